From an optimization exercise on the open Yosys and OpenROAD flow, aimed at small area; shortcuts taken in it are not production practice.
At most, simulation tests tie the RTL to the original design; equivalence was not proved.
The runs stand in the order in which they began. Some may have run side by side, so a run need not build on the results above it, and the first need not be the original design.
The series may have gaps, and a smaller design here may also do less where the tests do not look.
The RTL of run 5 was laid out without a check of its function.
Power is estimated from default activity; no workload was simulated.

==> design/flow/design.v <==
module char_ROM(
    input [6:0] addr,
    output reg [63:0] data
);
always @(*) begin
    case(addr)
        7'd33: data = 64'h0000005f00000000;
        7'd34: data = 64'h0000030003000000;
        7'd35: data = 64'h643c26643c262400;
        7'd36: data = 64'h2649497f49493200;
        7'd37: data = 64'h4225120824522100;
        7'd38: data = 64'h20504e5522582800;
        7'd39: data = 64'h0000000300000000;
        7'd40: data = 64'h00001c2241000000;
        7'd41: data = 64'h00000041221c0000;
        7'd42: data = 64'h0015150e0e151500;
        7'd43: data = 64'h0008083e08080000;
        7'd44: data = 64'h0000005030000000;
        7'd45: data = 64'h0008080808080000;
        7'd46: data = 64'h0000004000000000;
        7'd47: data = 64'h4020100804020100;
        7'd48: data = 64'h003e4141413e0000;
        7'd49: data = 64'h0000417f40000000;
        7'd50: data = 64'h00426151496e0000;
        7'd51: data = 64'h0022414949360000;
        7'd52: data = 64'h001814127f100000;
        7'd53: data = 64'h0027494949710000;
        7'd54: data = 64'h003c4a4948700000;
        7'd55: data = 64'h004321110d030000;
        7'd56: data = 64'h0036494949360000;
        7'd57: data = 64'h00060949291e0000;
        7'd58: data = 64'h0000001200000000;
        7'd59: data = 64'h0000005230000000;
        7'd60: data = 64'h0000081414220000;
        7'd61: data = 64'h0014141414141400;
        7'd62: data = 64'h0000221414080000;
        7'd63: data = 64'h0002015905020000;
        7'd64: data = 64'h3e415d554d512e00;
        7'd65: data = 64'h407c4a094a7c4000;
        7'd66: data = 64'h417f494949493600;
        7'd67: data = 64'h1c22414141412200;
        7'd68: data = 64'h417f414141221c00;
        7'd69: data = 64'h417f49495d416300;
        7'd70: data = 64'h417f49091d010300;
        7'd71: data = 64'h1c224149493a0800;
        7'd72: data = 64'h417f0808087f4100;
        7'd73: data = 64'h0041417f41410000;
        7'd74: data = 64'h304041413f010100;
        7'd75: data = 64'h417f080c12614100;
        7'd76: data = 64'h417f414040406000;
        7'd77: data = 64'h417f420c427f4100;
        7'd78: data = 64'h417f420c117f0100;
        7'd79: data = 64'h1c22414141221c00;
        7'd80: data = 64'h417f490909090600;
        7'd81: data = 64'h0c12212161524c00;
        7'd82: data = 64'h417f090919694600;
        7'd83: data = 64'h6649494949493300;
        7'd84: data = 64'h0301417f41010300;
        7'd85: data = 64'h013f4140413f0100;
        7'd86: data = 64'h010f3140310f0100;
        7'd87: data = 64'h011f6114611f0100;
        7'd88: data = 64'h4141360836414100;
        7'd89: data = 64'h0103447844030100;
        7'd90: data = 64'h4361514945436100;
        7'd91: data = 64'h00007f4141000000;
        7'd92: data = 64'h0102040810204000;
        7'd93: data = 64'h000041417f000000;
        7'd94: data = 64'h0004020101020400;
        7'd95: data = 64'h0040404040404000;
        7'd96: data = 64'h0001020000000000;
        7'd97: data = 64'h00344a4a4a3c4000;
        7'd98: data = 64'h00413f4848483000;
        7'd99: data = 64'h003c424242240000;
        7'd100: data = 64'h00304848493f4000;
        7'd101: data = 64'h003c4a4a4a2c0000;
        7'd102: data = 64'h0000487e49090000;
        7'd103: data = 64'h00264949493f0100;
        7'd104: data = 64'h417f480444784000;
        7'd105: data = 64'h0000447d40000000;
        7'd106: data = 64'h000040443d000000;
        7'd107: data = 64'h417f101824424200;
        7'd108: data = 64'h0040417f40400000;
        7'd109: data = 64'h427e027c027e4000;
        7'd110: data = 64'h427e4402427c4000;
        7'd111: data = 64'h003c4242423c0000;
        7'd112: data = 64'h00417f4909090600;
        7'd113: data = 64'h00060909497f4100;
        7'd114: data = 64'h00427e4402020400;
        7'd115: data = 64'h00644a4a4a360000;
        7'd116: data = 64'h00043f4444200000;
        7'd117: data = 64'h00023e4040227e40;
        7'd118: data = 64'h020e3240320e0200;
        7'd119: data = 64'h021e6218621e0200;
        7'd120: data = 64'h4262140814624200;
        7'd121: data = 64'h0143453805030100;
        7'd122: data = 64'h004662524a466200;
        7'd123: data = 64'h0000083641000000;
        7'd124: data = 64'h0000007f00000000;
        7'd125: data = 64'h0000004136080000;
        7'd126: data = 64'h0018080810101800;
        7'd127: data = 64'haa55aa55aa55aa55;
        default: data = 64'h0000000000000000;
    endcase
end
endmodule
module delay_generator(
    input clock,
    input en_delay,
    output reg delay_done
);
reg [17:0] counter;
always @(posedge clock) begin
    if(en_delay & counter!=200000) counter <= counter+1;
    else counter <= 0;
end
always @(posedge clock) begin
    if(en_delay & counter==200000) delay_done <= 1'b1;
    else delay_done <= 1'b0;
end
endmodule
module spi_controller(
    input  clock, reset, load_data,
    input [7:0] din,
    output reg msg_done, spi_data,
    output spi_clk
);
parameter IDLE = 'd0, SEND = 'd1, DONE = 'd2;
reg [7:0] shift_reg;
reg [2:0] counter, dataCount;
reg [1:0] state;
reg sd_clk, ce;
wire sd_fall = (counter == 4) & sd_clk;
assign spi_clk = (ce == 1) ? sd_clk : 1'b1;
always @(posedge clock) begin
    if(reset) counter <= 0;
    else if(counter != 4) counter <= counter + 1;
    else counter <= 0;
end
always @(posedge clock) begin
    if(reset) sd_clk <= 0;
    else if(counter == 4) sd_clk <= ~sd_clk;
end
always @(posedge clock) begin
    if(reset) begin
        state <= IDLE; dataCount <= 0;
        msg_done <= 1'b0; ce <= 0; spi_data <= 1'b1;
    end
    else if(sd_fall)
    begin
        case(state)
            IDLE:begin
                if(load_data) begin
                    shift_reg <= din; state <= SEND; dataCount <= 0;
                end
            end
            SEND:begin
                spi_data <= shift_reg[7]; ce <= 1;
                shift_reg <= {shift_reg[6:0],1'b0};
                if(dataCount != 7) dataCount <= dataCount + 1;
                else state <= DONE;
            end
            DONE:begin
                ce <= 0; msg_done <= 1'b1;
                if(!load_data) begin
                    msg_done <= 1'b0; state <= IDLE;
                end
            end
        endcase
    end
end
endmodule
module oled_controller(
    input  clock, reset, d_valid,
    input [6:0] sdin,
    output wire oled_spi_clk, oled_spi_data,
    output reg oled_vdd, oled_vbat, oled_reset_n, oled_dc_n, txDone
);
wire [63:0] charBitMap;
reg [7:0] spiData, columnAddr;
reg [4:0] state, next;
reg [3:0] byteCounter;
reg [1:0] currPage;
reg startDelay, spiLoadData;
wire delayDone, spiDone;
parameter   IDLE = 'd0, DELAY = 'd1, INIT  = 'd2, RESET = 'd3, CHRG_PUMP = 'd4,
            CHRG_PUMP1 = 'd5, WAIT_SPI = 'd6, PRE_CHRG = 'd7,
            PRE_CHRG1 = 'd8, VBAT_ON = 'd9, CONTRAST = 'd10,
            CONTRAST1 = 'd11, SEG_REMAP = 'd12, SCAN_DIR = 'd13,
            COM_PIN = 'd14, COM_PIN1 = 'd15, DISPLAY_ON = 'd16,
            FULL_DISPLAY = 'd17, DONE = 'd18, PAGE_ADDR = 'd19,
            PAGE_ADDR1 = 'd20, PAGE_ADDR2 = 'd21, COLUMN_ADDR = 'd22,
            SEND_DATA = 'd23;
always @(posedge clock) begin
    if(reset) begin
        state <= IDLE; next <= IDLE; oled_vdd <= 1'b1;
        oled_vbat <= 1'b1; oled_reset_n <= 1'b1; oled_dc_n <= 1'b1;
        startDelay <= 1'b0; spiData <= 8'd0; spiLoadData <= 1'b0;
        currPage <= 0; txDone <= 0; columnAddr <= 0;
    end
    else
    begin
        case(state)
            IDLE:begin
                oled_vbat <= 1'b1; oled_vdd <= 1'b0; state <= DELAY;
                oled_dc_n <= 1'b0; oled_reset_n <= 1'b1; next <= INIT;
            end
            DELAY:begin
                startDelay <= 1'b1;
                if(delayDone) begin
                    state <= next; startDelay <= 1'b0;
                end
            end
            INIT:begin
                spiData <= 'hAE; spiLoadData <= 1'b1;
                if(spiDone) begin
                    spiLoadData <= 1'b0; oled_reset_n <= 1'b0;
                    state <= DELAY; next <= RESET;
                end
            end
            RESET:begin
                 oled_reset_n <= 1'b1; state <= DELAY; next <= CHRG_PUMP;
            end
            CHRG_PUMP:begin
                spiData <= 'h8D; spiLoadData <= 1'b1;
                if(spiDone) begin
                    spiLoadData <= 1'b0; state <= WAIT_SPI; next <= CHRG_PUMP1;
                end
            end
            WAIT_SPI:begin
                if(!spiDone) state <= next;
            end
            CHRG_PUMP1:begin
                spiData <= 'h14; spiLoadData <= 1'b1;
                if(spiDone) begin
                    spiLoadData <= 1'b0; state <= WAIT_SPI; next <= PRE_CHRG;
                end
            end
            PRE_CHRG:begin
                spiData <= 'hD9; spiLoadData <= 1'b1;
                if(spiDone) begin
                    spiLoadData <= 1'b0; state <= WAIT_SPI; next <= PRE_CHRG1;
                end
            end
            PRE_CHRG1:begin
               spiData <= 'hF1; spiLoadData <= 1'b1;
               if(spiDone) begin
                   spiLoadData <= 1'b0; state <= WAIT_SPI; next <= VBAT_ON;
               end
            end            
            VBAT_ON:begin
                oled_vbat <= 1'b0; state <= DELAY; next <= CONTRAST;
            end
            CONTRAST:begin
               spiData <= 'h81; spiLoadData <= 1'b1;
               if(spiDone) begin
                   spiLoadData <= 1'b0; state <= WAIT_SPI; next <= CONTRAST1;
               end
            end  
            CONTRAST1:begin
               spiData <= 'hFF; spiLoadData <= 1'b1;
               if(spiDone) begin
                   spiLoadData <= 1'b0; state <= WAIT_SPI; next <= SEG_REMAP;
               end
            end            
            SEG_REMAP:begin
               spiData <= 'hA0; spiLoadData <= 1'b1;
               if(spiDone) begin
                   spiLoadData <= 1'b0; state <= WAIT_SPI; next <= SCAN_DIR;
               end
            end 
            SCAN_DIR:begin
               spiData <= 'hC0; spiLoadData <= 1'b1;
               if(spiDone) begin
                   spiLoadData <= 1'b0; state <= WAIT_SPI; next <= COM_PIN;
               end
            end 
            COM_PIN:begin
               spiData <= 'hDA; spiLoadData <= 1'b1;
               if(spiDone) begin
                   spiLoadData <= 1'b0; state <= WAIT_SPI; next <= COM_PIN1;
               end
            end
            COM_PIN1:begin
               spiData <= 'h00; spiLoadData <= 1'b1;
               if(spiDone)
               begin
                   spiLoadData <= 1'b0; state <= WAIT_SPI; next <= DISPLAY_ON;
               end
            end  
            DISPLAY_ON:begin
               spiData <= 'hAF; spiLoadData <= 1'b1;
               if(spiDone)
               begin
                   spiLoadData <= 1'b0; state <= WAIT_SPI; next <= PAGE_ADDR; 
               end
            end 
            PAGE_ADDR:begin
                spiData <= 'h22; spiLoadData <= 1'b1; oled_dc_n <= 1'b0;
                if(spiDone) begin
                    spiLoadData <= 1'b0; state <= WAIT_SPI; next <= PAGE_ADDR1;
                end
            end
            PAGE_ADDR1:begin
                spiData <= currPage; spiLoadData <= 1'b1;
                if(spiDone) begin
                    spiLoadData <= 1'b0; state <= WAIT_SPI;
                    currPage <= currPage+1; next <= PAGE_ADDR2;
                end
            end  
            PAGE_ADDR2:begin
                spiData <= currPage; spiLoadData <= 1'b1;
                if(spiDone) begin
                    spiLoadData <= 1'b0; state <= WAIT_SPI; next <= COLUMN_ADDR;
                end
            end              
            COLUMN_ADDR:begin
                spiData <= 'h10; spiLoadData <= 1'b1;
                if(spiDone) begin
                    spiLoadData <= 1'b0; state <= WAIT_SPI; next <= DONE;
                end
            end            
            DONE:begin
                txDone <= 1'b0;
                if(d_valid & columnAddr != 128 & !txDone) begin
                    state <= SEND_DATA;
                    byteCounter <= 8;
                end
                else if(d_valid & columnAddr == 128 & !txDone) begin
                    state <= PAGE_ADDR; columnAddr <= 0;  byteCounter <= 8;
                end
            end   
            SEND_DATA:begin
                spiData <= charBitMap[(byteCounter*8-1)-:8];
                spiLoadData <= 1'b1; oled_dc_n <= 1'b1;
                if(spiDone) begin
                    columnAddr <= columnAddr + 1;
                    spiLoadData <= 1'b0; state <= WAIT_SPI;
                    if(byteCounter != 1) begin
                        byteCounter <= byteCounter - 1; next <= SEND_DATA;
                    end
                    else begin
                        next <= DONE; txDone <= 1'b1;
                    end
                end
            end
        endcase
    end
end
delay_generator DG(.clock(clock), .en_delay(startDelay), .delay_done(delayDone)); 
spi_controller SC(
    .clock(clock), .reset(reset), .din(spiData),
    .load_data(spiLoadData), .msg_done(spiDone),
    .spi_clk(oled_spi_clk), .spi_data(oled_spi_data)
);
char_ROM CR(.addr(sdin), .data(charBitMap));
endmodule
==> design/flow/run.sh <==
#!/bin/bash
# synth_recipe.tcl (not shown) runs the flow's synth.tcl, then flattens the netlist and writes it again
# the make line also repeats each setting of config.mk as NAME=value (left out here)
make -C /OpenROAD-flow-scripts/flow DESIGN_CONFIG=/design/flow/config.mk WORK_HOME=/design/flow/orfs CLKGATE_MAP_FILE= SYNTH_SCRIPT=/design/flow/synth_recipe.tcl finish
==> design/flow/config.mk <==
export PLATFORM = sky130hd
export DESIGN_NAME = oled_controller
export DESIGN_NICKNAME = oled_controller
export VERILOG_FILES = /design/flow/design.v
export SDC_FILE = /design/flow/constraint.sdc
export NUM_CORES = 4
export LEC_CHECK = 0
export CAP_MARGIN = 20
export CORE_MARGIN = 2
export CORE_UTILIZATION = 40
export SLEW_MARGIN = 20
export SYNTH_MEMORY_MAX_BITS = 16384
==> design/flow/constraint.sdc <==
create_clock -name core_clock -period 10.0 [get_ports {clock}]
set_input_delay 2.0000 -clock core_clock [delete_from_list [all_inputs] [get_ports {clock}]]
set_output_delay 2.0000 -clock core_clock [all_outputs]
set_load 0.01 [all_outputs]
==> summary.md, run 1 <==
TritonCTS built the clock tree. Routability-driven placement finished with a final weighted congestion of 1.08. The longest clock path from root to sink contains 2 buffers. The number of buffers added by the clock tree synthesis step was 9; the ratio of final minimum period to clock period was 57.5%.

The data arrival time of the worst path is 6000 ps. The number of input and output port buffers inserted is 16, and the floorplan die area is 25700 µm². The run finished with no timing, DRC or antenna violations.

Cell area after synthesis: 9770 µm². Kind of launch point of the worst setup path: an input port. The tool flagged a number of max-cap violations equal to 0.

Via total after detailed routing: 12200. For the pin with the worst max-slew slack, the measured transition is 1270 ps. The global-route wire length before repair is 75800 µm, and the final routed wire length divided by cell count is 31.6 µm.

The tools report the worst IR drop on VDD as 0.0907 mV. Ranked by total cell area, the synthesized netlist is headed by dfxtp_1 (14%), o21ai_0 (6.4%), a21oi_1 (6.1%). Clock-pin slew was measured on the worst setup and hold paths at 60 ps. Number of max-slew violations in the final report: 0. Setup repair after global routing left no endpoint under its margin. For the HPWL after detailed placement, the log shows 36400 µm. The static leakage is 3.35 nW. Once the floorplan was initialized, standard cells occupied 40.4% of the core. The share of flip-flops with an asynchronous set or reset after synthesis was 0%.

17 I/O pins were placed. The setup slack of the critical path after layout was 4250 ps; the synthesized instance count was 1407. The proportion of synthesized chip area in sequential cells was 17.2%; the area of all placed cells without fillers was 10100 µm². The root cell of the clock tree is clkbuf_16. The critical path class was in -> reg. Counting flops and latches in the post-synthesis netlist gives 78. The distinct cell type count of the synthesized netlist came out at 102. The length of the first detailed-routing pass in iterations is 9, and the filler cell count in the final layout is 2625. Each instance of the synthesized netlist takes up on average 6.94 µm². Post-layout total power: 1.23 mW.

The largest individual stage delay along the critical path comes from the cell o311ai_0. Clock tree synthesis found a total of 78 sinks. The number of nets still failing antenna checks after routing is 0. After layout, the minimum clock period comes to 5750 ps. Gates resized during post-CTS repair numbered 0.

The flip-flop count of the largest register, all copies and words added is 18. The layout cell share with drive strength beyond 1 is 7.76%. The final hold violation count came out at 0. The worst setup path is captured at a register. DG.counter holds more flip-flops than any other register.

Global routing used 39.8% of the available tracks across all layers. Measured along the y axis, the die boundary spans 160 µm. The H-tree depth reported by CTS came out at 3.

The path class of the tightest hold or removal check is reg -> reg. Worst max-slew margin expressed relative to the limit: 15.2%. The clock arrives with 19.2 ps of skew. In the layout the commonest cells are nor2_1 (139), o21ai_0 (124), a21oi_1 (120).

The number of vias per cell after detailed routing is 7.35, and the net count of the mapped netlist is 1445. The number of flops mapped to enable cells by yosys works out to 12. The leading cell type in the layout, fill and taps excluded is nor2_1. Horizontal die dimension: 160 µm. The highest attainable clock frequency is 174 MHz. Once placement finished, the instance area stood at 9820 µm². The worst path required time is 10250 ps, and the via count of the first global-routing pass is 11000.

The net count of the finished layout was 1360. After detailed routing, the number of remaining DRC violations is 0. After clock tree synthesis, the flow added hold-fix buffers numbering 0.

The dominant cell type by area after synthesis is dfxtp_1. Traced cell by cell, the critical path runs through clkdlybuf4s50_1 > buf_4 > inv_1 > ha_1 > nand2_1 > nor2_1 > o21ai_0 > and3_1 > o311ai_0 > a31oi_1 > a221oi_2. The yosys synthesis warning count was 4.

Compared with the post-synthesis result, the final layout area differs by 3.63%. The run gives 0 as the overflow left after global routing. The worst-case setup slack after placement is 4180 ps, and the setup-violating endpoint count in the final report is 0.

Detailed-route wire length: 52400 µm. In the synthesized netlist the dominant register cell turns out to be dfxtp_1. The violation count after the first detailed-route iteration came out at 2543.

After floorplanning, the core was sized to cover 24200 µm². Entering global routing, the biggest net connects 166 pins. Summed over all failing endpoints, the final setup total negative slack is 0 ps.

The floorplan has 57 rows. The initial antenna violation count is 2. The critical path's largest stage delay is 640 ps, and the post-CTS setup buffer count is 0. Of all nets on the critical path, the largest fanout is 25. For the worst-skew pair, the clock arrives at the later sink with an insertion delay of 360 ps. In this run the biggest area consumer among cell types represents 13.5% of the synthesized area. The total power per unit cell area is 122 nW/µm².
-- metrics by stage --
step / instances / hold slack, ps / utilization, %
global placement: 1635 / 437 / 40.6
finish: 1658 / 454 / 41.9
global route: 1651 / 467 / 41.8
CTS: 1651 / 459 / 41.8
detailed placement: 1635 / 447 / 40.6
floorplan: 1407 / 425 / -
-- final cells by class --
class,instances,area (µm²),area share (%)
diodes,7,17.5,0.173
clock buffers,9,225,2.23
clock inverters,7,61.3,0.606
inverters,29,109,1.08
multi-input cells,1152,7190,71.0
flip-flops and latches,78,1680,16.6
well taps,324,405,4.01
repair buffers,52,430,4.25
-- worst max-delay path, delay by kind of cell --
family / cells / cell delay (ps)
buf+inv: 3 / 1060
compound gates: 4 / 1230
simple gates: 3 / 1070
fa+ha+maj: 1 / 610
-- kinds of logic after synthesis --
| family | share of synthesized area [%] |
|---|---|
| compound gates | 37.1 |
| simple gates | 28.0 |
| buf+inv | 9.16 |
| flops | 17.2 |
| fa+ha+maj | 3.70 |
| xor+xnor | 2.34 |
| mux | 2.45 |
-- worst paths after layout --
check                               start                 endpoint  slack, ps  cells after the start
min                 oled_vdd$_SDFFE_PP1P_    oled_vdd$_SDFFE_PP1P_        450                      1
max reg2reg  byteCounter[0]$_SDFFCE_PN0P_  spiData[1]$_SDFFE_PP0P_       5660                      9
max                               sdin[1]  spiData[1]$_SDFFE_PP0P_       4250                     11
min reg2reg         oled_vdd$_SDFFE_PP1P_    oled_vdd$_SDFFE_PP1P_        450                      1
-- power by group --
part           total (mW)  switching, mW  internal, mW  leakage, nW
clock               0.328          0.154         0.174        0.145
sequential          0.393         0.0425         0.350        0.646
combinational       0.510          0.345         0.165         2.56
-- synth_stat cells, types with 10 or more instances --
| master | instances |
|---|---|
| a22oi_1 | 14 |
| buf_6 | 12 |
| o21ai_0 | 124 |
| a211o_1 | 11 |
| nand2b_1 | 47 |
| dfxtp_1 | 66 |
| nor2b_1 | 38 |
| o211ai_1 | 23 |
| nor3_1 | 51 |
| a221oi_1 | 16 |
| clkbuf_1 | 62 |
| nand4_1 | 17 |
| nand2_1 | 108 |
| ha_1 | 28 |
| buf_1 | 10 |
| a21oi_1 | 120 |
| nor2_1 | 139 |
| edfxtp_1 | 12 |
| or3_1 | 16 |
| nand3_1 | 45 |
| buf_4 | 16 |
| a31oi_1 | 35 |
| buf_2 | 45 |
| mux2i_1 | 10 |
| inv_1 | 24 |
| and2_1 | 16 |
| nor4_1 | 10 |
| o22ai_1 | 17 |
| o31ai_1 | 15 |
| a211oi_1 | 30 |
| xor2_1 | 15 |
-- per-layer routing --
metal  global-route usage, %  share of wire (%)  up-vias
li1                        -                  -     5120
met1                    54.8                 40     5710
met2                    54.8                 39     1085
met3                    12.1                 14      269
met4                    21.7                7.1        2
met5                   0.758              0.025        -
==> run 2, diff against run 1 <==
==> design/flow/design.v (replaced) <==
module char_ROM(
    input [6:0] addr,
    input [2:0] col,
    output reg [7:0] data
);
always @(*) begin
    case({addr, col})
        10'd267: data = 8'h5f;
        10'd274: data = 8'h03;
        10'd276: data = 8'h03;
        10'd280: data = 8'h64;
        10'd281: data = 8'h3c;
        10'd282: data = 8'h26;
        10'd283: data = 8'h64;
        10'd284: data = 8'h3c;
        10'd285: data = 8'h26;
        10'd286: data = 8'h24;
        10'd288: data = 8'h26;
        10'd289: data = 8'h49;
        10'd290: data = 8'h49;
        10'd291: data = 8'h7f;
        10'd292: data = 8'h49;
        10'd293: data = 8'h49;
        10'd294: data = 8'h32;
        10'd296: data = 8'h42;
        10'd297: data = 8'h25;
        10'd298: data = 8'h12;
        10'd299: data = 8'h08;
        10'd300: data = 8'h24;
        10'd301: data = 8'h52;
        10'd302: data = 8'h21;
        10'd304: data = 8'h20;
        10'd305: data = 8'h50;
        10'd306: data = 8'h4e;
        10'd307: data = 8'h55;
        10'd308: data = 8'h22;
        10'd309: data = 8'h58;
        10'd310: data = 8'h28;
        10'd315: data = 8'h03;
        10'd322: data = 8'h1c;
        10'd323: data = 8'h22;
        10'd324: data = 8'h41;
        10'd331: data = 8'h41;
        10'd332: data = 8'h22;
        10'd333: data = 8'h1c;
        10'd337: data = 8'h15;
        10'd338: data = 8'h15;
        10'd339: data = 8'h0e;
        10'd340: data = 8'h0e;
        10'd341: data = 8'h15;
        10'd342: data = 8'h15;
        10'd345: data = 8'h08;
        10'd346: data = 8'h08;
        10'd347: data = 8'h3e;
        10'd348: data = 8'h08;
        10'd349: data = 8'h08;
        10'd355: data = 8'h50;
        10'd356: data = 8'h30;
        10'd361: data = 8'h08;
        10'd362: data = 8'h08;
        10'd363: data = 8'h08;
        10'd364: data = 8'h08;
        10'd365: data = 8'h08;
        10'd371: data = 8'h40;
        10'd376: data = 8'h40;
        10'd377: data = 8'h20;
        10'd378: data = 8'h10;
        10'd379: data = 8'h08;
        10'd380: data = 8'h04;
        10'd381: data = 8'h02;
        10'd382: data = 8'h01;
        10'd385: data = 8'h3e;
        10'd386: data = 8'h41;
        10'd387: data = 8'h41;
        10'd388: data = 8'h41;
        10'd389: data = 8'h3e;
        10'd394: data = 8'h41;
        10'd395: data = 8'h7f;
        10'd396: data = 8'h40;
        10'd401: data = 8'h42;
        10'd402: data = 8'h61;
        10'd403: data = 8'h51;
        10'd404: data = 8'h49;
        10'd405: data = 8'h6e;
        10'd409: data = 8'h22;
        10'd410: data = 8'h41;
        10'd411: data = 8'h49;
        10'd412: data = 8'h49;
        10'd413: data = 8'h36;
        10'd417: data = 8'h18;
        10'd418: data = 8'h14;
        10'd419: data = 8'h12;
        10'd420: data = 8'h7f;
        10'd421: data = 8'h10;
        10'd425: data = 8'h27;
        10'd426: data = 8'h49;
        10'd427: data = 8'h49;
        10'd428: data = 8'h49;
        10'd429: data = 8'h71;
        10'd433: data = 8'h3c;
        10'd434: data = 8'h4a;
        10'd435: data = 8'h49;
        10'd436: data = 8'h48;
        10'd437: data = 8'h70;
        10'd441: data = 8'h43;
        10'd442: data = 8'h21;
        10'd443: data = 8'h11;
        10'd444: data = 8'h0d;
        10'd445: data = 8'h03;
        10'd449: data = 8'h36;
        10'd450: data = 8'h49;
        10'd451: data = 8'h49;
        10'd452: data = 8'h49;
        10'd453: data = 8'h36;
        10'd457: data = 8'h06;
        10'd458: data = 8'h09;
        10'd459: data = 8'h49;
        10'd460: data = 8'h29;
        10'd461: data = 8'h1e;
        10'd467: data = 8'h12;
        10'd475: data = 8'h52;
        10'd476: data = 8'h30;
        10'd482: data = 8'h08;
        10'd483: data = 8'h14;
        10'd484: data = 8'h14;
        10'd485: data = 8'h22;
        10'd489: data = 8'h14;
        10'd490: data = 8'h14;
        10'd491: data = 8'h14;
        10'd492: data = 8'h14;
        10'd493: data = 8'h14;
        10'd494: data = 8'h14;
        10'd498: data = 8'h22;
        10'd499: data = 8'h14;
        10'd500: data = 8'h14;
        10'd501: data = 8'h08;
        10'd505: data = 8'h02;
        10'd506: data = 8'h01;
        10'd507: data = 8'h59;
        10'd508: data = 8'h05;
        10'd509: data = 8'h02;
        10'd512: data = 8'h3e;
        10'd513: data = 8'h41;
        10'd514: data = 8'h5d;
        10'd515: data = 8'h55;
        10'd516: data = 8'h4d;
        10'd517: data = 8'h51;
        10'd518: data = 8'h2e;
        10'd520: data = 8'h40;
        10'd521: data = 8'h7c;
        10'd522: data = 8'h4a;
        10'd523: data = 8'h09;
        10'd524: data = 8'h4a;
        10'd525: data = 8'h7c;
        10'd526: data = 8'h40;
        10'd528: data = 8'h41;
        10'd529: data = 8'h7f;
        10'd530: data = 8'h49;
        10'd531: data = 8'h49;
        10'd532: data = 8'h49;
        10'd533: data = 8'h49;
        10'd534: data = 8'h36;
        10'd536: data = 8'h1c;
        10'd537: data = 8'h22;
        10'd538: data = 8'h41;
        10'd539: data = 8'h41;
        10'd540: data = 8'h41;
        10'd541: data = 8'h41;
        10'd542: data = 8'h22;
        10'd544: data = 8'h41;
        10'd545: data = 8'h7f;
        10'd546: data = 8'h41;
        10'd547: data = 8'h41;
        10'd548: data = 8'h41;
        10'd549: data = 8'h22;
        10'd550: data = 8'h1c;
        10'd552: data = 8'h41;
        10'd553: data = 8'h7f;
        10'd554: data = 8'h49;
        10'd555: data = 8'h49;
        10'd556: data = 8'h5d;
        10'd557: data = 8'h41;
        10'd558: data = 8'h63;
        10'd560: data = 8'h41;
        10'd561: data = 8'h7f;
        10'd562: data = 8'h49;
        10'd563: data = 8'h09;
        10'd564: data = 8'h1d;
        10'd565: data = 8'h01;
        10'd566: data = 8'h03;
        10'd568: data = 8'h1c;
        10'd569: data = 8'h22;
        10'd570: data = 8'h41;
        10'd571: data = 8'h49;
        10'd572: data = 8'h49;
        10'd573: data = 8'h3a;
        10'd574: data = 8'h08;
        10'd576: data = 8'h41;
        10'd577: data = 8'h7f;
        10'd578: data = 8'h08;
        10'd579: data = 8'h08;
        10'd580: data = 8'h08;
        10'd581: data = 8'h7f;
        10'd582: data = 8'h41;
        10'd585: data = 8'h41;
        10'd586: data = 8'h41;
        10'd587: data = 8'h7f;
        10'd588: data = 8'h41;
        10'd589: data = 8'h41;
        10'd592: data = 8'h30;
        10'd593: data = 8'h40;
        10'd594: data = 8'h41;
        10'd595: data = 8'h41;
        10'd596: data = 8'h3f;
        10'd597: data = 8'h01;
        10'd598: data = 8'h01;
        10'd600: data = 8'h41;
        10'd601: data = 8'h7f;
        10'd602: data = 8'h08;
        10'd603: data = 8'h0c;
        10'd604: data = 8'h12;
        10'd605: data = 8'h61;
        10'd606: data = 8'h41;
        10'd608: data = 8'h41;
        10'd609: data = 8'h7f;
        10'd610: data = 8'h41;
        10'd611: data = 8'h40;
        10'd612: data = 8'h40;
        10'd613: data = 8'h40;
        10'd614: data = 8'h60;
        10'd616: data = 8'h41;
        10'd617: data = 8'h7f;
        10'd618: data = 8'h42;
        10'd619: data = 8'h0c;
        10'd620: data = 8'h42;
        10'd621: data = 8'h7f;
        10'd622: data = 8'h41;
        10'd624: data = 8'h41;
        10'd625: data = 8'h7f;
        10'd626: data = 8'h42;
        10'd627: data = 8'h0c;
        10'd628: data = 8'h11;
        10'd629: data = 8'h7f;
        10'd630: data = 8'h01;
        10'd632: data = 8'h1c;
        10'd633: data = 8'h22;
        10'd634: data = 8'h41;
        10'd635: data = 8'h41;
        10'd636: data = 8'h41;
        10'd637: data = 8'h22;
        10'd638: data = 8'h1c;
        10'd640: data = 8'h41;
        10'd641: data = 8'h7f;
        10'd642: data = 8'h49;
        10'd643: data = 8'h09;
        10'd644: data = 8'h09;
        10'd645: data = 8'h09;
        10'd646: data = 8'h06;
        10'd648: data = 8'h0c;
        10'd649: data = 8'h12;
        10'd650: data = 8'h21;
        10'd651: data = 8'h21;
        10'd652: data = 8'h61;
        10'd653: data = 8'h52;
        10'd654: data = 8'h4c;
        10'd656: data = 8'h41;
        10'd657: data = 8'h7f;
        10'd658: data = 8'h09;
        10'd659: data = 8'h09;
        10'd660: data = 8'h19;
        10'd661: data = 8'h69;
        10'd662: data = 8'h46;
        10'd664: data = 8'h66;
        10'd665: data = 8'h49;
        10'd666: data = 8'h49;
        10'd667: data = 8'h49;
        10'd668: data = 8'h49;
        10'd669: data = 8'h49;
        10'd670: data = 8'h33;
        10'd672: data = 8'h03;
        10'd673: data = 8'h01;
        10'd674: data = 8'h41;
        10'd675: data = 8'h7f;
        10'd676: data = 8'h41;
        10'd677: data = 8'h01;
        10'd678: data = 8'h03;
        10'd680: data = 8'h01;
        10'd681: data = 8'h3f;
        10'd682: data = 8'h41;
        10'd683: data = 8'h40;
        10'd684: data = 8'h41;
        10'd685: data = 8'h3f;
        10'd686: data = 8'h01;
        10'd688: data = 8'h01;
        10'd689: data = 8'h0f;
        10'd690: data = 8'h31;
        10'd691: data = 8'h40;
        10'd692: data = 8'h31;
        10'd693: data = 8'h0f;
        10'd694: data = 8'h01;
        10'd696: data = 8'h01;
        10'd697: data = 8'h1f;
        10'd698: data = 8'h61;
        10'd699: data = 8'h14;
        10'd700: data = 8'h61;
        10'd701: data = 8'h1f;
        10'd702: data = 8'h01;
        10'd704: data = 8'h41;
        10'd705: data = 8'h41;
        10'd706: data = 8'h36;
        10'd707: data = 8'h08;
        10'd708: data = 8'h36;
        10'd709: data = 8'h41;
        10'd710: data = 8'h41;
        10'd712: data = 8'h01;
        10'd713: data = 8'h03;
        10'd714: data = 8'h44;
        10'd715: data = 8'h78;
        10'd716: data = 8'h44;
        10'd717: data = 8'h03;
        10'd718: data = 8'h01;
        10'd720: data = 8'h43;
        10'd721: data = 8'h61;
        10'd722: data = 8'h51;
        10'd723: data = 8'h49;
        10'd724: data = 8'h45;
        10'd725: data = 8'h43;
        10'd726: data = 8'h61;
        10'd730: data = 8'h7f;
        10'd731: data = 8'h41;
        10'd732: data = 8'h41;
        10'd736: data = 8'h01;
        10'd737: data = 8'h02;
        10'd738: data = 8'h04;
        10'd739: data = 8'h08;
        10'd740: data = 8'h10;
        10'd741: data = 8'h20;
        10'd742: data = 8'h40;
        10'd746: data = 8'h41;
        10'd747: data = 8'h41;
        10'd748: data = 8'h7f;
        10'd753: data = 8'h04;
        10'd754: data = 8'h02;
        10'd755: data = 8'h01;
        10'd756: data = 8'h01;
        10'd757: data = 8'h02;
        10'd758: data = 8'h04;
        10'd761: data = 8'h40;
        10'd762: data = 8'h40;
        10'd763: data = 8'h40;
        10'd764: data = 8'h40;
        10'd765: data = 8'h40;
        10'd766: data = 8'h40;
        10'd769: data = 8'h01;
        10'd770: data = 8'h02;
        10'd777: data = 8'h34;
        10'd778: data = 8'h4a;
        10'd779: data = 8'h4a;
        10'd780: data = 8'h4a;
        10'd781: data = 8'h3c;
        10'd782: data = 8'h40;
        10'd785: data = 8'h41;
        10'd786: data = 8'h3f;
        10'd787: data = 8'h48;
        10'd788: data = 8'h48;
        10'd789: data = 8'h48;
        10'd790: data = 8'h30;
        10'd793: data = 8'h3c;
        10'd794: data = 8'h42;
        10'd795: data = 8'h42;
        10'd796: data = 8'h42;
        10'd797: data = 8'h24;
        10'd801: data = 8'h30;
        10'd802: data = 8'h48;
        10'd803: data = 8'h48;
        10'd804: data = 8'h49;
        10'd805: data = 8'h3f;
        10'd806: data = 8'h40;
        10'd809: data = 8'h3c;
        10'd810: data = 8'h4a;
        10'd811: data = 8'h4a;
        10'd812: data = 8'h4a;
        10'd813: data = 8'h2c;
        10'd818: data = 8'h48;
        10'd819: data = 8'h7e;
        10'd820: data = 8'h49;
        10'd821: data = 8'h09;
        10'd825: data = 8'h26;
        10'd826: data = 8'h49;
        10'd827: data = 8'h49;
        10'd828: data = 8'h49;
        10'd829: data = 8'h3f;
        10'd830: data = 8'h01;
        10'd832: data = 8'h41;
        10'd833: data = 8'h7f;
        10'd834: data = 8'h48;
        10'd835: data = 8'h04;
        10'd836: data = 8'h44;
        10'd837: data = 8'h78;
        10'd838: data = 8'h40;
        10'd842: data = 8'h44;
        10'd843: data = 8'h7d;
        10'd844: data = 8'h40;
        10'd850: data = 8'h40;
        10'd851: data = 8'h44;
        10'd852: data = 8'h3d;
        10'd856: data = 8'h41;
        10'd857: data = 8'h7f;
        10'd858: data = 8'h10;
        10'd859: data = 8'h18;
        10'd860: data = 8'h24;
        10'd861: data = 8'h42;
        10'd862: data = 8'h42;
        10'd865: data = 8'h40;
        10'd866: data = 8'h41;
        10'd867: data = 8'h7f;
        10'd868: data = 8'h40;
        10'd869: data = 8'h40;
        10'd872: data = 8'h42;
        10'd873: data = 8'h7e;
        10'd874: data = 8'h02;
        10'd875: data = 8'h7c;
        10'd876: data = 8'h02;
        10'd877: data = 8'h7e;
        10'd878: data = 8'h40;
        10'd880: data = 8'h42;
        10'd881: data = 8'h7e;
        10'd882: data = 8'h44;
        10'd883: data = 8'h02;
        10'd884: data = 8'h42;
        10'd885: data = 8'h7c;
        10'd886: data = 8'h40;
        10'd889: data = 8'h3c;
        10'd890: data = 8'h42;
        10'd891: data = 8'h42;
        10'd892: data = 8'h42;
        10'd893: data = 8'h3c;
        10'd897: data = 8'h41;
        10'd898: data = 8'h7f;
        10'd899: data = 8'h49;
        10'd900: data = 8'h09;
        10'd901: data = 8'h09;
        10'd902: data = 8'h06;
        10'd905: data = 8'h06;
        10'd906: data = 8'h09;
        10'd907: data = 8'h09;
        10'd908: data = 8'h49;
        10'd909: data = 8'h7f;
        10'd910: data = 8'h41;
        10'd913: data = 8'h42;
        10'd914: data = 8'h7e;
        10'd915: data = 8'h44;
        10'd916: data = 8'h02;
        10'd917: data = 8'h02;
        10'd918: data = 8'h04;
        10'd921: data = 8'h64;
        10'd922: data = 8'h4a;
        10'd923: data = 8'h4a;
        10'd924: data = 8'h4a;
        10'd925: data = 8'h36;
        10'd929: data = 8'h04;
        10'd930: data = 8'h3f;
        10'd931: data = 8'h44;
        10'd932: data = 8'h44;
        10'd933: data = 8'h20;
        10'd937: data = 8'h02;
        10'd938: data = 8'h3e;
        10'd939: data = 8'h40;
        10'd940: data = 8'h40;
        10'd941: data = 8'h22;
        10'd942: data = 8'h7e;
        10'd943: data = 8'h40;
        10'd944: data = 8'h02;
        10'd945: data = 8'h0e;
        10'd946: data = 8'h32;
        10'd947: data = 8'h40;
        10'd948: data = 8'h32;
        10'd949: data = 8'h0e;
        10'd950: data = 8'h02;
        10'd952: data = 8'h02;
        10'd953: data = 8'h1e;
        10'd954: data = 8'h62;
        10'd955: data = 8'h18;
        10'd956: data = 8'h62;
        10'd957: data = 8'h1e;
        10'd958: data = 8'h02;
        10'd960: data = 8'h42;
        10'd961: data = 8'h62;
        10'd962: data = 8'h14;
        10'd963: data = 8'h08;
        10'd964: data = 8'h14;
        10'd965: data = 8'h62;
        10'd966: data = 8'h42;
        10'd968: data = 8'h01;
        10'd969: data = 8'h43;
        10'd970: data = 8'h45;
        10'd971: data = 8'h38;
        10'd972: data = 8'h05;
        10'd973: data = 8'h03;
        10'd974: data = 8'h01;
        10'd977: data = 8'h46;
        10'd978: data = 8'h62;
        10'd979: data = 8'h52;
        10'd980: data = 8'h4a;
        10'd981: data = 8'h46;
        10'd982: data = 8'h62;
        10'd986: data = 8'h08;
        10'd987: data = 8'h36;
        10'd988: data = 8'h41;
        10'd995: data = 8'h7f;
        10'd1003: data = 8'h41;
        10'd1004: data = 8'h36;
        10'd1005: data = 8'h08;
        10'd1009: data = 8'h18;
        10'd1010: data = 8'h08;
        10'd1011: data = 8'h08;
        10'd1012: data = 8'h10;
        10'd1013: data = 8'h10;
        10'd1014: data = 8'h18;
        10'd1016: data = 8'haa;
        10'd1017: data = 8'h55;
        10'd1018: data = 8'haa;
        10'd1019: data = 8'h55;
        10'd1020: data = 8'haa;
        10'd1021: data = 8'h55;
        10'd1022: data = 8'haa;
        10'd1023: data = 8'h55;
        default: data = 8'h00;
    endcase
end
endmodule
module delay_generator(
    input clock,
    input clr,
    input inc,
    output reg [17:0] count
);
always @(posedge clock) begin
    if(clr) count <= 0;
    else if(inc) count <= count + 1;
end
endmodule
module spi_controller(
    input  clock, reset, load_data,
    input [7:0] din,
    output msg_done,
    output reg spi_data,
    output spi_clk
);
reg [2:0] counter;
reg [3:0] step;
reg [7:0] shift_reg;
reg sd_clk;
wire sd_fall = (counter == 4) & sd_clk;
wire ce = (step >= 2) & (step <= 9);
assign msg_done = (step == 10);
assign spi_clk = ce ? sd_clk : 1'b1;
always @(posedge clock) begin
    if(reset) counter <= 0;
    else if(counter != 4) counter <= counter + 1;
    else counter <= 0;
end
always @(posedge clock) begin
    if(reset) sd_clk <= 0;
    else if(counter == 4) sd_clk <= ~sd_clk;
end
always @(posedge clock) begin
    if(reset) step <= 0;
    else if(sd_fall) begin
        if(step == 0) step <= load_data ? 4'd1 : 4'd0;
        else if(step == 10) step <= 0;
        else step <= step + 1;
    end
end
always @(posedge clock) begin
    if(step == 0) begin
        if(!sd_fall) shift_reg <= din;
    end
    else if(sd_fall) shift_reg <= {shift_reg[6:0], 1'b0};
end
always @(posedge clock) begin
    if(reset) spi_data <= 1'b1;
    else if(sd_fall & (step >= 1) & (step <= 8)) spi_data <= shift_reg[7];
end
endmodule
module oled_controller(
    input  clock, reset, d_valid,
    input [6:0] sdin,
    output wire oled_spi_clk, oled_spi_data,
    output reg oled_dc_n, txDone,
    output wire oled_vdd, oled_vbat, oled_reset_n
);
localparam  IDLE = 6'd0, D1 = 6'd1, INIT = 6'd2, D2 = 6'd3, RESET = 6'd4,
            D3 = 6'd5, CHRG_PUMP = 6'd6, CHRG_PUMP1 = 6'd8, PRE_CHRG = 6'd10,
            PRE_CHRG1 = 6'd12, VBAT_ON = 6'd14, D4 = 6'd15, CONTRAST = 6'd16,
            CONTRAST1 = 6'd18, SEG_REMAP = 6'd20, SCAN_DIR = 6'd22,
            COM_PIN = 6'd24, COM_PIN1 = 6'd26, DISPLAY_ON = 6'd28,
            PAGE_ADDR = 6'd30, PAGE_ADDR1 = 6'd32, PAGE_ADDR2 = 6'd34,
            COLUMN_ADDR = 6'd36, COLUMN_W = 6'd37, DONE = 6'd38,
            SEND_DATA = 6'd39, SEND_W = 6'd40, LAST_W = 6'd41;
reg [5:0] state;
reg [1:0] currPage;
reg spiLoadData;
reg [7:0] spiData;
wire [7:0] fontData;
wire [17:0] count;
wire spiDone;
wire delayState = (state == D1) | (state == D2) | (state == D3) | (state == D4);
wire delayDone = (count == 18'd200002);
wire loadState = (state == INIT) | (state == SEND_DATA) |
                 ((state >= CHRG_PUMP) & (state <= COLUMN_ADDR) & !state[0] & (state != VBAT_ON));
wire waitState = (state >= CHRG_PUMP) & (state <= COLUMN_W) & state[0] & (state != D4);
wire accept = (state == DONE) & d_valid & !txDone;
assign oled_vdd = (state == IDLE);
assign oled_vbat = (state <= VBAT_ON);
assign oled_reset_n = !((state == D2) | (state == RESET));
always @(*) begin
    case(state)
        INIT:        spiData = 8'hAE;
        CHRG_PUMP:   spiData = 8'h8D;
        CHRG_PUMP1:  spiData = 8'h14;
        PRE_CHRG:    spiData = 8'hD9;
        PRE_CHRG1:   spiData = 8'hF1;
        CONTRAST:    spiData = 8'h81;
        CONTRAST1:   spiData = 8'hFF;
        SEG_REMAP:   spiData = 8'hA0;
        SCAN_DIR:    spiData = 8'hC0;
        COM_PIN:     spiData = 8'hDA;
        COM_PIN1:    spiData = 8'h00;
        DISPLAY_ON:  spiData = 8'hAF;
        PAGE_ADDR:   spiData = 8'h22;
        PAGE_ADDR1:  spiData = {6'd0, currPage};
        PAGE_ADDR2:  spiData = {6'd0, currPage};
        COLUMN_ADDR: spiData = 8'h10;
        default:     spiData = fontData;
    endcase
end
always @(posedge clock) begin
    if(reset) begin
        state <= IDLE; oled_dc_n <= 1'b1; spiLoadData <= 1'b0;
        currPage <= 0; txDone <= 0;
    end
    else begin
        spiLoadData <= loadState & !spiDone;
        if((state == IDLE) | (state == PAGE_ADDR)) oled_dc_n <= 1'b0;
        if(state == SEND_DATA) oled_dc_n <= 1'b1;
        if(state == DONE) txDone <= 1'b0;
        if((state == SEND_DATA) & spiDone & (count[2:0] == 7)) txDone <= 1'b1;
        if((state == PAGE_ADDR1) & spiDone) currPage <= currPage + 1;
        case(state)
            DONE: begin
                if(accept) state <= count[7] ? PAGE_ADDR : SEND_DATA;
            end
            SEND_DATA: begin
                if(spiDone) state <= (count[2:0] == 7) ? LAST_W : SEND_W;
            end
            SEND_W: begin
                if(!spiDone) state <= SEND_DATA;
            end
            LAST_W: begin
                if(!spiDone) state <= DONE;
            end
            default: begin
                if((state == IDLE) | (state == RESET) | (state == VBAT_ON) |
                   (delayState & delayDone) | (loadState & spiDone) |
                   (waitState & !spiDone))
                    state <= state + 1;
            end
        endcase
    end
end
delay_generator DG(
    .clock(clock),
    .clr(reset | (delayState & delayDone) | (accept & count[7])),
    .inc(delayState | ((state == SEND_DATA) & spiDone)),
    .count(count)
);
spi_controller SC(
    .clock(clock), .reset(reset), .din(spiData),
    .load_data(spiLoadData), .msg_done(spiDone),
    .spi_clk(oled_spi_clk), .spi_data(oled_spi_data)
);
char_ROM CR(.addr(sdin), .col(count[2:0]), .data(fontData));
endmodule
--- a/design/flow/config.mk
+++ b/design/flow/config.mk
@@ -7,2 +7,3 @@
 export LEC_CHECK = 0
+export ABC_AREA = 1
 export CAP_MARGIN = 20
==> summary.md, run 2 <==
The leading cell type in the layout, fill and taps excluded is nand2_1. The number of vias per cell after detailed routing came out at 6.18 (-16%). For the overflow left after global routing, the log shows 0 (unchanged).

The maximum buffer depth of the clock tree was 2 (unchanged). The highest-delay cell along the critical path was nand3_1. TritonCTS built the clock tree. The share of flip-flops with an asynchronous set or reset after synthesis works out to 0% (unchanged).

Dominant cell type by area after synthesis: nand2_1. The filler cell count in the final layout is 1979 (-25%). The logs give 34.8% (-5.0 points) for the global router's overall resource usage and 3.73 nW (+11%) for the static leakage.

Final routed wire length divided by cell count: 20.9 µm (-34%). Highest attainable clock frequency: 199 MHz (+15%). The logs give 0 (unchanged) for the number of max-slew violations in the final report and 17200 µm² (-29%) for the core area. For the flip-flop and latch area, the log shows 1000 µm² (-40%).

The logs give 8674 (-21%) for the via count of the first global-routing pass and 10060 ps (-190 ps) for the worst path required time. The tools report the setup slack of the critical path after layout as 4980 ps (+734 ps). For the post-cts resize count, the log shows 0 (unchanged). The time the final worst path needs with I/O delays and setup works out to 5020 ps (-734 ps). The tools report the slack of the worst reg-to-reg path as 5900 ps (+240 ps).

Ranked by instance count, the synthesized netlist is headed by nand2_1 (492), nand3_1 (188), nor2_1 (144), inv_1 (103), a21oi_1 (84). In the layout the commonest cells are nand2_1 (492), nand3_1 (188), nor2_1 (144). The logs give 0 (unchanged) for the final hold violation count and 4810 ps (+631 ps) for the worst-case setup slack after placement. The flip-flop count of the largest register, all copies and words added works out to 18 (unchanged).

The initial antenna violation count is 0 (-2). The starting utilization of the core area is 40.8% (+0.38 points), and the flip-flop and latch count after synthesis is 46 (-41%). The multi-input combinational cell area was 5240 µm² (-27%). The floorplan die area came out at 18700 µm² (-27%). The kind of launch point of the worst setup path was an input port. The routability congestion estimate from global placement came out at 1.13 (+4.1%). The worst hold path begins at SC.counter[0]$_SDFF_PP0_.

After synthesis, the largest family of logic cells by area is simple AND/OR/NAND/NOR gates. The flow ran to the end and the layout has no timing, DRC or antenna violations. The peak fanout along the critical path is 44 (+76%), and the row count is 48 (-16%). The logs give 47 (-54%) for the distinct cell type count of the synthesized netlist and 7320 µm² (-28%) for the area of all placed cells without fillers. The logs give 2 (-1) for the H-tree depth reported by CTS and 0 ps (unchanged) for the final sum of negative setup slack. The layout cell share with drive strength beyond 1 is 5.22% (-2.5 points). The clock latency on the worst-skew pair is 290 ps (-70 ps), and the utilization after layout is 42.5% (+0.59 points).

The proportion of netlist area held by the largest area contributor works out to 26.3% (+13 points). Type of the most critical hold path: reg -> reg. The worst hold path depth came out at 1 (unchanged). The HPWL after detailed placement is 23700 µm (-35%), and the transition at the pin with the smallest max-transition slack is 1020 ps (-252 ps). The ratio of final minimum period to clock period came out at 50.2% (-7.3 points).

The synthesized-area fraction occupied by xor and xnor cells was 0.498% (-1.8 points). The number of buffers inserted for hold repair after clock tree synthesis was 0 (unchanged). The worst setup path is of the in -> reg kind. The run gives 0 (unchanged) as the number of remaining DRC errors. The number of nets still failing antenna checks after routing came out at 0 (unchanged). The worst IR drop on VDD came out at 0.0878 mV (-3.2%). The antenna cell count was 0 (-7); the placed cell count was 1540 (-5.8%).

For the violation count after the first detailed-route iteration, the log shows 1939 (-24%). The simple-gate area share of the yosys netlist was 55.2% (+27 points). The height of the die is 137 µm (-15%). Setup repair after global routing left no endpoint under its margin. The clock edge transition at the registers on the reported setup and hold paths is 70 ps (about the same), and the number of input and output port buffers inserted is 16 (unchanged). The number of I/O pins came out at 17 (unchanged). The tree is rooted in a clkbuf_16.

STA classifies the critical path endpoint as a register. The setup-violating endpoint count in the final report was 0 (unchanged). The path with the worst hold slack has its endpoint at SC.counter[0]$_SDFF_PP0_. The horizontal die dimension works out to 137 µm (-15%). The post-CTS setup buffer count was 0 (unchanged); the total power per unit cell area was 152 nW/µm² (+25%). Number of cells on the worst reg-to-reg path: 17 (+8).

The main flop type after synthesis was dfxtp_1. The via total after detailed routing was 9566 (-22%). The post-synthesis area per instance works out to 5.18 µm² (-25%).

Net count of the mapped netlist: 1388 (-3.9%). In this run the critical register-to-register path is launched from DG.count[0]$_SDFFE_PP0P_. The number of sinks handled by clock tree synthesis came out at 46 (-41%). By instance count, the leading cell after synthesis is nand2_1. Placed standard-cell area: 7180 µm² (-27%). For the number of buffers added by the clock tree synthesis step, the log shows 5 (-4). The endpoint of the worst-slack reg-to-reg timing path is SC.shift_reg[4]$_DFFE_PP_. By area the synthesized netlist is led by nand2_1 (26%), nand3_1 (13%), dfxtp_1 (11%).

For the detailed-route wire length, the log shows 32300 µm (-38%). The post-synthesis share of cell area spent on full adders, half adders and majority gates is 3.92% (+0.21 points), and the mux share of post-synthesis cell area is 0% (-2.4 points). For the worst max-slew margin expressed relative to the limit, the log shows 32.1% (+17 points). The critical path's largest stage delay was 590 ps (-50 ps); the largest net degree at the start of global routing was 52 (-69%).

The worst clock skew was 6.59 ps (-12.6 ps); the compound-gate portion of the synthesized area was 14.9% (-22 points). The synthesized instance count is 1356 (-3.6%). The max-cap violation count was 0 (unchanged).

The global-route wire length before repair is 49500 µm (-35%), and the non-filler instance count after layout is 1547 (-6.7%). The run gives 1354 (-0.44%) as the net count of the finished layout. Final hold slack: 445 ps (-8.45 ps).

The logs give 1.12 mW (-9.4%) for the post-layout total power and 14.2% (-3.0 points) for the proportion of synthesized chip area in sequential cells. Compared with the post-synthesis result, the final layout area differs by 4.09%. The run gives 7030 µm² (-28%) as the cell area after synthesis. The signal on the critical path passes through clkdlybuf4s50_1 > buf_4 > inv_2 > nand3_1 > nand3_1 > a21oi_1 > o21ai_0 > nor2_1 > nor2_1 > nor2_1 > nand2_1 > nand2_1 > nand2_1.

The length of the first detailed-routing pass in iterations came out at 9 (unchanged). The yosys synthesis warning count is 4 (unchanged), and the data arrival time of the worst path is 5070 ps (-930 ps). The number of flops mapped to enable cells by yosys is 8 (-4).
run 2: routing by layer:
metal / vias up / routed length, µm / track usage [%]
met4: 0 / 2270 / 20.5
met1: 4257 / 12800 / 47.1
met2: 770 / 13300 / 51.3
met5: - / 0 / 0
met3: 180 / 3980 / 6.44
li1: 4359 / - / -
run 2: power breakdown:
part	leakage, nW	internal [mW]	switching, mW	total [mW]
combinational	3.27	0.185	0.521	0.707
sequential	0.399	0.217	0.0257	0.242
clock	0.0673	0.0917	0.0744	0.166
total	3.73	0.494	0.622	1.12
run 2: final cells by class:
type	count	area share (%)
timing repair buffer	23	2.77
multi-input combinational	1125	71.6
sequential	46	13.7
inverter	121	6.21
clock buffer	6	1.76
tap	225	3.85
clock inverter	1	0.0855
run 2: logic make-up after synthesis:
logic type / after synthesis
AND/OR/NAND/NOR: 906
AO/OA/AOI/OAI: 193
buffers and inverters: 185
flip-flops: 46
adder cells (fa/ha/maj): 22
XOR/XNOR: 4
run 2: critical path, delay by kind of cell:
kind                   cells  cell delay, ps
AOI/OAI and AO/OA          2             340
buffers and inverters      3            1360
and+or+nand+nor            8            1330
run 2: how the worst max path moves through the flow:
stage,endpoint,cells after the start,start,slack (ps)
6_report,SC.shift_reg[2]$_DFFE_PP_,13,sdin[0],4980
5_1_grt,SC.shift_reg[2]$_DFFE_PP_,13,sdin[0],4820
4_1_cts,SC.shift_reg[3]$_DFFE_PP_,17,sdin[0],5120
3_5_place_dp,SC.shift_reg[3]$_DFFE_PP_,17,sdin[0],4810
3_3_place_gp,SC.shift_reg[3]$_DFFE_PP_,17,sdin[0],4740
2_1_floorplan,SC.shift_reg[4]$_DFFE_PP_,14,sdin[0],6520
==> run 3, diff against run 2 <==
--- a/design/flow/design.v
+++ b/design/flow/design.v
@@ -535,3 +535,3 @@
     input inc,
-    output reg [17:0] count
+    output reg [14:0] count
 );
@@ -547,3 +547,5 @@
     output reg spi_data,
-    output spi_clk
+    output spi_clk,
+    output sd_fall,
+    output [3:0] phase
 );
@@ -553,3 +555,4 @@
 reg sd_clk;
-wire sd_fall = (counter == 4) & sd_clk;
+assign sd_fall = (counter == 4) & sd_clk;
+assign phase = {sd_clk, counter};
 wire ce = (step >= 2) & (step <= 9);
@@ -592,22 +595,27 @@
 );
-localparam  IDLE = 6'd0, D1 = 6'd1, INIT = 6'd2, D2 = 6'd3, RESET = 6'd4,
-            D3 = 6'd5, CHRG_PUMP = 6'd6, CHRG_PUMP1 = 6'd8, PRE_CHRG = 6'd10,
-            PRE_CHRG1 = 6'd12, VBAT_ON = 6'd14, D4 = 6'd15, CONTRAST = 6'd16,
-            CONTRAST1 = 6'd18, SEG_REMAP = 6'd20, SCAN_DIR = 6'd22,
-            COM_PIN = 6'd24, COM_PIN1 = 6'd26, DISPLAY_ON = 6'd28,
-            PAGE_ADDR = 6'd30, PAGE_ADDR1 = 6'd32, PAGE_ADDR2 = 6'd34,
-            COLUMN_ADDR = 6'd36, COLUMN_W = 6'd37, DONE = 6'd38,
-            SEND_DATA = 6'd39, SEND_W = 6'd40, LAST_W = 6'd41;
-reg [5:0] state;
+localparam  IDLE = 5'd0, D1 = 5'd1, INIT = 5'd2, D2 = 5'd3, RESET = 5'd4,
+            D3 = 5'd5, CHRG_PUMP = 5'd6, CHRG_PUMP1 = 5'd7, PRE_CHRG = 5'd8,
+            PRE_CHRG1 = 5'd9, VBAT_ON = 5'd10, D4 = 5'd11, CONTRAST = 5'd12,
+            CONTRAST1 = 5'd13, SEG_REMAP = 5'd14, SCAN_DIR = 5'd15,
+            COM_PIN = 5'd16, COM_PIN1 = 5'd17, DISPLAY_ON = 5'd18,
+            PAGE_ADDR = 5'd19, PAGE_ADDR1 = 5'd20, PAGE_ADDR2 = 5'd21,
+            COLUMN_ADDR = 5'd22, DONE = 5'd23, SEND_DATA = 5'd24;
+reg [4:0] state;
 reg [1:0] currPage;
-reg spiLoadData;
+reg spiLoadData, doneSeen;
 reg [7:0] spiData;
 wire [7:0] fontData;
-wire [17:0] count;
+wire [14:0] count;
+wire sdFall;
+wire [3:0] phase;
 wire spiDone;
 wire delayState = (state == D1) | (state == D2) | (state == D3) | (state == D4);
-wire delayDone = (count == 18'd200002);
-wire loadState = (state == INIT) | (state == SEND_DATA) |
-                 ((state >= CHRG_PUMP) & (state <= COLUMN_ADDR) & !state[0] & (state != VBAT_ON));
-wire waitState = (state >= CHRG_PUMP) & (state <= COLUMN_W) & state[0] & (state != D4);
+wire delayDone = (count == 15'd20000) &
+                 (((state == D1) | (state == D2)) ? (phase == 4'd3) :
+                  (state == D3) ? (phase == 4'd10) : (phase == 4'd4));
+wire cmdState = ((state >= CHRG_PUMP) & (state <= PRE_CHRG1)) |
+                ((state >= CONTRAST) & (state <= COLUMN_ADDR));
+wire loadState = cmdState | (state == INIT) | (state == SEND_DATA);
+wire byteSent = spiDone & !doneSeen;      
+wire spiIdle = doneSeen & !spiDone;       
 wire accept = (state == DONE) & d_valid & !txDone;
@@ -637,2 +645,3 @@
 end
+always @(posedge clock) doneSeen <= spiDone;
 always @(posedge clock) begin
@@ -643,3 +652,3 @@
     else begin
-        spiLoadData <= loadState & !spiDone;
+        spiLoadData <= loadState & !spiDone & !doneSeen;
         if((state == IDLE) | (state == PAGE_ADDR)) oled_dc_n <= 1'b0;
@@ -647,4 +656,4 @@
         if(state == DONE) txDone <= 1'b0;
-        if((state == SEND_DATA) & spiDone & (count[2:0] == 7)) txDone <= 1'b1;
-        if((state == PAGE_ADDR1) & spiDone) currPage <= currPage + 1;
+        if((state == SEND_DATA) & byteSent & (count[2:0] == 7)) txDone <= 1'b1;
+        if((state == PAGE_ADDR1) & byteSent) currPage <= currPage + 1;
         case(state)
@@ -654,9 +663,3 @@
             SEND_DATA: begin
-                if(spiDone) state <= (count[2:0] == 7) ? LAST_W : SEND_W;
-            end
-            SEND_W: begin
-                if(!spiDone) state <= SEND_DATA;
-            end
-            LAST_W: begin
-                if(!spiDone) state <= DONE;
+                if(spiIdle & txDone) state <= DONE;
             end
@@ -664,4 +667,4 @@
                 if((state == IDLE) | (state == RESET) | (state == VBAT_ON) |
-                   (delayState & delayDone) | (loadState & spiDone) |
-                   (waitState & !spiDone))
+                   (delayState & delayDone) | ((state == INIT) & spiDone) |
+                   (cmdState & spiIdle))
                     state <= state + 1;
@@ -674,3 +677,3 @@
     .clr(reset | (delayState & delayDone) | (accept & count[7])),
-    .inc(delayState | ((state == SEND_DATA) & spiDone)),
+    .inc((delayState & sdFall) | ((state == SEND_DATA) & byteSent)),
     .count(count)
@@ -680,3 +683,4 @@
     .load_data(spiLoadData), .msg_done(spiDone),
-    .spi_clk(oled_spi_clk), .spi_data(oled_spi_data)
+    .spi_clk(oled_spi_clk), .spi_data(oled_spi_data),
+    .sd_fall(sdFall), .phase(phase)
 );
==> design/flow/flow/run.sh (new file) <==
#!/bin/bash
# Standard synthesis, then the combinational logic re-mapped for area (the
# flip-flops are kept as the standard synthesis made them), proven equal to
# the standard netlist, then the standard layout from that netlist.
set -euo pipefail
R=orfs/results/$FLOW_PLATFORM/oled_controller/base
YOSYS=$(command -v yosys || echo "$FLOW_HOME/../tools/install/yosys/bin/yosys")
bash standard.sh synth > synth.log 2>&1
cp "$R/1_2_yosys.v" std_netlist.v
export REMAP_LIB="$FLOW_HOME/platforms/$FLOW_PLATFORM/lib/sky130_fd_sc_hd__tt_025C_1v80.lib"
export REMAP_IN=std_netlist.v REMAP_OUT=remap_netlist.v REMAP_ABC=flow/remap.abc
if "$YOSYS" -c flow/remap.tcl > remap.log 2>&1 && "$YOSYS" -c flow/equiv.tcl > equiv.log 2>&1; then
  cp remap_netlist.v "$R/1_2_yosys.v"
  rm -f "$R/1_synth.odb" "$R/1_synth.sdc"
  echo "using the re-mapped netlist"
else
  echo "re-mapping failed; using the standard netlist"
fi
bash standard.sh > layout.log 2>&1
==> design/flow/flow/equiv.tcl (new file) <==
# Prove the re-mapped netlist equal to the standard one: the flip-flops are
# the same instances, so the logic between them must compute the same.
yosys -import
set lib $::env(REMAP_LIB)
read_liberty -ignore_miss_func $lib
read_verilog $::env(REMAP_IN)
yosys rename $::env(FLOW_TOP) gold
read_verilog $::env(REMAP_OUT)
yosys rename $::env(FLOW_TOP) gate
foreach m [list sky130_fd_sc_hd__dfxtp_1 sky130_fd_sc_hd__edfxtp_1 sky130_fd_sc_hd__dfrtp_1 sky130_fd_sc_hd__dfstp_1 sky130_fd_sc_hd__dfxbp_1 sky130_fd_sc_hd__dfrbp_1 sky130_fd_sc_hd__dfbbp_1 sky130_fd_sc_hd__sdfxtp_1] {
  catch { setattr -mod -set keep_hierarchy 1 $m }
}
flatten gold gate
opt_clean
# internal nets get private names so that only ports and register outputs pair up
yosys rename -hide gate/w:*.* gate/w:_*_ gold/w:*.* gold/w:_*_
equiv_make gold gate equiv
hierarchy -top equiv
equiv_simple
equiv_status -assert
==> design/flow/flow/remap.abc (new file) <==
strash
dch -f
map -a
mfs2 -a
strash
dch -f
map -a
mfs2 -a
strash
dch -f
map -a
==> design/flow/flow/remap.tcl (new file) <==
# Re-map the combinational logic of the standard synthesis netlist for area.
# Flip-flops (and their instance names and cell types) are kept as they are.
yosys -import
set lib $::env(REMAP_LIB)
read_liberty -ignore_miss_func $lib
read_verilog $::env(REMAP_IN)
hierarchy -top $::env(FLOW_TOP)
foreach m [list sky130_fd_sc_hd__dfxtp_1 sky130_fd_sc_hd__edfxtp_1 sky130_fd_sc_hd__dfrtp_1 sky130_fd_sc_hd__dfstp_1 sky130_fd_sc_hd__dfxbp_1 sky130_fd_sc_hd__dfrbp_1 sky130_fd_sc_hd__dfbbp_1 sky130_fd_sc_hd__sdfxtp_1 sky130_fd_sc_hd__conb_1] {
  catch { setattr -mod -set keep_hierarchy 1 $m }
}
flatten
opt_clean -purge
abc -script $::env(REMAP_ABC) -liberty $lib -dont_use sky130_fd_sc_hd__lpflow_bleeder_1 -dont_use sky130_fd_sc_hd__lpflow_clkbufkapwr_1 -dont_use sky130_fd_sc_hd__lpflow_clkbufkapwr_16 -dont_use sky130_fd_sc_hd__lpflow_clkbufkapwr_2 -dont_use sky130_fd_sc_hd__lpflow_clkbufkapwr_4 -dont_use sky130_fd_sc_hd__lpflow_clkbufkapwr_8 -dont_use sky130_fd_sc_hd__lpflow_clkinvkapwr_1 -dont_use sky130_fd_sc_hd__lpflow_clkinvkapwr_16 -dont_use sky130_fd_sc_hd__lpflow_clkinvkapwr_2 -dont_use sky130_fd_sc_hd__lpflow_clkinvkapwr_4 -dont_use sky130_fd_sc_hd__lpflow_clkinvkapwr_8 -dont_use sky130_fd_sc_hd__lpflow_decapkapwr_12 -dont_use sky130_fd_sc_hd__lpflow_decapkapwr_3 -dont_use sky130_fd_sc_hd__lpflow_decapkapwr_4 -dont_use sky130_fd_sc_hd__lpflow_decapkapwr_6 -dont_use sky130_fd_sc_hd__lpflow_decapkapwr_8 -dont_use sky130_fd_sc_hd__lpflow_inputiso0n_1 -dont_use sky130_fd_sc_hd__lpflow_inputiso0p_1 -dont_use sky130_fd_sc_hd__lpflow_inputiso1n_1 -dont_use sky130_fd_sc_hd__lpflow_inputiso1p_1 -dont_use sky130_fd_sc_hd__lpflow_inputisolatch_1 -dont_use sky130_fd_sc_hd__lpflow_isobufsrc_1 -dont_use sky130_fd_sc_hd__lpflow_isobufsrc_16 -dont_use sky130_fd_sc_hd__lpflow_isobufsrc_2 -dont_use sky130_fd_sc_hd__lpflow_isobufsrc_4 -dont_use sky130_fd_sc_hd__lpflow_isobufsrc_8 -dont_use sky130_fd_sc_hd__lpflow_isobufsrckapwr_16 -dont_use sky130_fd_sc_hd__lpflow_lsbuf_lh_hl_isowell_tap_1 -dont_use sky130_fd_sc_hd__lpflow_lsbuf_lh_hl_isowell_tap_2 -dont_use sky130_fd_sc_hd__lpflow_lsbuf_lh_hl_isowell_tap_4 -dont_use sky130_fd_sc_hd__lpflow_lsbuf_lh_isowell_4 -dont_use sky130_fd_sc_hd__lpflow_lsbuf_lh_isowell_tap_1 -dont_use sky130_fd_sc_hd__lpflow_lsbuf_lh_isowell_tap_2 -dont_use sky130_fd_sc_hd__lpflow_lsbuf_lh_isowell_tap_4 -dont_use sky130_fd_sc_hd__probe_p_8 -dont_use sky130_fd_sc_hd__probec_p_8 
splitnets
opt_clean -purge
hilomap -singleton -hicell sky130_fd_sc_hd__conb_1 HI -locell sky130_fd_sc_hd__conb_1 LO
insbuf -buf sky130_fd_sc_hd__buf_4 A X
select $::env(FLOW_TOP)
tee -o $::env(REMAP_OUT).stat stat -liberty $lib
write_verilog -noattr -noexpr -nohex -nodec -selected $::env(REMAP_OUT)
==> design/flow/standard.sh (new file) <==
#!/bin/bash
# synth_recipe.tcl (not shown) runs the flow's synth.tcl, then flattens the netlist and writes it again
# the make line also repeats each setting of config.mk as NAME=value (left out here)
make -C /OpenROAD-flow-scripts/flow DESIGN_CONFIG=/design/flow/config.mk WORK_HOME=/design/flow/orfs CLKGATE_MAP_FILE= SYNTH_SCRIPT=/design/flow/synth_recipe.tcl "${@:-finish}"
removed: design/flow/run.sh
==> summary.md, run 3 <==
The logs give 10030 ps (-30 ps) for the worst path required time and 4 (unchanged) for the yosys synthesis warning count. Global-route wire length before repair: 45800 µm (-7.5%). The run finished with no timing, DRC or antenna violations. The run gives 5180 µm² (-26%) as the cell area after synthesis. The peak fanout along the critical path works out to 28 (-36%). Setup repair after global routing left no endpoint under its margin.

The critical path's largest stage delay was 580 ps (about the same); the time the final worst path needs with I/O delays and setup was 5940 ps (+929 ps). The max-cap violation count came out at 0 (unchanged). The HPWL after detailed placement is 22700 µm (-4.3%), and the data arrival time of the worst path is 5970 ps (+900 ps).

Static leakage: 2.03 nW (-46%). For the flip-flop and latch area, the log shows 941 µm² (-6.0%). Met1 layer wirelength in the final routing: 11500 µm (-10%). The run gives 5700 µm² (-21%) as the placed standard-cell area. The layout cell share with drive strength beyond 1 is 3.36% (-1.9 points).

The final hold violation count was 0 (unchanged). The number of sinks handled by clock tree synthesis is 43 (-6.5%). The run gives 21.0% (-11 points) as the worst max-slew margin expressed relative to the limit. The detailed-route wire length was 31100 µm (-4.0%); the filler cell count in the final layout was 1447 (-27%). The synthesized instance count came out at 939 (-31%).

The logs give 0 (unchanged) for the number of remaining DRC errors and 0 (unchanged) for the number of max-slew violations in the final report. For the violation count after the first detailed-route iteration, the log shows 1562 (-19%). The tools report the worst hold path startpoint as SC.spi_data$_SDFFE_PP1P_.

The post-CTS setup buffer count was 0 (unchanged); the number of buffers added by the clock tree synthesis step was 5 (unchanged). The tools report the setup-violating endpoint count in the final report as 0 (unchanged). Among the stages of the critical path, the cell type that occurs most often is o21ai_0. In this run the top signal layer used is met5. The clock edge transition at the registers on the reported setup and hold paths was 60 ps (about the same). On the critical path the largest part of the delay comes from compound AO/OA/AOI/OAI gates.

The length of the first detailed-routing pass in iterations is 10 (+1), and the sequential share of power is 31.7% (+10 points). The number of vias per cell after detailed routing is 7.05 (+14%), and the maximum buffer depth of the clock tree is 2 (unchanged). The via total after detailed routing was 8147 (-15%). The library cells used most frequently in the layout, excluding fill and tap cells, are nor2_1 (216), clkinv_1 (133), nand2_1 (122). The flip-flop count of the largest register, all copies and words added was 15 (-3). The worst setup path is captured at a register. Largest net degree at the start of global routing: 39 (-25%).

Ratio of final minimum period to clock period: 59.4% (+9.3 points). The kind of launch point of the worst setup path was an input port. For the part of the power in combinational logic, the log shows 41.4% (-22 points).

The logs give 0.708 mW (-37%) for the post-layout total power and 0 (unchanged) for the overflow left after global routing. The run gives 41 (-15%) as the row count. The final hold slack was 463 ps (+17.4 ps). In this run the critical register-to-register path is launched from DG.count[2]$_SDFFE_PP0P_. The area of all placed cells without fillers was 5880 µm² (-20%); the internal power was 0.422 mW (-14%).

The sum of buffers and inverters on the critical path came out at 5 (+2). The startpoint of the worst setup timing path was sdin[1]. The number of cells on the worst reg-to-reg path came out at 13 (-4). For the post-cts resize count, the log shows 0 (unchanged). The number of buffers inserted for hold repair after clock tree synthesis came out at 0 (unchanged). The core area came out at 12600 µm² (-27%).

The multi-input combinational cell area is 3740 µm² (-29%). The net count of the finished layout is 992 (-27%). The run gives 1 (+1) as the initial antenna violation count. The logs give 13900 µm² (-26%) for the floorplan die area and 0.285 mW (-54%) for the total net switching power. The total power per unit cell area came out at 120 nW/µm² (-21%).

Worst clock skew: 9.38 ps (+2.80 ps). The met3 routed wirelength is 5850 µm (+47%), and the routability congestion estimate from global placement is 1.16 (+2.9%). The number of I/O pins is 17 (unchanged). The signal on the critical path passes through clkdlybuf4s50_1 > buf_4 > clkinv_1 > buf_4 > nor2_1 > clkinv_1 > o21ai_0 > a21oi_1 > o21ai_0 > a31oi_1 > a311oi_1 > o2111ai_1 > o41ai_1 > o21ai_0. The placed cell count was 1147 (-26%).

TritonCTS built the clock tree. The library cell used most frequently in the layout, excluding fill and tap cells, is nor2_1. The post-synthesis area per instance came out at 5.51 µm² (+6.4%). The worst hold path depth works out to 2 (+1). Root cell of the clock tree: clkbuf_16. The tools report the starting utilization of the core area as 41.0% (+0.25 points). The global router's overall resource usage was 43.5% (+8.7 points).

Number of cells on the critical path: 14 (+1). The run gives 290 ps (about the same) as the clock latency on the worst-skew pair. The highest-delay cell along the critical path is nor2_1. The type of the most critical hold path was reg -> reg. The via count of the first global-routing pass was 7447 (-14%); the total length of routed met2 wires was 11300 µm (-15%). Worst IR drop on VDD: 0.0905 mV (+3.2%). For the proportion of power drawn by the clock network, the log shows 26.9% (+12 points). The H-tree depth reported by CTS was 2 (unchanged); the highest attainable clock frequency was 168 MHz (-16%).

The horizontal die dimension was 118 µm (-14%); the number of nets still failing antenna checks after routing was 0 (unchanged). The final sum of negative setup slack was 0 ps (unchanged); the net count of the mapped netlist was 949 (-32%). The height of the die is 118 µm (-14%), and the number of input and output port buffers inserted is 16 (unchanged). From synthesis to final layout, the design area changed by 13.6%.

The non-filler instance count after layout is 1156 (-25%), and the proportion of total power due to net switching is 40.3% (-15 points). The final routed wire length divided by cell count is 26.9 µm (+28%), and the transition at the pin with the smallest max-transition slack is 1180 ps (+163 ps). The setup path with the least slack is of type in -> reg.
-- run 3: per-layer routing --
layer	vias up	global-route usage, %
li1	3432	-
met1	3624	56.6
met2	840	57.6
met3	249	23.4
met4	2	20.5
met5	-	2.21
-- run 3: cell type report --
type,instances,share of cell area (%)
antenna,1,0.0426
clock buffer,6,2.36
clock inverter,2,0.596
inverter,133,8.49
multi-input combinational,763,63.6
sequential,43,16.0
tap,172,3.66
timing repair buffer,36,5.28
-- run 3: power by group through the flow --
| stage | clock network (mW) | registers (mW) | logic, mW |
|---|---|---|---|
| after global placement | 0 | 0.226 | 0.278 |
| after detailed placement | 0 | 0.227 | 0.274 |
| after floorplan | 0 | 0.223 | 0.174 |
| after CTS | 0.193 | 0.223 | 0.276 |
| after global routing | 0.200 | 0.226 | 0.310 |
| final | 0.190 | 0.225 | 0.293 |
-- run 3: worst paths after layout --
| path | to | slack, ps |
|---|---|---|
| worst max-delay path | SC.shift_reg[1]$_DFFE_PP_ | 4060 |
| worst min-delay path | SC.spi_data$_SDFFE_PP1P_ | 460 |
| worst max register to register | SC.shift_reg[0]$_SDFFCE_PN0P_ | 5140 |
| worst min register to register | SC.spi_data$_SDFFE_PP1P_ | 460 |
-- run 3: tightest hold or removal path: stages (launching register included) --
cell and delay [ps]:
dfxtp_1 310, clkinv_1 40, o21ai_0 70
-- run 3: per-stage QoR --
stage               util, %  setup slack, ps
global route           46.6             3960
finish                 46.6             4060
floorplan                 -             5180
detailed placement     45.2             4140
global placement       45.2             3980
CTS                    46.6             4440
==> run 4, diff against run 3 <==
==> design/flow/run.sh (new file) <==
#!/bin/bash
# synth_recipe.tcl (not shown) runs the flow's synth.tcl, then flattens the netlist and writes it again
# the make line also repeats each setting of config.mk as NAME=value (left out here)
make -C /OpenROAD-flow-scripts/flow DESIGN_CONFIG=/design/flow/config.mk WORK_HOME=/design/flow/orfs CLKGATE_MAP_FILE= SYNTH_SCRIPT=/design/flow/synth_recipe.tcl finish
removed: design/flow/flow/run.sh
removed: design/flow/flow/equiv.tcl
removed: design/flow/flow/remap.abc
removed: design/flow/flow/remap.tcl
removed: design/flow/standard.sh
==> summary.md, run 4 <==
The run finished with no timing, DRC or antenna violations. The clock latency on the worst-skew pair came out at 300 ps (about the same). The global router's overall resource usage was 35.1% (-8.4 points). The via count of the first global-routing pass came out at 8276 (+11%). After Yosys synthesis, and, or, nand and nor cells account for 53.5% of the synthesized area.

After synthesis, flip-flops and latches occupy 13.8% of the total area. The tools report the filler cell count in the final layout as 1911 (+32%). By area, the combinational part of the netlist is dominated by simple AND/OR/NAND/NOR gates. STA classifies the critical path endpoint as a register.

The number of sinks handled by clock tree synthesis came out at 43 (unchanged). In the post-synthesis netlist, the biggest area contributors are nand2_1 (28%), nand3_1 (11%), dfxtp_1 (10%). The tools report the H-tree depth reported by CTS as 2 (unchanged). The worst register-to-register path begins at DG.count[0]$_SDFFE_PP0P_. In the layout the commonest cells are nand2_1 (507), nand3_1 (148), nor2_1 (134). The horizontal die dimension was 135 µm (+14%); the total power per unit cell area was 119 nW/µm² (-1.0%). The tools report the synthesized instance count as 1312 (+40%). The biggest area contributor in the post-synthesis netlist is nand2_1. The clock edge transition at the registers on the reported setup and hold paths is 60 ps (about the same).

Type of the most critical hold path: reg -> reg. Sequential share of power: 27.9% (-3.8 points). For the post-CTS setup buffer count, the log shows 0 (unchanged).

The peak fanout along the critical path was 19 (-32%). The number of nets still failing antenna checks after routing came out at 0 (unchanged). The routability congestion estimate from global placement came out at 1.08 (-7.2%).

The data arrival time of the worst path came out at 5440 ps (-530 ps). The post-synthesis area per instance is 5.21 µm² (-5.5%), and the largest net degree at the start of global routing is 61 (+56%). The critical path class is in -> reg. The run gives 22.1% (-4.8 points) as the proportion of power drawn by the clock network.

The HPWL after detailed placement is 23300 µm (+2.7%), and the yosys synthesis warning count is 4 (unchanged). The run gives 3.63 nW (+79%) as the static leakage. In this run the worst setup path begins at sdin[4]. The transition at the pin with the smallest max-transition slack came out at 931 ps (-250 ps). The run gives 0 (unchanged) as the post-cts resize count.

For the highest attainable clock frequency, the log shows 186 MHz (+11%). The layout cell share with drive strength beyond 1 came out at 5.30% (+1.9 points). The layout-stage area growth over the synthesis result is 4.89%, and the synthesized-area fraction occupied by xor and xnor cells is 1.41%.

Proportion of netlist area held by the largest area contributor: 27.8%. The run gives 0 (unchanged) as the number of buffers inserted for hold repair after clock tree synthesis. Leading cell type in the layout, fill and taps excluded: nand2_1. Counting flops with an async set or reset pin after synthesis yields a share of 0%. The worst clock skew was 6.34 ps (-3.05 ps). The number of remaining DRC errors was 0 (unchanged); the final hold slack was 468 ps (+5.60 ps).

The final hold violation count came out at 0 (unchanged). The cell area after synthesis is 6830 µm² (+32%). The total net switching power came out at 0.390 mW (+37%). CTS placed an instance of clkbuf_16 at the clock tree root. The flip-flop and latch count after synthesis was 43; the net count of the mapped netlist was 1348 (+42%).

Violation count after the first detailed-route iteration: 1575 (+0.83%). The main flop type after synthesis was dfxtp_1. The number of input and output port buffers inserted was 16 (unchanged); the compound-gate portion of the synthesized area was 15.3%. The proportion of total power due to net switching works out to 45.7% (+5.4 points). The number of buffers added by the clock tree synthesis step is 5 (unchanged), and the floorplan die area is 18100 µm² (+31%). The part of the power in combinational logic came out at 49.9% (+8.5 points). Max-cap violation count: 0 (unchanged).

The row count came out at 47 (+15%). The height of the die was 135 µm (+14%). The post-synthesis share of cell area spent on full adders, half adders and majority gates works out to 4.76%. The overflow left after global routing was 0 (unchanged). The commonest cells after synthesis are nand2_1 (507), nand3_1 (148), nor2_1 (134), inv_1 (103), a21oi_1 (83).

The ratio of final minimum period to clock period was 53.8% (-5.7 points). The flip-flop count of the largest register, all copies and words added works out to 15 (unchanged). TritonCTS built the clock tree. For the number of max-slew violations in the final report, the log shows 0 (unchanged). Multiplexer cells account for 0% of the synthesized area. The number of vias per cell after detailed routing is 6.13 (-13%), and the starting utilization of the core area is 41.1% (about the same). The detailed-route wire length is 32100 µm (+3.3%), and the antenna cell count is 0 (-1). The most common cell in the synthesized netlist is nand2_1. For the worst max-slew margin expressed relative to the limit, the log shows 37.9% (+17 points). In this run the most critical hold path is launched from SC.spi_data$_SDFFE_PP1P_. Worst path required time: 10060 ps (+30 ps). The final routed wire length divided by cell count is 21.3 µm (-21%), and the length of the first detailed-routing pass in iterations is 7 (-3).

The core area was 16600 µm² (+32%). Setup-violating endpoint count in the final report: 0 (unchanged). The time the final worst path needs with I/O delays and setup is 5380 ps (-568 ps). The initial antenna violation count was 0 (-1). The distinct cell type count of the synthesized netlist was 47; the net count of the finished layout was 1319 (+33%).

The number of I/O pins came out at 17 (unchanged). The internal power is 0.464 mW (+9.8%), and the global-route wire length before repair is 48600 µm (+6.0%). The via total after detailed routing was 9227 (+13%).

Setup repair after global routing left no endpoint under its margin. The tools report the kind of launch point of the worst setup path as an input port. The number of flops mapped to enable cells by yosys was 8; the maximum buffer depth of the clock tree was 2 (unchanged).

The logs give 0 ps (unchanged) for the final sum of negative setup slack and 0.0979 mV (+8.1%) for the worst IR drop on VDD.
==> run 4: logic make-up (layout without fill, tap and decap cells) <==
logic type	Yosys count	count (layout)
AO/OA/AOI/OAI	189	189
XOR/XNOR	11	11
AND/OR/NAND/NOR	863	863
adder cells (fa/ha/maj)	26	26
buffers and inverters	180	152
flip-flops	43	43
==> run 4: layout make-up <==
class | instances | area, µm² | area share [%]
sequential | 43 | 941 | 13.1
inverter | 120 | 453 | 6.32
clock buffer | 7 | 164 | 2.29
multi-input combinational | 1089 | 5120 | 71.4
timing repair buffer | 24 | 210 | 2.93
clock inverter | 1 | 5.00 | 0.0698
tap | 220 | 275 | 3.84
==> run 4: power by group through the flow <==
stage	combinational (mW)	clock [mW]	sequential (mW)
3_5_place_dp	0.411	0	0.241
5_1_grt	0.467	0.200	0.242
2_1_floorplan	0.309	0	0.230
4_1_cts	0.412	0.194	0.238
3_3_place_gp	0.412	0	0.243
6_report	0.427	0.189	0.239
==> run 4: per-stage QoR <==
step,area [µm²],util (%),std cells,setup slack (ps),total power [mW]
finish,7170,43.1,1504,4620,0.854
detailed placement,7000,42.1,1496,4500,0.652
CTS,7170,43.1,1504,4790,0.844
global route,7170,43.1,1504,4400,0.909
global placement,7000,42.1,1496,4580,0.655
floorplan,6830,-,1312,6470,0.539
==> run 4: per-layer routing <==
layer / wire length, µm / GRT usage (%) / up-vias
met4: 2600 / 23.7 / 0
met2: 13500 / 52.7 / 704
met1: 12000 / 45.1 / 4123
met3: 3940 / 7.47 / 191
met5: 0 / 0 / -
li1: - / - / 4209
==> run 4: critical path, stage by stage <==
cell	delay [ps]
clkdlybuf4s50_1	910
clkinv_1	750
nor2_1	930
inv_1	240
a21oi_1	190
a21oi_1	90
a21oi_1	140
nand2_1	70
nand2_1	50
nand2_1	50
==> run 4: final timing paths <==
check / depth (start not counted) / slack (ps) / endpoint
hold / removal: 2 / 470 / SC.spi_data$_SDFFE_PP1P_
setup reg to reg: 15 / 6240 / SC.shift_reg[4]$_DFFE_PP_
setup / recovery: 10 / 4620 / SC.shift_reg[5]$_DFFE_PP_
hold reg to reg: 2 / 470 / SC.spi_data$_SDFFE_PP1P_
==> run 5, diff against run 4 <==
==> design/flow/design.v (replaced) <==
module char_ROM(
    input [6:0] addr,
    input [2:0] col,
    output [7:0] data
);
wire [9:0] a = {addr, col};
wire [7:0] d;
assign data = d;
  wire new_n19, new_n20, new_n21, new_n22, new_n23, new_n24, new_n25,
    new_n26, new_n27, new_n28, new_n29, new_n30, new_n31, new_n32, new_n33,
    new_n34, new_n35, new_n36, new_n37, new_n38, new_n39, new_n40, new_n41,
    new_n42, new_n43, new_n44, new_n45, new_n46, new_n47, new_n48, new_n49,
    new_n50, new_n51, new_n52, new_n53, new_n54, new_n55, new_n56, new_n57,
    new_n58, new_n59, new_n60, new_n61, new_n62, new_n63, new_n64, new_n65,
    new_n66, new_n67, new_n68, new_n69, new_n70, new_n71, new_n72, new_n73,
    new_n74, new_n75, new_n76, new_n77, new_n78, new_n79, new_n80, new_n81,
    new_n82, new_n83, new_n84, new_n85, new_n86, new_n87, new_n88, new_n89,
    new_n90, new_n91, new_n92, new_n93, new_n94, new_n95, new_n96, new_n97,
    new_n98, new_n99, new_n100, new_n101, new_n102, new_n103, new_n104,
    new_n105, new_n106, new_n107, new_n108, new_n109, new_n110, new_n111,
    new_n112, new_n113, new_n114, new_n115, new_n116, new_n117, new_n118,
    new_n119, new_n120, new_n121, new_n122, new_n123, new_n124, new_n125,
    new_n126, new_n127, new_n128, new_n129, new_n130, new_n131, new_n132,
    new_n133, new_n134, new_n135, new_n136, new_n137, new_n138, new_n139,
    new_n140, new_n141, new_n142, new_n143, new_n144, new_n145, new_n146,
    new_n147, new_n148, new_n149, new_n150, new_n151, new_n152, new_n153,
    new_n154, new_n155, new_n156, new_n157, new_n158, new_n159, new_n160,
    new_n161, new_n162, new_n163, new_n164, new_n165, new_n166, new_n167,
    new_n168, new_n169, new_n170, new_n171, new_n172, new_n173, new_n174,
    new_n175, new_n176, new_n177, new_n178, new_n179, new_n180, new_n181,
    new_n182, new_n183, new_n184, new_n185, new_n186, new_n187, new_n188,
    new_n189, new_n190, new_n191, new_n192, new_n193, new_n194, new_n195,
    new_n196, new_n197, new_n198, new_n199, new_n200, new_n201, new_n202,
    new_n203, new_n204, new_n205, new_n206, new_n207, new_n208, new_n209,
    new_n210, new_n212, new_n213, new_n214, new_n215, new_n216, new_n217,
    new_n218, new_n219, new_n220, new_n221, new_n222, new_n223, new_n224,
    new_n225, new_n226, new_n227, new_n228, new_n229, new_n230, new_n231,
    new_n232, new_n233, new_n234, new_n235, new_n236, new_n237, new_n238,
    new_n239, new_n240, new_n241, new_n242, new_n243, new_n244, new_n245,
    new_n246, new_n247, new_n248, new_n249, new_n250, new_n251, new_n252,
    new_n253, new_n254, new_n255, new_n256, new_n257, new_n258, new_n259,
    new_n260, new_n261, new_n262, new_n263, new_n264, new_n265, new_n266,
    new_n267, new_n268, new_n269, new_n270, new_n271, new_n272, new_n273,
    new_n274, new_n275, new_n276, new_n277, new_n278, new_n279, new_n280,
    new_n281, new_n282, new_n283, new_n284, new_n285, new_n286, new_n287,
    new_n288, new_n289, new_n290, new_n291, new_n292, new_n293, new_n294,
    new_n295, new_n296, new_n297, new_n298, new_n299, new_n300, new_n301,
    new_n302, new_n303, new_n304, new_n305, new_n306, new_n307, new_n308,
    new_n309, new_n310, new_n311, new_n312, new_n313, new_n314, new_n315,
    new_n316, new_n317, new_n318, new_n319, new_n320, new_n321, new_n322,
    new_n323, new_n324, new_n325, new_n326, new_n327, new_n328, new_n329,
    new_n330, new_n331, new_n332, new_n333, new_n334, new_n335, new_n336,
    new_n337, new_n338, new_n339, new_n340, new_n341, new_n342, new_n343,
    new_n344, new_n345, new_n346, new_n347, new_n348, new_n349, new_n350,
    new_n351, new_n352, new_n353, new_n354, new_n355, new_n356, new_n357,
    new_n358, new_n360, new_n361, new_n362, new_n363, new_n364, new_n365,
    new_n366, new_n367, new_n368, new_n369, new_n370, new_n371, new_n372,
    new_n373, new_n374, new_n375, new_n376, new_n377, new_n378, new_n379,
    new_n380, new_n381, new_n382, new_n383, new_n384, new_n385, new_n386,
    new_n387, new_n388, new_n389, new_n390, new_n391, new_n392, new_n393,
    new_n394, new_n395, new_n396, new_n397, new_n398, new_n399, new_n400,
    new_n401, new_n402, new_n403, new_n404, new_n405, new_n406, new_n407,
    new_n408, new_n409, new_n410, new_n411, new_n412, new_n413, new_n414,
    new_n415, new_n416, new_n417, new_n418, new_n419, new_n420, new_n421,
    new_n422, new_n423, new_n424, new_n425, new_n426, new_n427, new_n428,
    new_n429, new_n430, new_n431, new_n432, new_n433, new_n434, new_n435,
    new_n436, new_n437, new_n438, new_n439, new_n440, new_n441, new_n442,
    new_n443, new_n444, new_n445, new_n446, new_n447, new_n448, new_n449,
    new_n450, new_n451, new_n452, new_n453, new_n454, new_n455, new_n456,
    new_n457, new_n458, new_n459, new_n460, new_n461, new_n462, new_n463,
    new_n464, new_n465, new_n466, new_n467, new_n468, new_n469, new_n470,
    new_n471, new_n472, new_n473, new_n474, new_n475, new_n476, new_n477,
    new_n478, new_n479, new_n480, new_n481, new_n482, new_n483, new_n484,
    new_n485, new_n486, new_n487, new_n488, new_n489, new_n490, new_n491,
    new_n492, new_n493, new_n494, new_n495, new_n496, new_n497, new_n498,
    new_n499, new_n500, new_n501, new_n502, new_n503, new_n504, new_n506,
    new_n507, new_n508, new_n509, new_n510, new_n511, new_n512, new_n513,
    new_n514, new_n515, new_n516, new_n517, new_n518, new_n519, new_n520,
    new_n521, new_n522, new_n523, new_n524, new_n525, new_n526, new_n527,
    new_n528, new_n529, new_n530, new_n531, new_n532, new_n533, new_n534,
    new_n535, new_n536, new_n537, new_n538, new_n539, new_n540, new_n541,
    new_n542, new_n543, new_n544, new_n545, new_n546, new_n547, new_n548,
    new_n549, new_n550, new_n551, new_n552, new_n553, new_n554, new_n555,
    new_n556, new_n557, new_n558, new_n559, new_n560, new_n561, new_n562,
    new_n563, new_n564, new_n565, new_n566, new_n567, new_n568, new_n569,
    new_n570, new_n571, new_n572, new_n573, new_n574, new_n575, new_n576,
    new_n577, new_n578, new_n579, new_n580, new_n581, new_n582, new_n583,
    new_n584, new_n585, new_n586, new_n587, new_n588, new_n589, new_n590,
    new_n591, new_n592, new_n593, new_n594, new_n595, new_n596, new_n597,
    new_n598, new_n599, new_n600, new_n601, new_n602, new_n603, new_n604,
    new_n605, new_n606, new_n607, new_n608, new_n609, new_n610, new_n611,
    new_n612, new_n613, new_n614, new_n615, new_n616, new_n617, new_n619,
    new_n620, new_n621, new_n622, new_n623, new_n624, new_n625, new_n626,
    new_n627, new_n628, new_n629, new_n630, new_n631, new_n632, new_n633,
    new_n634, new_n635, new_n636, new_n637, new_n638, new_n639, new_n640,
    new_n641, new_n642, new_n643, new_n644, new_n645, new_n646, new_n647,
    new_n648, new_n649, new_n650, new_n651, new_n652, new_n653, new_n654,
    new_n655, new_n656, new_n657, new_n658, new_n659, new_n660, new_n661,
    new_n662, new_n663, new_n664, new_n665, new_n666, new_n667, new_n668,
    new_n669, new_n670, new_n671, new_n672, new_n673, new_n674, new_n675,
    new_n676, new_n677, new_n678, new_n679, new_n681, new_n682, new_n683,
    new_n684, new_n685, new_n686, new_n687, new_n688, new_n689, new_n690,
    new_n691, new_n692, new_n693, new_n694, new_n695, new_n696, new_n697,
    new_n698, new_n699, new_n700, new_n701, new_n702, new_n703, new_n704,
    new_n705, new_n706, new_n707, new_n708, new_n709, new_n710, new_n711,
    new_n712, new_n713, new_n714, new_n715, new_n716, new_n717, new_n718,
    new_n719, new_n720, new_n721, new_n722, new_n723, new_n724, new_n725,
    new_n726, new_n727, new_n728, new_n729, new_n730, new_n731, new_n732,
    new_n733, new_n734, new_n735, new_n736, new_n737, new_n738, new_n739,
    new_n740, new_n741, new_n742, new_n744, new_n745, new_n746, new_n747,
    new_n748, new_n749, new_n750, new_n751, new_n752, new_n753, new_n754,
    new_n755, new_n756, new_n757, new_n758, new_n759, new_n760, new_n761,
    new_n762, new_n763, new_n764, new_n765, new_n766, new_n767, new_n768,
    new_n769, new_n770, new_n771, new_n772, new_n773, new_n774, new_n775,
    new_n776, new_n777, new_n778, new_n779, new_n780, new_n781, new_n782,
    new_n783, new_n784, new_n785, new_n786, new_n787, new_n788, new_n789,
    new_n790, new_n791, new_n792, new_n793, new_n794, new_n795, new_n796,
    new_n797, new_n798, new_n799, new_n800, new_n801, new_n802, new_n803,
    new_n804, new_n805, new_n806, new_n807, new_n808, new_n809, new_n810,
    new_n811, new_n812, new_n813, new_n814, new_n815, new_n816, new_n817,
    new_n818, new_n819, new_n820, new_n821, new_n822, new_n823, new_n824,
    new_n825, new_n826;
  assign new_n19 = ~a[8] & a[9];
  assign new_n20 = ~a[6] & ~a[7];
  assign new_n21 = a[0] & ~a[1];
  assign new_n22 = a[5] & new_n21;
  assign new_n23 = a[3] & a[4];
  assign new_n24 = ~a[3] & ~a[4];
  assign new_n25 = a[2] & new_n24;
  assign new_n26 = ~new_n23 & ~new_n25;
  assign new_n27 = new_n22 & ~new_n26;
  assign new_n28 = new_n20 & ~new_n27;
  assign new_n29 = a[1] & a[2];
  assign new_n30 = ~a[0] & new_n29;
  assign new_n31 = ~a[1] & ~a[2];
  assign new_n32 = ~a[0] & new_n31;
  assign new_n33 = ~a[4] & new_n32;
  assign new_n34 = ~new_n30 & ~new_n33;
  assign new_n35 = a[3] & ~a[4];
  assign new_n36 = ~a[5] & ~new_n35;
  assign new_n37 = ~new_n34 & new_n36;
  assign new_n38 = new_n28 & ~new_n37;
  assign new_n39 = ~new_n29 & ~new_n31;
  assign new_n40 = ~new_n26 & ~new_n39;
  assign new_n41 = new_n38 & ~new_n40;
  assign new_n42 = ~a[0] & a[3];
  assign new_n43 = new_n31 & new_n42;
  assign new_n44 = ~new_n30 & ~new_n43;
  assign new_n45 = ~new_n23 & ~new_n24;
  assign new_n46 = ~a[5] & ~new_n45;
  assign new_n47 = new_n31 & new_n46;
  assign new_n48 = ~a[5] & ~new_n23;
  assign new_n49 = ~new_n39 & ~new_n48;
  assign new_n50 = ~new_n47 & new_n49;
  assign new_n51 = ~new_n44 & ~new_n50;
  assign new_n52 = ~a[6] & a[7];
  assign new_n53 = a[0] & a[1];
  assign new_n54 = a[5] & ~new_n24;
  assign new_n55 = new_n53 & new_n54;
  assign new_n56 = new_n52 & ~new_n55;
  assign new_n57 = ~new_n51 & new_n56;
  assign new_n58 = ~new_n41 & ~new_n57;
  assign new_n59 = ~a[4] & ~a[5];
  assign new_n60 = new_n21 & new_n59;
  assign new_n61 = ~a[3] & new_n60;
  assign new_n62 = new_n52 & ~new_n61;
  assign new_n63 = new_n42 & new_n59;
  assign new_n64 = ~new_n62 & new_n63;
  assign new_n65 = a[0] & new_n29;
  assign new_n66 = ~a[5] & new_n35;
  assign new_n67 = new_n21 & new_n66;
  assign new_n68 = ~new_n65 & ~new_n67;
  assign new_n69 = ~new_n64 & new_n68;
  assign new_n70 = ~new_n58 & new_n69;
  assign new_n71 = a[6] & a[7];
  assign new_n72 = ~a[1] & a[2];
  assign new_n73 = ~a[0] & new_n72;
  assign new_n74 = a[1] & ~a[2];
  assign new_n75 = ~new_n73 & ~new_n74;
  assign new_n76 = a[5] & new_n23;
  assign new_n77 = ~new_n59 & ~new_n76;
  assign new_n78 = ~new_n75 & ~new_n77;
  assign new_n79 = new_n71 & ~new_n78;
  assign new_n80 = new_n24 & new_n32;
  assign new_n81 = a[0] & a[4];
  assign new_n82 = ~a[3] & ~new_n81;
  assign new_n83 = new_n74 & ~new_n82;
  assign new_n84 = ~new_n80 & ~new_n83;
  assign new_n85 = new_n48 & ~new_n53;
  assign new_n86 = ~new_n24 & new_n73;
  assign new_n87 = ~new_n85 & ~new_n86;
  assign new_n88 = new_n84 & new_n87;
  assign new_n89 = new_n79 & ~new_n88;
  assign new_n90 = a[6] & ~a[7];
  assign new_n91 = new_n46 & new_n74;
  assign new_n92 = new_n90 & ~new_n91;
  assign new_n93 = ~new_n63 & ~new_n76;
  assign new_n94 = new_n75 & ~new_n93;
  assign new_n95 = a[4] & ~a[5];
  assign new_n96 = a[3] & new_n95;
  assign new_n97 = ~new_n75 & new_n96;
  assign new_n98 = ~new_n94 & ~new_n97;
  assign new_n99 = new_n92 & new_n98;
  assign new_n100 = ~a[3] & a[5];
  assign new_n101 = ~a[4] & new_n100;
  assign new_n102 = ~a[5] & new_n31;
  assign new_n103 = ~new_n101 & ~new_n102;
  assign new_n104 = ~a[3] & a[4];
  assign new_n105 = a[2] & ~a[3];
  assign new_n106 = ~new_n104 & ~new_n105;
  assign new_n107 = ~new_n103 & ~new_n106;
  assign new_n108 = a[0] & ~a[2];
  assign new_n109 = a[1] & new_n108;
  assign new_n110 = ~a[4] & a[5];
  assign new_n111 = new_n109 & new_n110;
  assign new_n112 = ~new_n65 & ~new_n111;
  assign new_n113 = ~new_n107 & new_n112;
  assign new_n114 = a[5] & new_n45;
  assign new_n115 = new_n74 & new_n114;
  assign new_n116 = a[3] & ~a[5];
  assign new_n117 = ~a[4] & new_n73;
  assign new_n118 = ~new_n116 & new_n117;
  assign new_n119 = ~new_n115 & ~new_n118;
  assign new_n120 = new_n113 & new_n119;
  assign new_n121 = new_n99 & new_n120;
  assign new_n122 = ~new_n89 & ~new_n121;
  assign new_n123 = ~new_n70 & new_n122;
  assign new_n124 = new_n19 & ~new_n123;
  assign new_n125 = a[8] & a[9];
  assign new_n126 = new_n109 & new_n116;
  assign new_n127 = ~a[4] & new_n126;
  assign new_n128 = new_n90 & ~new_n127;
  assign new_n129 = ~a[5] & new_n104;
  assign new_n130 = new_n73 & new_n129;
  assign new_n131 = new_n74 & new_n101;
  assign new_n132 = ~new_n130 & ~new_n131;
  assign new_n133 = ~new_n47 & new_n132;
  assign new_n134 = new_n128 & new_n133;
  assign new_n135 = new_n125 & ~new_n134;
  assign new_n136 = ~a[0] & a[2];
  assign new_n137 = ~a[3] & ~a[5];
  assign new_n138 = new_n74 & ~new_n137;
  assign new_n139 = ~new_n136 & ~new_n138;
  assign new_n140 = new_n76 & ~new_n139;
  assign new_n141 = ~a[1] & new_n108;
  assign new_n142 = new_n137 & new_n141;
  assign new_n143 = new_n20 & ~new_n142;
  assign new_n144 = ~a[0] & a[1];
  assign new_n145 = ~a[2] & new_n144;
  assign new_n146 = new_n129 & new_n145;
  assign new_n147 = a[5] & new_n72;
  assign new_n148 = ~new_n35 & new_n147;
  assign new_n149 = ~new_n146 & ~new_n148;
  assign new_n150 = new_n143 & new_n149;
  assign new_n151 = ~new_n140 & new_n150;
  assign new_n152 = a[0] & new_n76;
  assign new_n153 = ~new_n111 & ~new_n152;
  assign new_n154 = new_n73 & new_n116;
  assign new_n155 = new_n71 & ~new_n154;
  assign new_n156 = ~new_n53 & new_n66;
  assign new_n157 = new_n155 & ~new_n156;
  assign new_n158 = new_n153 & new_n157;
  assign new_n159 = new_n101 & new_n145;
  assign new_n160 = new_n62 & ~new_n159;
  assign new_n161 = new_n39 & new_n59;
  assign new_n162 = a[2] & new_n63;
  assign new_n163 = ~new_n161 & ~new_n162;
  assign new_n164 = new_n160 & new_n163;
  assign new_n165 = ~new_n158 & ~new_n164;
  assign new_n166 = ~new_n151 & new_n165;
  assign new_n167 = new_n135 & new_n166;
  assign new_n168 = a[4] & a[5];
  assign new_n169 = new_n109 & new_n168;
  assign new_n170 = new_n110 & new_n141;
  assign new_n171 = ~a[6] & ~new_n170;
  assign new_n172 = ~new_n169 & new_n171;
  assign new_n173 = ~a[2] & a[3];
  assign new_n174 = a[5] & new_n104;
  assign new_n175 = ~new_n66 & ~new_n174;
  assign new_n176 = ~new_n173 & ~new_n175;
  assign new_n177 = ~a[0] & new_n39;
  assign new_n178 = new_n104 & new_n177;
  assign new_n179 = ~a[7] & ~new_n178;
  assign new_n180 = new_n110 & new_n144;
  assign new_n181 = a[3] & new_n180;
  assign new_n182 = a[2] & new_n181;
  assign new_n183 = new_n39 & new_n100;
  assign new_n184 = ~new_n127 & ~new_n183;
  assign new_n185 = ~new_n182 & new_n184;
  assign new_n186 = new_n179 & new_n185;
  assign new_n187 = ~new_n176 & ~new_n186;
  assign new_n188 = new_n172 & ~new_n187;
  assign new_n189 = new_n117 & new_n137;
  assign new_n190 = ~a[0] & new_n76;
  assign new_n191 = new_n29 & new_n190;
  assign new_n192 = new_n129 & new_n144;
  assign new_n193 = new_n21 & new_n129;
  assign new_n194 = ~new_n192 & ~new_n193;
  assign new_n195 = ~new_n191 & new_n194;
  assign new_n196 = ~new_n189 & new_n195;
  assign new_n197 = new_n128 & new_n196;
  assign new_n198 = ~a[0] & ~a[1];
  assign new_n199 = ~a[2] & ~new_n198;
  assign new_n200 = new_n101 & new_n199;
  assign new_n201 = ~new_n75 & ~new_n200;
  assign new_n202 = new_n22 & ~new_n24;
  assign new_n203 = ~new_n201 & ~new_n202;
  assign new_n204 = new_n52 & new_n203;
  assign new_n205 = a[8] & ~a[9];
  assign new_n206 = ~new_n79 & new_n205;
  assign new_n207 = ~new_n204 & new_n206;
  assign new_n208 = ~new_n197 & new_n207;
  assign new_n209 = ~new_n188 & new_n208;
  assign new_n210 = ~new_n167 & ~new_n209;
  assign d[0] = new_n124 | ~new_n210;
  assign new_n212 = a[5] & new_n141;
  assign new_n213 = new_n45 & ~new_n212;
  assign new_n214 = new_n22 & ~new_n213;
  assign new_n215 = a[4] & new_n141;
  assign new_n216 = ~new_n214 & ~new_n215;
  assign new_n217 = new_n39 & new_n63;
  assign new_n218 = new_n30 & new_n114;
  assign new_n219 = ~new_n217 & ~new_n218;
  assign new_n220 = new_n38 & new_n219;
  assign new_n221 = new_n216 & new_n220;
  assign new_n222 = new_n73 & new_n95;
  assign new_n223 = new_n46 & new_n141;
  assign new_n224 = ~new_n61 & ~new_n223;
  assign new_n225 = ~new_n222 & new_n224;
  assign new_n226 = new_n128 & new_n225;
  assign new_n227 = a[5] & new_n145;
  assign new_n228 = new_n45 & new_n227;
  assign new_n229 = a[5] & new_n35;
  assign new_n230 = new_n73 & new_n229;
  assign new_n231 = ~new_n202 & ~new_n230;
  assign new_n232 = ~new_n228 & new_n231;
  assign new_n233 = new_n226 & new_n232;
  assign new_n234 = ~new_n221 & ~new_n233;
  assign new_n235 = ~new_n212 & ~new_n234;
  assign new_n236 = ~a[0] & ~a[2];
  assign new_n237 = ~new_n74 & new_n129;
  assign new_n238 = ~new_n91 & ~new_n237;
  assign new_n239 = new_n236 & ~new_n238;
  assign new_n240 = ~a[0] & new_n174;
  assign new_n241 = new_n74 & new_n240;
  assign new_n242 = new_n71 & ~new_n241;
  assign new_n243 = ~new_n73 & ~new_n141;
  assign new_n244 = ~new_n105 & ~new_n173;
  assign new_n245 = new_n110 & new_n244;
  assign new_n246 = ~new_n243 & new_n245;
  assign new_n247 = a[0] & new_n72;
  assign new_n248 = new_n104 & new_n247;
  assign new_n249 = ~new_n189 & ~new_n248;
  assign new_n250 = ~new_n246 & new_n249;
  assign new_n251 = new_n242 & new_n250;
  assign new_n252 = ~new_n239 & new_n251;
  assign new_n253 = new_n32 & new_n101;
  assign new_n254 = ~new_n142 & ~new_n202;
  assign new_n255 = ~new_n253 & new_n254;
  assign new_n256 = new_n101 & new_n109;
  assign new_n257 = new_n52 & ~new_n256;
  assign new_n258 = ~new_n35 & ~new_n168;
  assign new_n259 = ~new_n44 & new_n258;
  assign new_n260 = new_n257 & ~new_n259;
  assign new_n261 = new_n255 & new_n260;
  assign new_n262 = ~new_n252 & ~new_n261;
  assign new_n263 = ~new_n67 & ~new_n262;
  assign new_n264 = new_n19 & ~new_n263;
  assign new_n265 = ~new_n235 & new_n264;
  assign new_n266 = new_n42 & new_n147;
  assign new_n267 = ~new_n256 & ~new_n266;
  assign new_n268 = ~a[4] & new_n142;
  assign new_n269 = new_n90 & ~new_n268;
  assign new_n270 = new_n74 & new_n76;
  assign new_n271 = new_n30 & new_n96;
  assign new_n272 = new_n229 & new_n236;
  assign new_n273 = ~new_n271 & ~new_n272;
  assign new_n274 = ~new_n270 & new_n273;
  assign new_n275 = ~a[1] & ~new_n81;
  assign new_n276 = new_n114 & new_n275;
  assign new_n277 = new_n108 & new_n174;
  assign new_n278 = new_n21 & new_n96;
  assign new_n279 = ~new_n277 & ~new_n278;
  assign new_n280 = ~new_n276 & new_n279;
  assign new_n281 = new_n274 & new_n280;
  assign new_n282 = new_n269 & new_n281;
  assign new_n283 = new_n71 & ~new_n190;
  assign new_n284 = ~new_n130 & new_n283;
  assign new_n285 = new_n74 & new_n129;
  assign new_n286 = ~a[4] & new_n137;
  assign new_n287 = new_n31 & new_n286;
  assign new_n288 = ~new_n285 & ~new_n287;
  assign new_n289 = new_n21 & new_n48;
  assign new_n290 = new_n137 & new_n144;
  assign new_n291 = a[2] & new_n290;
  assign new_n292 = new_n95 & new_n109;
  assign new_n293 = ~new_n291 & ~new_n292;
  assign new_n294 = ~new_n289 & new_n293;
  assign new_n295 = new_n288 & new_n294;
  assign new_n296 = new_n284 & new_n295;
  assign new_n297 = ~new_n282 & ~new_n296;
  assign new_n298 = new_n267 & ~new_n297;
  assign new_n299 = ~a[3] & new_n169;
  assign new_n300 = ~a[5] & new_n145;
  assign new_n301 = a[3] & ~new_n168;
  assign new_n302 = ~new_n75 & new_n301;
  assign new_n303 = ~new_n300 & ~new_n302;
  assign new_n304 = ~new_n299 & new_n303;
  assign new_n305 = new_n28 & new_n304;
  assign new_n306 = a[1] & ~new_n116;
  assign new_n307 = ~a[4] & ~new_n306;
  assign new_n308 = new_n29 & new_n95;
  assign new_n309 = ~new_n53 & ~new_n308;
  assign new_n310 = new_n103 & new_n309;
  assign new_n311 = ~new_n307 & new_n310;
  assign new_n312 = new_n52 & ~new_n227;
  assign new_n313 = new_n74 & new_n96;
  assign new_n314 = new_n21 & new_n45;
  assign new_n315 = ~new_n313 & ~new_n314;
  assign new_n316 = new_n312 & new_n315;
  assign new_n317 = ~new_n311 & new_n316;
  assign new_n318 = new_n125 & ~new_n317;
  assign new_n319 = ~new_n305 & new_n318;
  assign new_n320 = ~new_n298 & new_n319;
  assign new_n321 = new_n116 & new_n117;
  assign new_n322 = new_n46 & new_n109;
  assign new_n323 = new_n90 & ~new_n322;
  assign new_n324 = ~new_n321 & new_n323;
  assign new_n325 = ~new_n130 & new_n324;
  assign new_n326 = ~new_n27 & ~new_n60;
  assign new_n327 = new_n242 & new_n326;
  assign new_n328 = ~new_n325 & ~new_n327;
  assign new_n329 = new_n76 & new_n247;
  assign new_n330 = ~new_n292 & ~new_n329;
  assign new_n331 = ~new_n328 & new_n330;
  assign new_n332 = new_n96 & new_n145;
  assign new_n333 = ~new_n253 & ~new_n272;
  assign new_n334 = ~new_n332 & new_n333;
  assign new_n335 = new_n179 & new_n334;
  assign new_n336 = new_n168 & new_n173;
  assign new_n337 = a[2] & ~new_n59;
  assign new_n338 = new_n301 & new_n337;
  assign new_n339 = ~new_n336 & ~new_n338;
  assign new_n340 = a[0] & new_n39;
  assign new_n341 = ~new_n339 & new_n340;
  assign new_n342 = new_n30 & new_n101;
  assign new_n343 = ~a[6] & ~new_n256;
  assign new_n344 = ~new_n342 & new_n343;
  assign new_n345 = ~new_n341 & new_n344;
  assign new_n346 = new_n335 & new_n345;
  assign new_n347 = new_n21 & ~new_n35;
  assign new_n348 = ~new_n212 & ~new_n347;
  assign new_n349 = ~new_n100 & ~new_n348;
  assign new_n350 = ~new_n241 & new_n257;
  assign new_n351 = new_n73 & new_n101;
  assign new_n352 = new_n350 & ~new_n351;
  assign new_n353 = ~new_n349 & new_n352;
  assign new_n354 = ~new_n346 & ~new_n353;
  assign new_n355 = ~new_n127 & ~new_n354;
  assign new_n356 = new_n205 & ~new_n355;
  assign new_n357 = ~new_n331 & new_n356;
  assign new_n358 = ~new_n320 & ~new_n357;
  assign d[1] = new_n265 | ~new_n358;
  assign new_n360 = a[2] & new_n240;
  assign new_n361 = ~new_n152 & ~new_n360;
  assign new_n362 = ~new_n29 & ~new_n361;
  assign new_n363 = new_n21 & new_n35;
  assign new_n364 = ~new_n142 & ~new_n363;
  assign new_n365 = ~new_n271 & new_n364;
  assign new_n366 = new_n350 & new_n365;
  assign new_n367 = ~new_n362 & new_n366;
  assign new_n368 = new_n129 & new_n198;
  assign new_n369 = new_n128 & ~new_n368;
  assign new_n370 = new_n22 & ~new_n25;
  assign new_n371 = ~new_n39 & new_n76;
  assign new_n372 = ~new_n370 & ~new_n371;
  assign new_n373 = ~new_n152 & ~new_n372;
  assign new_n374 = new_n225 & ~new_n373;
  assign new_n375 = new_n369 & new_n374;
  assign new_n376 = ~new_n367 & ~new_n375;
  assign new_n377 = new_n110 & ~new_n376;
  assign new_n378 = new_n52 & ~new_n377;
  assign new_n379 = a[5] & new_n108;
  assign new_n380 = ~new_n45 & new_n379;
  assign new_n381 = ~new_n22 & ~new_n142;
  assign new_n382 = ~new_n380 & new_n381;
  assign new_n383 = ~new_n51 & new_n382;
  assign new_n384 = new_n378 & ~new_n383;
  assign new_n385 = ~new_n30 & ~new_n141;
  assign new_n386 = new_n174 & ~new_n385;
  assign new_n387 = ~new_n24 & ~new_n116;
  assign new_n388 = new_n145 & ~new_n387;
  assign new_n389 = new_n35 & new_n73;
  assign new_n390 = new_n73 & new_n137;
  assign new_n391 = ~new_n389 & ~new_n390;
  assign new_n392 = ~new_n388 & new_n391;
  assign new_n393 = ~new_n386 & new_n392;
  assign new_n394 = new_n71 & ~new_n393;
  assign new_n395 = ~a[0] & new_n147;
  assign new_n396 = ~new_n141 & ~new_n395;
  assign new_n397 = new_n45 & ~new_n396;
  assign new_n398 = ~a[2] & ~new_n21;
  assign new_n399 = new_n286 & new_n398;
  assign new_n400 = a[4] & new_n43;
  assign new_n401 = ~new_n342 & ~new_n400;
  assign new_n402 = ~new_n399 & new_n401;
  assign new_n403 = new_n171 & new_n402;
  assign new_n404 = ~new_n397 & new_n403;
  assign new_n405 = new_n136 & new_n286;
  assign new_n406 = ~new_n67 & ~new_n291;
  assign new_n407 = ~new_n405 & new_n406;
  assign new_n408 = new_n404 & new_n407;
  assign new_n409 = a[6] & ~new_n130;
  assign new_n410 = ~new_n126 & new_n409;
  assign new_n411 = new_n224 & new_n410;
  assign new_n412 = new_n108 & new_n114;
  assign new_n413 = ~new_n373 & ~new_n412;
  assign new_n414 = new_n411 & new_n413;
  assign new_n415 = ~a[7] & ~new_n414;
  assign new_n416 = ~new_n408 & new_n415;
  assign new_n417 = ~new_n394 & ~new_n416;
  assign new_n418 = ~new_n384 & new_n417;
  assign new_n419 = new_n19 & ~new_n418;
  assign new_n420 = new_n21 & ~new_n104;
  assign new_n421 = ~new_n137 & new_n420;
  assign new_n422 = new_n20 & ~new_n192;
  assign new_n423 = ~new_n421 & new_n422;
  assign new_n424 = ~new_n299 & new_n423;
  assign new_n425 = a[7] & ~new_n181;
  assign new_n426 = new_n21 & new_n168;
  assign new_n427 = new_n425 & ~new_n426;
  assign new_n428 = ~new_n290 & ~new_n351;
  assign new_n429 = ~new_n200 & new_n428;
  assign new_n430 = new_n427 & ~new_n429;
  assign new_n431 = new_n21 & ~new_n110;
  assign new_n432 = new_n425 & ~new_n431;
  assign new_n433 = a[2] & a[5];
  assign new_n434 = ~a[3] & ~new_n168;
  assign new_n435 = ~new_n433 & new_n434;
  assign new_n436 = ~new_n432 & ~new_n435;
  assign new_n437 = ~new_n285 & ~new_n436;
  assign new_n438 = ~new_n430 & new_n437;
  assign new_n439 = ~new_n424 & ~new_n438;
  assign new_n440 = ~a[6] & ~new_n439;
  assign new_n441 = a[3] & ~new_n226;
  assign new_n442 = ~new_n202 & ~new_n390;
  assign new_n443 = ~a[4] & new_n109;
  assign new_n444 = new_n66 & new_n74;
  assign new_n445 = ~new_n443 & ~new_n444;
  assign new_n446 = new_n442 & new_n445;
  assign new_n447 = ~new_n23 & new_n109;
  assign new_n448 = ~new_n54 & new_n447;
  assign new_n449 = ~new_n241 & ~new_n448;
  assign new_n450 = new_n446 & new_n449;
  assign new_n451 = new_n269 & new_n450;
  assign new_n452 = ~new_n441 & new_n451;
  assign new_n453 = new_n71 & ~new_n193;
  assign new_n454 = new_n23 & new_n109;
  assign new_n455 = ~new_n389 & ~new_n454;
  assign new_n456 = new_n453 & new_n455;
  assign new_n457 = ~new_n152 & ~new_n256;
  assign new_n458 = new_n59 & new_n177;
  assign new_n459 = new_n457 & ~new_n458;
  assign new_n460 = new_n456 & new_n459;
  assign new_n461 = new_n125 & ~new_n460;
  assign new_n462 = ~new_n452 & new_n461;
  assign new_n463 = ~new_n440 & new_n462;
  assign new_n464 = ~new_n108 & ~new_n136;
  assign new_n465 = new_n244 & new_n464;
  assign new_n466 = new_n59 & ~new_n465;
  assign new_n467 = a[6] & ~new_n466;
  assign new_n468 = ~new_n60 & ~new_n192;
  assign new_n469 = ~new_n292 & new_n468;
  assign new_n470 = new_n72 & new_n190;
  assign new_n471 = ~new_n21 & ~new_n39;
  assign new_n472 = new_n137 & ~new_n471;
  assign new_n473 = ~new_n470 & ~new_n472;
  assign new_n474 = new_n469 & new_n473;
  assign new_n475 = new_n467 & ~new_n474;
  assign new_n476 = ~a[5] & new_n53;
  assign new_n477 = new_n301 & ~new_n476;
  assign new_n478 = ~new_n213 & new_n477;
  assign new_n479 = ~a[7] & ~new_n478;
  assign new_n480 = ~new_n126 & ~new_n230;
  assign new_n481 = new_n100 & new_n109;
  assign new_n482 = ~new_n253 & ~new_n481;
  assign new_n483 = ~new_n241 & new_n482;
  assign new_n484 = new_n480 & new_n483;
  assign new_n485 = new_n479 & new_n484;
  assign new_n486 = ~new_n90 & ~new_n485;
  assign new_n487 = ~new_n475 & ~new_n486;
  assign new_n488 = ~new_n45 & ~new_n395;
  assign new_n489 = ~new_n213 & ~new_n488;
  assign new_n490 = new_n95 & new_n247;
  assign new_n491 = ~new_n127 & ~new_n490;
  assign new_n492 = new_n160 & new_n491;
  assign new_n493 = ~new_n489 & new_n492;
  assign new_n494 = ~new_n60 & ~new_n395;
  assign new_n495 = ~new_n481 & new_n494;
  assign new_n496 = a[0] & ~new_n29;
  assign new_n497 = new_n229 & new_n496;
  assign new_n498 = new_n71 & ~new_n181;
  assign new_n499 = ~new_n497 & new_n498;
  assign new_n500 = new_n495 & new_n499;
  assign new_n501 = new_n205 & ~new_n500;
  assign new_n502 = ~new_n493 & new_n501;
  assign new_n503 = ~new_n487 & new_n502;
  assign new_n504 = ~new_n463 & ~new_n503;
  assign d[2] = new_n419 | ~new_n504;
  assign new_n506 = ~new_n35 & new_n300;
  assign new_n507 = ~new_n118 & ~new_n506;
  assign new_n508 = a[3] & ~new_n507;
  assign new_n509 = a[7] & ~new_n508;
  assign new_n510 = ~new_n448 & new_n509;
  assign new_n511 = a[5] & new_n177;
  assign new_n512 = ~a[0] & ~new_n511;
  assign new_n513 = new_n24 & ~new_n512;
  assign new_n514 = a[0] & ~new_n433;
  assign new_n515 = new_n45 & ~new_n514;
  assign new_n516 = ~new_n177 & new_n515;
  assign new_n517 = new_n23 & ~new_n433;
  assign new_n518 = ~new_n32 & new_n517;
  assign new_n519 = ~a[7] & ~new_n65;
  assign new_n520 = ~new_n253 & new_n519;
  assign new_n521 = ~new_n518 & new_n520;
  assign new_n522 = ~new_n516 & new_n521;
  assign new_n523 = ~new_n513 & new_n522;
  assign new_n524 = new_n172 & ~new_n523;
  assign new_n525 = ~new_n510 & ~new_n524;
  assign new_n526 = ~a[0] & ~new_n39;
  assign new_n527 = new_n66 & ~new_n526;
  assign new_n528 = new_n32 & ~new_n35;
  assign new_n529 = new_n29 & ~new_n66;
  assign new_n530 = ~new_n21 & new_n168;
  assign new_n531 = ~new_n529 & ~new_n530;
  assign new_n532 = ~new_n528 & new_n531;
  assign new_n533 = ~new_n527 & new_n532;
  assign new_n534 = new_n378 & new_n533;
  assign new_n535 = ~new_n525 & ~new_n534;
  assign new_n536 = new_n92 & ~new_n390;
  assign new_n537 = new_n414 & new_n536;
  assign new_n538 = new_n19 & ~new_n537;
  assign new_n539 = ~new_n535 & new_n538;
  assign new_n540 = ~new_n59 & ~new_n168;
  assign new_n541 = new_n74 & ~new_n110;
  assign new_n542 = ~new_n42 & ~new_n104;
  assign new_n543 = new_n541 & new_n542;
  assign new_n544 = new_n71 & ~new_n543;
  assign new_n545 = new_n31 & new_n190;
  assign new_n546 = ~new_n481 & ~new_n545;
  assign new_n547 = new_n128 & new_n546;
  assign new_n548 = ~new_n544 & ~new_n547;
  assign new_n549 = ~new_n189 & ~new_n548;
  assign new_n550 = ~new_n540 & ~new_n549;
  assign new_n551 = a[3] & new_n161;
  assign new_n552 = new_n22 & new_n104;
  assign new_n553 = a[2] & new_n552;
  assign new_n554 = new_n24 & new_n145;
  assign new_n555 = new_n71 & ~new_n554;
  assign new_n556 = ~new_n553 & new_n555;
  assign new_n557 = ~new_n551 & new_n556;
  assign new_n558 = ~new_n550 & new_n557;
  assign new_n559 = ~a[1] & new_n168;
  assign new_n560 = ~new_n100 & ~new_n559;
  assign new_n561 = ~new_n190 & new_n560;
  assign new_n562 = ~new_n471 & new_n561;
  assign new_n563 = new_n467 & new_n562;
  assign new_n564 = new_n197 & new_n563;
  assign new_n565 = new_n96 & ~new_n243;
  assign new_n566 = new_n100 & new_n247;
  assign new_n567 = new_n35 & new_n109;
  assign new_n568 = ~new_n566 & ~new_n567;
  assign new_n569 = ~new_n565 & new_n568;
  assign new_n570 = new_n101 & ~new_n471;
  assign new_n571 = a[1] & new_n240;
  assign new_n572 = ~new_n570 & ~new_n571;
  assign new_n573 = new_n569 & new_n572;
  assign new_n574 = ~a[6] & ~new_n573;
  assign new_n575 = ~a[7] & ~new_n574;
  assign new_n576 = ~new_n564 & new_n575;
  assign new_n577 = ~a[3] & new_n21;
  assign new_n578 = ~a[2] & ~a[5];
  assign new_n579 = ~new_n433 & ~new_n578;
  assign new_n580 = new_n577 & new_n579;
  assign new_n581 = new_n198 & new_n337;
  assign new_n582 = ~new_n126 & ~new_n581;
  assign new_n583 = ~new_n580 & new_n582;
  assign new_n584 = new_n62 & ~new_n115;
  assign new_n585 = new_n583 & new_n584;
  assign new_n586 = new_n205 & ~new_n585;
  assign new_n587 = ~new_n576 & new_n586;
  assign new_n588 = ~new_n558 & new_n587;
  assign new_n589 = ~new_n111 & ~new_n202;
  assign new_n590 = new_n411 & new_n589;
  assign new_n591 = ~new_n92 & ~new_n487;
  assign new_n592 = new_n590 & ~new_n591;
  assign new_n593 = new_n108 & new_n478;
  assign new_n594 = new_n39 & ~new_n46;
  assign new_n595 = new_n20 & ~new_n594;
  assign new_n596 = ~new_n593 & new_n595;
  assign new_n597 = new_n125 & ~new_n596;
  assign new_n598 = ~a[6] & ~new_n154;
  assign new_n599 = new_n145 & ~new_n168;
  assign new_n600 = ~new_n161 & ~new_n454;
  assign new_n601 = ~new_n599 & new_n600;
  assign new_n602 = new_n598 & new_n601;
  assign new_n603 = new_n427 & new_n602;
  assign new_n604 = new_n59 & new_n109;
  assign new_n605 = ~new_n277 & ~new_n332;
  assign new_n606 = ~new_n604 & new_n605;
  assign new_n607 = ~new_n571 & new_n606;
  assign new_n608 = ~new_n23 & ~new_n173;
  assign new_n609 = new_n22 & new_n608;
  assign new_n610 = new_n35 & new_n609;
  assign new_n611 = ~new_n481 & ~new_n610;
  assign new_n612 = new_n284 & new_n611;
  assign new_n613 = new_n607 & new_n612;
  assign new_n614 = ~new_n603 & ~new_n613;
  assign new_n615 = new_n597 & new_n614;
  assign new_n616 = ~new_n592 & new_n615;
  assign new_n617 = ~new_n588 & ~new_n616;
  assign d[3] = new_n539 | ~new_n617;
  assign new_n619 = new_n73 & new_n104;
  assign new_n620 = ~new_n376 & ~new_n619;
  assign new_n621 = new_n21 & ~new_n77;
  assign new_n622 = ~new_n192 & ~new_n621;
  assign new_n623 = a[2] & ~new_n622;
  assign new_n624 = ~a[7] & ~new_n623;
  assign new_n625 = new_n404 & new_n624;
  assign new_n626 = new_n71 & ~new_n127;
  assign new_n627 = new_n507 & new_n626;
  assign new_n628 = new_n19 & ~new_n627;
  assign new_n629 = ~new_n625 & new_n628;
  assign new_n630 = ~new_n620 & new_n629;
  assign new_n631 = new_n180 & ~new_n244;
  assign new_n632 = ~new_n552 & ~new_n631;
  assign new_n633 = ~new_n127 & new_n632;
  assign new_n634 = ~new_n565 & new_n633;
  assign new_n635 = new_n611 & new_n634;
  assign new_n636 = ~a[6] & ~new_n635;
  assign new_n637 = new_n109 & ~new_n387;
  assign new_n638 = new_n144 & new_n336;
  assign new_n639 = ~new_n289 & ~new_n638;
  assign new_n640 = ~new_n637 & new_n639;
  assign new_n641 = new_n428 & new_n640;
  assign new_n642 = new_n467 & ~new_n641;
  assign new_n643 = ~a[7] & ~new_n642;
  assign new_n644 = ~new_n636 & new_n643;
  assign new_n645 = ~new_n495 & new_n608;
  assign new_n646 = ~new_n109 & ~new_n154;
  assign new_n647 = a[4] & ~new_n646;
  assign new_n648 = new_n499 & ~new_n647;
  assign new_n649 = ~new_n645 & new_n648;
  assign new_n650 = ~new_n46 & ~new_n114;
  assign new_n651 = new_n109 & new_n650;
  assign new_n652 = ~new_n351 & ~new_n609;
  assign new_n653 = a[3] & new_n490;
  assign new_n654 = new_n652 & ~new_n653;
  assign new_n655 = new_n160 & new_n654;
  assign new_n656 = ~new_n651 & new_n655;
  assign new_n657 = new_n205 & ~new_n656;
  assign new_n658 = ~new_n649 & new_n657;
  assign new_n659 = ~new_n644 & new_n658;
  assign new_n660 = ~new_n313 & new_n590;
  assign new_n661 = new_n39 & ~new_n147;
  assign new_n662 = new_n465 & new_n661;
  assign new_n663 = new_n425 & ~new_n662;
  assign new_n664 = ~new_n362 & new_n663;
  assign new_n665 = new_n125 & ~new_n424;
  assign new_n666 = new_n20 & ~new_n339;
  assign new_n667 = new_n665 & ~new_n666;
  assign new_n668 = ~new_n664 & new_n667;
  assign new_n669 = ~new_n660 & new_n668;
  assign new_n670 = new_n71 & new_n125;
  assign new_n671 = ~a[3] & new_n458;
  assign new_n672 = ~new_n292 & ~new_n426;
  assign new_n673 = new_n457 & new_n672;
  assign new_n674 = ~new_n360 & new_n480;
  assign new_n675 = new_n673 & new_n674;
  assign new_n676 = ~new_n671 & new_n675;
  assign new_n677 = new_n670 & ~new_n676;
  assign new_n678 = ~new_n669 & ~new_n677;
  assign new_n679 = ~new_n659 & new_n678;
  assign d[4] = new_n630 | ~new_n679;
  assign new_n681 = ~new_n110 & ~new_n142;
  assign new_n682 = ~new_n193 & new_n681;
  assign new_n683 = new_n35 & ~new_n75;
  assign new_n684 = new_n96 & new_n526;
  assign new_n685 = ~new_n511 & ~new_n684;
  assign new_n686 = ~new_n683 & new_n685;
  assign new_n687 = new_n682 & new_n686;
  assign new_n688 = new_n378 & ~new_n687;
  assign new_n689 = ~new_n342 & ~new_n349;
  assign new_n690 = ~new_n129 & ~new_n689;
  assign new_n691 = new_n369 & ~new_n370;
  assign new_n692 = ~new_n690 & new_n691;
  assign new_n693 = new_n129 & ~new_n385;
  assign new_n694 = new_n101 & new_n247;
  assign new_n695 = ~new_n127 & ~new_n694;
  assign new_n696 = ~new_n693 & new_n695;
  assign new_n697 = ~new_n671 & new_n696;
  assign new_n698 = new_n509 & new_n697;
  assign new_n699 = ~a[6] & ~new_n67;
  assign new_n700 = ~new_n182 & new_n699;
  assign new_n701 = ~new_n37 & new_n700;
  assign new_n702 = new_n216 & new_n701;
  assign new_n703 = ~new_n52 & ~new_n702;
  assign new_n704 = ~new_n698 & new_n703;
  assign new_n705 = ~new_n692 & new_n704;
  assign new_n706 = ~new_n688 & ~new_n705;
  assign new_n707 = new_n19 & ~new_n706;
  assign new_n708 = new_n226 & new_n589;
  assign new_n709 = new_n73 & new_n168;
  assign new_n710 = new_n110 & new_n247;
  assign new_n711 = ~new_n278 & ~new_n710;
  assign new_n712 = ~new_n709 & new_n711;
  assign new_n713 = new_n312 & new_n712;
  assign new_n714 = new_n663 & new_n713;
  assign new_n715 = ~new_n61 & ~new_n126;
  assign new_n716 = ~new_n192 & new_n715;
  assign new_n717 = new_n267 & new_n283;
  assign new_n718 = new_n716 & new_n717;
  assign new_n719 = new_n665 & ~new_n718;
  assign new_n720 = ~new_n714 & new_n719;
  assign new_n721 = ~new_n708 & new_n720;
  assign new_n722 = new_n21 & new_n336;
  assign new_n723 = new_n324 & ~new_n722;
  assign new_n724 = new_n21 & ~new_n650;
  assign new_n725 = new_n52 & ~new_n146;
  assign new_n726 = ~new_n638 & new_n725;
  assign new_n727 = new_n491 & new_n726;
  assign new_n728 = ~new_n724 & new_n727;
  assign new_n729 = ~new_n723 & ~new_n728;
  assign new_n730 = ~new_n351 & ~new_n729;
  assign new_n731 = ~a[3] & ~new_n327;
  assign new_n732 = new_n155 & ~new_n731;
  assign new_n733 = new_n114 & new_n136;
  assign new_n734 = new_n32 & new_n100;
  assign new_n735 = ~new_n313 & ~new_n734;
  assign new_n736 = ~new_n733 & new_n735;
  assign new_n737 = new_n344 & new_n736;
  assign new_n738 = new_n479 & new_n737;
  assign new_n739 = new_n205 & ~new_n738;
  assign new_n740 = ~new_n732 & new_n739;
  assign new_n741 = ~new_n730 & new_n740;
  assign new_n742 = ~new_n721 & ~new_n741;
  assign d[5] = new_n707 | ~new_n742;
  assign new_n744 = ~new_n81 & ~new_n476;
  assign new_n745 = ~new_n42 & ~new_n180;
  assign new_n746 = new_n744 & new_n745;
  assign new_n747 = new_n123 & ~new_n746;
  assign new_n748 = new_n90 & ~new_n237;
  assign new_n749 = new_n68 & new_n748;
  assign new_n750 = ~new_n747 & new_n749;
  assign new_n751 = new_n59 & new_n141;
  assign new_n752 = new_n63 & new_n74;
  assign new_n753 = ~new_n222 & ~new_n752;
  assign new_n754 = ~new_n751 & new_n753;
  assign new_n755 = ~new_n21 & ~new_n30;
  assign new_n756 = new_n137 & ~new_n755;
  assign new_n757 = new_n153 & new_n288;
  assign new_n758 = ~new_n756 & new_n757;
  assign new_n759 = new_n754 & new_n758;
  assign new_n760 = new_n71 & ~new_n759;
  assign new_n761 = a[1] & ~new_n35;
  assign new_n762 = ~new_n137 & ~new_n761;
  assign new_n763 = new_n744 & new_n762;
  assign new_n764 = a[2] & ~new_n763;
  assign new_n765 = ~new_n22 & new_n52;
  assign new_n766 = ~new_n152 & new_n765;
  assign new_n767 = ~a[2] & new_n66;
  assign new_n768 = ~new_n240 & ~new_n767;
  assign new_n769 = new_n766 & new_n768;
  assign new_n770 = new_n236 & ~new_n541;
  assign new_n771 = new_n769 & ~new_n770;
  assign new_n772 = ~new_n764 & new_n771;
  assign new_n773 = ~new_n24 & new_n529;
  assign new_n774 = a[0] & new_n137;
  assign new_n775 = new_n139 & ~new_n774;
  assign new_n776 = new_n20 & ~new_n286;
  assign new_n777 = ~new_n775 & new_n776;
  assign new_n778 = ~new_n773 & new_n777;
  assign new_n779 = ~new_n772 & ~new_n778;
  assign new_n780 = ~new_n760 & new_n779;
  assign new_n781 = ~new_n750 & new_n780;
  assign new_n782 = new_n125 & ~new_n253;
  assign new_n783 = ~new_n781 & new_n782;
  assign new_n784 = new_n39 & ~new_n76;
  assign new_n785 = ~new_n371 & ~new_n784;
  assign new_n786 = ~new_n203 & ~new_n785;
  assign new_n787 = new_n52 & ~new_n193;
  assign new_n788 = ~new_n786 & new_n787;
  assign new_n789 = new_n43 & new_n540;
  assign new_n790 = new_n74 & new_n100;
  assign new_n791 = new_n20 & ~new_n790;
  assign new_n792 = ~new_n126 & new_n791;
  assign new_n793 = ~new_n789 & new_n792;
  assign new_n794 = new_n652 & new_n793;
  assign new_n795 = new_n205 & ~new_n794;
  assign new_n796 = ~new_n788 & new_n795;
  assign new_n797 = ~new_n549 & new_n796;
  assign new_n798 = ~new_n237 & ~new_n412;
  assign new_n799 = ~new_n141 & ~new_n798;
  assign new_n800 = new_n104 & new_n136;
  assign new_n801 = ~new_n390 & ~new_n800;
  assign new_n802 = new_n99 & new_n801;
  assign new_n803 = ~new_n799 & new_n802;
  assign new_n804 = ~new_n53 & ~new_n433;
  assign new_n805 = ~new_n175 & ~new_n804;
  assign new_n806 = new_n41 & ~new_n805;
  assign new_n807 = ~a[2] & ~new_n53;
  assign new_n808 = new_n286 & ~new_n807;
  assign new_n809 = ~new_n75 & new_n129;
  assign new_n810 = ~new_n808 & ~new_n809;
  assign new_n811 = ~new_n50 & new_n810;
  assign new_n812 = new_n769 & new_n811;
  assign new_n813 = ~new_n137 & ~new_n342;
  assign new_n814 = new_n75 & ~new_n813;
  assign new_n815 = ~new_n32 & new_n76;
  assign new_n816 = ~a[3] & ~new_n95;
  assign new_n817 = ~new_n75 & ~new_n816;
  assign new_n818 = ~new_n815 & ~new_n817;
  assign new_n819 = ~new_n814 & new_n818;
  assign new_n820 = new_n71 & ~new_n819;
  assign new_n821 = ~new_n812 & ~new_n820;
  assign new_n822 = ~new_n806 & new_n821;
  assign new_n823 = ~new_n803 & new_n822;
  assign new_n824 = new_n19 & ~new_n65;
  assign new_n825 = ~new_n823 & new_n824;
  assign new_n826 = ~new_n797 & ~new_n825;
  assign d[6] = new_n783 | ~new_n826;
  assign d[7] = new_n190 & new_n670;
endmodule
module delay_generator(
    input clock,
    input clr,
    input inc,
    output reg [14:0] count
);
always @(posedge clock) begin
    if(clr) count <= 0;
    else if(inc) count <= count + 1;
end
endmodule
module spi_controller(
    input  clock, reset, load_data,
    input [7:0] din,
    output msg_done,
    output reg spi_data,
    output spi_clk,
    output sd_fall,
    output [3:0] phase
);
reg [2:0] counter;
reg [3:0] step;
reg [7:0] shift_reg;
reg sd_clk;
assign sd_fall = (counter == 4) & sd_clk;
assign phase = {sd_clk, counter};
wire ce = (step >= 2) & (step <= 9);
assign msg_done = (step == 10);
assign spi_clk = ce ? sd_clk : 1'b1;
always @(posedge clock) begin
    if(reset) counter <= 0;
    else if(counter != 4) counter <= counter + 1;
    else counter <= 0;
end
always @(posedge clock) begin
    if(reset) sd_clk <= 0;
    else if(counter == 4) sd_clk <= ~sd_clk;
end
always @(posedge clock) begin
    if(reset) step <= 0;
    else if(sd_fall) begin
        if(step == 0) step <= load_data ? 4'd1 : 4'd0;
        else if(step == 10) step <= 0;
        else step <= step + 1;
    end
end
always @(posedge clock) begin
    if(step == 0) begin
        if(!sd_fall) shift_reg <= din;
    end
    else if(sd_fall) shift_reg <= {shift_reg[6:0], 1'b0};
end
always @(posedge clock) begin
    if(reset) spi_data <= 1'b1;
    else if(sd_fall & (step >= 1) & (step <= 8)) spi_data <= shift_reg[7];
end
endmodule
module oled_controller(
    input  clock, reset, d_valid,
    input [6:0] sdin,
    output wire oled_spi_clk, oled_spi_data,
    output reg oled_dc_n, txDone,
    output wire oled_vdd, oled_vbat, oled_reset_n
);
localparam  IDLE = 5'd0, D1 = 5'd1, INIT = 5'd2, D2 = 5'd3, RESET = 5'd4,
            D3 = 5'd5, CHRG_PUMP = 5'd6, CHRG_PUMP1 = 5'd7, PRE_CHRG = 5'd8,
            PRE_CHRG1 = 5'd9, VBAT_ON = 5'd10, D4 = 5'd11, CONTRAST = 5'd12,
            CONTRAST1 = 5'd13, SEG_REMAP = 5'd14, SCAN_DIR = 5'd15,
            COM_PIN = 5'd16, COM_PIN1 = 5'd17, DISPLAY_ON = 5'd18,
            PAGE_ADDR = 5'd19, PAGE_ADDR1 = 5'd20, PAGE_ADDR2 = 5'd21,
            COLUMN_ADDR = 5'd22, DONE = 5'd23, SEND_DATA = 5'd24;
reg [4:0] state;
reg [1:0] currPage;
reg spiLoadData, doneSeen;
reg [7:0] spiData;
wire [7:0] fontData;
wire [14:0] count;
wire sdFall;
wire [3:0] phase;
wire spiDone;
wire delayState = (state == D1) | (state == D2) | (state == D3) | (state == D4);
wire delayDone = (count == 15'd20000) &
                 (((state == D1) | (state == D2)) ? (phase == 4'd3) :
                  (state == D3) ? (phase == 4'd10) : (phase == 4'd4));
wire cmdState = ((state >= CHRG_PUMP) & (state <= PRE_CHRG1)) |
                ((state >= CONTRAST) & (state <= COLUMN_ADDR));
wire loadState = cmdState | (state == INIT) | (state == SEND_DATA);
wire byteSent = spiDone & !doneSeen;      
wire spiIdle = doneSeen & !spiDone;       
wire accept = (state == DONE) & d_valid & !txDone;
assign oled_vdd = (state == IDLE);
assign oled_vbat = (state <= VBAT_ON);
assign oled_reset_n = !((state == D2) | (state == RESET));
always @(*) begin
    case(state)
        INIT:        spiData = 8'hAE;
        CHRG_PUMP:   spiData = 8'h8D;
        CHRG_PUMP1:  spiData = 8'h14;
        PRE_CHRG:    spiData = 8'hD9;
        PRE_CHRG1:   spiData = 8'hF1;
        CONTRAST:    spiData = 8'h81;
        CONTRAST1:   spiData = 8'hFF;
        SEG_REMAP:   spiData = 8'hA0;
        SCAN_DIR:    spiData = 8'hC0;
        COM_PIN:     spiData = 8'hDA;
        COM_PIN1:    spiData = 8'h00;
        DISPLAY_ON:  spiData = 8'hAF;
        PAGE_ADDR:   spiData = 8'h22;
        PAGE_ADDR1:  spiData = {6'd0, currPage};
        PAGE_ADDR2:  spiData = {6'd0, currPage};
        COLUMN_ADDR: spiData = 8'h10;
        default:     spiData = fontData;
    endcase
end
always @(posedge clock) doneSeen <= spiDone;
always @(posedge clock) begin
    if(reset) begin
        state <= IDLE; oled_dc_n <= 1'b1; spiLoadData <= 1'b0;
        currPage <= 0; txDone <= 0;
    end
    else begin
        spiLoadData <= loadState & !spiDone & !doneSeen;
        if((state == IDLE) | (state == PAGE_ADDR)) oled_dc_n <= 1'b0;
        if(state == SEND_DATA) oled_dc_n <= 1'b1;
        if(state == DONE) txDone <= 1'b0;
        if((state == SEND_DATA) & byteSent & (count[2:0] == 7)) txDone <= 1'b1;
        if((state == PAGE_ADDR1) & byteSent) currPage <= currPage + 1;
        case(state)
            DONE: begin
                if(accept) state <= count[7] ? PAGE_ADDR : SEND_DATA;
            end
            SEND_DATA: begin
                if(spiIdle & txDone) state <= DONE;
            end
            default: begin
                if((state == IDLE) | (state == RESET) | (state == VBAT_ON) |
                   (delayState & delayDone) | ((state == INIT) & spiDone) |
                   (cmdState & spiIdle))
                    state <= state + 1;
            end
        endcase
    end
end
delay_generator DG(
    .clock(clock),
    .clr(reset | (delayState & delayDone) | (accept & count[7])),
    .inc((delayState & sdFall) | ((state == SEND_DATA) & byteSent)),
    .count(count)
);
spi_controller SC(
    .clock(clock), .reset(reset), .din(spiData),
    .load_data(spiLoadData), .msg_done(spiDone),
    .spi_clk(oled_spi_clk), .spi_data(oled_spi_data),
    .sd_fall(sdFall), .phase(phase)
);
char_ROM CR(.addr(sdin), .col(count[2:0]), .data(fontData));
endmodule
==> design/flow/flow/run.sh (new file) <==
#!/bin/bash
# Standard synthesis, then the combinational logic re-mapped for area (the
# flip-flops are kept as the standard synthesis made them), proven equal to
# the standard netlist, then the standard layout from that netlist.
set -euo pipefail
R=orfs/results/$FLOW_PLATFORM/oled_controller/base
YOSYS=$(command -v yosys || echo "$FLOW_HOME/../tools/install/yosys/bin/yosys")
bash standard.sh synth > synth.log 2>&1
cp "$R/1_2_yosys.v" std_netlist.v
export REMAP_LIB="$FLOW_HOME/platforms/$FLOW_PLATFORM/lib/sky130_fd_sc_hd__tt_025C_1v80.lib"
export REMAP_IN=std_netlist.v REMAP_OUT=remap_netlist.v REMAP_ABC=flow/remap.abc
if "$YOSYS" -c flow/remap.tcl > remap.log 2>&1 && "$YOSYS" -c flow/equiv.tcl > equiv.log 2>&1; then
  cp remap_netlist.v "$R/1_2_yosys.v"
  rm -f "$R/1_synth.odb" "$R/1_synth.sdc"
  echo "using the re-mapped netlist"
else
  echo "re-mapping failed; using the standard netlist"
fi
# extra ORFS settings for the layout, one NAME=value per line
KNOBS=()
if [[ -f flow/knobs.txt ]]; then
  while IFS= read -r line; do
    [[ -z "$line" || "$line" == \#* ]] || KNOBS+=("$line")
  done < flow/knobs.txt
fi
bash standard.sh "${KNOBS[@]}" finish > layout.log 2>&1
==> design/flow/flow/equiv.tcl (new file) <==
# Prove the re-mapped netlist equal to the standard one: the flip-flops are
# the same instances, so the logic between them must compute the same.
yosys -import
set lib $::env(REMAP_LIB)
read_liberty -ignore_miss_func $lib
read_verilog $::env(REMAP_IN)
yosys rename $::env(FLOW_TOP) gold
read_verilog $::env(REMAP_OUT)
yosys rename $::env(FLOW_TOP) gate
foreach m [list sky130_fd_sc_hd__dfxtp_1 sky130_fd_sc_hd__edfxtp_1 sky130_fd_sc_hd__dfrtp_1 sky130_fd_sc_hd__dfstp_1 sky130_fd_sc_hd__dfxbp_1 sky130_fd_sc_hd__dfrbp_1 sky130_fd_sc_hd__dfbbp_1 sky130_fd_sc_hd__sdfxtp_1] {
  catch { setattr -mod -set keep_hierarchy 1 $m }
}
flatten gold gate
opt_clean
# internal nets get private names so that only ports and register outputs pair up
yosys rename -hide gate/w:*.* gate/w:_*_ gold/w:*.* gold/w:_*_
equiv_make gold gate equiv
hierarchy -top equiv
equiv_simple
equiv_status -assert
==> design/flow/flow/knobs.txt (new file) <==
# port buffers: a small buffer instead of the default delay cell
BUFFER_PORTS_ARGS=-buffer_cell sky130_fd_sc_hd__buf_2
# clock tree without dummy loads
CTS_ARGS=-sink_clustering_enable -repair_clock_nets -dont_use_dummy_load
==> design/flow/flow/remap.abc (new file) <==
strash
dch -f
map -a
mfs2 -a
strash
dch -f
map -a
mfs2 -a
strash
dch -f
map -a
==> design/flow/flow/remap.tcl: back to that of run 3 <==
==> design/flow/standard.sh (new file) <==
#!/bin/bash
# synth_recipe.tcl (not shown) runs the flow's synth.tcl, then flattens the netlist and writes it again
# the make line also repeats each setting of config.mk as NAME=value (left out here)
make -C /OpenROAD-flow-scripts/flow DESIGN_CONFIG=/design/flow/config.mk WORK_HOME=/design/flow/orfs CLKGATE_MAP_FILE= SYNTH_SCRIPT=/design/flow/synth_recipe.tcl "${@:-finish}"
--- a/design/flow/config.mk
+++ b/design/flow/config.mk
@@ -11,2 +11,3 @@
 export CORE_UTILIZATION = 40
+export GPL_TIMING_DRIVEN = 0
 export SLEW_MARGIN = 20
removed: design/flow/run.sh
==> summary.md, run 5 <==
The critical path is of the in -> reg type. The highest-delay cell along the critical path is nor2_1. The time the final worst path needs with I/O delays and setup works out to 7290 ps (+1920 ps). The ratio of final minimum period to clock period works out to 72.9% (+19 points). The category of the worst setup path capture point was a register. The final routed wire length divided by cell count is 28.5 µm (+34%), and the layout-stage area growth over the synthesis result is 8.15%.

The flip-flop count of the largest register, all copies and words added works out to 15 (unchanged). Routability congestion estimate from global placement: 1.20 (+12%). The tools report the antenna cell count as 0 (unchanged).

The run gives 41.1% (about the same) as the starting utilization of the core area. The run gives 0 (unchanged) as the number of buffers inserted for hold repair after clock tree synthesis. The layout cell share with drive strength beyond 1 came out at 2.79% (-2.5 points). The peak fanout along the critical path was 13 (-6); the clock edge transition at the registers on the reported setup and hold paths was 70 ps (about the same). The run gives 0 (unchanged) as the max-cap violation count. The HPWL after detailed placement is 21500 µm (-7.7%), and the number of I/O pins is 17 (unchanged). The data arrival time of the worst path is 7440 ps (+2000 ps), and the static leakage is 1.67 nW (-54%). The tools report the worst hold path startpoint as currPage[1]$_SDFFE_PP0P_. The run gives 12700 µm² (-30%) as the floorplan die area. Leading cell type in the layout, fill and taps excluded: nor2_1. Worst path required time: 10150 ps (+90 ps). The run gives 4710 µm² (-31%) as the cell area after synthesis.

For the number of remaining DRC errors, the log shows 0 (unchanged). Traced cell by cell, the critical path runs through buf_2 > clkinv_1 > nor2_1 > clkinv_1 > nor2_1 > clkinv_1 > nor2_1 > o21ai_0 > o21ai_0 > a21boi_0 > o311ai_0 > a21oi_1 > o21ai_0. The number of input and output port buffers inserted came out at 16 (unchanged). The tools report the overflow left after global routing as 0 (unchanged).

The worst IR drop on VDD was 0.114 mV (+16%); the horizontal die dimension was 113 µm (-16%). The worst setup path is launched from an input port. The worst max-slew margin expressed relative to the limit was 24.9% (-13 points); the number of nets still failing antenna checks after routing was 0 (unchanged). The post-CTS setup buffer count came out at 0 (unchanged).

The critical path's largest stage delay is 890 ps (-40 ps). The utilization after layout is 44.4% (+1.4 points). The row count is 39 (-17%). The transition at the pin with the smallest max-transition slack is 1120 ps (+192 ps), and the number of buffers added by the clock tree synthesis step is 5 (unchanged). The tools report the root cell of the clock tree as clkbuf_16. The number of vias per cell after detailed routing works out to 7.26 (+18%).

The number of max-slew violations in the final report is 0 (unchanged). The post-synthesis area per instance was 5.62 µm² (+7.9%); the height of the die was 113 µm (-16%). Post-cts resize count: 0 (unchanged). The tools report the synthesized instance count as 838 (-36%). The run finished with no timing, DRC or antenna violations. Highest attainable clock frequency: 137 MHz (-26%). The tightest min-delay check is of the reg -> reg type. The worst clock skew was 16.2 ps (+9.85 ps); the final hold violation count was 0 (unchanged). On the critical path the largest part of the delay comes from simple AND/OR/NAND/NOR gates. The global router's overall resource usage is 44.0% (+8.9 points). The violation count after the first detailed-route iteration was 1591 (+1.0%); the yosys synthesis warning count was 3 (-1). The net count of the mapped netlist is 848 (-37%), and the sum of buffers and inverters on the critical path is 4 (+1). The final sum of negative setup slack was 0 ps (unchanged); the setup-violating endpoint count in the final report was 0 (unchanged).

The total power per unit cell area was 128 nW/µm² (+7.5%); the via total after detailed routing was 7279 (-21%). The run gives 19 (-69%) as the largest net degree at the start of global routing. In the layout the commonest cells are nor2_1 (208), clkinv_1 (139), o21ai_0 (92). The core area came out at 11500 µm² (-31%). The run gives 28600 µm (-11%) as the detailed-route wire length. The via count of the first global-routing pass is 6831 (-17%), and the global-route wire length before repair is 41500 µm (-15%).

TritonCTS built the clock tree. The logs give 1 (+1) for the initial antenna violation count and 300 ps (about the same) for the clock latency on the worst-skew pair. The H-tree depth reported by CTS was 2 (unchanged); the maximum buffer depth of the clock tree was 2 (unchanged). The startpoint of the most critical register-to-register path was DG.count[0]$_SDFFE_PP0P_.

In this run the worst setup path begins at sdin[1]. The net count of the finished layout was 871 (-34%); the number of sinks handled by clock tree synthesis was 43 (unchanged). The length of the first detailed-routing pass in iterations came out at 15 (+8). Setup repair after global routing left no endpoint under its margin.
## run 5: final cells by class
cell class              count  area [µm²]
well taps                 143         179
repair buffers             16        80.1
fillers                  1262        6370
flip-flops and latches     43         941
multi-input cells         656        3250
clock buffers               5         125
inverters                 139         522
## run 5: worst paths after layout
check | to | slack (ps) | depth (start not counted)
worst min register to register | currPage[1]$_SDFFE_PP0P_ | 460 | 2
worst min-delay path | currPage[1]$_SDFFE_PP0P_ | 460 | 2
worst max-delay path | SC.shift_reg[3]$_DFFE_PP_ | 2710 | 13
worst max register to register | SC.shift_reg[3]$_DFFE_PP_ | 3330 | 11
## run 5: stage by stage
| stage | hold WS [ps] | power, mW | area, µm² | worst slack, ps | std cells |
|---|---|---|---|---|---|
| 2_1_floorplan | 424 | 0.392 | 4710 | 5590 | 838 |
| 3_5_place_dp | 448 | 0.482 | 4970 | 3270 | 997 |
| 6_report | 464 | 0.653 | 5090 | 2710 | 1002 |
| 3_3_place_gp | 442 | 0.483 | 4970 | 2940 | 997 |
| 4_1_cts | 457 | 0.633 | 5090 | 3550 | 1002 |
| 5_1_grt | 476 | 0.677 | 5090 | 2980 | 1002 |
## run 5: layer usage
metal  wire length [µm]  global-route usage, %  up-vias
met5                  0                      0        -
met4               2700                   28.4        0
met3               5420                   26.5      268
met2              10400                   58.0      783
met1              10100                   53.3     3208
li1                   -                      -     3020
## run 5: power breakdown
part	switching (mW)	total (mW)	internal, mW
logic	0.192	0.268	0.0760
registers	0.0227	0.232	0.209
clock network	0.0649	0.153	0.0883
## run 5: tightest hold or removal path, cell delays in order, from the launching register on
cell and delay (ps):
dfxtp_1 300, clkinv_1 60, a21oi_1 50
==> run 6, diff against run 5 <==
--- a/design/flow/design.v
+++ b/design/flow/design.v
@@ -937,3 +937,3 @@
     input inc,
-    output reg [14:0] count
+    output reg [7:0] count
 );
@@ -951,3 +951,5 @@
     output sd_fall,
-    output [3:0] phase
+    output [3:0] phase,
+    input count_mode,
+    output reg [7:0] shift_reg
 );
@@ -955,3 +957,2 @@
 reg [3:0] step;
-reg [7:0] shift_reg;
 reg sd_clk;
@@ -979,7 +980,8 @@
 end
+wire feedback = count_mode & ~(shift_reg[7] ^ shift_reg[5] ^ shift_reg[4] ^ shift_reg[3]);
 always @(posedge clock) begin
-    if(step == 0) begin
+    if((step == 0) & !count_mode) begin
         if(!sd_fall) shift_reg <= din;
     end
-    else if(sd_fall) shift_reg <= {shift_reg[6:0], 1'b0};
+    else if(sd_fall) shift_reg <= {shift_reg[6:0], feedback};
 end
@@ -1009,3 +1011,4 @@
 wire [7:0] fontData;
-wire [14:0] count;
+wire [7:0] count;
+wire [7:0] shiftReg;
 wire sdFall;
@@ -1014,5 +1017,6 @@
 wire delayState = (state == D1) | (state == D2) | (state == D3) | (state == D4);
-wire delayDone = (count == 15'd20000) &
+wire delayDone = (count == 8'd78) & (shiftReg == 8'h21) &
                  (((state == D1) | (state == D2)) ? (phase == 4'd3) :
                   (state == D3) ? (phase == 4'd10) : (phase == 4'd4));
+wire lfsrWrap = sdFall & (shiftReg == 8'h80);
 wire cmdState = ((state >= CHRG_PUMP) & (state <= PRE_CHRG1)) |
@@ -1044,3 +1048,4 @@
         COLUMN_ADDR: spiData = 8'h10;
-        default:     spiData = fontData;
+        SEND_DATA:   spiData = fontData;
+        default:     spiData = 8'h00;
     endcase
@@ -1079,3 +1084,3 @@
     .clr(reset | (delayState & delayDone) | (accept & count[7])),
-    .inc((delayState & sdFall) | ((state == SEND_DATA) & byteSent)),
+    .inc((delayState & lfsrWrap) | ((state == SEND_DATA) & byteSent)),
     .count(count)
@@ -1086,3 +1091,4 @@
     .spi_clk(oled_spi_clk), .spi_data(oled_spi_data),
-    .sd_fall(sdFall), .phase(phase)
+    .sd_fall(sdFall), .phase(phase),
+    .count_mode(delayState), .shift_reg(shiftReg)
 );
==> design/flow/flow/knobs.txt (replaced) <==
# port buffers: a small buffer instead of the default delay cell
BUFFER_PORTS_ARGS=-buffer_cell sky130_fd_sc_hd__buf_2
# clock tree without dummy loads, in as few clusters as the slew allows
CTS_ARGS=-sink_clustering_enable -repair_clock_nets -dont_use_dummy_load -sink_clustering_size 50 -sink_clustering_max_diameter 500
--- a/design/flow/config.mk
+++ b/design/flow/config.mk
@@ -10,4 +10,5 @@
 export CORE_MARGIN = 2
-export CORE_UTILIZATION = 40
+export CORE_UTILIZATION = 30
 export GPL_TIMING_DRIVEN = 0
+export PLACE_DENSITY = 0.45
 export SLEW_MARGIN = 20
==> summary.md, run 6 <==
The root cell of the clock tree was clkbuf_16. The critical path class was in -> reg. The run gives 44 (+13%) as the row count.

The highest layer touched by signal routing is met5. TritonCTS built the clock tree. The final hold violation count is 0 (unchanged).

The flow ran to the end and the layout has no timing, DRC or antenna violations. The via total after detailed routing is 6913 (-5.0%). For the maximum buffer depth of the clock tree, the log shows 2 (unchanged).

Proportion of total power due to net switching: 46.9% (+4.1 points). The tools report the global-route wire length before repair as 43800 µm (+5.6%). The post-synthesis area per instance works out to 5.60 µm² (-0.31%). For the global router's overall resource usage, the log shows 37.6% (-6.4 points). The tools report the end of the worst hold path as spiLoadData$_SDFF_PP0_. For the yosys synthesis warning count, the log shows 3 (unchanged). The worst setup path is captured at a register. The final routed wire length divided by cell count came out at 30.5 µm (+6.9%). The met3 routed wirelength was 4750 µm (-12%); the final sum of negative setup slack was 0 ps (unchanged).

The peak fanout along the critical path is 10 (-3), and the proportion of power drawn by the clock network is 20.5% (-3.0 points). The tools report the number of remaining DRC errors as 0 (unchanged). The cell area after synthesis is 4510 µm² (-4.4%), and the filler cell count in the final layout is 1704 (+35%). For the internal power, the log shows 0.378 mW (+1.4%). The worst-case setup slack after placement is 2930 ps (-337 ps), and the slack of the worst reg-to-reg path is 3050 ps (-280 ps).

The routability congestion estimate from global placement is 1.15 (-4.0%), and the horizontal die dimension is 127 µm (+12%). The library cell used most frequently in the layout, excluding fill and tap cells, is nor2_1. For the net count of the mapped netlist, the log shows 814 (-4.0%).

The number of cells on the worst reg-to-reg path is 15 (+4). The setup-violating endpoint count in the final report was 0 (unchanged); the worst max-slew margin expressed relative to the limit was 21.3% (-3.6 points). The final hold slack is 447 ps (-16.8 ps).

The met1 layer wirelength in the final routing came out at 12500 µm (+24%). The tools report the worst clock skew as 10.1 ps (-6.08 ps). The net count of the finished layout came out at 837 (-3.9%). Number of max-slew violations in the final report: 0 (unchanged). The total length of routed met2 wires came out at 11300 µm (+8.9%). The run gives 0.334 mW (+20%) as the total net switching power. The worst hold path belongs to the class reg -> reg.

The worst IR drop on VDD was 0.124 mV (+9.2%). The worst path required time came out at 10130 ps (-20 ps). The post-CTS setup buffer count came out at 0 (unchanged). The number of vias per cell after detailed routing is 6.85 (-5.7%), and the height of the die is 127 µm (+12%).

The tools report the floorplan die area as 16000 µm² (+26%). The run gives 3190 µm² (-1.7%) as the multi-input combinational cell area. The post-layout total power came out at 0.712 mW (+9.2%). The transition at the pin with the smallest max-transition slack was 1180 ps (+54.1 ps); the number of buffers added by the clock tree synthesis step was 5 (unchanged).

Worst hold path depth: 1 (-1). The part of the power in combinational logic is 48.5% (+7.5 points), and the time the final worst path needs with I/O delays and setup is 7410 ps (+114 ps). For the HPWL after detailed placement, the log shows 23600 µm (+9.8%).

The layout cell share with drive strength beyond 1 was 3.15% (+0.36 points). The run gives 36 (-16%) as the number of sinks handled by clock tree synthesis. In this run the critical register-to-register path is captured at SC.shift_reg[6]$_DFFE_PP_. The run gives 2590 ps (-114 ps) as the setup slack of the critical path after layout. The sequential share of power is 31.0% (-4.5 points).

Area of all placed cells without fillers: 4950 µm² (-2.8%). The placed standard-cell area is 4820 µm² (-2.9%). For the clock latency on the worst-skew pair, the log shows 280 ps (-20 ps). The violation count after the first detailed-route iteration was 1201 (-25%); the highest attainable clock frequency was 135 MHz (-1.5%).

Setup repair after global routing left no endpoint under its margin. The logs give 1 (unchanged) for the initial antenna violation count and 30.9% (-10 points) for the starting utilization of the core area. The layout-stage area growth over the synthesis result is 9.86%, and the antenna cell count is 0 (unchanged). The clock edge transition at the registers on the reported setup and hold paths is 60 ps (about the same). The overflow left after global routing is 0 (unchanged). The core area is 14600 µm² (+27%). The data arrival time of the worst path came out at 7540 ps (+100 ps). The startpoint of the most critical register-to-register path is DG.count[1]$_SDFFE_PP0P_. The run gives 0 (unchanged) as the post-cts resize count.

The worst hold path startpoint is doneSeen$_DFF_P_. The detailed-route wire length was 30800 µm (+7.6%). For the synthesized instance count, the log shows 804 (-4.1%).

The top cell types in the final layout, fill and taps aside, are nor2_1 (206), clkinv_1 (139), nand2_1 (74). The kind of launch point of the worst setup path is an input port. For the number of nets still failing antenna checks after routing, the log shows 0 (unchanged).

The ratio of final minimum period to clock period works out to 74.1% (+1.1 points). The total power per unit cell area came out at 144 nW/µm² (+12%). The number of buffers inserted for hold repair after clock tree synthesis was 0 (unchanged); the number of I/O pins was 17 (unchanged).

The static leakage is 1.61 nW (-3.9%), and the length of the first detailed-routing pass in iterations is 6 (-9). The run gives 0 (unchanged) as the max-cap violation count. The number of input and output port buffers inserted was 16 (unchanged). The via count of the first global-routing pass is 6372 (-6.7%). The logs give 2 (unchanged) for the H-tree depth reported by CTS and 801 µm² (-15%) for the flip-flop and latch area. For the largest net degree at the start of global routing, the log shows 18 (-1).
## run 6: cell count changes in the layout (fill, tap and decap cells not counted), moves of 4 or more
cell,delta
nand3_1,+5
o221ai_1,-4
a2111oi_0,+6
a211oi_1,-5
a21oi_1,-4
nand2_1,-16
nor3_1,+7
o21ai_0,-30
a22oi_1,+7
o41ai_1,+6
dfxtp_1,-7
nand4_1,-4
## run 6: final cells by class
class                           count  area share [%]
Timing Repair Buffer               16            1.62
Sequential cell                    36            16.2
Clock buffer                        5            2.53
Inverter                          139            10.5
Multi-Input combinational cell    629            64.5
Tap cell                          184            4.65
## run 6: worst max-delay path: stages
cell and delay (ps):
buf_2 290, clkinv_1 440, nor2_1 260, clkinv_1 210, nor2_1 390, clkinv_1 590, nor2_1 860, clkinv_1 240
o21ai_0 180, nand2_1 160, nor2_1 290, o32ai_1 200, a21oi_1 320, nand4_1 140, a221oi_1 650, o31ai_1 140
a31oi_1 170
## run 6: power by group through the flow
stage	clock [mW]	sequential (mW)	combinational [mW]
after detailed placement	0	0.223	0.328
after global placement	0	0.222	0.332
after global routing	0.154	0.224	0.378
after floorplan	0	0.216	0.222
final	0.146	0.221	0.345
after CTS	0.149	0.220	0.329
## run 6: metal layers
| layer | GRT usage (%) | vias to the layer above |
|---|---|---|
| met5 | 0 | - |
| met4 | 19.2 | 2 |
| met3 | 16.8 | 167 |
| met2 | 49.4 | 621 |
| met1 | 51.2 | 3181 |
| li1 | - | 2942 |
## run 6: metrics by stage
| stage | std cells | util (%) |
|---|---|---|
| floorplan | 804 | - |
| global placement | 1004 | 33.0 |
| detailed placement | 1004 | 33.1 |
| CTS | 1009 | 33.9 |
| global route | 1009 | 33.9 |
| finish | 1009 | 33.9 |
## run 6: how the worst max path moves through the flow
stage                       start  depth (start not counted)                        end
final                     sdin[1]                         17  SC.shift_reg[3]$_DFFE_PP_
after global placement    sdin[0]                         17  SC.shift_reg[3]$_DFFE_PP_
after detailed placement  sdin[0]                         17  SC.shift_reg[3]$_DFFE_PP_
after floorplan           sdin[0]                         14  SC.shift_reg[3]$_DFFE_PP_
after CTS                 sdin[0]                         17  SC.shift_reg[3]$_DFFE_PP_
after global routing      sdin[0]                         17  SC.shift_reg[3]$_DFFE_PP_
==> run 7, diff against run 6 <==
==> design/flow/flow/knobs.txt (replaced) <==
# port buffers: a small buffer instead of the default delay cell
BUFFER_PORTS_ARGS=-buffer_cell sky130_fd_sc_hd__buf_1
# clock tree without dummy loads, from clkbuf_8 buffers
CTS_ARGS=-sink_clustering_enable -repair_clock_nets -dont_use_dummy_load -buf_list sky130_fd_sc_hd__clkbuf_8
==> design/flow/flow/remap.abc (replaced) <==
strash
&get -n
&deepsyn -T 400 -S 1
&put
dch -f
map -a
mfs2 -a
strash
dch -f
map -a
mfs2 -a
strash
dch -f
map -a
==> summary.md, run 7 <==
The flow ran to the end and the layout has no timing, DRC or antenna violations. met2 is the most crowded layer. The tools report the max-cap violation count as 0 (unchanged). Setup repair after global routing left no endpoint under its margin. Global router's overall resource usage: 37.5% (-0.068 points). For the core area, the log shows 14500 µm² (-0.75%). The critical path's largest stage delay works out to 810 ps (-50 ps). The worst hold path depth is 1 (unchanged).

For this design, the slowest cell found on the critical path is buf_1. The routing usage on met1 is 44.4% (-6.7 points). The worst setup path is captured at a register. The number of remaining DRC errors is 0 (unchanged), and the length of the first detailed-routing pass in iterations is 6 (unchanged). The peak fanout along the critical path was 17 (+7); the starting utilization of the core area was 30.7% (-0.18 points). TritonCTS built the clock tree. The cell area after synthesis was 4450 µm² (-1.3%); the via count of the first global-routing pass was 6505 (+2.1%).

The ratio of final minimum period to clock period works out to 78.4% (+4.3 points). By startpoint and endpoint, the worst setup path is classified as in -> reg. The tools report the internal power as 0.225 mW (-40%).

The proportion of total power due to net switching came out at 39.4% (-7.5 points). The worst IR drop on VDD is 0.0359 mV (-71%). The number of vias per cell after detailed routing was 6.80 (-0.71%). The transition at the pin with the smallest max-transition slack is 1370 ps (+193 ps). Traced cell by cell, the critical path runs through buf_1 > clkinv_1 > nor2_1 > clkinv_1 > nor2_1 > clkinv_1 > nor2_1 > clkinv_1 > o22ai_1 > nor2_1 > a32o_1 > a21oi_1 > nand2_1 > o221ai_1 > nand3_1 > a31oi_1. The final routed wire length divided by cell count came out at 30.0 µm (-1.5%). The synthesized instance count was 805 (+0.12%); the yosys synthesis warning count was 3 (unchanged). The time the final worst path needs with I/O delays and setup was 7840 ps (+431 ps); the number of I/O pins was 17 (unchanged). The post-synthesis area per instance works out to 5.52 µm² (-1.5%). The tools report the global-route wire length before repair as 43300 µm (-1.2%). The run gives 6.33% (-15 points) as the worst max-slew margin expressed relative to the limit. Setup slack of the critical path after layout: 2160 ps (-431 ps).

The number of cells on the worst reg-to-reg path is 13 (-2), and the violation count after the first detailed-route iteration is 1184 (-1.4%). The run gives 30400 µm (-1.2%) as the detailed-route wire length. The logs give 10.9% (-5.9 points) for the routing usage on met3 and 1 (unchanged) for the initial antenna violation count. The setup-violating endpoint count in the final report was 0 (unchanged). The number of input and output port buffers inserted works out to 16 (unchanged).

For the via total after detailed routing, the log shows 6884 (-0.42%). The height of the die works out to 126 µm (-0.65%). The tools report the number of nets still failing antenna checks after routing as 0 (unchanged).

The worst-case setup slack after placement came out at 2410 ps (-521 ps). From synthesis to final layout, the design area changed by 8.27%. The part of the power in combinational logic came out at 31.1% (-17 points). The library cells used most frequently in the layout, excluding fill and tap cells, are nor2_1 (225), clkinv_1 (133), o21ai_0 (70), a21oi_1 (70), nand2_1 (67). The overflow left after global routing was 0 (unchanged). Root cell of the clock tree: clkbuf_8. The largest net degree at the start of global routing was 18 (unchanged).

The kind of launch point of the worst setup path was an input port. The static leakage was 1.46 nW (-9.4%). The worst path required time came out at 10130 ps (about the same). The clock edge transition at the registers on the reported setup and hold paths was 80 ps (+20 ps). The data arrival time of the worst path came out at 7970 ps (+430 ps). The number of buffers added by the clock tree synthesis step was 5 (unchanged); the horizontal die dimension was 126 µm (-0.65%). The tools report the proportion of power drawn by the clock network as 26.6% (+6.1 points). The leading cell type in the layout, fill and taps excluded was nor2_1. The post-cts resize count is 0 (unchanged), and the HPWL after detailed placement is 23600 µm (about the same). The run gives 56.6% (+7.2 points) as the global-route met2 utilization.

The type of the most critical hold path was reg -> reg. The total net switching power is 0.146 mW (-56%), and the layout cell share with drive strength beyond 1 is 0.967% (-2.2 points). The utilization after layout came out at 33.2% (-0.68 points). Row count: 44 (unchanged).

The final sum of negative setup slack is 0 ps (unchanged), and the highest attainable clock frequency is 128 MHz (-5.5%). Routability congestion estimate from global placement: 1.12 (-2.8%). Floorplan die area: 15800 µm² (-1.3%). For the number of buffers inserted for hold repair after clock tree synthesis, the log shows 0 (unchanged). The net count of the mapped netlist is 815 (+0.12%), and the sequential share of power is 42.3% (+11 points). The maximum buffer depth of the clock tree was 2 (unchanged); the net count of the finished layout was 839 (+0.24%).

The H-tree depth reported by CTS came out at 2 (unchanged). For the final hold violation count, the log shows 0 (unchanged). The total power per unit cell area was 77.1 nW/µm² (-46%); the post-CTS setup buffer count was 0 (unchanged). The number of max-slew violations in the final report was 0 (unchanged). The clock latency on the worst-skew pair is 310 ps (+30 ps). The logs give 19.8 ps (+9.73 ps) for the worst clock skew and 36 (unchanged) for the number of sinks handled by clock tree synthesis.
run 7: metrics by stage:
step	power [mW]	hold WS [ps]	std cells	cell area, µm²
after floorplan	0.220	423	805	4450
after global placement	0.272	453	1005	4740
after detailed placement	0.266	452	1005	4740
after CTS	0.366	470	1010	4800
after global routing	0.384	493	1011	4810
final	0.371	471	1012	4810
run 7: routing by layer:
metal	wire length, µm	vias up
met5	0	-
met4	3340	0
met3	3890	221
met2	12600	678
met1	10600	3087
li1	-	2898
run 7: path summary, 6_finish.rpt:
kind,start,end,slack (ps)
max,sdin[0],SC.shift_reg[3]$_DFFE_PP_,2160
min,doneSeen$_DFF_P_,spiLoadData$_SDFF_PP0_,470
max reg2reg,DG.count[0]$_SDFFE_PP0P_,SC.shift_reg[0]$_DFFE_PP_,4240
min reg2reg,doneSeen$_DFF_P_,spiLoadData$_SDFF_PP0_,470
run 7: area by class of cell:
class / count / area [µm²]
diodes: 1 / 2.50
clock buffers: 5 / 68.8
fillers: 1739 / 9670
inverters: 133 / 499
multi-input cells: 636 / 3150
flip-flops and latches: 36 / 801
well taps: 184 / 230
repair buffers: 17 / 65.1
run 7: worst max-delay path, delay by kind of cell:
kind            cells  cell delay [ps]
buf+inv             5             2740
simple gates        6             1650
compound gates      5             1550
run 7: power by group through the flow:
| stage | logic (mW) | clock network (mW) | registers, mW |
|---|---|---|---|
| floorplan | 0.0612 | 0 | 0.159 |
| global placement | 0.112 | 0 | 0.160 |
| detailed placement | 0.105 | 0 | 0.160 |
| CTS | 0.106 | 0.103 | 0.157 |
| global route | 0.118 | 0.108 | 0.158 |
| finish | 0.116 | 0.0987 | 0.157 |
==> run 8, diff against run 7 <==
--- a/design/flow/design.v
+++ b/design/flow/design.v
@@ -958,6 +958,7 @@
 reg sd_clk;
-assign sd_fall = (counter == 4) & sd_clk;
+wire cnt_last = (counter == 3'b110);
+assign sd_fall = cnt_last & sd_clk;
 assign phase = {sd_clk, counter};
-wire ce = (step >= 2) & (step <= 9);
-assign msg_done = (step == 10);
+wire ce = step[3];
+assign msg_done = (step == 2);
 assign spi_clk = ce ? sd_clk : 1'b1;
@@ -965,4 +966,3 @@
     if(reset) counter <= 0;
-    else if(counter != 4) counter <= counter + 1;
-    else counter <= 0;
+    else counter <= {counter[1] & counter[0], counter[0], ~counter[2]};
 end
@@ -970,3 +970,3 @@
     if(reset) sd_clk <= 0;
-    else if(counter == 4) sd_clk <= ~sd_clk;
+    else if(cnt_last) sd_clk <= ~sd_clk;
 end
@@ -976,3 +976,5 @@
         if(step == 0) step <= load_data ? 4'd1 : 4'd0;
-        else if(step == 10) step <= 0;
+        else if(step == 1) step <= 4'd8;
+        else if(step == 15) step <= 4'd2;
+        else if(step == 2) step <= 4'd0;
         else step <= step + 1;
@@ -989,3 +991,3 @@
     if(reset) spi_data <= 1'b1;
-    else if(sd_fall & (step >= 1) & (step <= 8)) spi_data <= shift_reg[7];
+    else if(sd_fall & ((step == 1) | (step[3] & (step != 15)))) spi_data <= shift_reg[7];
 end
@@ -1018,4 +1020,4 @@
 wire delayDone = (count == 8'd78) & (shiftReg == 8'h21) &
-                 (((state == D1) | (state == D2)) ? (phase == 4'd3) :
-                  (state == D3) ? (phase == 4'd10) : (phase == 4'd4));
+                 (((state == D1) | (state == D2)) ? (phase == 4'b0111) :
+                  (state == D3) ? (phase == 4'b1011) : (phase == 4'b0110));
 wire lfsrWrap = sdFall & (shiftReg == 8'h80);
==> summary.md, run 8 <==
The maximum buffer depth of the clock tree is 2 (unchanged). The total power per unit cell area was 75.6 nW/µm² (-2.0%). The critical path is of the in -> reg type. For the final sum of negative setup slack, the log shows 0 ps (unchanged). The number of buffers inserted for hold repair after clock tree synthesis came out at 0 (unchanged). Overflow left after global routing: 0 (unchanged). The logs give 816 (+0.12%) for the net count of the mapped netlist and 34.9% (-2.6 points) for the global router's overall resource usage. The tools report the number of max-slew violations in the final report as 0 (unchanged). Critical path's largest stage delay: 830 ps (+20 ps). TritonCTS built the clock tree. Walking the worst path, the cells encountered are buf_1 > clkinv_1 > nor2_1 > clkinv_1 > nor2_1 > clkinv_1 > nor2_1 > nor2_1 > o2111ai_1 > o32ai_1 > a21oi_1 > nand3_1 > a311oi_1 > o211ai_1 > a31oi_1. For the clock latency on the worst-skew pair, the log shows 300 ps (about the same). The post-CTS setup buffer count is 0 (unchanged). The number of vias per cell after detailed routing works out to 6.71 (-1.4%). The flip-flop and latch area came out at 801 µm² (unchanged).

The tools report the HPWL after detailed placement as 21900 µm (-7.5%). For the detailed-route wire length, the log shows 28200 µm (-7.1%). Starting utilization of the core area: 30.5% (-0.22 points).

The highest-delay cell along the critical path is clkinv_1. The setup-violating endpoint count in the final report was 0 (unchanged); the time the final worst path needs with I/O delays and setup was 7670 ps (-171 ps). The via count of the first global-routing pass was 6261 (-3.8%). The leading cell type in the layout, fill and taps excluded was nor2_1. The run gives 6787 (-1.4%) as the via total after detailed routing. The clock edge transition at the registers on the reported setup and hold paths was 70 ps (about the same). The final hold slack was 452 ps (-18.6 ps); the final hold violation count was 0 (unchanged). The library cells used most frequently in the layout, excluding fill and tap cells, are nor2_1 (219), clkinv_1 (134), nand2_1 (83).

The layout-stage area growth over the synthesis result works out to 8.25% (about the same). The ratio of final minimum period to clock period is 76.7% (-1.7 points). For the worst max-slew margin expressed relative to the limit, the log shows 20.8% (+14 points).

The worst setup path is launched from an input port. The cell repeated most along the worst path was nor2_1. The peak fanout along the critical path is 15 (-2), and the routability congestion estimate from global placement is 1.12 (-0.45%). The layout cell share with drive strength beyond 1 works out to 0.967% (unchanged). The max-cap violation count came out at 0 (unchanged). The number of I/O pins is 17 (unchanged). The sequential share of power is 43.1% (+0.8 points). The root cell of the clock tree was clkbuf_8.

The worst IR drop on VDD is 0.0651 mV (+81%). The tools report the highest attainable clock frequency as 130 MHz (+2.2%). The height of the die is 125 µm (-0.35%). The run gives 19 (+1) as the largest net degree at the start of global routing. The horizontal die dimension was 125 µm (-0.35%); the total net switching power was 0.138 mW (-5.7%). The run gives 806 (+0.12%) as the synthesized instance count.

The run finished with no timing, DRC or antenna violations. For the cell area after synthesis, the log shows 4410 µm² (-0.73%). For the worst path required time, the log shows 10140 ps (about the same).

The tightest min-delay check is of the reg -> reg type. The H-tree depth reported by CTS is 2 (unchanged). Setup repair after global routing left no endpoint under its margin.

For the number of sinks handled by clock tree synthesis, the log shows 36 (unchanged). The number of buffers added by the clock tree synthesis step is 5 (unchanged). The run gives 40700 µm (-6.1%) as the global-route wire length before repair. The tools report the initial antenna violation count as 1 (unchanged). For the number of nets still failing antenna checks after routing, the log shows 0 (unchanged).

The number of input and output port buffers inserted was 16 (unchanged); the multi-input combinational cell area was 3110 µm² (-1.1%). Violation count after the first detailed-route iteration: 1394 (+18%). The data arrival time of the worst path is 7810 ps (-160 ps). Filler cell count in the final layout: 1731 (-0.46%). The post-cts resize count was 0 (unchanged); the net count of the finished layout was 839 (unchanged). The static leakage was 1.48 nW (+1.8%).

Internal power: 0.223 mW (-0.89%). The floorplan die area was 15700 µm² (-0.71%); the proportion of total power due to net switching was 38.2% (-1.2 points). For the row count, the log shows 44 (unchanged). Length of the first detailed-routing pass in iterations: 9 (+3). The core area was 14500 µm² (unchanged); the post-synthesis area per instance was 5.48 µm² (-0.85%). The proportion of power drawn by the clock network was 26.3% (-0.3 points); the worst clock skew was 12.8 ps (-7.02 ps). The tools report the number of remaining DRC errors as 0 (unchanged). The category of the worst setup path capture point is a register. The yosys synthesis warning count was 3 (unchanged). The final routed wire length divided by cell count is 27.9 µm (-7.1%), and the part of the power in combinational logic is 30.6% (-0.5 points). Transition at the pin with the smallest max-transition slack: 1180 ps (-192 ps).
## run 8: cell count changes in the layout (fill, tap and decap cells not counted), sizes merged, moves of 4 or more
cell	delta
nand2	+16
nor3	+12
o21ai	-10
nand4	-5
nor2	-5
nor4	-5
a2111oi	-4
## run 8: layer usage
metal  part of all wire, %  routed length, µm  global-route usage [%]
met2                    36              10200                    45.5
met5                     0                  0                       0
met4                   7.7               2190                    17.5
met1                    40              11400                    47.6
met3                    16               4430                    16.3
## run 8: critical path: cells and delay by family
kind                   cells  cell delay [ps]
AOI/OAI and AO/OA          6             1550
buffers and inverters      4             2350
and+or+nand+nor            5             1920
## run 8: power by group through the flow
stage | clock [mW] | sequential, mW | combinational [mW]
4_1_cts | 0.0989 | 0.156 | 0.102
2_1_floorplan | 0 | 0.158 | 0.0588
3_5_place_dp | 0 | 0.159 | 0.101
5_1_grt | 0.105 | 0.156 | 0.113
3_3_place_gp | 0 | 0.159 | 0.107
6_report | 0.0949 | 0.156 | 0.111
## run 8: final timing paths
path / start / to / slack (ps) / cells after the start
setup / recovery: sdin[0] / SC.shift_reg[3]$_DFFE_PP_ / 2330 / 15
hold / removal: SC.counter[1]$_SDFF_PP0_ / SC.counter[2]$_SDFF_PP0_ / 450 / 2
setup reg to reg: DG.count[0]$_SDFFE_PP0P_ / SC.shift_reg[6]$_DFFE_PP_ / 2770 / 19
hold reg to reg: SC.counter[1]$_SDFF_PP0_ / SC.counter[2]$_SDFF_PP0_ / 450 / 2
## run 8: metrics by stage
stage | std cells | setup WS [ps] | total power, mW | area [µm²] | util, %
global route | 1011 | 2400 | 0.374 | 4770 | 33.0
finish | 1012 | 2330 | 0.361 | 4780 | 33.0
detailed placement | 1006 | 2620 | 0.260 | 4700 | 32.5
global placement | 1006 | 2050 | 0.267 | 4700 | 32.5
CTS | 1011 | 2920 | 0.356 | 4770 | 33.0
floorplan | 806 | 5450 | 0.217 | 4410 | -
## run 8: area by class of cell
| class | instances | share of cell area, % |
|---|---|---|
| sequential | 36 | 16.8 |
| multi-input combinational | 636 | 65.1 |
| antenna | 1 | 0.0524 |
| clock buffer | 5 | 1.44 |
| timing repair buffer | 16 | 1.26 |
| inverter | 134 | 10.5 |
| tap | 184 | 4.82 |
==> run 9, diff against run 8 <==
==> design/flow/flow/run.sh (replaced) <==
#!/bin/bash
# Standard synthesis, then the combinational logic re-mapped for area with a
# few ABC scripts (the flip-flops are kept as the standard synthesis made
# them); each result is proven equal to the standard netlist and the smallest
# is laid out with the standard layout.
set -euo pipefail
R=orfs/results/$FLOW_PLATFORM/oled_controller/base
YOSYS=$(command -v yosys || echo "$FLOW_HOME/../tools/install/yosys/bin/yosys")
bash standard.sh synth > synth.log 2>&1
cp "$R/1_2_yosys.v" std_netlist.v
export REMAP_LIB="$FLOW_HOME/platforms/$FLOW_PLATFORM/lib/sky130_fd_sc_hd__tt_025C_1v80.lib"
export REMAP_IN=std_netlist.v
remap() {
  local n=$1
  if REMAP_OUT=remap_$n.v REMAP_ABC=flow/cand$n.abc "$YOSYS" -c flow/remap.tcl > remap_$n.log 2>&1 &&
     REMAP_OUT=remap_$n.v "$YOSYS" -c flow/equiv.tcl > equiv_$n.log 2>&1; then
    awk '/Chip area/ {print $NF}' remap_$n.v.stat > area_$n.txt
  fi
}
for n in 1 2 3 4; do remap $n & done
wait
best=""; best_area=""
for n in 1 2 3 4; do
  if [[ -s area_$n.txt ]]; then
    a=$(cat area_$n.txt)
    echo "candidate $n: $a"
    if [[ -z "$best" ]] || awk -v a="$a" -v b="$best_area" 'BEGIN {exit !(a < b)}'; then
      best=$n; best_area=$a
    fi
  else
    echo "candidate $n: failed"
  fi
done
if [[ -n "$best" ]]; then
  echo "using candidate $best ($best_area)"
  cp remap_$best.v "$R/1_2_yosys.v"
  rm -f "$R/1_synth.odb" "$R/1_synth.sdc"
else
  echo "re-mapping failed; using the standard netlist"
fi
# extra ORFS settings for the layout, one NAME=value per line
KNOBS=()
if [[ -f flow/knobs.txt ]]; then
  while IFS= read -r line; do
    [[ -z "$line" || "$line" == \#* ]] || KNOBS+=("$line")
  done < flow/knobs.txt
fi
bash standard.sh "${KNOBS[@]}" finish > layout.log 2>&1
==> design/flow/flow/cand1.abc (new file) <==
strash
&get -n
&deepsyn -T 400 -S 1
&put
dch -f
amap -F 2000 -A 5
mfs2 -a
strash
dch -f
amap -F 2000 -A 5
==> design/flow/flow/cand2.abc (new file) <==
strash
&get -n
&deepsyn -T 400 -S 2
&put
dch -f
amap -F 2000 -A 5
mfs2 -a
strash
dch -f
amap -F 2000 -A 5
==> design/flow/flow/cand3.abc (new file) <==
strash
dch -f
amap -F 2000 -A 5
mfs2 -a
strash
dch -f
amap -F 2000 -A 5
==> design/flow/flow/cand4.abc (new file) <==
strash
&get -n
&deepsyn -T 400 -S 3
&put
dch -f
map -a
mfs2 -a
strash
dch -f
map -a
mfs2 -a
strash
dch -f
map -a
removed: design/flow/flow/remap.abc
==> summary.md, run 9 <==
The flow ran to the end and the layout has no timing, DRC or antenna violations. In the layout the commonest cells are nor2_1 (166), clkinv_1 (103), o21ai_0 (62). Yosys synthesis warning count: 3 (unchanged). The worst clock skew is 12.2 ps (-0.636 ps), and the clock latency on the worst-skew pair is 300 ps (about the same).

The core area was 13900 µm² (-3.8%); the net count of the mapped netlist was 721 (-12%). The number of buffers inserted for hold repair after clock tree synthesis is 0 (unchanged). The critical path class was in -> reg. The area of all placed cells without fillers was 4650 µm² (-2.7%); the layout cell share with drive strength beyond 1 was 0.956% (-0.011 points). The violation count after the first detailed-route iteration is 1114 (-20%), and the time the final worst path needs with I/O delays and setup is 8560 ps (+897 ps). The number of buffers added by the clock tree synthesis step came out at 5 (unchanged). The total power per unit cell area was 77.9 nW/µm² (+3.1%); the ratio of final minimum period to clock period was 85.6% (+9.0 points). The tools report the number of remaining DRC errors as 0 (unchanged). The setup-violating endpoint count in the final report came out at 0 (unchanged).

The slowest stage of the critical path belongs to the cell clkinv_1. STA classifies the critical path endpoint as a register. The via count of the first global-routing pass is 6352 (+1.5%), and the overflow left after global routing is 0 (unchanged).

The cell sitting at the root of the clock tree is a clkbuf_8. The global router's overall resource usage is 38.3% (+3.4 points). The tools report the static leakage as 1.38 nW (-7.2%). The final sum of negative setup slack was 0 ps (unchanged); the H-tree depth reported by CTS was 2 (unchanged). The largest net degree at the start of global routing is 26 (+7), and the critical path's largest stage delay is 940 ps (+110 ps). For the number of sinks handled by clock tree synthesis, the log shows 36 (unchanged). The utilization after layout was 33.4% (+0.37 points); the number of I/O pins was 17 (unchanged). For the highest attainable clock frequency, the log shows 117 MHz (-10%). TritonCTS built the clock tree. The starting utilization of the core area is 30.8% (+0.33 points), and the number of nets still failing antenna checks after routing is 0 (unchanged). The signal on the critical path passes through buf_1 > clkinv_1 > nor2_1 > clkinv_1 > nor2_1 > clkinv_1 > nor2_1 > or4_1 > nor4_1 > o21bai_1 > o32ai_1 > o41a_1 > o32ai_1 > a21oi_1 > o21ai_0 > o21a_1.

The tools report the data arrival time of the worst path as 8740 ps (+930 ps). The run gives 7 (-2) as the length of the first detailed-routing pass in iterations. The worst IR drop on VDD came out at 0.0942 mV (+45%). For the synthesized instance count, the log shows 711 (-12%). The post-synthesis area per instance came out at 6.04 µm² (+10%). The floorplan die area is 15300 µm² (-2.6%), and the row count is 43 (-2.3%).

The min-delay analysis places its worst path in the category reg -> reg. For the post-cts resize count, the log shows 0 (unchanged). The non-filler instance count after layout is 912 (-9.9%). The transition at the pin with the smallest max-transition slack was 1120 ps (-60.9 ps). The net count of the finished layout is 744 (-11%). The final hold violation count is 0 (unchanged). Layout-stage area growth over the synthesis result: 8.31% (about the same).

Setup repair after global routing left no endpoint under its margin. The logs give 6670 (-1.7%) for the via total after detailed routing and 41600 µm (+2.1%) for the global-route wire length before repair. The logs give 10180 ps (+40 ps) for the worst path required time and 0 (unchanged) for the max-cap violation count. The detailed-route wire length is 28900 µm (+2.5%), and the height of the die is 124 µm (-1.3%).

The final routed wire length divided by cell count is 31.7 µm (+14%), and the HPWL after detailed placement is 21300 µm (-2.5%). The initial antenna violation count was 0 (-1). The horizontal die dimension was 124 µm (-1.3%).

For the cell area after synthesis, the log shows 4290 µm² (-2.7%). Kind of launch point of the worst setup path: an input port. Clock edge transition at the registers on the reported setup and hold paths: 70 ps (about the same). The number of max-slew violations in the final report came out at 0 (unchanged). Placed standard-cell area: 4580 µm² (-2.6%).

The logs give 0 (unchanged) for the post-CTS setup buffer count and 24.9% (+4.1 points) for the worst max-slew margin expressed relative to the limit. The run gives 0 (-1) as the antenna cell count. The number of input and output port buffers inserted was 16 (unchanged).

The number of vias per cell after detailed routing was 7.31 (+9.1%); the placed cell count was 907 (-9.8%). Leading cell type in the layout, fill and taps excluded: nor2_1. The peak fanout along the critical path is 19 (+4), and the routability congestion estimate from global placement is 1.12 (about the same).

The maximum buffer depth of the clock tree came out at 2 (unchanged).
## run 9: cell types whose count changed in the layout (fill, tap and decap cells not counted), moves of 5 or more
cell and change:
nor2_1 -53, nand2_1 -39, o221ai_1 +5, nand3_1 -25
a21oi_1 -13, a221oi_1 +5, o22ai_1 +11, o41ai_1 -5
clkinv_1 -31, a222oi_1 +9, o21a_1 +8, a2111oi_0 +5
## run 9: through the flow
step	hold WS (ps)	total power, mW	worst slack (ps)
finish	456	0.362	1440
floorplan	402	0.216	4850
global route	477	0.369	1700
global placement	419	0.266	1070
detailed placement	438	0.260	1830
CTS	457	0.354	2130
## run 9: metal layers
metal	vias to the layer above	global-route usage [%]	wire (µm)
li1	2737	-	-
met1	3051	41.2	9640
met2	652	60.0	12400
met3	230	14.6	3940
met4	0	30.8	2910
met5	-	0	0
## run 9: path summary, 6_finish.rpt
check / from / to / slack, ps / cells after the start
worst min register to register: SC.counter[1]$_SDFF_PP0_ / SC.counter[2]$_SDFF_PP0_ / 460 / 2
worst max-delay path: sdin[1] / SC.shift_reg[6]$_DFFE_PP_ / 1440 / 16
worst max register to register: DG.count[2]$_SDFFE_PP0P_ / SC.shift_reg[3]$_DFFE_PP_ / 2460 / 18
worst min-delay path: SC.counter[1]$_SDFF_PP0_ / SC.counter[2]$_SDFF_PP0_ / 460 / 2
## run 9: power breakdown
group / total [mW] / internal, mW / switching (mW) / leakage [nW]
logic: 0.112 / 0.0272 / 0.0847 / 1.03
registers: 0.156 / 0.153 / 0.00293 / 0.306
clock network: 0.0948 / 0.0449 / 0.0500 / 0.0359
total: 0.362 / 0.225 / 0.138 / 1.38
## run 9: layout make-up
cell class | instances | area [µm²]
Inverter | 103 | 387
Clock buffer | 5 | 68.8
Sequential cell | 36 | 801
Multi-Input combinational cell | 572 | 3110
Tap cell | 180 | 225
Fill cell | 1598 | 9290
Timing Repair Buffer | 16 | 62.6
## run 9: critical path, delay by kind of cell
kind | cells | cell delay [ps]
buffers and inverters | 4 | 2610
AO/OA/AOI/OAI | 7 | 1700
AND/OR/NAND/NOR | 5 | 2400
==> run 10, diff against run 9 <==
--- a/design/flow/flow/run.sh
+++ b/design/flow/flow/run.sh
@@ -19,6 +19,6 @@
 }
-for n in 1 2 3 4; do remap $n & done
+for n in 1 2 3 4 5; do remap $n & done
 wait
 best=""; best_area=""
-for n in 1 2 3 4; do
+for n in 1 2 3 4 5; do
   if [[ -s area_$n.txt ]]; then
==> design/flow/flow/cand1.abc (replaced) <==
strash
&get -n
&deepsyn -T 700 -S 1
&put
dch -f
amap -F 2000 -A 5
mfs2 -a
strash
dch -f
amap -F 2000 -A 5
==> design/flow/flow/cand2.abc (replaced) <==
strash
&get -n
&deepsyn -T 700 -S 2
&put
dch -f
amap -F 2000 -A 5
mfs2 -a
strash
dch -f
amap -F 2000 -A 5
==> design/flow/flow/cand3.abc (replaced) <==
strash
&get -n
&deepsyn -T 700 -S 3
&put
dch -f
amap -F 2000 -A 5
mfs2 -a
strash
dch -f
amap -F 2000 -A 5
==> design/flow/flow/cand4.abc (replaced) <==
strash
&get -n
&deepsyn -T 700 -S 4
&put
dch -f
amap -F 2000 -A 5
mfs2 -a
strash
dch -f
amap -F 2000 -A 5
==> design/flow/flow/cand5.abc (new file) <==
strash
dch -f
amap -F 2000 -A 5
mfs2 -a
strash
dch -f
amap -F 2000 -A 5
==> summary.md, run 10 <==
The logs give 15100 µm² (-0.98%) for the floorplan die area and 36 (unchanged) for the number of sinks handled by clock tree synthesis. Final routed wire length divided by cell count: 31.5 µm (-0.86%). The overflow left after global routing is 0 (unchanged), and the post-synthesis area per instance is 6.16 µm² (+2.0%). The top cell types in the final layout, fill and taps aside, are nor2_1 (152), clkinv_1 (110), o21ai_0 (64). The number of remaining DRC errors was 0 (unchanged). The logs give 6480 (-2.8%) for the via total after detailed routing and 11.7 ps (-0.535 ps) for the worst clock skew.

The run gives 10160 ps (-20 ps) as the worst path required time. The clock edge transition at the registers on the reported setup and hold paths was 70 ps (about the same). The horizontal die dimension is 123 µm (-0.49%), and the clock latency on the worst-skew pair is 290 ps (about the same). Final hold slack: 426 ps (-30.3 ps).

The antenna cell count is 0 (unchanged). Core area: 13900 µm² (-0.39%). The post-layout total power was 0.567 mW (+56%); the violation count after the first detailed-route iteration was 1326 (+19%). The highest attainable clock frequency is 118 MHz (+0.63%). The worst setup path is of the in -> reg kind. The total power per unit cell area is 123 nW/µm² (+58%). The number of nets still failing antenna checks after routing was 0 (unchanged); the peak fanout along the critical path was 16 (-3).

The run gives 0 (unchanged) as the number of buffers inserted for hold repair after clock tree synthesis. For the length of the first detailed-routing pass in iterations, the log shows 7 (unchanged). The number of max-slew violations in the final report is 0 (unchanged), and the time the final worst path needs with I/O delays and setup is 8510 ps (-53.6 ps). The multi-input combinational cell area was 3050 µm² (-1.8%). The number of I/O pins was 17 (unchanged). The H-tree depth reported by CTS came out at 2 (unchanged).

The tools report the number of buffers added by the clock tree synthesis step as 5 (unchanged). The ratio of final minimum period to clock period was 85.1% (-0.54 points); the final sum of negative setup slack was 0 ps (unchanged). The starting utilization of the core area was 30.6% (-0.20 points). The number of vias per cell after detailed routing is 7.27 (-0.56%), and the worst max-slew margin expressed relative to the limit is 18.9% (-6.0 points).

The type of the most critical hold path was reg -> reg. For the HPWL after detailed placement, the log shows 21400 µm (+0.46%). The yosys synthesis warning count came out at 3 (unchanged). Transition at the pin with the smallest max-transition slack: 1220 ps (+100 ps).

The critical path's largest stage delay is 920 ps (-20 ps). Number of input and output port buffers inserted: 16 (unchanged). The flip-flop and latch area came out at 801 µm² (unchanged). The final hold violation count is 0 (unchanged).

The global router's overall resource usage is 37.2% (-1.2 points). The run gives 700 (-2.9%) as the net count of the mapped netlist. The data arrival time of the worst path was 8670 ps (-70 ps).

The synthesized instance count was 690 (-3.0%); the largest net degree at the start of global routing was 24 (-7.7%). The tools report the category of the worst setup path capture point as a register. The tools report the slack of the worst reg-to-reg path as 2830 ps (+370 ps). The library cell used most frequently in the layout, excluding fill and tap cells, is nor2_1. The net count of the finished layout is 723 (-2.8%). The post-cts resize count came out at 0 (unchanged).

The sum of buffers and inverters on the critical path was 4 (unchanged); the setup-violating endpoint count in the final report was 0 (unchanged). The logs give 43 (unchanged) for the row count and 4250 µm² (-1.0%) for the cell area after synthesis. For the max-cap violation count, the log shows 0 (unchanged). The root cell of the clock tree is clkbuf_8. TritonCTS built the clock tree. The top cell family by delay on the critical path was buffers and inverters. For the worst IR drop on VDD, the log shows 0.0779 mV (-17%). The filler cell count in the final layout was 1597 (-0.063%). The layout cell share with drive strength beyond 1 came out at 1.13% (+0.17 points). The layout-stage area growth over the synthesis result came out at 8.66%. Routability congestion estimate from global placement: 1.11 (about the same). The worst setup path is launched from an input port.

The via count of the first global-routing pass is 5933 (-6.6%). Detailed-route wire length: 28000 µm (-3.1%). The post-CTS setup buffer count is 0 (unchanged). The height of the die is 123 µm (-0.49%). The run gives 2 (unchanged) as the maximum buffer depth of the clock tree.

The tools report the global-route wire length before repair as 39900 µm (-4.0%). Walking the worst path, the cells encountered are buf_1 > clkinv_1 > nor2_1 > clkinv_1 > nor2_1 > clkinv_1 > nor2_1 > a222oi_1 > o21ai_0 > o22a_1 > o21ai_0 > o22ai_1 > o221ai_1 > a31o_1 > o221ai_1 > o21a_1. The run gives 1.33 nW (-3.2%) as the static leakage.

The tools report the initial antenna violation count as 1 (+1). Setup repair after global routing left no endpoint under its margin. The run finished with no timing, DRC or antenna violations.

Among all stages on the critical path, the largest delay is contributed by clkinv_1.
-- run 10: path summary, 6_finish.rpt --
check	from	cells after the start	end
max	sdin[0]	16	SC.shift_reg[3]$_DFFE_PP_
min	SC.counter[2]$_SDFF_PP0_	1	SC.counter[0]$_SDFF_PP0_
max reg2reg	DG.count[0]$_SDFFE_PP0P_	15	SC.shift_reg[3]$_DFFE_PP_
min reg2reg	SC.counter[2]$_SDFF_PP0_	1	SC.counter[0]$_SDFF_PP0_
-- run 10: where the power goes --
| group | leakage (nW) | internal (mW) | switching, mW |
|---|---|---|---|
| Combinational | 0.983 | 0.0780 | 0.192 |
| Clock | 0.0359 | 0.0448 | 0.0463 |
| Sequential | 0.313 | 0.183 | 0.0231 |
-- run 10: per-stage QoR --
step,cells,area (µm²),utilization (%),setup slack [ps]
6_report,891,4620,33.3,1490
5_1_grt,891,4620,33.3,1580
4_1_cts,891,4610,33.2,1950
3_5_place_dp,886,4540,32.7,1730
3_3_place_gp,886,4530,32.7,1300
2_1_floorplan,690,4250,-,4520
-- run 10: area by class of cell --
| type | count | share of cell area [%] |
|---|---|---|
| Clock buffer | 5 | 1.49 |
| Multi-Input combinational cell | 544 | 66.0 |
| Tap cell | 180 | 4.88 |
| Inverter | 110 | 8.94 |
| Sequential cell | 36 | 17.3 |
| Timing Repair Buffer | 16 | 1.30 |
-- run 10: worst reg2reg max path: cells and delay by family (launching register included) --
kind | cells | cell delay [ps]
buffers and inverters | 3 | 2010
and+or+nand+nor | 5 | 2490
DFF | 1 | 810
AOI/OAI and AO/OA | 7 | 1700
-- run 10: layer usage --
metal / global-route usage (%) / vias to the layer above / routed length, µm
met5: 0 / - / 0
met4: 20.4 / 0 / 2190
met3: 16.0 / 161 / 4490
met2: 49.6 / 629 / 10400
met1: 49.6 / 3024 / 10900
li1: - / 2666 / -

[static timing again, ports no longer ideal]
In the flow no input, the clock included, has a driving cell. The finished layouts below were timed again as built, in two steps.
Step 1 assumes that a clkbuf_16 drives the clock port and a buf_2 every other input.
Step 2 also shifts input and output timing later by t, the mid clock arrival at the registers, as if the neighbouring blocks saw the same clock.
Slacks: ideal ports / drivers / drivers and shift; pairs: ideal ports / drivers.
run	t, ns	slack for setup (ns)	worst hold slack (ns)	slew at the worst register clock pin (ns)
run 1	0.396	4.250 / 4.279 / 3.882	0.454 / 0.454 / 0.454	0.08 / 0.08
run 2	0.332	4.985 / 5.003 / 4.671	0.445 / 0.445 / 0.445	0.07 / 0.07
run 3	0.321	4.056 / 4.070 / 3.749	0.463 / 0.463 / 0.463	0.06 / 0.06
run 4	0.341	4.623 / 4.645 / 4.304	0.468 / 0.468 / 0.468	0.06 / 0.06
run 5	0.328	2.706 / 2.723 / 2.395	0.464 / 0.464 / 0.464	0.07 / 0.07
run 6	0.313	2.592 / 2.602 / 2.289	0.447 / 0.447 / 0.447	0.06 / 0.06
run 7	0.337	2.161 / 2.165 / 1.828	0.471 / 0.471 / 0.471	0.08 / 0.08
run 8	0.322	2.332 / 2.337 / 2.015	0.452 / 0.452 / 0.452	0.07 / 0.07
run 9	0.329	1.436 / 1.430 / 1.102	0.456 / 0.456 / 0.456	0.07 / 0.07
run 10	0.319	1.489 / 1.492 / 1.173	0.426 / 0.426 / 0.426	0.07 / 0.07
After both steps setup and hold are still met in every run listed. For run 1, which loses most, drivers alone change the setup slack by +0.029 ns; drivers and shift together by -0.368 ns.
